From an optimization exercise on the open Yosys and OpenROAD flow, aimed at small area; shortcuts taken in it are not production practice.
At most, simulation tests tie the RTL to the original design; equivalence was not proved.
Runs are listed by start time; runs that overlapped did not see each other's results, and the first one shown may already differ from the original design.
The series may have gaps, and a smaller design here may also do less where the tests do not look.
The RTL of runs 2 to 7, 12 and 13 was laid out without a check of its function.
The clock cells of runs 16 to 19 come from the design's own scripts or RTL, not from TritonCTS.
The clock port is modelled as an ideal driver, which makes a skipped or thinned clock tree look cheaper than it is; a real chip needs a root buffer or a tree.
No activity file was given, so power comes from the tool's default toggle rates.

**design/flow/config.mk**
```make
export PLATFORM = sky130hd
export DESIGN_NAME = sv_uart_engine
export DESIGN_NICKNAME = sv_uart_engine
export VERILOG_FILES = /design/flow/design.v
export SDC_FILE = /design/flow/constraint.sdc
export NUM_CORES = 4
export LEC_CHECK = 0
export CAP_MARGIN = 20
export CORE_MARGIN = 2
export CORE_UTILIZATION = 40
export PLACE_DENSITY = 0.6
export SLEW_MARGIN = 20
```
**design/flow/constraint.sdc**
```tcl
create_clock -name core_clock -period 5.0 [get_ports {iclk}]
set_input_delay 1.0000 -clock core_clock [delete_from_list [all_inputs] [get_ports {iclk}]]
set_output_delay 1.0000 -clock core_clock [all_outputs]
set_load 0.01 [all_outputs]
```
**design/flow/design.v**
```verilog
module sv_uart_rx
#(
  parameter int DATA_WIDTH = 8 ,
  parameter int IN_PIPE    = 5 
)
(
  input  logic                  iclk          ,
  input  logic                  irst          ,
  output logic [DATA_WIDTH-1:0] m_axis_tdata  ,
  output logic                  m_axis_tvalid ,
  input  logic                  m_axis_tready ,
  input  logic           [15:0] idivider      ,
  input  logic                  irx           
);
  logic               [2:0] metastab;
  logic       [IN_PIPE-1:0] frx;
  logic                     true_rx;
  logic                     dtrue_rx;
  logic                     ena;
  logic                     clk_ena;
  logic                     fall_rx;
  logic                     eop;
  logic              [15:0] cnt;
  logic               [3:0] cnt_pack;
  logic               [7:0] freg;
  always_ff@(posedge iclk) begin
    if (irst) begin
      metastab <= '0;
      frx      <= '0;
      true_rx  <= 1'b0;
      dtrue_rx <= 1'b0;
    end else begin
      metastab <= metastab << 1 | irx;
      frx <= frx << 1 | metastab[2];
      if (&frx)             true_rx <= 1'b1;
      else if (frx == 'd0)  true_rx <= 1'b0;
      dtrue_rx <= true_rx;
    end
  end
  always_ff@(posedge iclk) begin
    if (irst)  fall_rx <= 1'b0;
    else       fall_rx <= dtrue_rx & ~true_rx;
  end
  always_ff@(posedge iclk) begin
    if (irst)          ena <= 1'b0;
    else if (fall_rx)  ena <= 1'b1;
    else if (eop)      ena <= 1'b0;
    if (irst)          cnt <= '0;
    else if (clk_ena)  cnt <= '0;
      else if (~ena)   cnt <= '0;
        else if (ena)  cnt <= cnt + 1'b1;
    if (irst)
      clk_ena <= 1'b0;
    else if (cnt_pack == 0)
      clk_ena <= (cnt == (idivider >> 2)-2) && ena;
    else
      clk_ena <= (cnt == idivider-2) && ena;
    if (irst)                  cnt_pack <= '0;
    else if (~ena)             cnt_pack <= '0;
      else if (ena & clk_ena)  cnt_pack <= cnt_pack + 1'b1;
    if (irst)  eop <= 1'b0;
    else       eop <= (cnt_pack == 4'd8) & ena & clk_ena;  
  end
  always_ff@(posedge iclk) begin
    if (irst)          freg <= '0;
    else if (clk_ena)  freg <= {true_rx, freg[7:1]};
  end
  always_ff@(posedge iclk) begin
    if (irst)
      m_axis_tvalid <= 1'b0;
    else
      m_axis_tvalid <= eop && m_axis_tready;
    if (irst)
      m_axis_tdata <= '0;
    else if (m_axis_tready && eop)
      m_axis_tdata <= freg;
  end
endmodule
module sv_uart_tx
#(
  parameter int DATA_WIDTH = 8 ,
  parameter int STOP_BITS  = 1 
)
(
  input  logic                  iclk          ,
  input  logic                  irst          ,
  input  logic [DATA_WIDTH-1:0] s_axis_tdata  ,
  input  logic                  s_axis_tvalid ,
  output logic                  s_axis_tready ,
  input  logic           [15:0] idivider      ,
  output logic                  otx           
);
  localparam int INT_WIDTH = DATA_WIDTH + STOP_BITS + 1;
  localparam logic [STOP_BITS-1:0] stopbits = '1;
  logic                       clk_ena;
  logic                [15:0] baud_gen;
  logic                 [4:0] cnt;
  logic       [INT_WIDTH-1:0] freg;
  enum logic [1:0] {
    ST_WAIT = 2'd0,
    ST_SOP  = 2'd1,
    ST_DAT  = 2'd2,
    ST_EOP  = 2'd3
  } ST;
  always_ff@(posedge iclk) begin
    if (irst)                  baud_gen <= '0;
    else if (clk_ena)          baud_gen <= '0;
      else if (ST != ST_WAIT)  baud_gen <= baud_gen + 1'b1;
    if (irst)  clk_ena <= 1'b0;
    else       clk_ena <= (baud_gen == idivider-1);
  end
  always_ff@(posedge iclk) begin
    if (irst)  ST <= ST_WAIT;
    else case (ST)
      ST_WAIT : if (s_axis_tvalid)                  ST <= ST_SOP;
      ST_SOP  : if (clk_ena)                        ST <= ST_DAT;
      ST_DAT  : if (cnt == INT_WIDTH-2 && clk_ena)  ST <= ST_EOP;
      ST_EOP  : if (clk_ena)                        ST <= ST_WAIT;
      default : ST <= ST_WAIT;
    endcase
  end
  always_ff@(posedge iclk) begin
    if (irst)                            cnt <= '0;
    else if (ST == ST_SOP)               cnt <= '0;
    else if (clk_ena)                    cnt <= cnt + 1'b1;
    if (irst)                            freg <= '0;
    else if (s_axis_tvalid && s_axis_tready)  freg <= {stopbits, s_axis_tdata, 1'b0};  
    else if (clk_ena)                    freg <= freg >> 1;
  end
  assign s_axis_tready = (ST == ST_WAIT);
  always_ff@(posedge iclk) begin
    if (irst)
      otx <= 1'b1;
    else if ((cnt > INT_WIDTH-2) || (ST == ST_WAIT))
      otx <= 1'b1;
    else if (clk_ena)
      otx <= freg[$low(freg)];
  end
endmodule
module sv_uart_engine
#(
  parameter int DATA_WIDTH = 24 ,  
  parameter int RX_PIPE = 5  
)
(
  input  logic                  iclk          ,
  input  logic                  irst          ,
  output logic [DATA_WIDTH-1:0] m_axis_tdata  ,
  output logic                  m_axis_tvalid ,
  input  logic                  m_axis_tready ,
  input  logic [DATA_WIDTH-1:0] s_axis_tdata  ,
  input  logic                  s_axis_tvalid ,
  output logic                  s_axis_tready ,
  input  logic           [15:0] idivider      ,
  output logic                  otx           ,
  input  logic                  irx           
);
  localparam int WORD_WIDTH = 8;
  localparam int STOP_BITS  = 1;
  localparam int WORDS_NUM  = DATA_WIDTH/WORD_WIDTH;
  logic                  tx__iclk          ;
  logic                  tx__irst          ;
  logic [WORD_WIDTH-1:0] tx__s_axis_tdata  ;
  logic                  tx__s_axis_tvalid ;
  logic                  tx__s_axis_tready ;
  logic           [15:0] tx__idivider      ;
  logic                  tx__otx           ;
  logic                  rx__iclk          ;
  logic                  rx__irst          ;
  logic [WORD_WIDTH-1:0] rx__m_axis_tdata  ;
  logic                  rx__m_axis_tvalid ;
  logic                  rx__m_axis_tready ;
  logic           [15:0] rx__idivider      ;
  logic                  rx__irx           ;
  logic          [WORDS_NUM-1:0] tx_busy;
  logic                          busy;
  logic                          val_data;
  logic         [DATA_WIDTH-1:0] tx_dat;
  always_ff@(posedge iclk) begin
    if (irst)
      tx_busy <= 1'b0;
    else if (s_axis_tvalid && s_axis_tready)
      tx_busy <= '1;
    else if (tx__s_axis_tvalid && tx__s_axis_tready)
      tx_busy <= tx_busy << 1 | 1'b0;
    if (irst)
      busy <= 1'b0;
    else if (s_axis_tvalid && ~busy)
      busy <= 1'b1;
    else if ((tx_busy == 'd0) && tx__s_axis_tready)
      busy <= 1'b0;
    if (irst)
      tx_dat <= '0;
    if (s_axis_tvalid && s_axis_tready)
      tx_dat <= s_axis_tdata;
    else if (busy && (tx_busy != 'd0) && tx__s_axis_tready && tx__s_axis_tvalid)
      tx_dat <= tx_dat << 8 | 8'h00;
    if (irst)  val_data <= 1'b0;
    else       val_data <= busy && (tx_busy != 'd0);
  end
  assign m_axis_tdata = rx__m_axis_tdata;
  assign m_axis_tvalid = rx__m_axis_tvalid;
  assign s_axis_tready = ~busy;
  always_ff@(posedge iclk) begin
    if (irst)  otx <= 1'b1;
    else       otx <= tx__otx;
  end
  assign rx__iclk          = iclk;
  assign rx__irst          = irst;
  assign rx__m_axis_tready = m_axis_tready;
  assign rx__idivider      = idivider;
  assign rx__irx           = irx;
  assign tx__iclk          = iclk;
  assign tx__irst          = irst;
  assign tx__s_axis_tdata  = tx_dat[$high(tx_dat):$high(tx_dat)-7];
  assign tx__s_axis_tvalid = val_data;
  assign tx__idivider      = idivider;
  sv_uart_rx
  #(
    . DATA_WIDTH    (WORD_WIDTH              ) ,
    . IN_PIPE       (RX_PIPE                 ) 
  )
  rx__
  (
    .iclk           (rx__iclk               ) ,
    .irst           (rx__irst               ) ,
    .m_axis_tdata   (rx__m_axis_tdata       ) ,
    .m_axis_tvalid  (rx__m_axis_tvalid      ) ,
    .m_axis_tready  (rx__m_axis_tready      ) ,
    .idivider       (rx__idivider           ) ,
    .irx            (rx__irx                ) 
  );
  sv_uart_tx
  #(
    . DATA_WIDTH    (WORD_WIDTH             ) ,
    . STOP_BITS     (STOP_BITS              ) 
  )
  tx__
  (
    .iclk           (tx__iclk               ) ,
    .irst           (tx__irst               ) ,
    .s_axis_tdata   (tx__s_axis_tdata       ) ,
    .s_axis_tvalid  (tx__s_axis_tvalid      ) ,
    .s_axis_tready  (tx__s_axis_tready      ) ,
    .idivider       (tx__idivider           ) ,
    .otx            (tx__otx                ) 
  );
endmodule
```
**design/flow/run.sh**
```bash
#!/bin/bash
# synth_recipe.tcl (not shown) runs the flow's synth.tcl, then flattens the netlist and writes it again
# the make line also repeats each setting of config.mk as NAME=value (left out here)
make -C /OpenROAD-flow-scripts/flow DESIGN_CONFIG=/design/flow/config.mk WORK_HOME=/design/flow/orfs CLKGATE_MAP_FILE= SYNTH_SCRIPT=/design/flow/synth_recipe.tcl finish
```
==> impl_metrics.toml, run 1 <==
[layout]
fillers = 1492
fin_util = 0.492
stdcell_area_um2 = 7530
layout.cells.non_filler = 967
syn_to_final_growth_pct = 19.7
drive_above_1_share = 0.0662
final_nets = 802

[synthesis]
synth_edf_count = 24
yosysTopAreaCell = "dfxtp_1"
synth_area_leaders = "dfxtp_1 29%, edfxtp_1 11%, xnor2_1 5.7%"
ys.warnings.count = 3
synth_top_area_frac = 0.293
avgSynthCellArea_um2 = 8.84
syn_area_um2 = 6290
yosys_most_used_dff = "dfxtp_1"
syn-instance-count = 712
yosysMostFrequentCell = "dfxtp_1"
ys_ff_latch = 116
synth_seq_area_share = 0.407
synth_common_cells = "92 x dfxtp_1, 79 x nor2_1, 44 x nand2_1"
ys_async_sr_fraction = 0
ys_types = 57

[min_path]
whs_path_depth = 2
hp-class = "register to register"

[worst_setup_path]
required_ns = 5.28
critPathLaunchType = "input pin"
r2r_slack_ns = 1.91
startpoint = "idivider[3]"
cp.arrival_ns = 4.11
crit_fanout = 10
crit_path_end_kind = "register"
criticalPathCategory = "input pin to register"
r2r-end = "tx_dat[0]"
worstSetupEndpoint = "tx__.clk_ena"
worstRegToRegCells = 6
reg2reg_from = "tx__.ST[0]"

[place]
place.gp.congestion = 0.969
portBuffers = 55
place_ws_ns = 0.843
placed_area_um2 = 6890
dp_hpwl_um = 11100
placed_cells = 934

[route]
first_iter_violations = 432
wirelength_um = 15300
drt-pass1-iter-count = 5
num_vias = 5115
via_per_inst = 5.29
drtAntennaViolNets = 0
drcViolationCount = 0
post_drt_wl_per_cell_um = 15.9

[global_routing]
grt.total_usage = 0.194
grt_overflow = 0
grt_pass1_vias = 4799
antenna_found_initial = 1
grt_pass1_wl_um = 25300
grt_max_degree = 48

[outcome]
status = "no timing/DRC/antenna violations"

[floorplan]
io_pins = 72
coreArea_um2 = 15300
start_util = 0.411
die_w_um = 129
rows = 45
dieArea_um2 = 16800
die_h_um = 129

[sta]
drv_slew = 0
hold_violations = 0
fin_crit_sh = 0.766
hold-worst-slack_ns = 0.433
setup-tns-final_ns = 0
layout_setup_ws_ns = 1.17
rsz0062_at_grt = "false"
fin_skew_ns = 0.00941
setup_viol = 0
worst_slew_pin_slew_ns = 1.04
clock.fmax_mhz = 261
period_minus_slack_ns = 3.83
slew_headroom = 0.308

[clock_tree]
cts_tree = "done"
cts-root-buf = "clkbuf_16"
clk_path_buf_depth = 2
clk_latency_ns = 0.41
clk_pin_slew_ns = 0.05
cts.hold.buffers_added = 0
post_cts_resized = 0
clock_sinks = 116
cts_setup_buffers = 0
cts_made_buffers = 17
h-tree-depth = 4

[flow_run]
drv_cap = 0

[pwr]
p_per_area_nw_per_um2 = 350
ir_drop_uv = 277
power_mw = 2.64
power_leakage_nw = 2.68
-- critical path, stage by stage --
cell             delay [ns]
clkdlybuf4s50_1        0.60
inv_1                  0.23
ha_1                   0.31
nor3b_2                0.57
nand3_1                0.27
or3b_2                 0.52
a31oi_1                0.19
a21oi_1                0.08
a2111oi_0              0.32
-- final cells by class --
| cell class | count | area, um2 | share of cell area |
|---|---|---|---|
| repair buffers | 62 | 598 | 0.0794 |
| well taps | 211 | 264 | 0.0350 |
| diodes | 1 | 2.50 | 0.000332 |
| multi-input cells | 523 | 3390 | 0.450 |
| clock buffers | 18 | 429 | 0.0570 |
| flip-flops and latches | 116 | 2560 | 0.340 |
| inverters | 22 | 82.6 | 0.0110 |
| clock inverters | 14 | 209 | 0.0277 |
-- metal layers --
metal	global-route usage	routed length [um]	up-vias	share of wire
met3	0.0475	834	18	0.054
met5	0	0	-	0
met4	0.0670	254	0	0.017
met2	0.290	6880	137	0.45
met1	0.274	7380	2416	0.48
li1	-	-	2544	-
-- how the worst min path moves through the flow --
stage                                start                to
final                         rx__.fall_rx          rx__.ena
after detailed placement      rx__.true_rx      rx__.fall_rx
after CTS                     rx__.true_rx      rx__.fall_rx
after floorplan               rx__.true_rx      rx__.fall_rx
after global routing      rx__.metastab[0]  rx__.metastab[1]
after global placement        rx__.fall_rx          rx__.ena
-- layout by cell type, fill, tap and decap left out, types with 17 or more instances in the layout --
master / instances
mux2i_1: 27
o21ai_0: 17
nand2_1: 44
clkdlybuf4s50_1: 54
edfxtp_1: 24
nor2_1: 79
inv_1: 22
xor2_1: 35
a21oi_1: 24
nor3_1: 23
clkbuf_16: 17
nand3_1: 36
a211oi_1: 18
xnor2_1: 41
dfxtp_1: 92
-- state kept, by name, indices dropped and copies added (netlist names), 2 cells and up --
name and count:
tx_busy 3, rx__.cnt 16, tx__.ST 2, tx__.baud_gen 16
tx_dat 24, rx__.cnt_pack 4, tx__.freg 10, tx__.cnt 5
rx__.freg 8, rx__.frx 5, rx__.m_axis_tdata 8, rx__.metastab 3
-- power by group --
part | switching, mW | leakage (nW) | total, mW | internal, mW
Clock | 0.442 | 0.307 | 1.32 | 0.881
Sequential | 0.0256 | 1.00 | 1.03 | 1.00
Combinational | 0.161 | 1.37 | 0.283 | 0.123
-- kinds of logic after synthesis --
kind of cell | Yosys count | synth area share
and+or+nand+nor | 271 | 0.218
AOI/OAI and AO/OA | 118 | 0.131
muxes | 27 | 0.0429
other | 1 | 0.000596
DFF | 116 | 0.407
adders and majority gates | 15 | 0.0298
xor gates and xnor gates | 76 | 0.106
buffers and inverters | 88 | 0.0648
==> inputs of run 2 (changes only) <==
==> design/flow/design.v (replaced) <==
module sv_uart_rx
(
  input  logic        iclk          ,
  input  logic        irst          ,
  output logic  [7:0] m_axis_tdata  ,
  output logic        m_axis_tvalid ,
  input  logic        m_axis_tready ,
  input  logic [15:0] idivider      ,
  input  logic        irx
);
  logic  [2:0] metastab;
  logic  [4:0] frx;
  logic        true_rx;
  logic        dtrue_rx;
  logic        fall_rx;
  logic        ena;
  logic        eop;
  logic [15:0] cnt;
  logic  [3:0] cnt_pack;
  logic  [7:0] freg;
  logic        quarter;
  logic [15:0] cnt_inc;
  logic        clk_ena;
  always_ff @(posedge iclk) begin
    if (irst) begin
      metastab <= '0;
      frx      <= '0;
      true_rx  <= 1'b0;
      dtrue_rx <= 1'b0;
      fall_rx  <= 1'b0;
    end else begin
      metastab <= {metastab[1:0], irx};
      frx      <= {frx[3:0], metastab[2]};
      if (&frx)          true_rx <= 1'b1;
      else if (~|frx)    true_rx <= 1'b0;
      dtrue_rx <= true_rx;
      fall_rx  <= dtrue_rx & ~true_rx;
    end
  end
  assign quarter = (cnt_pack == 4'd0);
  assign cnt_inc = quarter ? {cnt[15:2] + 14'd1, cnt[1:0]} : cnt + 16'd1;
  assign clk_ena = ena && (cnt_inc[15:2] == idivider[15:2]) &&
                   (quarter || (cnt_inc[1:0] == idivider[1:0]));
  always_ff @(posedge iclk) begin
    if (irst)          ena <= 1'b0;
    else if (fall_rx)  ena <= 1'b1;
    else if (eop)      ena <= 1'b0;
    if (clk_ena || !ena)  cnt <= '0;
    else                  cnt <= cnt_inc;
    if (!ena)          cnt_pack <= '0;
    else if (clk_ena)  cnt_pack <= cnt_pack + 4'd1;
    eop <= (cnt_pack == 4'd8) && clk_ena;
    if (clk_ena)  freg <= {true_rx, freg[7:1]};
    if (irst)  m_axis_tvalid <= 1'b0;
    else       m_axis_tvalid <= eop && ena && m_axis_tready;
  end
  assign m_axis_tdata = freg;
endmodule
module sv_uart_tx
(
  input  logic        iclk          ,
  input  logic        irst          ,
  input  logic [23:0] s_axis_tdata  ,
  input  logic        s_axis_tvalid ,
  output logic        s_axis_tready ,
  input  logic [15:0] idivider      ,
  output logic        otx
);
  localparam logic [3:0] P_STOP  = 4'd0;    
  localparam logic [3:0] P_IDLE  = 4'd1;    
  localparam logic [3:0] P_EXTRA = 4'd4;    
  localparam logic [3:0] P_WAIT  = 4'd5;    
  localparam logic [3:0] P_SOP   = 4'd6;    
  localparam logic [3:0] P_START = 4'd7;    
  logic  [3:0] phase;
  logic  [1:0] byte_idx;
  logic [15:0] baud;
  logic [23:0] dat;      
  logic        timed;
  logic        bit_end;
  logic        dbit;
  assign s_axis_tready = (phase == P_IDLE);
  assign timed   = (phase == P_STOP) || (phase[3:1] == 3'b011) || phase[3];
  assign bit_end = timed && (baud == idivider);
  assign dbit    = dat[{byte_idx, phase[2:0]}];
  always_ff @(posedge iclk) begin
    if (timed && !bit_end)  baud <= baud + 16'd1;
    else                    baud <= '0;
    if (s_axis_tvalid && s_axis_tready)
      dat <= {s_axis_tdata[7:0], s_axis_tdata[15:8], s_axis_tdata[23:16]};
    if (s_axis_tvalid && s_axis_tready)  byte_idx <= 2'd0;
    else if (phase == P_STOP && bit_end) byte_idx <= byte_idx + 2'd1;
    if (irst)
      phase <= P_IDLE;
    else case (phase)
      P_IDLE  : if (s_axis_tvalid) phase <= P_EXTRA;
      P_EXTRA : phase <= P_WAIT;
      P_WAIT  : phase <= (byte_idx == 2'd3) ? P_IDLE : P_SOP;
      P_STOP  : if (bit_end) phase <= P_WAIT;
      default : if (bit_end) phase <= phase + 4'd1;    
    endcase
    if (irst)
      otx <= 1'b1;
    else
      otx <= !(phase == P_START || phase[3]) || (phase[3] && dbit);
  end
endmodule
module sv_uart_engine
#(
  parameter int DATA_WIDTH = 24
)
(
  input  logic                  iclk          ,
  input  logic                  irst          ,
  output logic [DATA_WIDTH-1:0] m_axis_tdata  ,
  output logic                  m_axis_tvalid ,
  input  logic                  m_axis_tready ,
  input  logic [DATA_WIDTH-1:0] s_axis_tdata  ,
  input  logic                  s_axis_tvalid ,
  output logic                  s_axis_tready ,
  input  logic           [15:0] idivider      ,
  output logic                  otx           ,
  input  logic                  irx
);
  logic [7:0] rx_data;
  sv_uart_rx rx__ (
    .iclk          (iclk          ),
    .irst          (irst          ),
    .m_axis_tdata  (rx_data       ),
    .m_axis_tvalid (m_axis_tvalid ),
    .m_axis_tready (m_axis_tready ),
    .idivider      (idivider      ),
    .irx           (irx           )
  );
  assign m_axis_tdata = {{(DATA_WIDTH-8){1'b0}}, rx_data};
  sv_uart_tx tx__ (
    .iclk          (iclk          ),
    .irst          (irst          ),
    .s_axis_tdata  (s_axis_tdata  ),
    .s_axis_tvalid (s_axis_tvalid ),
    .s_axis_tready (s_axis_tready ),
    .idivider      (idivider      ),
    .otx           (otx           )
  );
endmodule
==> run 2 against run 1 <==
Final cell count shrank 37%. Utilization down 0.48 points. Power fell by 33%. Non-clock buffer count fell by 5. Critical path type is now register to register. Highest routed layer unchanged.
==> impl_metrics.toml, run 2 <==
[sta]
period_minus_slack_ns = 3.67
fin_crit_sh = 0.734
rsz0062_at_grt = "false"
fin_skew_ns = 0.00678
hold_violations = 0
setup_viol = 0
drv_slew = 0
worst_slew_pin_slew_ns = 0.726
clock.fmax_mhz = 273
setup-tns-final_ns = 0
slew_headroom = 0.516
hold-worst-slack_ns = 0.444

[global_routing]
grt_max_degree = 27
grt_overflow = 0
grt_pass1_vias = 3051
antenna_found_initial = 0
grt.total_usage = 0.162
grt_pass1_wl_um = 14800

[synthesis]
avgSynthCellArea_um2 = 10.7
ys_async_sr_fraction = 0
yosys_most_used_dff = "dfxtp_1"
synth_edf_count = 32
synth_top_area_frac = 0.256
syn-instance-count = 416
ys_types = 55
yosysTopAreaCell = "dfxtp_1"
yosysMostFrequentCell = "dfxtp_1"
synth_seq_area_share = 0.472
ys.warnings.count = 2
synth_area_leaders = "dfxtp_1 26%, edfxtp_1 22%, xor2_1 6.7%"
syn_area_um2 = 4450
ys_ff_latch = 89
synth_common_cells = "57 x dfxtp_1, 49 x nor2_1, 34 x xor2_1"

[clock_tree]
cts.hold.buffers_added = 0
cts_setup_buffers = 0
clock_sinks = 89
clk_latency_ns = 0.36
cts_made_buffers = 9
clk_pin_slew_ns = 0.09
cts-root-buf = "clkbuf_8"
cts_tree = "done"
h-tree-depth = 3
post_cts_resized = 0
clk_path_buf_depth = 2

[pwr]
p_int_mw = 1.27
p_per_area_nw_per_um2 = 332
swShare = 0.274
p_clk_frac = 0.315
power_leakage_nw = 1.86
pwr-share-seq = 0.501
comb_power_share = 0.185
ir_drop_uv = 228
p_switching_mw = 0.481

[worst_setup_path]
cpPeakStageDelay_ns = 0.68
crit_path_top_delay_cell = "or3b_1"
crit_path_end_kind = "register"
crit_chain = "inv_1 -> ha_1 -> or3b_1 -> a211oi_1 -> xnor3_1 -> o21ai_0 -> nor4b_1 -> nand4_4 -> nand2_1 -> nor2_1"
cp.arrival_ns = 3.90
crit_fanout = 16
critPathLaunchType = "register"
required_ns = 5.23
criticalPathCategory = "register to register"

[layout]
antenna_cells = 0
top_regs = "tx__.dat: 24 flops, rx__.cnt: 16 flops, tx__.baud: 16 flops"
syn_to_final_growth_pct = 18.7
largest_reg_flops = 24
final_common_cell = "dfxtp_1"
final_cell_mix = "57 x dfxtp_1, 55 x clkdlybuf4s50_1, 49 x nor2_1, 34 x xor2_1, 32 x edfxtp_1"
final_nets = 524
regMostFlops = "tx__.dat"
drive_above_1_share = 0.0675

[floorplan]
die_w_um = 109
die_h_um = 109
start_util = 0.410
dieArea_um2 = 12000
io_pins = 72
rows = 38
coreArea_um2 = 10800

[route]
wirelength_um = 8740
post_drt_wl_per_cell_um = 14.2
first_iter_violations = 168
via_per_inst = 5.03
drcViolationCount = 0
num_vias = 3091
drtAntennaViolNets = 0
drt-pass1-iter-count = 4

[flow_run]
drv_cap = 0

[outcome]
status = "no timing/DRC/antenna violations"

[place]
dp_hpwl_um = 6660
place.gp.congestion = 0.816
portBuffers = 55

[min_path]
hp-class = "register to register"
run 2: changes by cell type after synthesis, moves of 13 or more:
cell,before,now
nor3_1,23,2
nand3_1,36,13
a21oi_1,24,10
nand2_1,44,19
xnor2_1,41,28
a22o_1,16,0
nor2_1,79,49
mux2i_1,27,11
dfxtp_1,92,57
clkbuf_1,39,9
run 2: final cells by class:
class	count	area, um2
repair buffers	57	566
clock inverters	7	100
clock buffers	9	124
inverters	18	67.6
fillers	1018	5560
multi-input cells	294	2150
flip-flops and latches	89	2100
well taps	140	175
run 2: worst max-delay path, delay by kind of cell (launching register included):
family	cells	cell delay, ns
AO/OA/AOI/OAI	2	0.63
buffers and inverters	1	0.10
flip-flops	1	0.34
adder cells (fa/ha/maj)	1	0.18
AND/OR/NAND/NOR	5	2.05
XOR/XNOR	1	0.23
run 2: power by group through the flow:
stage / Combinational [mW] / Sequential, mW / Clock (mW)
floorplan: 0.266 / 0.856 / 0
global placement: 0.319 / 0.895 / 0
detailed placement: 0.324 / 0.899 / 0
CTS: 0.326 / 0.882 / 0.572
global route: 0.361 / 0.891 / 0.602
finish: 0.324 / 0.878 / 0.552
run 2: through the flow:
step	instance area, um2	setup WS [ns]	util	total power, mW	instances
finish	5280	1.33	0.487	1.75	614
global route	5280	0.964	0.487	1.85	614
CTS	5280	1.32	0.487	1.78	614
detailed placement	5060	1.36	0.466	1.22	598
global placement	5060	1.44	0.466	1.21	598
floorplan	4510	1.80	-	1.12	431
run 2: cells by family (layout without fill, tap and decap cells):
kind of cell / Yosys count / after routing / share of synthesized area
AOI/OAI and AO/OA: 42 / 42 / 0.0734
xor gates and xnor gates: 64 / 64 / 0.132
muxes: 19 / 19 / 0.0627
and+or+nand+nor: 143 / 143 / 0.172
other: 1 / 16 / 0.000843
DFF: 89 / 89 / 0.472
buffers and inverters: 48 / 91 / 0.0579
adders and majority gates: 10 / 10 / 0.0281
run 2: worst paths after layout:
path | startpoint | to | slack, ns | depth (start not counted)
worst min-delay path | rx__.metastab[0] | rx__.metastab[1] | 0.44 | 1
worst max register to register | rx__.cnt_pack[0] | rx__.cnt[12] | 1.33 | 10
worst min register to register | rx__.metastab[0] | rx__.metastab[1] | 0.44 | 1
worst max-delay path | rx__.cnt_pack[0] | rx__.cnt[12] | 1.33 | 10
run 2: layer usage:
layer,up-vias,wire length (um),GRT usage
met4,0,182,0.0669
met1,1441,3950,0.209
met2,89,4160,0.265
met3,16,453,0.0320
met5,-,0,0
li1,1545,-,-
==> inputs of run 3 (changes only) <==
--- a/design/flow/design.v
+++ b/design/flow/design.v
@@ -39,5 +39,12 @@
   end
   assign quarter = (cnt_pack == 4'd0);
-  assign cnt_inc = quarter ? {cnt[15:2] + 14'd1, cnt[1:0]} : cnt + 16'd1;
+  logic [16:0] cy;
+  assign cy[0] = ~quarter;
+  assign cy[1] = cnt[0] & ~quarter;
+  assign cy[2] = quarter | (cnt[1] & cnt[0]);
+  for (genvar i = 2; i < 16; i++) begin : g_inc
+    assign cy[i+1] = cy[i] & cnt[i];
+  end
+  assign cnt_inc = cnt ^ cy[15:0];
   assign clk_ena = ena && (cnt_inc[15:2] == idivider[15:2]) &&
                    (quarter || (cnt_inc[1:0] == idivider[1:0]));
@@ -80,4 +87,11 @@
   logic        bit_end;
   logic        dbit;
+  logic [16:0] cy;
+  logic [15:0] baud_inc;
+  assign cy[0] = 1'b1;
+  for (genvar i = 0; i < 16; i++) begin : g_inc
+    assign cy[i+1] = cy[i] & baud[i];
+  end
+  assign baud_inc = baud ^ cy[15:0];
   assign s_axis_tready = (phase == P_IDLE);
   assign timed   = (phase == P_STOP) || (phase[3:1] == 3'b011) || phase[3];
@@ -85,5 +99,5 @@
   assign dbit    = dat[{byte_idx, phase[2:0]}];
   always_ff @(posedge iclk) begin
-    if (timed && !bit_end)  baud <= baud + 16'd1;
+    if (timed && !bit_end)  baud <= baud_inc;
     else                    baud <= '0;
     if (s_axis_tvalid && s_axis_tready)
--- a/design/flow/config.mk
+++ b/design/flow/config.mk
@@ -8,5 +8,8 @@
 export CAP_MARGIN = 20
 export CORE_MARGIN = 2
-export CORE_UTILIZATION = 40
-export PLACE_DENSITY = 0.6
+export CORE_UTILIZATION = 60
+export CTS_BUF_LIST = sky130_fd_sc_hd__clkbuf_4 sky130_fd_sc_hd__clkbuf_8
+export CTS_CLUSTER_DIAMETER = 60
+export CTS_CLUSTER_SIZE = 20
+export PLACE_DENSITY = 0.7
 export SLEW_MARGIN = 20
==> run 3 against run 2 <==
Sequential share of layout area rose by 3.0 points. Still clean. Non-clock buffer count up 1. Routed wire length decreased by 22%. First-iteration DRC count is 46% lower. Critical path depth up 12. Synthesized cell count shrank 19%. Highest routed layer unchanged. Clock-buffer cell count up 1. Sequential cell count unchanged. Die area is 37% lower. Final cell count shrank 21%. Clock skew increased by 0.0019 ns.
==> impl_metrics.toml, run 3 <==
[outcome]
status = "no timing/DRC/antenna violations"

[flow_run]
drv_cap = 0

[synthesis]
ys_ff_latch = 89
yosys_most_used_dff = "dfxtp_1"
yosys.area_share.simple = 0.166
synth.area.mux_share = 0.0489
synth-xor-area-share = 0.0785
yosysTopAreaCell = "dfxtp_1"
synth_common_cells = "57 x dfxtp_1, 34 x ha_1, 33 x xor2_1"
synth_area_leaders = "dfxtp_1 28%, edfxtp_1 23%, ha_1 10%"
synth_top_area_frac = 0.279
syn_area_um2 = 4100
ys_types = 45
synthAdderAreaFrac = 0.104
yosysMostFrequentCell = "dfxtp_1"
avgSynthCellArea_um2 = 12.1
ys_async_sr_fraction = 0
syn-instance-count = 339
synth_compound_area_frac = 0.0422
ys.warnings.count = 2
synth_edf_count = 32
synth_top_family_by_area = "simple AND/OR/NAND/NOR gates"
synth_seq_area_share = 0.513

[worst_setup_path]
cpPeakStageDelay_ns = 0.36
crit_path_end_kind = "register"
cp_top_family = "adder cells"
cp.buffers_inverters = 2
required_ns = 5.24
crit_top_cell = "ha_1"
crit_chain = "inv_1 -> ha_1 -> or3b_4 -> nand2_1 -> ha_1 -> ha_1 -> ha_1 -> ha_1 -> ha_1 -> ha_1 -> ha_1 -> ha_1 -> ha_1 -> ha_1 -> ha_1 -> ha_1 -> xor2_1 -> nor4_2 -> nand4_1 -> buf_4 -> o31ai_2 -> a21oi_1"
critPathLaunchType = "register"
cp.arrival_ns = 5.03
criticalPathCategory = "register to register"
crit_path_top_delay_cell = "dfxtp_2"
crit_fanout = 4

[place]
portBuffers = 55
placed_area_um2 = 4650
place_ws_ns = 0.0503
place.gp.congestion = 0.866
dp_hpwl_um = 5020

[route]
wirelength_um = 6820
first_iter_violations = 90
drcViolationCount = 0
drtAntennaViolNets = 0
drt-pass1-iter-count = 4
num_vias = 2519
via_per_inst = 5.19
post_drt_wl_per_cell_um = 14.1

[floorplan]
start_util = 0.613
die_h_um = 86.6
io_pins = 72
rows = 30
die_w_um = 86.6
dieArea_um2 = 7500
coreArea_um2 = 6680

[layout]
top_regs = "tx__.dat: 24 flops, rx__.cnt: 16 flops, tx__.baud: 16 flops"
regMostFlops = "tx__.dat"
final_cell_mix = "55 x clkdlybuf4s50_1, 55 x dfxtp_1, 33 x xor2_1, 33 x ha_1, 32 x edfxtp_1"
syn_to_final_growth_pct = 19.9
antenna_cells = 0
stdcell_area_um2 = 4910
multi_input_area_um2 = 1900
final_nets = 479
register_area_um2 = 2100
fillers = 472
drive_above_1_share = 0.114
largest_reg_flops = 24

[clock_tree]
clock_sinks = 89
h-tree-depth = 3
clk_latency_ns = 0.37
cts-root-buf = "clkbuf_8"
cts_tree = "done"
cts_made_buffers = 9
clk_path_buf_depth = 2
cts.hold.buffers_added = 0
clk_pin_slew_ns = 0.09

[sta]
hold-worst-slack_ns = 0.439
clock.fmax_mhz = 209
fin_skew_ns = 0.00867
worst_slew_pin_slew_ns = 0.707
period_minus_slack_ns = 4.79
hold_violations = 0
layout_setup_ws_ns = 0.210
slew_headroom = 0.527
setup_viol = 0
rsz0062_at_grt = "true"
drv_slew = 0
fin_crit_sh = 0.958

[min_path]
hp-class = "register to register"

[global_routing]
use_met2 = 0.307
antenna_found_initial = 0
busiest_layer = "met2"
grt.total_usage = 0.198
grt_overflow = 0
met3_usage = 0.0638
grt_pass1_wl_um = 11300
grt_pass1_vias = 2462
grt_max_degree = 27
met1_usage = 0.268

[pwr]
power_leakage_nw = 2.04
p_per_area_nw_per_um2 = 353
ir_drop_uv = 294
power_mw = 1.73
## run 3: cell types whose count changed in the layout (fill, tap and decap cells not counted), sizes merged, moves of 9 or more
cell / before / now
nor2: 49 / 16
and2: 2 / 32
xnor2: 28 / 1
ha: 10 / 34
nand2: 19 / 7
inv: 21 / 10
nand3: 13 / 4
## run 3: worst register-to-register path, cell delays in order (launching register included)
cell and delay (ns):
dfxtp_2 0.36, inv_1 0.07, ha_1 0.21, or3b_4 0.24
nand2_1 0.05, ha_1 0.19, ha_1 0.20, ha_1 0.21
ha_1 0.20, ha_1 0.19, ha_1 0.19, ha_1 0.19
ha_1 0.20, ha_1 0.19, ha_1 0.19, ha_1 0.19
ha_1 0.32, xor2_1 0.18, nor4_2 0.29, nand4_1 0.22
buf_4 0.21, o31ai_2 0.27, a21oi_1 0.10
## run 3: per-stage QoR
stage,cells,setup TNS (ns),utilization
after floorplan,354,0,-
after global placement,467,0,0.697
after detailed placement,467,0,0.697
after CTS,484,0,0.728
after global routing,485,-0.0693,0.735
final,485,0,0.735
## run 3: power by group
group          internal (mW)  switching [mW]  leakage [nW]
Sequential             0.830          0.0541         0.751
Clock                  0.245           0.259        0.0965
Combinational          0.171           0.172          1.19
Total                   1.25           0.485          2.04
## run 3: cell type report
class,instances,share of cell area
Multi-Input combinational cell,233,0.386
Clock buffer,10,0.0280
Sequential cell,89,0.428
Inverter,9,0.00688
Clock inverter,6,0.0135
Timing Repair Buffer,58,0.117
Tap cell,80,0.0204
## run 3: routing by layer
layer  routed length, um  share of wire
met1                3220           0.47
met2                3150           0.46
met3                 344          0.050
met4                  95          0.014
met5                   0              0
## run 3: logic make-up after synthesis
kind of cell,Yosys count
and+or+nand+nor,107
DFF,89
xor gates and xnor gates,35
adders and majority gates,34
buffers and inverters,32
AOI/OAI and AO/OA,29
muxes,12
other,1
## run 3: what timing repair did
| item | CTS | global route |
|---|---|---|
| buffers inserted | 1 | 1 |
| resized for setup | 0 | 7 |
| endpoints found under the setup margin | 8 | 29 |
| endpoints found under the hold margin | 0 | 0 |
| gates cloned | 0 | 0 |
| pin swaps | 1 | 5 |
## run 3: path summary, 6_finish.rpt
path / from / endpoint / slack [ns] / depth (start not counted)
setup / recovery: rx__.cnt_pack[0] / rx__.cnt_pack[1] / 0.21 / 22
hold / removal: rx__.true_rx / rx__.fall_rx / 0.44 / 1
setup reg to reg: rx__.cnt_pack[0] / rx__.cnt_pack[1] / 0.21 / 22
hold reg to reg: rx__.true_rx / rx__.fall_rx / 0.44 / 1
==> inputs of run 4 (changes only) <==
--- a/design/flow/config.mk
+++ b/design/flow/config.mk
@@ -9,7 +9,6 @@
 export CORE_MARGIN = 2
 export CORE_UTILIZATION = 60
-export CTS_BUF_LIST = sky130_fd_sc_hd__clkbuf_4 sky130_fd_sc_hd__clkbuf_8
-export CTS_CLUSTER_DIAMETER = 60
-export CTS_CLUSTER_SIZE = 20
+export CTS_BUF_LIST = sky130_fd_sc_hd__clkbuf_8
+export CTS_CLUSTER_SIZE = 30
 export PLACE_DENSITY = 0.7
 export SLEW_MARGIN = 20
==> run 4 against run 3 <==
Register-to-register slack about the same. Sequential share of layout area unchanged. Fmax unchanged. Utilization unchanged. Global-route usage is the same. Final cell count unchanged. Largest power group unchanged.
==> impl_metrics.toml, run 4 <==
[outcome]
status = "no timing/DRC/antenna violations"

[global_routing]
grt_overflow = 0
grt.total_usage = 0.198
antenna_found_initial = 0
grt_pass1_wl_um = 11300
grt_pass1_vias = 2462
grt_max_degree = 27

[layout]
largest_reg_flops = 24
multi_input_area_um2 = 1900
register_area_um2 = 2100
fillers = 472
syn_to_final_growth_pct = 19.9
final_nets = 479
layout.cells.non_filler = 485
regMostFlops = "tx__.dat"
final_cell_mix = "55 x clkdlybuf4s50_1, 55 x dfxtp_1, 33 x xor2_1, 33 x ha_1, 32 x edfxtp_1"
drive_above_1_share = 0.114
antenna_cells = 0
top_regs = "tx__.dat: 24 flops, rx__.cnt: 16 flops, tx__.baud: 16 flops"

[worst_setup_path]
crit_path_end_kind = "register"
criticalPathCategory = "register to register"
r2r_slack_ns = 0.21
cp.arrival_ns = 5.03
required_ns = 5.24
critPathLaunchType = "register"
r2r-end = "rx__.cnt_pack[1]"
worstRegToRegCells = 22
crit_fanout = 4
reg2reg_from = "rx__.cnt_pack[0]"

[sta]
fin_skew_ns = 0.00867
hold-worst-slack_ns = 0.439
clock.fmax_mhz = 209
setup_viol = 0
hold_violations = 0
fin_crit_sh = 0.958
worst_slew_pin_slew_ns = 0.707
period_minus_slack_ns = 4.79
slew_headroom = 0.527
drv_slew = 0
rsz0062_at_grt = "true"

[synthesis]
synth_top_area_frac = 0.279
yosys.area_share.simple = 0.166
synth-xor-area-share = 0.0785
synth_area_leaders = "dfxtp_1 28%, edfxtp_1 23%, ha_1 10%"
ys.warnings.count = 2
avgSynthCellArea_um2 = 12.1
synth_common_cells = "57 x dfxtp_1, 34 x ha_1, 33 x xor2_1"
synth_edf_count = 32
yosys_most_used_dff = "dfxtp_1"
ys_async_sr_fraction = 0
yosysMostFrequentCell = "dfxtp_1"
ys_types = 45
ys_ff_latch = 89
synth_top_family_by_area = "simple AND/OR/NAND/NOR gates"
synthAdderAreaFrac = 0.104
synth_compound_area_frac = 0.0422
synth_seq_area_share = 0.513
yosysTopAreaCell = "dfxtp_1"
syn_area_um2 = 4100
synth.area.mux_share = 0.0489
syn-instance-count = 339

[min_path]
whs_path_depth = 1
hold_start = "rx__.true_rx"
hp-class = "register to register"
hold_end = "rx__.fall_rx"

[route]
wirelength_um = 6820
post_drt_wl_per_cell_um = 14.1
num_vias = 2519
drtAntennaViolNets = 0
via_per_inst = 5.19
first_iter_violations = 90
drcViolationCount = 0
drt-pass1-iter-count = 4

[clock_tree]
cts_tree = "done"
clk_path_buf_depth = 2
cts_made_buffers = 9
clk_pin_slew_ns = 0.09
cts-root-buf = "clkbuf_8"
clk_latency_ns = 0.37
h-tree-depth = 3
clock_sinks = 89

[pwr]
ir_drop_uv = 294
power_leakage_nw = 2.04
p_per_area_nw_per_um2 = 353

[place]
dp_hpwl_um = 5020
place.gp.congestion = 0.866
placed_cells = 467
portBuffers = 55

[floorplan]
rows = 30
start_util = 0.613
die_h_um = 86.6
dieArea_um2 = 7500
coreArea_um2 = 6680
io_pins = 72
die_w_um = 86.6

[flow_run]
drv_cap = 0
## run 4: worst max path at each step
stage          slack [ns]              from               end
2_1_floorplan        0.17  rx__.cnt_pack[0]      rx__.freg[0]
3_3_place_gp         0.15  rx__.cnt_pack[0]      rx__.freg[7]
3_5_place_dp         0.05  rx__.cnt_pack[0]      rx__.freg[5]
4_1_cts              0.02  rx__.cnt_pack[0]      rx__.freg[4]
5_1_grt             -0.05  rx__.cnt_pack[0]  rx__.cnt_pack[1]
6_report             0.21  rx__.cnt_pack[0]  rx__.cnt_pack[1]
## run 4: cell families after synthesis
kind of cell | Yosys count
flip-flops | 89
adder cells (fa/ha/maj) | 34
XOR/XNOR | 35
other | 1
buffers and inverters | 32
multiplexers | 12
AO/OA/AOI/OAI | 29
AND/OR/NAND/NOR | 107
## run 4: final cells by class
cell class | instances | share of cell area
flip-flops and latches | 89 | 0.428
multi-input cells | 233 | 0.386
repair buffers | 58 | 0.117
clock buffers | 10 | 0.0280
well taps | 80 | 0.0204
clock inverters | 6 | 0.0135
inverters | 9 | 0.00688
## run 4: worst max-delay path: stages (launching register included)
cell     delay, ns
dfxtp_2       0.36
inv_1         0.07
ha_1          0.21
or3b_4        0.24
nand2_1       0.05
ha_1          0.19
ha_1          0.20
ha_1          0.21
ha_1          0.20
ha_1          0.19
ha_1          0.19
ha_1          0.19
ha_1          0.20
ha_1          0.19
ha_1          0.19
ha_1          0.19
ha_1          0.32
xor2_1        0.18
nor4_2        0.29
nand4_1       0.22
buf_4         0.21
o31ai_2       0.27
a21oi_1       0.10
## run 4: what timing repair did
action,in CTS,in global routing
setup endpoints to repair,8,29
gates resized for setup,0,7
setup buffers,1,1
pin swaps,1,5
hold buffers,0,0
## run 4: metrics by stage
stage / power, mW / worst slack (ns) / instance area [um2] / TNS (ns) / util
after floorplan: 1.15 / 0.174 / 4150 / 0 / -
after global placement: 1.24 / 0.148 / 4650 / 0 / 0.697
after detailed placement: 1.25 / 0.0503 / 4650 / 0 / 0.697
after CTS: 1.75 / 0.0177 / 4870 / 0 / 0.728
after global routing: 1.82 / -0.0507 / 4910 / -0.0693 / 0.735
final: 1.73 / 0.210 / 4910 / 0 / 0.735
## run 4: report_power, final
part / leakage (nW) / total (mW) / switching, mW / internal, mW
registers: 0.751 / 0.884 / 0.0541 / 0.830
logic: 1.19 / 0.343 / 0.172 / 0.171
clock network: 0.0965 / 0.504 / 0.259 / 0.245
total: 2.04 / 1.73 / 0.485 / 1.25
## run 4: per-layer routing
layer	vias up	share of wire	GRT usage	wire, um
met1	1167	0.47	0.268	3220
met3	11	0.050	0.0638	344
met4	0	0.014	0.0597	95
met5	-	0	0	0
li1	1283	-	-	-
met2	58	0.46	0.307	3150
==> inputs of run 5 (changes only) <==
--- a/design/flow/design.v
+++ b/design/flow/design.v
@@ -16,9 +16,9 @@
   logic        ena;
   logic        eop;
-  logic [15:0] cnt;
+  logic [15:0] ncnt;
   logic  [3:0] cnt_pack;
   logic  [7:0] freg;
   logic        quarter;
-  logic [15:0] cnt_inc;
+  logic [15:0] ncnt_inc;
   logic        clk_ena;
   always_ff @(posedge iclk) begin
@@ -41,18 +41,18 @@
   logic [16:0] cy;
   assign cy[0] = ~quarter;
-  assign cy[1] = cnt[0] & ~quarter;
-  assign cy[2] = quarter | (cnt[1] & cnt[0]);
+  assign cy[1] = ~quarter & ncnt[0];
+  assign cy[2] = quarter | (ncnt[1] & ncnt[0]);
   for (genvar i = 2; i < 16; i++) begin : g_inc
-    assign cy[i+1] = cy[i] & cnt[i];
+    assign cy[i+1] = cy[i] & ncnt[i];
   end
-  assign cnt_inc = cnt ^ cy[15:0];
-  assign clk_ena = ena && (cnt_inc[15:2] == idivider[15:2]) &&
-                   (quarter || (cnt_inc[1:0] == idivider[1:0]));
+  assign ncnt_inc = ncnt ^ cy[15:0];
+  assign clk_ena  = ena && (&ncnt[15:3]) &&
+                    (quarter ? !ncnt[2] : (ncnt[2:0] == 3'b110));
   always_ff @(posedge iclk) begin
     if (irst)          ena <= 1'b0;
     else if (fall_rx)  ena <= 1'b1;
     else if (eop)      ena <= 1'b0;
-    if (clk_ena || !ena)  cnt <= '0;
-    else                  cnt <= cnt_inc;
+    if (clk_ena || !ena)  ncnt <= ~idivider;
+    else                  ncnt <= ncnt_inc;
     if (!ena)          cnt_pack <= '0;
     else if (clk_ena)  cnt_pack <= cnt_pack + 4'd1;
@@ -82,23 +82,23 @@
   logic  [3:0] phase;
   logic  [1:0] byte_idx;
-  logic [15:0] baud;
+  logic [15:0] nbaud;
   logic [23:0] dat;      
   logic        timed;
   logic        bit_end;
   logic        dbit;
-  logic [16:0] cy;
-  logic [15:0] baud_inc;
+  logic [16:0] cy;         
+  logic [15:0] nbaud_inc;
   assign cy[0] = 1'b1;
   for (genvar i = 0; i < 16; i++) begin : g_inc
-    assign cy[i+1] = cy[i] & baud[i];
+    assign cy[i+1] = cy[i] & nbaud[i];
   end
-  assign baud_inc = baud ^ cy[15:0];
+  assign nbaud_inc = nbaud ^ cy[15:0];
   assign s_axis_tready = (phase == P_IDLE);
   assign timed   = (phase == P_STOP) || (phase[3:1] == 3'b011) || phase[3];
-  assign bit_end = timed && (baud == idivider);
+  assign bit_end = timed && cy[16];
   assign dbit    = dat[{byte_idx, phase[2:0]}];
   always_ff @(posedge iclk) begin
-    if (timed && !bit_end)  baud <= baud_inc;
-    else                    baud <= '0;
+    if (timed && !bit_end)  nbaud <= nbaud_inc;
+    else                    nbaud <= ~idivider;
     if (s_axis_tvalid && s_axis_tready)
       dat <= {s_axis_tdata[7:0], s_axis_tdata[15:8], s_axis_tdata[23:16]};
--- a/design/flow/config.mk
+++ b/design/flow/config.mk
@@ -8,7 +8,5 @@
 export CAP_MARGIN = 20
 export CORE_MARGIN = 2
-export CORE_UTILIZATION = 60
-export CTS_BUF_LIST = sky130_fd_sc_hd__clkbuf_8
-export CTS_CLUSTER_SIZE = 30
-export PLACE_DENSITY = 0.7
+export CORE_UTILIZATION = 50
+export PLACE_DENSITY = 0.65
 export SLEW_MARGIN = 20
==> run 5 against run 4 <==
Still clean. Fmax increased by 14%. Global-route usage shrank 2.8 points. Power increased by 14%. Synthesized area decreased by 5.3%. Design area decreased by 5.0%. Sequential cell count did not move. First-iteration DRC count rose by 6.7%. Die area up 13%. Critical path depth decreased by 3. Final cell count up 1.9%. Sequential power up 8.9%. Clock-buffer cell count up 4. Critical endpoint is now tx__.nbaud[7]. Largest cell class unchanged. Highest routed layer unchanged.
==> impl_metrics.toml, run 5 <==
[global_routing]
grt_overflow = 0
antenna_found_initial = 0
grt.total_usage = 0.170
grt_pass1_wl_um = 11300
grt_pass1_vias = 2426
grt_max_degree = 27

[layout]
final_cell_mix = "57 x dfxtp_1, 55 x clkdlybuf4s50_1, 35 x ha_1, 32 x o21ai_0, 32 x edfxtp_1"
register_area_um2 = 2100
largest_reg_flops = 24
syn_to_final_growth_pct = 20.3
top_regs = "tx__.dat: 24 flops, rx__.ncnt: 16 flops, tx__.nbaud: 16 flops"
fillers = 631
regMostFlops = "tx__.dat"
antenna_cells = 0
drive_above_1_share = 0.0663
final_nets = 467
final_common_cell = "dfxtp_1"
multi_input_area_um2 = 1610

[route]
num_vias = 2562
drt-pass1-iter-count = 5
drtAntennaViolNets = 0
wirelength_um = 6660
first_iter_violations = 96
drcViolationCount = 0
via_per_inst = 5.19
post_drt_wl_per_cell_um = 13.5

[worst_setup_path]
cp_top_family = "adder cells"
worstSetupEndpoint = "tx__.nbaud[7]"
crit_top_cell = "ha_1"
crit_path_end_kind = "register"
crit_chain = "ha_1 -> ha_1 -> ha_1 -> ha_1 -> ha_1 -> ha_1 -> ha_1 -> ha_1 -> ha_1 -> ha_1 -> ha_1 -> ha_1 -> ha_1 -> ha_1 -> ha_1 -> a21oi_2 -> buf_4 -> nand2_1 -> o21ai_0"
crit_cells = 19
crit_path_top_delay_cell = "a21oi_2"
reg2reg_from = "tx__.nbaud[0]"
criticalPathCategory = "register to register"
r2r_slack_ns = 0.79
worstRegToRegCells = 19
crit_fanout = 18
startpoint = "tx__.nbaud[0]"
r2r-end = "tx__.nbaud[7]"
critPathLaunchType = "register"
cp.arrival_ns = 4.48
cpPeakStageDelay_ns = 0.41
cp.buffers_inverters = 1
required_ns = 5.27

[floorplan]
start_util = 0.510
rows = 32
dieArea_um2 = 8480
die_w_um = 92.1
io_pins = 72
die_h_um = 92.1
coreArea_um2 = 7610

[clock_tree]
clock_sinks = 89
cts-root-buf = "clkbuf_8"
cts_made_buffers = 9
cts_setup_buffers = 0
cts.hold.buffers_added = 0
clk_latency_ns = 0.34
h-tree-depth = 3
clk_path_buf_depth = 2
cts_tree = "done"
post_cts_resized = 0
clk_pin_slew_ns = 0.08

[pwr]
power_mw = 1.97
power_leakage_nw = 1.81
ir_drop_uv = 294
p_per_area_nw_per_um2 = 423

[synthesis]
ys_types = 48
synth_seq_area_share = 0.542
yosys_most_used_dff = "dfxtp_1"
synth_common_cells = "57 x dfxtp_1, 35 x ha_1, 32 x edfxtp_1, 32 x o21ai_0, 19 x nand2_1"
ys_async_sr_fraction = 0
yosysTopAreaCell = "dfxtp_1"
synth_edf_count = 32
yosysMostFrequentCell = "dfxtp_1"
ys_ff_latch = 89
avgSynthCellArea_um2 = 11.6
ys.warnings.count = 2
syn_area_um2 = 3880
synth_area_leaders = "dfxtp_1 29%, edfxtp_1 25%, ha_1 11%"
synth_top_area_frac = 0.294
syn-instance-count = 335

[sta]
fin_skew_ns = 0.00964
fin_crit_sh = 0.842
drv_slew = 0
period_minus_slack_ns = 4.21
hold_violations = 0
setup_viol = 0
clock.fmax_mhz = 237
hold-worst-slack_ns = 0.437
worst_slew_pin_slew_ns = 0.822
slew_headroom = 0.452
rsz0062_at_grt = "false"
setup-tns-final_ns = 0

[place]
place.gp.congestion = 0.830
dp_hpwl_um = 4710
portBuffers = 55

[flow_run]
drv_cap = 0

[outcome]
status = "no timing/DRC/antenna violations"

[min_path]
hold_start = "rx__.true_rx"
hp-class = "register to register"
## run 5: metal layers
| layer | vias up | part of all wire | track usage | routed length [um] |
|---|---|---|---|---|
| met5 | - | 0 | 0 | 0 |
| met4 | 0 | 0.012 | 0.0448 | 80 |
| met3 | 9 | 0.054 | 0.0509 | 357 |
| met2 | 67 | 0.44 | 0.263 | 2940 |
| met1 | 1187 | 0.49 | 0.235 | 3280 |
| li1 | 1299 | - | - | - |
## run 5: cell families after synthesis
group,count (synthesis),share of synthesized area
DFF,89,0.542
AOI/OAI and AO/OA,77,0.123
and+or+nand+nor,70,0.102
buffers and inverters,43,0.0593
adders and majority gates,35,0.113
muxes,16,0.0513
xor gates and xnor gates,4,0.00903
other,1,0.000967
## run 5: report_power, final
part / internal (mW) / switching, mW / total, mW
Combinational: 0.233 / 0.272 / 0.505
Clock: 0.275 / 0.230 / 0.505
Sequential: 0.891 / 0.0725 / 0.963
Total: 1.40 / 0.574 / 1.97
## run 5: how the worst min path moves through the flow
stage	end	slack (ns)	cells past startpoint
floorplan	rx__.fall_rx	0.41	1
global placement	rx__.metastab[1]	0.42	1
detailed placement	rx__.fall_rx	0.43	1
CTS	rx__.fall_rx	0.44	1
global route	tx__.nbaud[0]	0.46	1
finish	rx__.fall_rx	0.44	1
## run 5: per-stage QoR
step / util / instances / setup WS (ns) / area, um2
3_3_place_gp: 0.585 / 478 / 0.862 / 4450
5_1_grt: 0.613 / 494 / 0.434 / 4670
3_5_place_dp: 0.586 / 478 / 0.772 / 4460
4_1_cts: 0.613 / 494 / 0.752 / 4660
6_report: 0.613 / 494 / 0.788 / 4670
2_1_floorplan: - / 350 / 1.14 / 3940
## run 5: layout make-up
class	count	share of cell area
Clock buffer	14	0.0373
Clock inverter	2	0.00751
Inverter	11	0.00885
Multi-Input combinational cell	218	0.346
Sequential cell	89	0.451
Tap cell	102	0.0274
Timing Repair Buffer	58	0.123
==> inputs of run 6 (changes only) <==
==> design/flow/flow/run.sh (new file) <==
#!/bin/bash
# Standard ORFS layout with the smallest buffer on each port and a clock
# tree of small buffers without dummy loads. make's output goes to
# make_flow.log here; ORFS writes each step's log under orfs/logs.
set -euo pipefail
export BUFFER_PORTS_ARGS="-buffer_cell sky130_fd_sc_hd__buf_1"
export CTS_ARGS="-sink_clustering_enable -repair_clock_nets -dont_use_dummy_load -buf_list \"sky130_fd_sc_hd__clkbuf_4 sky130_fd_sc_hd__clkbuf_8\""
bash standard.sh > make_flow.log 2>&1
==> design/flow/standard.sh (new file) <==
#!/bin/bash
# synth_recipe.tcl (not shown) runs the flow's synth.tcl, then flattens the netlist and writes it again
# the make line also repeats each setting of config.mk as NAME=value (left out here)
make -C /OpenROAD-flow-scripts/flow DESIGN_CONFIG=/design/flow/config.mk WORK_HOME=/design/flow/orfs CLKGATE_MAP_FILE= SYNTH_SCRIPT=/design/flow/synth_recipe.tcl "${@:-finish}"
removed: design/flow/run.sh
==> run 6 against run 5 <==
Still clean on timing, DRC and antenna. Clock skew up 0.0040 ns. Utilization fell by 5.8 points. Die area did not move. Final cell count down 1.6%. Synthesized area unchanged. Largest power group unchanged.
==> impl_metrics.toml, run 6 <==
[worst_setup_path]
cpPeakStageDelay_ns = 0.31
cp.arrival_ns = 4.22
crit_chain = "ha_1 -> ha_1 -> ha_1 -> ha_1 -> ha_1 -> ha_1 -> ha_1 -> ha_1 -> ha_1 -> ha_1 -> ha_1 -> ha_1 -> ha_1 -> ha_1 -> ha_1 -> a21oi_2 -> buf_4 -> mux2i_1"
criticalPathCategory = "register to register"
crit_top_cell = "ha_1"
worstRegToRegCells = 18
required_ns = 5.27
crit_fanout = 31
crit_path_top_delay_cell = "dfxtp_1"
critPathLaunchType = "register"
crit_path_end_kind = "register"
r2r_slack_ns = 1.05

[layout]
top_regs = "tx__.dat: 24 flops, rx__.ncnt: 16 flops, tx__.nbaud: 16 flops"
syn_to_final_growth_pct = 8.90
antenna_cells = 0
drive_above_1_share = 0.0521
final_cell_mix = "57 x dfxtp_1, 55 x buf_1, 35 x ha_1, 32 x o21ai_0, 32 x edfxtp_1"
fillers = 694
fin_util = 0.555
largest_reg_flops = 24
regMostFlops = "tx__.dat"
final_nets = 466
stdcell_area_um2 = 4230
final_common_cell = "dfxtp_1"

[clock_tree]
cts_setup_buffers = 0
h-tree-depth = 3
clk_path_buf_depth = 2
clk_pin_slew_ns = 0.08
cts_tree = "done"
cts-root-buf = "clkbuf_8"
cts_made_buffers = 9
cts.hold.buffers_added = 0
clock_sinks = 89
clk_latency_ns = 0.35
post_cts_resized = 0

[sta]
setup-tns-final_ns = 0
slew_headroom = 0.497
hold-worst-slack_ns = 0.445
fin_crit_sh = 0.790
fin_skew_ns = 0.0137
worst_slew_pin_slew_ns = 0.753
drv_slew = 0
hold_violations = 0
period_minus_slack_ns = 3.95
setup_viol = 0
clock.fmax_mhz = 253
rsz0062_at_grt = "false"

[route]
via_per_inst = 5.19
drcViolationCount = 0
drt-pass1-iter-count = 4
first_iter_violations = 123
post_drt_wl_per_cell_um = 13.3
num_vias = 2521
drtAntennaViolNets = 0
wirelength_um = 6460

[synthesis]
synth_area_leaders = "dfxtp_1 29%, edfxtp_1 25%, ha_1 11%"
ys.warnings.count = 2
yosysMostFrequentCell = "dfxtp_1"
ys_async_sr_fraction = 0
ys_ff_latch = 89
synth_top_area_frac = 0.294
yosys_most_used_dff = "dfxtp_1"
synth_seq_area_share = 0.542
syn_area_um2 = 3880
syn-instance-count = 335
synth_common_cells = "57 x dfxtp_1, 35 x ha_1, 32 x edfxtp_1, 32 x o21ai_0, 19 x nand2_1"
avgSynthCellArea_um2 = 11.6
ys_types = 48
yosysTopAreaCell = "dfxtp_1"
synth_edf_count = 32

[place]
dp_hpwl_um = 4670
portBuffers = 55
place.gp.congestion = 0.790
placed_area_um2 = 4100

[global_routing]
antenna_found_initial = 0
grt_pass1_vias = 2402
grt_pass1_wl_um = 10900
grt.total_usage = 0.165
grt_overflow = 0
grt_max_degree = 32

[floorplan]
dieArea_um2 = 8480
die_h_um = 92.1
coreArea_um2 = 7610
io_pins = 72
start_util = 0.510
die_w_um = 92.1
rows = 32

[min_path]
hp-class = "register to register"
whs_path_depth = 1

[outcome]
status = "no timing/DRC/antenna violations"

[pwr]
p_per_area_nw_per_um2 = 425
power_mw = 1.80
ir_drop_uv = 200
power_leakage_nw = 1.62

[flow_run]
drv_cap = 0
==> run 6: cell count changes in the layout (fill, tap and decap cells not counted) <==
cell	previous run	this run
clkbuf_1	3	0
buf_4	3	2
clkbuf_8	10	9
bufinv_16	1	0
clkdlybuf4s50_1	55	0
a21oi_1	11	12
a21oi_2	2	1
buf_1	0	55
clkinv_2	1	0
clkbuf_16	1	0
==> run 6: worst paths after layout <==
| kind | start | to |
|---|---|---|
| worst max-delay path | tx__.nbaud[0] | tx__.nbaud[0] |
| worst min-delay path | rx__.metastab[0] | rx__.metastab[1] |
| worst max register to register | tx__.nbaud[0] | tx__.nbaud[0] |
| worst min register to register | rx__.metastab[0] | rx__.metastab[1] |
==> run 6: final cells by class <==
class                           instances  area [um2]  share of cell area
Sequential cell                        89        2100               0.497
Multi-Input combinational cell        218        1610               0.381
Timing Repair Buffer                   57         221              0.0524
Tap cell                              102         128              0.0302
Clock buffer                            9         124              0.0293
Inverter                               11        41.3             0.00977
==> run 6: kinds of logic after synthesis <==
family                   count (synthesis)  share of synthesized area
AND/OR/NAND/NOR                         70                      0.102
multiplexers                            16                     0.0513
adder cells (fa/ha/maj)                 35                      0.113
AO/OA/AOI/OAI                           77                      0.123
buffers and inverters                   43                     0.0593
XOR/XNOR                                 4                    0.00903
other                                    1                   0.000967
flip-flops                              89                      0.542
==> run 6: critical path: cells and delay by family, from the launching register on <==
family / cells / cell delay [ns]
fa+ha+maj: 15 / 2.96
flops: 1 / 0.31
buf+inv: 1 / 0.27
mux: 1 / 0.21
compound gates: 1 / 0.11
==> run 6: metrics by stage <==
step           setup slack (ns)  std cells
6_report                   1.05        486
5_1_grt                   0.802        486
4_1_cts                    1.02        486
3_5_place_dp               1.04        477
3_3_place_gp               1.12        477
2_1_floorplan              1.14        350
==> run 6: where the power goes <==
group          internal (mW)  switching [mW]  leakage (nW)
Combinational          0.197           0.247         0.770
Clock                  0.161           0.210        0.0647
Sequential             0.891          0.0903         0.786
==> run 6: layer usage <==
| layer | track usage | part of all wire |
|---|---|---|
| met5 | 0 | 0 |
| met4 | 0.0883 | 0.017 |
| met3 | 0.0304 | 0.051 |
| met2 | 0.246 | 0.45 |
| met1 | 0.228 | 0.49 |
==> inputs of run 7 (changes only) <==
==> design/flow/flow/run.sh (replaced) <==
#!/bin/bash
# Standard ORFS layout with the smallest buffer on each port and a clock
# tree of small buffers without dummy loads. make's output goes to
# make_flow.log here; ORFS writes each step's log under orfs/logs.
set -euo pipefail
export BUFFER_PORTS_ARGS="-buffer_cell sky130_fd_sc_hd__buf_1"
export CTS_ARGS="-sink_clustering_enable -repair_clock_nets -dont_use_dummy_load -buf_list sky130_fd_sc_hd__clkbuf_4 -root_buf sky130_fd_sc_hd__clkbuf_8 -sink_clustering_size 10"
bash standard.sh > make_flow.log 2>&1
==> run 7 against run 6 <==
Fmax is the same. Die area unchanged. Still clean. Global-route usage is the same. Critical path depth did not move. Final cell count stayed put. Utilization did not move.
==> impl_metrics.toml, run 7 <==
[outcome]
status = "no timing/DRC/antenna violations"

[clock_tree]
cts_made_buffers = 9
clk_path_buf_depth = 2
cts-root-buf = "clkbuf_8"
cts.hold.buffers_added = 0
cts_setup_buffers = 0
clk_pin_slew_ns = 0.08
clock_sinks = 89
post_cts_resized = 0
clk_latency_ns = 0.35
cts_tree = "done"
h-tree-depth = 3

[min_path]
hold_end = "rx__.metastab[1]"
hp-class = "register to register"
hold_start = "rx__.metastab[0]"
whs_path_depth = 1

[layout]
largest_reg_flops = 24
multi_input_area_um2 = 1610
top_regs = "tx__.dat: 24 flops, rx__.ncnt: 16 flops, tx__.nbaud: 16 flops"
antenna_cells = 0
final_common_cell = "dfxtp_1"
drive_above_1_share = 0.0521
final_nets = 466
register_area_um2 = 2100
regMostFlops = "tx__.dat"
fin_util = 0.555
final_cell_mix = "57 x dfxtp_1, 55 x buf_1, 35 x ha_1, 32 x o21ai_0, 32 x edfxtp_1"
syn_to_final_growth_pct = 8.90
fillers = 694

[global_routing]
grt_overflow = 0
grt_max_degree = 32
antenna_found_initial = 0
grt.total_usage = 0.165
grt_pass1_vias = 2402
grt_pass1_wl_um = 10900

[floorplan]
rows = 32
die_w_um = 92.1
io_pins = 72
die_h_um = 92.1
dieArea_um2 = 8480
coreArea_um2 = 7610
start_util = 0.510

[sta]
fin_skew_ns = 0.0137
period_minus_slack_ns = 3.95
clock.fmax_mhz = 253
setup-tns-final_ns = 0
fin_crit_sh = 0.790
worst_slew_pin_slew_ns = 0.753
slew_headroom = 0.497
drv_slew = 0
rsz0062_at_grt = "false"
hold_violations = 0
setup_viol = 0

[pwr]
pwr-share-seq = 0.546
ir_drop_uv = 200
p_switching_mw = 0.548
p_clk_frac = 0.207
p_int_mw = 1.25
power_mw = 1.80
swShare = 0.305
p_per_area_nw_per_um2 = 425
power_leakage_nw = 1.62
comb_power_share = 0.247

[worst_setup_path]
crit_top_cell = "ha_1"
critPathLaunchType = "register"
reg2reg_from = "tx__.nbaud[0]"
crit_fanout = 31
r2r-end = "tx__.nbaud[0]"
crit_chain = "ha_1 -> ha_1 -> ha_1 -> ha_1 -> ha_1 -> ha_1 -> ha_1 -> ha_1 -> ha_1 -> ha_1 -> ha_1 -> ha_1 -> ha_1 -> ha_1 -> ha_1 -> a21oi_2 -> buf_4 -> mux2i_1"
required_ns = 5.27
crit_path_end_kind = "register"
cpPeakStageDelay_ns = 0.31
cp.arrival_ns = 4.22
worstRegToRegCells = 18
crit_path_top_delay_cell = "dfxtp_1"
r2r_slack_ns = 1.05
criticalPathCategory = "register to register"

[route]
wirelength_um = 6460
via_per_inst = 5.19
post_drt_wl_per_cell_um = 13.3
drtAntennaViolNets = 0
drt-pass1-iter-count = 4
first_iter_violations = 123
num_vias = 2521
drcViolationCount = 0

[synthesis]
yosysTopAreaCell = "dfxtp_1"
ys_ff_latch = 89
synth_common_cells = "57 x dfxtp_1, 35 x ha_1, 32 x edfxtp_1, 32 x o21ai_0, 19 x nand2_1"
synth_edf_count = 32
synth_area_leaders = "dfxtp_1 29%, edfxtp_1 25%, ha_1 11%"
avgSynthCellArea_um2 = 11.6
synth_top_area_frac = 0.294
syn-instance-count = 335
ys_types = 48
yosysMostFrequentCell = "dfxtp_1"
ys_async_sr_fraction = 0
yosys_most_used_dff = "dfxtp_1"
synth_seq_area_share = 0.542
ys.warnings.count = 2
syn_area_um2 = 3880

[place]
place.gp.congestion = 0.790
portBuffers = 55
dp_hpwl_um = 4670

[flow_run]
drv_cap = 0
run 7: cell counts after synthesis:
No cell type changed its count.
run 7: worst max path at each step:
stage / from / end / slack [ns]
final: tx__.nbaud[0] / tx__.nbaud[0] / 1.05
after global routing: tx__.nbaud[0] / tx__.nbaud[13] / 0.80
after CTS: tx__.nbaud[0] / tx__.nbaud[0] / 1.02
after detailed placement: tx__.nbaud[0] / tx__.nbaud[0] / 1.04
after global placement: tx__.nbaud[0] / tx__.phase[0] / 1.12
after floorplan: tx__.nbaud[0] / tx__.nbaud[15] / 1.14
run 7: power by group through the flow:
stage | registers, mW | logic, mW | clock network, mW
after floorplan | 0.940 | 0.403 | 0
after global placement | 0.997 | 0.436 | 0
after detailed placement | 0.999 | 0.447 | 0
after CTS | 0.983 | 0.447 | 0.387
after global routing | 0.999 | 0.515 | 0.412
final | 0.982 | 0.444 | 0.371
run 7: area by class of cell:
type	instances	area share
clock buffer	9	0.0293
inverter	11	0.00977
timing repair buffer	57	0.0524
tap	102	0.0302
sequential	89	0.497
multi-input combinational	218	0.381
run 7: metrics by stage:
stage / std cells / setup slack, ns / hold WS (ns) / area [um2]
6_report: 486 / 1.05 / 0.445 / 4230
2_1_floorplan: 350 / 1.14 / 0.408 / 3940
4_1_cts: 486 / 1.02 / 0.451 / 4220
3_5_place_dp: 477 / 1.04 / 0.426 / 4100
5_1_grt: 486 / 0.802 / 0.460 / 4230
3_3_place_gp: 477 / 1.12 / 0.420 / 4100
run 7: cells by family after synthesis:
group | share of synthesized area
compound gates | 0.123
xor+xnor | 0.00903
fa+ha+maj | 0.113
buf+inv | 0.0593
flops | 0.542
mux | 0.0513
other cells | 0.000967
simple gates | 0.102
run 7: per-layer routing:
metal | GRT usage | vias up | part of all wire
met1 | 0.228 | 1163 | 0.49
met2 | 0.246 | 58 | 0.45
li1 | - | 1292 | -
met5 | 0 | - | 0
met3 | 0.0304 | 8 | 0.051
met4 | 0.0883 | 0 | 0.017
run 7: worst max-delay path, delay by kind of cell (launching register included):
kind | cells | cell delay [ns]
flip-flops | 1 | 0.31
buffers and inverters | 1 | 0.27
adder cells (fa/ha/maj) | 15 | 2.96
multiplexers | 1 | 0.21
AO/OA/AOI/OAI | 1 | 0.11
==> inputs of run 8 (changes only) <==
--- a/design/flow/design.v
+++ b/design/flow/design.v
@@ -76,5 +76,6 @@
   localparam logic [3:0] P_STOP  = 4'd0;    
   localparam logic [3:0] P_IDLE  = 4'd1;    
-  localparam logic [3:0] P_EXTRA = 4'd4;    
+  localparam logic [3:0] P_PRE0  = 4'd3;    
+  localparam logic [3:0] P_PRE1  = 4'd4;    
   localparam logic [3:0] P_WAIT  = 4'd5;    
   localparam logic [3:0] P_SOP   = 4'd6;    
@@ -108,15 +109,13 @@
       phase <= P_IDLE;
     else case (phase)
-      P_IDLE  : if (s_axis_tvalid) phase <= P_EXTRA;
-      P_EXTRA : phase <= P_WAIT;
-      P_WAIT  : phase <= (byte_idx == 2'd3) ? P_IDLE : P_SOP;
-      P_STOP  : if (bit_end) phase <= P_WAIT;
+      P_IDLE  : if (s_axis_tvalid) phase <= P_PRE0;
+      P_PRE0  : phase <= P_PRE1;
+      P_PRE1  : phase <= P_WAIT;
+      P_WAIT  : phase <= P_SOP;
+      P_STOP  : if (bit_end) phase <= (byte_idx == 2'd2) ? P_IDLE : P_WAIT;
       default : if (bit_end) phase <= phase + 4'd1;    
     endcase
-    if (irst)
-      otx <= 1'b1;
-    else
-      otx <= !(phase == P_START || phase[3]) || (phase[3] && dbit);
   end
+  assign otx = !(phase == P_START || phase[3]) || (phase[3] && dbit);
 endmodule
 module sv_uart_engine
==> design/flow/flow/run.sh (replaced) <==
#!/bin/bash
# Standard ORFS layout, with three changes: every port gets the smallest
# buffer, logic cells start at their smallest drive strength (flow/downsize.tcl,
# before floorplanning; the repair steps size up what needs it), and the
# clock tree is built without dummy loads. make's output goes to
# make_flow.log here; ORFS writes each step's log under orfs/logs.
set -euo pipefail
here=$(pwd)
export BUFFER_PORTS_ARGS="-buffer_cell sky130_fd_sc_hd__buf_1"
export CTS_ARGS="-sink_clustering_enable -repair_clock_nets -dont_use_dummy_load -buf_list sky130_fd_sc_hd__clkbuf_8"
export PRE_FLOORPLAN_TCL="$here/flow/downsize.tcl"
bash standard.sh > make_flow.log 2>&1
==> design/flow/flow/downsize.tcl (new file) <==
# Sourced before floorplanning: give every logic cell the smallest drive
# strength of its function. Registers keep their cells. Later repair steps
# size up whatever slew, capacitance or timing needs.
set db [ord::get_db]
set dont_use {}
if { [info exists ::env(DONT_USE_CELLS)] } { set dont_use $::env(DONT_USE_CELLS) }
proc ds_usable { name dont_use } {
  foreach pat $dont_use { if { [string match $pat $name] } { return 0 } }
  return 1
}
set n 0
foreach inst [[ord::get_db_block] getInsts] {
  set m [$inst getMaster]
  set name [$m getName]
  if { ![regexp {^(sky130_fd_sc_hd__[a-z0-9]+)_([0-9]+)$} $name -> base drv] } { continue }
  if { [regexp {__(df|edf|sdf|sedf|dl|conb|tap|fill|decap)} $base] } { continue }
  set best $m
  set best_area [expr { [$m getWidth] * [$m getHeight] }]
  foreach s {0 1 2 3 4 6 8 12 16} {
    set c [$db findMaster ${base}_$s]
    if { $c eq "NULL" || $c eq "" } { continue }
    if { ![ds_usable ${base}_$s $dont_use] } { continue }
    set a [expr { [$c getWidth] * [$c getHeight] }]
    if { $a < $best_area } { set best $c; set best_area $a }
  }
  if { $best ne $m } { $inst swapMaster $best; incr n }
}
puts "downsize: $n cells swapped to a smaller drive strength"
==> run 8 against run 7 <==
First-iteration DRC count shrank 7.3%. Die area is 5.1% lower. Sequential cell count fell by 1. Fmax is 4.9% lower. Combinational power fell by 22%. Sequential power shrank 5.1%. Power shrank 8.5%. Design area fell by 2.9%. Clock-buffer cell count did not move. Sequential share of layout area increased by 1.0 points. Largest cell class unchanged.
==> impl_metrics.toml, run 8 <==
[outcome]
status = "no timing/DRC/antenna violations"

[pwr]
ir_drop_uv = 197
power_leakage_nw = 1.67
power_mw = 1.64
p_per_area_nw_per_um2 = 401

[layout]
final_nets = 459
register_area_um2 = 2080
top_regs = "tx__.dat: 24 flops, rx__.ncnt: 16 flops, tx__.nbaud: 16 flops"
fillers = 648
stdcell_area_um2 = 4100
drive_above_1_share = 0.0451
final_cell_mix = "56 x dfxtp_1, 55 x buf_1, 35 x ha_1, 33 x nand2_1, 32 x edfxtp_1"
multi_input_area_um2 = 1510
largest_reg_flops = 24
antenna_cells = 0
final_common_cell = "dfxtp_1"
regMostFlops = "tx__.dat"

[clock_tree]
clk_path_buf_depth = 2
cts.hold.buffers_added = 0
cts-root-buf = "clkbuf_8"
clock_sinks = 88
post_cts_resized = 0
h-tree-depth = 3
clk_pin_slew_ns = 0.08
clk_latency_ns = 0.35
cts_made_buffers = 9
cts_setup_buffers = 0
cts_tree = "done"

[floorplan]
dieArea_um2 = 8050
start_util = 0.512
io_pins = 72
rows = 31
die_w_um = 89.7
die_h_um = 89.7
coreArea_um2 = 7180

[synthesis]
syn-instance-count = 324
ys.warnings.count = 2

[global_routing]
grt_pass1_vias = 2231
grt_max_degree = 30
grt_overflow = 0
grt_pass1_wl_um = 9490
grt.total_usage = 0.147
antenna_found_initial = 0

[min_path]
hp-class = "register to register"

[worst_setup_path]
criticalPathCategory = "register to register"
crit_path_top_delay_cell = "or3_1"
crit_fanout = 5
required_ns = 5.23
cp_top_family = "adder cells"
critPathLaunchType = "register"
crit_top_cell = "ha_1"
cp.arrival_ns = 4.38
cp.buffers_inverters = 0
crit_path_end_kind = "register"
crit_chain = "ha_1 -> ha_1 -> ha_1 -> ha_1 -> ha_1 -> ha_1 -> ha_1 -> ha_1 -> ha_1 -> ha_1 -> ha_1 -> ha_1 -> ha_1 -> ha_1 -> ha_1 -> o31ai_1 -> a2bb2oi_1 -> o311a_1 -> or3_1"
cpPeakStageDelay_ns = 0.34

[sta]
hold_violations = 0
slew_headroom = 0.366
clock.fmax_mhz = 241
setup_viol = 0
fin_crit_sh = 0.831
layout_setup_ws_ns = 0.845
hold-worst-slack_ns = 0.436
worst_slew_pin_slew_ns = 0.942
period_minus_slack_ns = 4.16
drv_slew = 0
fin_skew_ns = 0.0206
rsz0062_at_grt = "false"
setup-tns-final_ns = 0

[flow_run]
drv_cap = 0

[route]
first_iter_violations = 114
wirelength_um = 5690
drtAntennaViolNets = 0
drt-pass1-iter-count = 4
drcViolationCount = 0
num_vias = 2355
post_drt_wl_per_cell_um = 12.0
via_per_inst = 4.95

[place]
place.gp.congestion = 0.807
portBuffers = 55
dp_hpwl_um = 4190
placed_area_um2 = 3970
place_ws_ns = 0.848
[run 8: worst paths after layout]
check	start	endpoint	slack [ns]	cells after the start
min reg2reg	rx__.metastab[1]	rx__.metastab[2]	0.44	1
max	tx__.nbaud[0]	tx__.phase[0]	0.84	19
min	rx__.metastab[1]	rx__.metastab[2]	0.44	1
max reg2reg	tx__.nbaud[0]	tx__.phase[0]	0.84	19
[run 8: layout make-up]
type	instances	share of cell area
flip-flops and latches	88	0.507
multi-input cells	210	0.367
repair buffers	56	0.0522
clock buffers	9	0.0302
well taps	99	0.0302
inverters	14	0.0128
[run 8: where the power goes]
group          internal [mW]  switching, mW  leakage (nW)
clock                  0.161          0.207        0.0647
combinational          0.155          0.191         0.824
sequential             0.865         0.0667         0.778
total                   1.18          0.464          1.67
[run 8: metal layers]
layer	wire, um	vias to the layer above	GRT usage
li1	-	1218	-
met4	157	0	0.0782
met3	285	13	0.0360
met1	2720	1061	0.190
met2	2520	63	0.228
met5	0	-	0
[run 8: through the flow]
step            util  std cells
2_1_floorplan      -        339
3_3_place_gp   0.553        467
3_5_place_dp   0.553        467
4_1_cts        0.571        476
5_1_grt        0.572        476
6_report       0.572        476
==> inputs of run 9 (changes only) <==
==> design/flow/flow/run.sh (replaced) <==
#!/bin/bash
# Standard ORFS layout, with these changes: every port gets the smallest
# buffer; logic cells start at their smallest drive strength (flow/downsize.tcl,
# before floorplanning; the repair steps size up what needs it); one tie cell
# drives all constant outputs; the clock tree is built from clkbuf_8, and leaves with at most 12 sinks get clkbuf_4 (flow/cts_leaves.tcl),
# without dummy loads. make's output goes to make_flow.log here; ORFS writes
# each step's log under orfs/logs.
set -euo pipefail
here=$(pwd)
export BUFFER_PORTS_ARGS="-buffer_cell sky130_fd_sc_hd__buf_1"
export CTS_ARGS="-sink_clustering_enable -repair_clock_nets -dont_use_dummy_load -buf_list sky130_fd_sc_hd__clkbuf_8"
export PRE_FLOORPLAN_TCL="$here/flow/downsize.tcl"
export SKIP_REPAIR_TIE_FANOUT=1
export POST_CTS_TCL="$here/flow/cts_leaves.tcl"
bash standard.sh > make_flow.log 2>&1
==> design/flow/flow/cts_leaves.tcl (new file) <==
set db [ord::get_db]
set small [$db findMaster sky130_fd_sc_hd__clkbuf_4]
set n 0
foreach inst [[ord::get_db_block] getInsts] {
  if { [[$inst getMaster] getName] ne "sky130_fd_sc_hd__clkbuf_8" } { continue }
  set out [$inst findITerm X]
  if { $out eq "NULL" } { continue }
  set net [$out getNet]
  if { $net eq "NULL" } { continue }
  set sinks 0
  set leaf 1
  foreach it [$net getITerms] {
    if { [$it isOutputSignal] } { continue }
    incr sinks
    if { [string match "*clkbuf*" [[[$it getInst] getMaster] getName]] } { set leaf 0 }
  }
  if { $leaf && $sinks <= 12 } { $inst swapMaster $small; incr n }
}
puts "cts_leaves: $n leaf clock buffers swapped to clkbuf_4"
detailed_placement
==> run 9 against run 8 <==
Global-route usage rose by 0.85 points. Clock-buffer cell count did not move. First-iteration DRC count rose by 17%. Routed wire length rose by 1.3%. Power fell by 3.7%. Sequential share of layout area rose by 1.3 points. Register-to-register slack got worse by 0.09 ns. Final cell count fell by 3.2%. Clock skew rose by 0.012 ns. Critical endpoint unchanged. Largest cell class unchanged. Highest routed layer unchanged.
==> impl_metrics.toml, run 9 <==
[min_path]
hold_end = "rx__.freg[6]"
hp-class = "register to register"
hold_start = "rx__.freg[7]"
whs_path_depth = 0

[sta]
fin_skew_ns = 0.0325
slew_headroom = 0.365
setup-tns-final_ns = 0
hold_violations = 0
worst_slew_pin_slew_ns = 0.944
hold-worst-slack_ns = 0.435
drv_slew = 0
clock.fmax_mhz = 235
period_minus_slack_ns = 4.25
setup_viol = 0
layout_setup_ws_ns = 0.753
rsz0062_at_grt = "false"
fin_crit_sh = 0.849

[floorplan]
rows = 31
die_h_um = 89.7
die_w_um = 89.7
coreArea_um2 = 7180
start_util = 0.512
io_pins = 72
dieArea_um2 = 8050

[layout]
fin_util = 0.558
register_area_um2 = 2080
regMostFlops = "tx__.dat"
layout.cells.non_filler = 461
top_regs = "tx__.dat: 24 flops, rx__.ncnt: 16 flops, tx__.nbaud: 16 flops"
drive_above_1_share = 0.0470
antenna_cells = 0
stdcell_area_um2 = 4000
largest_reg_flops = 24
final_nets = 444
final_cell_mix = "56 x dfxtp_1, 55 x buf_1, 35 x ha_1, 33 x nand2_1, 32 x edfxtp_1"
multi_input_area_um2 = 1450
fillers = 649
final_common_cell = "dfxtp_1"

[place]
placed_cells = 452
place_ws_ns = 0.788
placed_area_um2 = 3910
dp_hpwl_um = 4120
place.gp.congestion = 0.738
portBuffers = 55

[pwr]
power_leakage_nw = 1.60
swShare = 0.292
pwr-share-seq = 0.587
comb_power_share = 0.220
ir_drop_uv = 259
p_clk_frac = 0.193
power_mw = 1.58
p_per_area_nw_per_um2 = 396
p_int_mw = 1.12
p_switching_mw = 0.462

[worst_setup_path]
r2r_slack_ns = 0.75
crit_path_end_kind = "register"
critPathLaunchType = "register"
required_ns = 5.23
r2r-end = "tx__.phase[0]"
worstRegToRegCells = 19
criticalPathCategory = "register to register"
crit_fanout = 5
reg2reg_from = "tx__.nbaud[0]"
cp.arrival_ns = 4.48

[global_routing]
grt_pass1_vias = 2238
grt_max_degree = 30
grt_pass1_wl_um = 9950
antenna_found_initial = 0
grt_overflow = 0
grt.total_usage = 0.155

[synthesis]
ys.warnings.count = 2
syn-instance-count = 324

[route]
via_per_inst = 4.97
drtAntennaViolNets = 0
post_drt_wl_per_cell_um = 12.5
drcViolationCount = 0
wirelength_um = 5770
first_iter_violations = 133
drt-pass1-iter-count = 4
num_vias = 2291

[outcome]
status = "no timing/DRC/antenna violations"

[clock_tree]
cts_tree = "done"
clock_sinks = 88
clk_pin_slew_ns = 0.12
clk_latency_ns = 0.36

[flow_run]
drv_cap = 0
==> run 9: cell type report <==
type                       count  area share
clock buffer                   9      0.0200
inverter                      14      0.0131
sequential                    88       0.520
tap                           99      0.0309
timing repair buffer          56      0.0535
multi-input combinational    195       0.362
==> run 9: critical path, stage by stage, from the launching register on <==
cell       delay (ns)
dfxtp_1          0.34
ha_1             0.20
ha_1             0.20
ha_1             0.20
ha_1             0.20
ha_1             0.20
ha_1             0.20
ha_1             0.19
ha_1             0.20
ha_1             0.20
ha_1             0.21
ha_1             0.20
ha_1             0.20
ha_1             0.20
ha_1             0.20
ha_1             0.24
o31ai_1          0.08
a2bb2oi_1        0.17
o311a_1          0.14
or3_1            0.34
==> run 9: power by group through the flow <==
stage | logic (mW) | clock network (mW) | registers [mW]
finish | 0.348 | 0.305 | 0.930
global route | 0.404 | 0.352 | 0.945
detailed placement | 0.352 | 0 | 0.949
global placement | 0.343 | 0 | 0.948
floorplan | 0.300 | 0 | 0.909
==> run 9: routing by layer <==
metal / vias to the layer above / track usage / part of all wire
li1: 1198 / - / -
met1: 1040 / 0.203 / 0.49
met2: 45 / 0.235 / 0.44
met3: 8 / 0.0545 / 0.049
met4: 0 / 0.0654 / 0.018
met5: - / 0 / 0
==> run 9: how the worst max path moves through the flow <==
stage | depth (start not counted) | slack [ns] | end | start
floorplan | 19 | 0.89 | tx__.nbaud[15] | tx__.nbaud[0]
detailed placement | 19 | 0.79 | tx__.phase[0] | tx__.nbaud[0]
global placement | 19 | 0.89 | tx__.phase[0] | tx__.nbaud[0]
finish | 19 | 0.75 | tx__.phase[0] | tx__.nbaud[0]
global route | 19 | 0.59 | tx__.phase[0] | tx__.nbaud[0]
==> inputs of run 10 (changes only) <==
==> design/flow/flow/run.sh (replaced) <==
#!/bin/bash
# Standard ORFS layout, with these changes: every port gets the smallest
# buffer; logic cells start at their smallest drive strength (flow/downsize.tcl,
# before floorplanning; the repair steps size up what needs it); one tie cell
# drives all constant outputs; the clock tree is built from small buffers
# without dummy loads. make's output goes to make_flow.log here; ORFS writes
# each step's log under orfs/logs.
set -euo pipefail
here=$(pwd)
export BUFFER_PORTS_ARGS="-buffer_cell sky130_fd_sc_hd__buf_1"
export CTS_ARGS="-sink_clustering_enable -repair_clock_nets -dont_use_dummy_load -buf_list sky130_fd_sc_hd__clkbuf_8 -sink_clustering_size 25 -sink_clustering_max_diameter 100"
export PRE_FLOORPLAN_TCL="$here/flow/downsize.tcl"
export SKIP_REPAIR_TIE_FANOUT=1
bash standard.sh > make_flow.log 2>&1
removed: design/flow/flow/cts_leaves.tcl
==> run 10 against run 9 <==
Critical path type unchanged. Critical endpoint unchanged. Via count up 0.17%. Design area is 1.1% higher. Utilization grew 0.61 points. Synthesized cell count did not move. Non-clock buffer count stayed put. First-iteration DRC count decreased by 15%. Die area did not move. Global-route usage is the same. Sequential share of layout area shrank 0.56 points. Highest routed layer unchanged.
==> impl_metrics.toml, run 10 <==
[min_path]
hp-class = "register to register"

[clock_tree]
clk_path_buf_depth = 2
post_cts_resized = 0
clk_latency_ns = 0.36
cts_tree = "done"
clk_pin_slew_ns = 0.08
cts_made_buffers = 9
cts_setup_buffers = 0
h-tree-depth = 3
cts-root-buf = "clkbuf_8"
clock_sinks = 88
cts.hold.buffers_added = 0

[synthesis]
syn-instance-count = 324
ys.warnings.count = 2

[place]
portBuffers = 55
place_ws_ns = 0.788
dp_hpwl_um = 4120
place.gp.congestion = 0.738
placed_cells = 452

[floorplan]
dieArea_um2 = 8050
die_w_um = 89.7
die_h_um = 89.7
io_pins = 72
coreArea_um2 = 7180
start_util = 0.512
rows = 31

[pwr]
swShare = 0.286
p_switching_mw = 0.473
p_clk_frac = 0.227
p_per_area_nw_per_um2 = 409
power_mw = 1.65
power_leakage_nw = 1.62
comb_power_share = 0.210
ir_drop_uv = 263
pwr-share-seq = 0.563
p_int_mw = 1.18

[layout]
top_regs = "tx__.dat: 24 flops, rx__.ncnt: 16 flops, tx__.nbaud: 16 flops"
fillers = 644
final_nets = 444
regMostFlops = "tx__.dat"
multi_input_area_um2 = 1450
largest_reg_flops = 24
final_common_cell = "dfxtp_1"
final_cell_mix = "56 x dfxtp_1, 55 x buf_1, 35 x ha_1, 33 x nand2_1, 32 x edfxtp_1"
layout.cells.non_filler = 461
antenna_cells = 0
drive_above_1_share = 0.0470
register_area_um2 = 2080

[sta]
rsz0062_at_grt = "false"
hold_violations = 0
slew_headroom = 0.365
setup_viol = 0
setup-tns-final_ns = 0
hold-worst-slack_ns = 0.435
fin_skew_ns = 0.0243
fin_crit_sh = 0.845
period_minus_slack_ns = 4.23
drv_slew = 0
worst_slew_pin_slew_ns = 0.944
clock.fmax_mhz = 237
layout_setup_ws_ns = 0.774

[route]
drt-pass1-iter-count = 4
first_iter_violations = 113
via_per_inst = 4.98
drcViolationCount = 0
num_vias = 2295
drtAntennaViolNets = 0
post_drt_wl_per_cell_um = 12.6
wirelength_um = 5790

[global_routing]
grt_pass1_vias = 2241
grt_overflow = 0
antenna_found_initial = 0
grt_pass1_wl_um = 9940
grt_max_degree = 30
grt.total_usage = 0.155

[flow_run]
drv_cap = 0

[worst_setup_path]
criticalPathCategory = "register to register"
crit_fanout = 5
crit_path_end_kind = "register"
critPathLaunchType = "register"
cp.arrival_ns = 4.44
required_ns = 5.22

[outcome]
status = "no timing/DRC/antenna violations"
==> run 10: worst paths after layout <==
kind               startpoint          endpoint  slack [ns]  cells past startpoint
min reg2reg  rx__.metastab[1]  rx__.metastab[2]        0.43                      1
max reg2reg     tx__.nbaud[0]     tx__.phase[0]        0.77                     19
max             tx__.nbaud[0]     tx__.phase[0]        0.77                     19
min          rx__.metastab[1]  rx__.metastab[2]        0.43                      1
==> run 10: cell type report <==
class                   count  area share
well taps                  99      0.0306
flip-flops and latches     88       0.515
clock buffers               9      0.0306
repair buffers             56      0.0529
multi-input cells         195       0.358
inverters                  14      0.0130
==> run 10: routing by layer <==
layer / global-route usage / wire length (um) / vias up
li1: - / - / 1195
met1: 0.204 / 2860 / 1042
met2: 0.234 / 2520 / 49
met3: 0.0545 / 305 / 9
met4: 0.0654 / 105 / 0
met5: 0 / 0 / -
==> run 10: power groups by stage <==
stage          logic (mW)  registers [mW]  clock network (mW)
5_1_grt             0.404           0.945               0.420
3_5_place_dp        0.352           0.949                   0
6_report            0.348           0.932               0.375
3_3_place_gp        0.343           0.948                   0
2_1_floorplan       0.300           0.909                   0
4_1_cts             0.352           0.933               0.388
==> run 10: worst max-delay path, stage by stage, from the launching register on <==
cell       delay [ns]
dfxtp_1          0.33
ha_1             0.20
ha_1             0.20
ha_1             0.20
ha_1             0.20
ha_1             0.20
ha_1             0.20
ha_1             0.19
ha_1             0.20
ha_1             0.20
ha_1             0.21
ha_1             0.20
ha_1             0.20
ha_1             0.20
ha_1             0.20
ha_1             0.24
o31ai_1          0.08
a2bb2oi_1        0.17
o311a_1          0.14
or3_1            0.34
==> run 10: per-stage QoR <==
step           instance area (um2)  utilization
3_3_place_gp                  3910        0.545
5_1_grt                       4050        0.564
3_5_place_dp                  3910        0.545
4_1_cts                       4040        0.563
6_report                      4050        0.564
2_1_floorplan                 3670            -
==> inputs of run 11 (changes only) <==
==> design/flow/flow/run.sh (replaced) <==
#!/bin/bash
# Standard ORFS layout, with these changes: every port gets the smallest
# buffer; logic cells start at their smallest drive strength (flow/downsize.tcl,
# before floorplanning; the repair steps size up what needs it); one tie cell
# drives all constant outputs; the clock tree is built from clkbuf_8, and leaves with at most 10 sinks get clkbuf_4 (flow/cts_leaves.tcl),
# without dummy loads. make's output goes to make_flow.log here; ORFS writes
# each step's log under orfs/logs.
set -euo pipefail
here=$(pwd)
export BUFFER_PORTS_ARGS="-buffer_cell sky130_fd_sc_hd__buf_1"
export CTS_ARGS="-sink_clustering_enable -repair_clock_nets -dont_use_dummy_load -buf_list sky130_fd_sc_hd__clkbuf_8"
export PRE_FLOORPLAN_TCL="$here/flow/downsize.tcl"
export SKIP_REPAIR_TIE_FANOUT=1
export POST_CTS_TCL="$here/flow/cts_leaves.tcl"
bash standard.sh > make_flow.log 2>&1
==> design/flow/flow/cts_leaves.tcl (new file) <==
set db [ord::get_db]
set small [$db findMaster sky130_fd_sc_hd__clkbuf_4]
set n 0
foreach inst [[ord::get_db_block] getInsts] {
  if { [[$inst getMaster] getName] ne "sky130_fd_sc_hd__clkbuf_8" } { continue }
  set out [$inst findITerm X]
  if { $out eq "NULL" } { continue }
  set net [$out getNet]
  if { $net eq "NULL" } { continue }
  set sinks 0
  set leaf 1
  foreach it [$net getITerms] {
    if { [$it isOutputSignal] } { continue }
    incr sinks
    if { [string match "*clkbuf*" [[[$it getInst] getMaster] getName]] } { set leaf 0 }
  }
  if { $leaf && $sinks <= 10 } { $inst swapMaster $small; incr n }
}
puts "cts_leaves: $n leaf clock buffers swapped to clkbuf_4"
detailed_placement
--- a/design/flow/config.mk
+++ b/design/flow/config.mk
@@ -6,7 +6,7 @@
 export NUM_CORES = 4
 export LEC_CHECK = 0
-export CAP_MARGIN = 20
+export CAP_MARGIN = 0
 export CORE_MARGIN = 2
 export CORE_UTILIZATION = 50
 export PLACE_DENSITY = 0.65
-export SLEW_MARGIN = 20
+export SLEW_MARGIN = 0
==> run 11 against run 10 <==
Combinational power barely moved. Worst hold slack improved by 0.0014 ns. Clock power fell by 11%. Final cell count did not move. Worst setup slack improved by 0.036 ns. Utilization fell by 0.47 points. Register-to-register slack improved by 0.04 ns. Still clean on timing, DRC and antenna. Largest power group unchanged. Power fell by 2.6%. Die area did not move. Design area fell by 0.83%. Highest routed layer unchanged. Sequential share of layout area rose by 0.43 points.
==> impl_metrics.toml, run 11 <==
[layout]
antenna_cells = 0
largest_reg_flops = 24
regMostFlops = "tx__.dat"
final_cell_mix = "56 x dfxtp_1, 55 x buf_1, 35 x ha_1, 33 x nand2_1, 32 x edfxtp_1"
fillers = 648
final_nets = 444
final_common_cell = "dfxtp_1"
top_regs = "tx__.dat: 24 flops, rx__.ncnt: 16 flops, tx__.nbaud: 16 flops"
stdcell_area_um2 = 4010
drive_above_1_share = 0.0442

[synthesis]
ys.warnings.count = 2
syn-instance-count = 324

[worst_setup_path]
critPathLaunchType = "register"
r2r_slack_ns = 0.81
crit_path_end_kind = "register"
cp.arrival_ns = 4.43
crit_fanout = 5
worstRegToRegCells = 19
required_ns = 5.24
criticalPathCategory = "register to register"

[place]
dp_hpwl_um = 4120
portBuffers = 55
placed_area_um2 = 3910
place.gp.congestion = 0.738

[clock_tree]
clk_latency_ns = 0.36
clock_sinks = 88
cts_tree = "done"
clk_pin_slew_ns = 0.09

[pwr]
ir_drop_uv = 261
p_per_area_nw_per_um2 = 401
power_leakage_nw = 1.61

[min_path]
hp-class = "register to register"
whs_path_depth = 0

[route]
num_vias = 2275
first_iter_violations = 106
drt-pass1-iter-count = 4
wirelength_um = 5720
drcViolationCount = 0
drtAntennaViolNets = 0
via_per_inst = 4.93
post_drt_wl_per_cell_um = 12.4

[sta]
period_minus_slack_ns = 4.19
hold_violations = 0
setup_viol = 0
worst_slew_pin_slew_ns = 1.15
setup-tns-final_ns = 0
drv_slew = 0
clock.fmax_mhz = 239
slew_headroom = 0.232
fin_crit_sh = 0.838
hold-worst-slack_ns = 0.436
rsz0062_at_grt = "false"
fin_skew_ns = 0.0350

[floorplan]
rows = 31
die_w_um = 89.7
start_util = 0.512
coreArea_um2 = 7180
io_pins = 72
die_h_um = 89.7
dieArea_um2 = 8050

[outcome]
status = "no timing/DRC/antenna violations"

[global_routing]
grt_pass1_wl_um = 9940
antenna_found_initial = 0
grt.total_usage = 0.155
grt_pass1_vias = 2244
grt_overflow = 0
grt_max_degree = 30

[flow_run]
drv_cap = 0
## run 11: cell type report
cell class / instances / area (um2) / area share
inverters: 14 / 52.6 / 0.0131
well taps: 99 / 124 / 0.0309
clock buffers: 9 / 98.8 / 0.0246
flip-flops and latches: 88 / 2080 / 0.519
multi-input cells: 195 / 1440 / 0.359
repair buffers: 56 / 214 / 0.0533
## run 11: critical path, cell delays in order, from the launching register on
cell and delay, ns:
dfxtp_1 0.33, ha_1 0.20, ha_1 0.20, ha_1 0.20, ha_1 0.20, ha_1 0.20, ha_1 0.20, ha_1 0.19
ha_1 0.20, ha_1 0.20, ha_1 0.21, ha_1 0.20, ha_1 0.20, ha_1 0.20, ha_1 0.20, ha_1 0.24
o31ai_1 0.08, a2bb2oi_1 0.17, o311a_1 0.14, or3_1 0.34
## run 11: final timing paths
check	start	endpoint
setup / recovery	tx__.nbaud[0]	tx__.phase[0]
hold / removal	rx__.freg[6]	rx__.freg[5]
setup reg to reg	tx__.nbaud[0]	tx__.phase[0]
hold reg to reg	rx__.freg[6]	rx__.freg[5]
## run 11: per-layer routing
layer	track usage	routed length, um	vias to the layer above
met1	0.203	2800	1023
met2	0.235	2500	48
li1	-	-	1195
met3	0.0545	313	9
met5	0	0	-
met4	0.0654	108	0
## run 11: power breakdown
group | switching, mW | leakage [nW] | internal, mW
Sequential | 0.0655 | 0.778 | 0.865
Combinational | 0.191 | 0.775 | 0.154
Clock | 0.206 | 0.0544 | 0.128
## run 11: stage by stage
stage	utilization	power, mW	std cells	worst slack (ns)
global route	0.559	1.73	461	0.649
detailed placement	0.545	1.30	452	0.788
global placement	0.545	1.29	452	0.895
floorplan	-	1.21	324	0.893
finish	0.559	1.61	461	0.810
==> inputs of run 12 (changes only) <==
--- a/design/flow/design.v
+++ b/design/flow/design.v
@@ -22,19 +22,23 @@
   logic [15:0] ncnt_inc;
   logic        clk_ena;
+  logic m0_n, m1, m2_n, f0, f1_n, f2, f3_n, f4;
+  logic true_rx_n;
+  assign metastab = {~m2_n, m1, ~m0_n};
+  assign frx      = {f4, ~f3_n, f2, ~f1_n, f0};
+  assign true_rx  = ~true_rx_n;
   always_ff @(posedge iclk) begin
-    if (irst) begin
-      metastab <= '0;
-      frx      <= '0;
-      true_rx  <= 1'b0;
-      dtrue_rx <= 1'b0;
-      fall_rx  <= 1'b0;
-    end else begin
-      metastab <= {metastab[1:0], irx};
-      frx      <= {frx[3:0], metastab[2]};
-      if (&frx)          true_rx <= 1'b1;
-      else if (~|frx)    true_rx <= 1'b0;
-      dtrue_rx <= true_rx;
-      fall_rx  <= dtrue_rx & ~true_rx;
-    end
+    m0_n <= ~(irx & ~irst);
+    m1   <= ~(m0_n | irst);
+    m2_n <= ~(m1 & ~irst);
+    f0   <= ~(m2_n | irst);
+    f1_n <= ~(f0 & ~irst);
+    f2   <= ~(f1_n | irst);
+    f3_n <= ~(f2 & ~irst);
+    f4   <= ~(f3_n | irst);
+    if (irst)             true_rx_n <= 1'b1;
+    else if (&frx)        true_rx_n <= 1'b0;
+    else if (~|frx)       true_rx_n <= 1'b1;
+    dtrue_rx <= ~(true_rx_n | irst);
+    fall_rx  <= dtrue_rx & true_rx_n & ~irst;
   end
   assign quarter = (cnt_pack == 4'd0);
--- a/design/flow/config.mk
+++ b/design/flow/config.mk
@@ -6,7 +6,7 @@
 export NUM_CORES = 4
 export LEC_CHECK = 0
-export CAP_MARGIN = 0
+export CAP_MARGIN = 20
 export CORE_MARGIN = 2
 export CORE_UTILIZATION = 50
 export PLACE_DENSITY = 0.65
-export SLEW_MARGIN = 0
+export SLEW_MARGIN = 20
==> run 12 against run 11 <==
Highest routed layer unchanged. Design area grew 2.8%. Clock-buffer cell count is the same. Power grew 5.3%.
==> impl_metrics.toml, run 12 <==
[outcome]
status = "no timing/DRC/antenna violations"

[sta]
drv_slew = 0
layout_setup_ws_ns = 0.756
setup_viol = 0
setup-tns-final_ns = 0
period_minus_slack_ns = 4.24
worst_slew_pin_slew_ns = 1.09
fin_crit_sh = 0.849
rsz0062_at_grt = "false"
fin_skew_ns = 0.0325
slew_headroom = 0.273
hold_violations = 0
clock.fmax_mhz = 236

[place]
place_ws_ns = 0.756
placed_area_um2 = 4030
dp_hpwl_um = 4750
place.gp.congestion = 0.880
portBuffers = 55

[global_routing]
grt_pass1_wl_um = 11200
grt.total_usage = 0.169
grt_max_degree = 32
antenna_found_initial = 0
grt_overflow = 0
grt_pass1_vias = 2373

[worst_setup_path]
cp_top_family = "adder cells"
crit_path_top_delay_cell = "o21bai_2"
required_ns = 5.20
crit_chain = "ha_1 -> ha_1 -> ha_1 -> ha_1 -> ha_1 -> ha_1 -> ha_1 -> ha_1 -> ha_1 -> ha_1 -> ha_1 -> ha_1 -> ha_1 -> ha_1 -> ha_1 -> o21bai_2 -> nor2_1 -> a21oi_1"
reg2reg_from = "tx__.nbaud[0]"
startpoint = "tx__.nbaud[0]"
cp.arrival_ns = 4.44
cpPeakStageDelay_ns = 0.48
cp.buffers_inverters = 0
criticalPathCategory = "register to register"
crit_top_cell = "ha_1"
crit_path_end_kind = "register"
critPathLaunchType = "register"
crit_fanout = 31

[layout]
stdcell_area_um2 = 4130
drive_above_1_share = 0.0456
fin_util = 0.566
fillers = 649
register_area_um2 = 2080
antenna_cells = 0
top_regs = "tx__.dat: 24 flops, rx__.ncnt: 16 flops, tx__.nbaud: 16 flops"
final_common_cell = "dfxtp_1"
largest_reg_flops = 24
final_cell_mix = "56 x dfxtp_1, 55 x buf_1, 35 x ha_1, 32 x edfxtp_1, 28 x nor2_1"
final_nets = 455
regMostFlops = "tx__.dat"
multi_input_area_um2 = 1560

[flow_run]
drv_cap = 0

[floorplan]
coreArea_um2 = 7290
die_h_um = 91.2
io_pins = 72
start_util = 0.522
dieArea_um2 = 8320
die_w_um = 91.2
rows = 31

[synthesis]
syn-instance-count = 340
ys.warnings.count = 2

[clock_tree]
clk_pin_slew_ns = 0.10
cts_tree = "done"
clock_sinks = 88
clk_latency_ns = 0.34

[route]
first_iter_violations = 111
wirelength_um = 6440
via_per_inst = 5.28
post_drt_wl_per_cell_um = 13.6
num_vias = 2494
drt-pass1-iter-count = 4
drcViolationCount = 0
drtAntennaViolNets = 0

[pwr]
power_mw = 1.70
p_per_area_nw_per_um2 = 411
power_leakage_nw = 1.56
ir_drop_uv = 202

[min_path]
hp-class = "register to register"
hold_start = "rx__.m0_n"
==> run 12: layout make-up <==
class,count,share of cell area
repair buffers,56,0.0519
flip-flops and latches,88,0.505
clock buffers,9,0.0240
well taps,99,0.0300
multi-input cells,208,0.379
inverters,12,0.0109
==> run 12: layer usage <==
layer  track usage  vias to the layer above  part of all wire
met2         0.227                       72              0.41
met4        0.0745                        0             0.015
met5             0                        -                 0
met1         0.264                     1128              0.54
met3        0.0266                        8             0.038
li1              -                     1286                 -
==> run 12: path summary, 6_finish.rpt <==
path | to | slack (ns) | cells after the start
setup reg to reg | tx__.nbaud[9] | 0.76 | 18
setup / recovery | tx__.nbaud[9] | 0.76 | 18
hold / removal | rx__.m1 | 0.38 | 1
hold reg to reg | rx__.m1 | 0.38 | 1
==> run 12: through the flow <==
step	std cells	hold WS, ns
finish	472	0.378
global route	472	0.392
detailed placement	463	0.366
global placement	463	0.369
floorplan	340	0.356
==> run 12: report_power, final <==
part           internal [mW]  switching [mW]  leakage (nW)
logic                  0.184           0.242         0.747
registers              0.872          0.0749         0.756
clock network          0.128           0.195        0.0544
==> inputs of run 13 (changes only) <==
--- a/design/flow/design.v
+++ b/design/flow/design.v
@@ -22,23 +22,19 @@
   logic [15:0] ncnt_inc;
   logic        clk_ena;
-  logic m0_n, m1, m2_n, f0, f1_n, f2, f3_n, f4;
-  logic true_rx_n;
-  assign metastab = {~m2_n, m1, ~m0_n};
-  assign frx      = {f4, ~f3_n, f2, ~f1_n, f0};
-  assign true_rx  = ~true_rx_n;
   always_ff @(posedge iclk) begin
-    m0_n <= ~(irx & ~irst);
-    m1   <= ~(m0_n | irst);
-    m2_n <= ~(m1 & ~irst);
-    f0   <= ~(m2_n | irst);
-    f1_n <= ~(f0 & ~irst);
-    f2   <= ~(f1_n | irst);
-    f3_n <= ~(f2 & ~irst);
-    f4   <= ~(f3_n | irst);
-    if (irst)             true_rx_n <= 1'b1;
-    else if (&frx)        true_rx_n <= 1'b0;
-    else if (~|frx)       true_rx_n <= 1'b1;
-    dtrue_rx <= ~(true_rx_n | irst);
-    fall_rx  <= dtrue_rx & true_rx_n & ~irst;
+    if (irst) begin
+      metastab <= '0;
+      frx      <= '0;
+      true_rx  <= 1'b0;
+      dtrue_rx <= 1'b0;
+      fall_rx  <= 1'b0;
+    end else begin
+      metastab <= {metastab[1:0], irx};
+      frx      <= {frx[3:0], metastab[2]};
+      if (&frx)          true_rx <= 1'b1;
+      else if (~|frx)    true_rx <= 1'b0;
+      dtrue_rx <= true_rx;
+      fall_rx  <= dtrue_rx & ~true_rx;
+    end
   end
   assign quarter = (cnt_pack == 4'd0);
@@ -78,11 +74,11 @@
   output logic        otx
 );
-  localparam logic [3:0] P_STOP  = 4'd0;    
-  localparam logic [3:0] P_IDLE  = 4'd1;    
-  localparam logic [3:0] P_PRE0  = 4'd3;    
-  localparam logic [3:0] P_PRE1  = 4'd4;    
-  localparam logic [3:0] P_WAIT  = 4'd5;    
-  localparam logic [3:0] P_SOP   = 4'd6;    
-  localparam logic [3:0] P_START = 4'd7;    
+  localparam logic [3:0] P_STOP  = 4'd8;     
+  localparam logic [3:0] P_IDLE  = 4'd10;    
+  localparam logic [3:0] P_PRE0  = 4'd11;    
+  localparam logic [3:0] P_PRE1  = 4'd12;    
+  localparam logic [3:0] P_WAIT  = 4'd13;    
+  localparam logic [3:0] P_SOP   = 4'd14;    
+  localparam logic [3:0] P_START = 4'd15;    
   logic  [3:0] phase;
   logic  [1:0] byte_idx;
@@ -100,5 +96,5 @@
   assign nbaud_inc = nbaud ^ cy[15:0];
   assign s_axis_tready = (phase == P_IDLE);
-  assign timed   = (phase == P_STOP) || (phase[3:1] == 3'b011) || phase[3];
+  assign timed   = !phase[3] || (phase == P_STOP) || (phase[3:1] == 3'b111);
   assign bit_end = timed && cy[16];
   assign dbit    = dat[{byte_idx, phase[2:0]}];
@@ -114,12 +110,10 @@
     else case (phase)
       P_IDLE  : if (s_axis_tvalid) phase <= P_PRE0;
-      P_PRE0  : phase <= P_PRE1;
-      P_PRE1  : phase <= P_WAIT;
-      P_WAIT  : phase <= P_SOP;
+      P_PRE0, P_PRE1, P_WAIT : phase <= phase + 4'd1;
       P_STOP  : if (bit_end) phase <= (byte_idx == 2'd2) ? P_IDLE : P_WAIT;
       default : if (bit_end) phase <= phase + 4'd1;    
     endcase
   end
-  assign otx = !(phase == P_START || phase[3]) || (phase[3] && dbit);
+  assign otx = phase[3] ? (phase != P_START) : dbit;
 endmodule
 module sv_uart_engine
--- a/design/flow/config.mk
+++ b/design/flow/config.mk
@@ -6,7 +6,7 @@
 export NUM_CORES = 4
 export LEC_CHECK = 0
-export CAP_MARGIN = 20
+export CAP_MARGIN = 0
 export CORE_MARGIN = 2
 export CORE_UTILIZATION = 50
 export PLACE_DENSITY = 0.65
-export SLEW_MARGIN = 20
+export SLEW_MARGIN = 0
==> run 13 against run 12 <==
Still clean. Global-route usage barely moved. Via count fell by 1.2%. Clock power rose by 5%. Worst hold slack improved by 0.056 ns. Final cell count rose by 0.42%. Clock-buffer cell count did not move. Routed wire length rose by 1.1%. First-iteration DRC count rose by 1.8%. Sequential power rose by 4.2%. Utilization rose by 0.059 points. Power rose by 6.9%. Critical endpoint is now tx__.phase[2]. Highest routed layer unchanged.
==> impl_metrics.toml, run 13 <==
[outcome]
status = "no timing/DRC/antenna violations"

[worst_setup_path]
worstRegToRegCells = 19
crit_fanout = 4
critPathLaunchType = "register"
crit_path_end_kind = "register"
required_ns = 5.25
criticalPathCategory = "register to register"
cp.arrival_ns = 4.33

[flow_run]
drv_cap = 0

[floorplan]
dieArea_um2 = 8330
die_h_um = 91.3
rows = 31
coreArea_um2 = 7330
start_util = 0.519
die_w_um = 91.3
io_pins = 72

[route]
drt-pass1-iter-count = 4
wirelength_um = 6510
via_per_inst = 5.20
drcViolationCount = 0
drtAntennaViolNets = 0
post_drt_wl_per_cell_um = 13.7
first_iter_violations = 113
num_vias = 2463

[clock_tree]
clock_sinks = 88
clk_latency_ns = 0.35
clk_pin_slew_ns = 0.10
cts_tree = "done"

[global_routing]
grt.total_usage = 0.169
grt_pass1_wl_um = 11100
antenna_found_initial = 0
grt_max_degree = 31
grt_pass1_vias = 2373
grt_overflow = 0

[synthesis]
syn-instance-count = 339
ys.warnings.count = 2

[pwr]
power_mw = 1.81
ir_drop_uv = 193
power_leakage_nw = 1.59
p_per_area_nw_per_um2 = 436

[sta]
setup_viol = 0
fin_skew_ns = 0.0287
setup-tns-final_ns = 0
period_minus_slack_ns = 4.08
rsz0062_at_grt = "false"
fin_crit_sh = 0.816
drv_slew = 0
hold_violations = 0
clock.fmax_mhz = 245
worst_slew_pin_slew_ns = 1.13
slew_headroom = 0.249

[layout]
drive_above_1_share = 0.0427
final_nets = 458
largest_reg_flops = 24
final_cell_mix = "56 x dfxtp_1, 55 x buf_1, 36 x ha_1, 32 x edfxtp_1, 26 x o21ai_0"
fillers = 648
top_regs = "tx__.dat: 24 flops, rx__.ncnt: 16 flops, tx__.nbaud: 16 flops"
multi_input_area_um2 = 1560
antenna_cells = 0
regMostFlops = "tx__.dat"
final_common_cell = "dfxtp_1"
register_area_um2 = 2080

[place]
place.gp.congestion = 0.856
portBuffers = 55
dp_hpwl_um = 4710

[min_path]
hp-class = "register to register"
whs_path_depth = 0
run 13: cell type report:
type                            instances  area share
Inverter                               16      0.0145
Tap cell                               99      0.0298
Sequential cell                        88       0.502
Clock buffer                            9      0.0253
Multi-Input combinational cell        205       0.376
Timing Repair Buffer                   57      0.0533
run 13: path summary, 6_finish.rpt:
kind	start	to	slack, ns
min	rx__.freg[7]	rx__.freg[6]	0.43
max	tx__.nbaud[0]	tx__.phase[2]	0.92
min reg2reg	rx__.freg[7]	rx__.freg[6]	0.43
max reg2reg	tx__.nbaud[0]	tx__.phase[2]	0.92
run 13: routing by layer:
layer | share of wire | global-route usage | up-vias | wire [um]
met5 | 0 | 0 | - | 0
met4 | 0.025 | 0.0783 | 0 | 161
met3 | 0.042 | 0.0365 | 13 | 271
met2 | 0.41 | 0.238 | 51 | 2650
met1 | 0.53 | 0.247 | 1107 | 3420
li1 | - | - | 1292 | -
run 13: worst max-delay path: stages (launching register included):
cell and delay [ns]:
dfxtp_1 0.33, ha_1 0.20, ha_1 0.20, ha_1 0.19, ha_1 0.20, ha_1 0.20
ha_1 0.20, ha_1 0.19, ha_1 0.20, ha_1 0.20, ha_1 0.19, ha_1 0.19
ha_1 0.19, ha_1 0.20, ha_1 0.20, ha_1 0.24, inv_1 0.09, a31oi_1 0.07
o21a_1 0.24, a221oi_1 0.28
run 13: per-stage QoR:
| stage | std cells | area (um2) | worst slack [ns] | hold WS [ns] | util |
|---|---|---|---|---|---|
| after global routing | 474 | 4150 | 0.695 | 0.451 | 0.566 |
| after floorplan | 339 | 3810 | 1.06 | 0.408 | - |
| after global placement | 465 | 4050 | 1.00 | 0.421 | 0.552 |
| final | 474 | 4150 | 0.921 | 0.434 | 0.566 |
| after detailed placement | 465 | 4050 | 0.927 | 0.434 | 0.552 |
run 13: report_power, final:
part | leakage, nW | internal [mW] | switching, mW
registers | 0.779 | 0.900 | 0.0862
logic | 0.754 | 0.211 | 0.274
clock network | 0.0569 | 0.136 | 0.204
total | 1.59 | 1.25 | 0.565
==> inputs of run 14 (changes only) <==
--- a/design/flow/design.v
+++ b/design/flow/design.v
@@ -74,11 +74,11 @@
   output logic        otx
 );
-  localparam logic [3:0] P_STOP  = 4'd8;     
-  localparam logic [3:0] P_IDLE  = 4'd10;    
-  localparam logic [3:0] P_PRE0  = 4'd11;    
-  localparam logic [3:0] P_PRE1  = 4'd12;    
-  localparam logic [3:0] P_WAIT  = 4'd13;    
-  localparam logic [3:0] P_SOP   = 4'd14;    
-  localparam logic [3:0] P_START = 4'd15;    
+  localparam logic [3:0] P_STOP  = 4'd0;    
+  localparam logic [3:0] P_IDLE  = 4'd1;    
+  localparam logic [3:0] P_PRE0  = 4'd3;    
+  localparam logic [3:0] P_PRE1  = 4'd4;    
+  localparam logic [3:0] P_WAIT  = 4'd5;    
+  localparam logic [3:0] P_SOP   = 4'd6;    
+  localparam logic [3:0] P_START = 4'd7;    
   logic  [3:0] phase;
   logic  [1:0] byte_idx;
@@ -96,5 +96,5 @@
   assign nbaud_inc = nbaud ^ cy[15:0];
   assign s_axis_tready = (phase == P_IDLE);
-  assign timed   = !phase[3] || (phase == P_STOP) || (phase[3:1] == 3'b111);
+  assign timed   = (phase == P_STOP) || (phase[3:1] == 3'b011) || phase[3];
   assign bit_end = timed && cy[16];
   assign dbit    = dat[{byte_idx, phase[2:0]}];
@@ -110,10 +110,12 @@
     else case (phase)
       P_IDLE  : if (s_axis_tvalid) phase <= P_PRE0;
-      P_PRE0, P_PRE1, P_WAIT : phase <= phase + 4'd1;
+      P_PRE0  : phase <= P_PRE1;
+      P_PRE1  : phase <= P_WAIT;
+      P_WAIT  : phase <= P_SOP;
       P_STOP  : if (bit_end) phase <= (byte_idx == 2'd2) ? P_IDLE : P_WAIT;
       default : if (bit_end) phase <= phase + 4'd1;    
     endcase
   end
-  assign otx = phase[3] ? (phase != P_START) : dbit;
+  assign otx = !(phase == P_START || phase[3]) || (phase[3] && dbit);
 endmodule
 module sv_uart_engine
--- a/design/flow/config.mk
+++ b/design/flow/config.mk
@@ -6,4 +6,5 @@
 export NUM_CORES = 4
 export LEC_CHECK = 0
+export ABC_AREA = 1
 export CAP_MARGIN = 0
 export CORE_MARGIN = 2
==> run 14 against run 13 <==
Register-to-register slack lost 0.31 ns. Fmax fell by 7.1%. Sequential cell count unchanged. Combinational power decreased by 11%. Routed wire length grew 4.6%. Global-route usage grew 0.94 points. Clock-buffer cell count stayed put. Largest power group unchanged. Highest routed layer unchanged.
==> impl_metrics.toml, run 14 <==
[layout]
regMostFlops = "tx__.dat"
antenna_cells = 0
largest_reg_flops = 24
layout.cells.non_filler = 579
fin_util = 0.552
fillers = 710
final_cell_mix = "97 x nand2_1, 56 x dfxtp_1, 55 x buf_1, 52 x inv_1, 45 x nand3_1"
drive_above_1_share = 0.0335
final_common_cell = "nand2_1"
top_regs = "tx__.dat: 24 flops, rx__.ncnt: 16 flops, tx__.nbaud: 16 flops"
stdcell_area_um2 = 4200
final_nets = 559

[route]
wirelength_um = 6810
post_drt_wl_per_cell_um = 11.8
first_iter_violations = 106
num_vias = 2823
via_per_inst = 4.88
drt-pass1-iter-count = 4
drcViolationCount = 0
drtAntennaViolNets = 0

[outcome]
status = "no timing/DRC/antenna violations"

[worst_setup_path]
worstRegToRegCells = 19
r2r-end = "tx__.nbaud[2]"
crit_chain = "ha_1 -> ha_1 -> ha_1 -> ha_1 -> ha_1 -> ha_1 -> ha_1 -> ha_1 -> ha_1 -> ha_1 -> ha_1 -> ha_1 -> ha_1 -> ha_1 -> ha_1 -> inv_1 -> nand2_1 -> nor2_1 -> a21oi_1"
cp.arrival_ns = 4.59
crit_top_cell = "ha_1"
crit_fanout = 32
reg2reg_from = "tx__.nbaud[0]"
cpPeakStageDelay_ns = 0.50
cp_top_family = "adder cells"
required_ns = 5.20
r2r_slack_ns = 0.61
critPathLaunchType = "register"
criticalPathCategory = "register to register"
cp.buffers_inverters = 1
crit_path_end_kind = "register"
crit_path_top_delay_cell = "nand2_1"

[pwr]
p_per_area_nw_per_um2 = 407
power_mw = 1.71
ir_drop_uv = 173
power_leakage_nw = 1.90

[floorplan]
start_util = 0.509
io_pins = 72
coreArea_um2 = 7610
dieArea_um2 = 8460
die_w_um = 92.0
die_h_um = 92.0
rows = 32

[clock_tree]
clk_latency_ns = 0.35
clock_sinks = 88
clk_pin_slew_ns = 0.09
cts_tree = "done"

[global_routing]
grt_overflow = 0
grt.total_usage = 0.178
grt_pass1_vias = 2774
grt_max_degree = 33
antenna_found_initial = 0
grt_pass1_wl_um = 12300

[sta]
fin_crit_sh = 0.878
setup_viol = 0
period_minus_slack_ns = 4.39
rsz0062_at_grt = "false"
clock.fmax_mhz = 228
layout_setup_ws_ns = 0.610
hold-worst-slack_ns = 0.406
fin_skew_ns = 0.0317
hold_violations = 0
setup-tns-final_ns = 0
drv_slew = 0
slew_headroom = 0.396
worst_slew_pin_slew_ns = 0.903

[min_path]
hold_end = "rx__.metastab[2]"
hp-class = "register to register"
whs_path_depth = 2
hold_start = "rx__.metastab[1]"

[flow_run]
drv_cap = 0

[synthesis]
ys.warnings.count = 2
syn-instance-count = 442

[place]
dp_hpwl_um = 4820
place_ws_ns = 0.608
portBuffers = 55
placed_cells = 570
place.gp.congestion = 0.792
placed_area_um2 = 4100
[run 14: worst min-delay path: cells and delay by family, from the launching register on]
family                 cells  cell delay (ns)
and+or+nand+nor            1             0.03
buffers and inverters      1             0.04
DFF                        1             0.30
[run 14: worst max path at each step]
stage             startpoint             end  slack [ns]  cells past startpoint
2_1_floorplan  tx__.nbaud[0]  tx__.nbaud[11]        1.25                     20
3_3_place_gp   tx__.nbaud[0]   tx__.nbaud[3]        0.77                     19
3_5_place_dp   tx__.nbaud[0]   tx__.nbaud[2]        0.61                     19
5_1_grt        tx__.nbaud[0]   tx__.nbaud[2]        0.35                     19
6_report       tx__.nbaud[0]   tx__.nbaud[2]        0.61                     19
[run 14: cell type report]
cell class / count / area (um2) / area share
Clock buffer: 9 / 98.8 / 0.0235
Inverter: 58 / 218 / 0.0518
Timing Repair Buffer: 56 / 214 / 0.0509
Sequential cell: 88 / 2080 / 0.495
Tap cell: 102 / 128 / 0.0304
Multi-Input combinational cell: 266 / 1460 / 0.348
[run 14: metal layers]
| metal | GRT usage | up-vias | share of wire |
|---|---|---|---|
| li1 | - | 1469 | - |
| met1 | 0.243 | 1280 | 0.51 |
| met2 | 0.284 | 66 | 0.44 |
| met3 | 0.0312 | 8 | 0.038 |
| met4 | 0.0672 | 0 | 0.015 |
| met5 | 0 | - | 0 |
[run 14: power by group]
part           leakage (nW)  total [mW]  internal, mW  switching [mW]
logic                  1.08       0.432         0.155           0.277
registers             0.765       0.948         0.880          0.0682
clock network        0.0544       0.332         0.128           0.204
total                  1.90        1.71          1.16           0.549
==> inputs of run 15 (changes only) <==
==> design/flow/flow/run.sh (replaced) <==
#!/bin/bash
# The standard ORFS layout with these changes:
# - synthesis is synth_recipe.tcl unchanged except that ABC maps with
#   flow/abc_area.script (an area-oriented mapping) instead of ORFS's speed
#   script; registers are mapped before ABC, so they are the same as the
#   standard synthesis's;
# - logic cells start at their smallest drive strength (flow/downsize.tcl,
#   before floorplanning); the repair steps size up whatever needs it;
# - every port gets the smallest buffer, buf_1;
# - one tie cell drives all constant outputs;
# - the clock tree is built from clkbuf_8 without dummy loads, and leaves
#   with at most 10 sinks then get clkbuf_4 (flow/cts_leaves.tcl).
# make's output goes to make_synth.log and make_flow.log here; ORFS writes
# each step's log under orfs/logs.
set -euo pipefail
here=$(pwd)
{
  printf 'proc abc {args} {\n'
  printf '  set i [lsearch $args -script]\n'
  printf '  if {$i >= 0} { lset args [expr {$i + 1}] {%s} }\n' "$here/flow/abc_area.script"
  printf '  yosys abc {*}$args\n'
  printf '}\n'
  cat synth_recipe.tcl
} > area_synth.tcl
sed "s|SYNTH_SCRIPT=[^ ]*|SYNTH_SCRIPT=$here/area_synth.tcl|" standard.sh > area_standard.sh
grep -q "SYNTH_SCRIPT=$here/area_synth.tcl" area_standard.sh

export BUFFER_PORTS_ARGS="-buffer_cell sky130_fd_sc_hd__buf_1"
export CTS_ARGS="-sink_clustering_enable -repair_clock_nets -dont_use_dummy_load -buf_list sky130_fd_sc_hd__clkbuf_8"
export PRE_FLOORPLAN_TCL="$here/flow/downsize.tcl"
export POST_CTS_TCL="$here/flow/cts_leaves.tcl"
export SKIP_REPAIR_TIE_FANOUT=1

bash area_standard.sh synth > make_synth.log 2>&1
bash standard.sh > make_flow.log 2>&1
==> design/flow/flow/abc_area.script (new file) <==
strash
dch
amap
topo
--- a/design/flow/config.mk
+++ b/design/flow/config.mk
@@ -6,5 +6,4 @@
 export NUM_CORES = 4
 export LEC_CHECK = 0
-export ABC_AREA = 1
 export CAP_MARGIN = 0
 export CORE_MARGIN = 2
==> run 15 against run 14 <==
Still clean on timing, DRC and antenna. Worst hold slack improved by 0.029 ns. Clock power down 2%. Sequential cell count unchanged. Power down 2.9%. Critical path depth grew 1. Via count shrank 16%. Sequential share of layout area up 3.6 points. Global-route usage shrank 1.7 points. Worst setup slack got worse by 0.092 ns. Highest routed layer unchanged.
==> impl_metrics.toml, run 15 <==
[outcome]
status = "no timing/DRC/antenna violations"

[worst_setup_path]
crit_fanout = 8
startpoint = "tx__.nbaud[0]"
crit_chain = "ha_1 -> ha_1 -> ha_1 -> ha_1 -> ha_1 -> ha_1 -> ha_1 -> ha_1 -> ha_1 -> ha_1 -> ha_1 -> ha_1 -> ha_1 -> ha_1 -> ha_1 -> nand2b_1 -> o21ai_0 -> o21ai_0 -> nor4_1 -> a2111oi_0"
criticalPathCategory = "register to register"
crit_top_cell = "ha_1"
crit_path_end_kind = "register"
cpPeakStageDelay_ns = 0.40
reg2reg_from = "tx__.nbaud[0]"
crit_path_top_delay_cell = "a2111oi_0"
critPathLaunchType = "register"
cp.arrival_ns = 4.69
required_ns = 5.21

[min_path]
hp-class = "register to register"
hold_start = "rx__.frx[1]"

[layout]
final_cell_mix = "56 x dfxtp_1, 55 x buf_1, 38 x o21ai_0, 35 x ha_1, 33 x nand2_1"
fillers = 610
fin_util = 0.574
final_nets = 458
stdcell_area_um2 = 3920
regMostFlops = "tx__.dat"
top_regs = "tx__.dat: 24 flops, rx__.ncnt: 16 flops, tx__.nbaud: 16 flops"
antenna_cells = 0
drive_above_1_share = 0.0346
final_common_cell = "dfxtp_1"
largest_reg_flops = 24

[global_routing]
grt.total_usage = 0.162
grt_max_degree = 32
grt_overflow = 0
grt_pass1_wl_um = 9580
grt_pass1_vias = 2185
antenna_found_initial = 0

[synthesis]
syn-instance-count = 325
ys.warnings.count = 2

[route]
wirelength_um = 5660
m1WireLength_um = 2770
drtAntennaViolNets = 0
post_drt_wl_per_cell_um = 12.0
drcViolationCount = 0
num_vias = 2382
drt-pass1-iter-count = 4
met3WireLength_um = 236
via_per_inst = 5.05
route.met2.wl_um = 2540
top_layer = "met4"
first_iter_violations = 79

[sta]
rsz0062_at_grt = "false"
drv_slew = 0
slew_headroom = 0.496
fin_crit_sh = 0.896
worst_slew_pin_slew_ns = 0.748
clock.fmax_mhz = 223
setup_viol = 0
fin_skew_ns = 0.0240
period_minus_slack_ns = 4.48
setup-tns-final_ns = 0
hold_violations = 0

[place]
portBuffers = 55
placed_area_um2 = 3820
place.gp.congestion = 0.950
dp_hpwl_um = 4150

[clock_tree]
clk_pin_slew_ns = 0.10
clk_latency_ns = 0.34
cts_tree = "done"
clock_sinks = 88

[floorplan]
start_util = 0.517
io_pins = 72
dieArea_um2 = 7750
rows = 30
die_h_um = 88.0
die_w_um = 88.0
coreArea_um2 = 6830

[flow_run]
drv_cap = 0

[pwr]
power_leakage_nw = 1.46
p_per_area_nw_per_um2 = 424
ir_drop_uv = 206
[run 15: power breakdown]
group / switching (mW) / internal, mW
registers: 0.0628 / 0.876
clock network: 0.198 / 0.128
logic: 0.248 / 0.149
[run 15: critical path: cells and delay by family (launching register included)]
| family | cells | cell delay, ns |
|---|---|---|
| AND/OR/NAND/NOR | 2 | 0.25 |
| flip-flops | 1 | 0.33 |
| AO/OA/AOI/OAI | 3 | 0.79 |
| adder cells (fa/ha/maj) | 15 | 2.97 |
[run 15: cell type report]
type,count,area (um2),area share
flip-flops and latches,88,2080,0.531
multi-input cells,197,1300,0.332
repair buffers,58,229,0.0584
well taps,96,120,0.0306
clock buffers,9,98.8,0.0252
inverters,24,90.1,0.0230
[run 15: worst paths after layout]
check	endpoint	slack, ns	depth (start not counted)
worst max-delay path	tx__.phase[3]	0.52	20
worst min-delay path	rx__.frx[2]	0.44	2
worst max register to register	tx__.phase[3]	0.52	20
worst min register to register	rx__.frx[2]	0.44	2
[run 15: per-layer routing]
layer,vias up,track usage
met5,-,0
met4,0,0.0785
met3,13,0.0368
met2,62,0.256
met1,1050,0.210
li1,1257,-
[run 15: stage by stage]
step                power, mW  setup slack [ns]  instances  hold WS [ns]
finish                   1.66             0.518        472         0.435
global placement         1.35             0.698        463         0.425
detailed placement       1.36             0.576        463         0.423
floorplan                1.24             0.677        325         0.401
global route             1.78             0.240        472         0.456
==> inputs of run 16 (changes only) <==
--- a/design/flow/flow/run.sh
+++ b/design/flow/flow/run.sh
@@ -9,6 +9,7 @@
 # - every port gets the smallest buffer, buf_1;
 # - one tie cell drives all constant outputs;
-# - the clock tree is built from clkbuf_8 without dummy loads, and leaves
-#   with at most 10 sinks then get clkbuf_4 (flow/cts_leaves.tcl).
+# - instead of a clock tree, four clkbuf_8, each driving a quarter of the
+#   registers grouped by position, hang directly off the clock port
+#   (flow/clock_buffer.tcl, before CTS).
 # make's output goes to make_synth.log and make_flow.log here; ORFS writes
 # each step's log under orfs/logs.
@@ -27,7 +28,7 @@
 
 export BUFFER_PORTS_ARGS="-buffer_cell sky130_fd_sc_hd__buf_1"
-export CTS_ARGS="-sink_clustering_enable -repair_clock_nets -dont_use_dummy_load -buf_list sky130_fd_sc_hd__clkbuf_8"
+
 export PRE_FLOORPLAN_TCL="$here/flow/downsize.tcl"
-export POST_CTS_TCL="$here/flow/cts_leaves.tcl"
+export PRE_CTS_TCL="$here/flow/clock_buffer.tcl"
 export SKIP_REPAIR_TIE_FANOUT=1
 
==> design/flow/flow/clock_buffer.tcl (new file) <==
# Sourced before CTS, in place of the tree: the register clock pins are split
# into four groups by position (halves by x, then each half by y), and one
# clock buffer at each group's centre drives its group. The clock port drives
# only these four buffers. clock_tree_synthesis then has nothing to build.
set block [ord::get_db_block]
set db [ord::get_db]
set clknet [$block findNet iclk]
set master [$db findMaster sky130_fd_sc_hd__clkbuf_8]
set sinks {}
foreach it [$clknet getITerms] {
  if { ![$it isInputSignal] } { continue }
  set bb [[$it getInst] getBBox]
  lappend sinks [list $it [expr { ([$bb xMin] + [$bb xMax]) / 2 }] [expr { ([$bb yMin] + [$bb yMax]) / 2 }]]
}
proc halves { items key } {
  set s [lsort -integer -index $key $items]
  set h [expr { [llength $s] / 2 }]
  return [list [lrange $s 0 [expr { $h - 1 }]] [lrange $s $h end]]
}
set groups {}
foreach half [halves $sinks 1] {
  foreach q [halves $half 2] { lappend groups $q }
}
set g 0
foreach grp $groups {
  set buf [odb::dbInst_create $block $master clkbuf_leaf_${g}_iclk]
  set net [odb::dbNet_create $block clknet_leaf_${g}_iclk]
  $net setSigType CLOCK
  set sx 0; set sy 0
  foreach s $grp {
    lassign $s it x y
    set sx [expr { $sx + $x }]; set sy [expr { $sy + $y }]
    $it disconnect
    $it connect $net
  }
  [$buf findITerm A] connect $clknet
  [$buf findITerm X] connect $net
  set n [llength $grp]
  $buf setLocation [expr { $sx / $n }] [expr { $sy / $n }]
  $buf setPlacementStatus PLACED
  puts "clock_buffer: clkbuf_leaf_${g}_iclk drives $n clock pins"
  incr g
}
proc clock_tree_synthesis { args } { puts "clock_tree_synthesis skipped: the clock is buffered already" }
removed: design/flow/flow/cts_leaves.tcl
==> run 16 against run 15 <==
Still clean. Design area decreased by 1.1%. Power decreased by 5.3%. First-iteration DRC count fell by 8.9%. Critical path depth is the same. Synthesized cell count unchanged. Sequential cell count stayed put. Combinational power about the same. Clock skew shrank 0.017 ns. Largest power group unchanged. Via count decreased by 0.88%. Global-route usage down 1.4 points.
==> impl_metrics.toml, run 16 <==
[outcome]
status = "no timing/DRC/antenna violations"

[place]
placed_cells = 463
place.gp.congestion = 0.950
portBuffers = 55
place_ws_ns = 0.576
dp_hpwl_um = 4150

[global_routing]
grt.total_usage = 0.148
antenna_found_initial = 0
grt_overflow = 0
grt_pass1_wl_um = 9520
use_met2 = 0.258
met3_usage = 0.0141
met1_usage = 0.209
grt_max_degree = 32
busiest_layer = "met2"
grt_pass1_vias = 2157

[floorplan]
start_util = 0.517
dieArea_um2 = 7750
die_w_um = 88.0
io_pins = 72
coreArea_um2 = 6830
die_h_um = 88.0
rows = 30

[worst_setup_path]
crit_path_end_kind = "register"
criticalPathCategory = "register to register"
crit_path_top_delay_cell = "a2111oi_0"
cpPeakStageDelay_ns = 0.40
crit_top_cell = "ha_1"
crit_fanout = 8
required_ns = 5.07
crit_chain = "ha_1 -> ha_1 -> ha_1 -> ha_1 -> ha_1 -> ha_1 -> ha_1 -> ha_1 -> ha_1 -> ha_1 -> ha_1 -> ha_1 -> ha_1 -> ha_1 -> ha_1 -> nand2b_1 -> o21ai_0 -> o21ai_0 -> nor4_1 -> a2111oi_0"
critPathLaunchType = "register"
cp.arrival_ns = 4.53

[sta]
hold-worst-slack_ns = 0.439
fin_crit_sh = 0.891
layout_setup_ws_ns = 0.543
worst_slew_pin_slew_ns = 0.732
drv_slew = 0
rsz0062_at_grt = "false"
setup_viol = 0
period_minus_slack_ns = 4.46
fin_skew_ns = 0.00667
hold_violations = 0
slew_headroom = 0.507
setup-tns-final_ns = 0
clock.fmax_mhz = 224

[min_path]
hp-class = "register to register"

[layout]
layout.cells.non_filler = 467
regMostFlops = "tx__.dat"
top_regs = "tx__.dat: 24 flops, rx__.ncnt: 16 flops, tx__.nbaud: 16 flops"
antenna_cells = 0
drive_above_1_share = 0.0216
final_cell_mix = "56 x dfxtp_1, 55 x buf_1, 38 x o21ai_0, 35 x ha_1, 33 x nand2_1"
final_nets = 453
final_common_cell = "dfxtp_1"
largest_reg_flops = 24

[clock_tree]
cts.hold.buffers_added = 0
cts_setup_buffers = 0
clk_latency_ns = 0.17
post_cts_resized = 0
clk_pin_slew_ns = 0.12

[pwr]
p_per_area_nw_per_um2 = 406
p_clk_frac = 0.151
p_int_mw = 1.10
ir_drop_uv = 212
power_leakage_nw = 1.43
pwr-share-seq = 0.596
p_switching_mw = 0.475
comb_power_share = 0.253
swShare = 0.301

[route]
first_iter_violations = 72
via_per_inst = 5.06
post_drt_wl_per_cell_um = 12.0
drt-pass1-iter-count = 4
wirelength_um = 5600
drtAntennaViolNets = 0
num_vias = 2361
drcViolationCount = 0

[flow_run]
drv_cap = 0

[synthesis]
ys.warnings.count = 2
syn-instance-count = 325
-- run 16: metrics by stage --
| step | utilization | power, mW | cell area, um2 |
|---|---|---|---|
| floorplan | - | 1.24 | 3530 |
| global placement | 0.560 | 1.35 | 3820 |
| detailed placement | 0.560 | 1.36 | 3820 |
| CTS | 0.568 | 1.54 | 3880 |
| global route | 0.568 | 1.69 | 3880 |
| finish | 0.568 | 1.57 | 3880 |
-- run 16: path summary, 6_finish.rpt --
path | start | end | cells after the start | slack (ns)
worst min register to register | rx__.frx[1] | rx__.frx[2] | 2 | 0.44
worst max register to register | tx__.nbaud[0] | tx__.phase[3] | 20 | 0.54
worst min-delay path | rx__.frx[1] | rx__.frx[2] | 2 | 0.44
worst max-delay path | tx__.nbaud[0] | tx__.phase[3] | 20 | 0.54
-- run 16: layout make-up --
cell class,instances,area [um2]
Inverter,24,90.1
Fill cell,606,2950
Buffer,4,55.1
Tap cell,96,120
Timing Repair Buffer,58,229
Multi-Input combinational cell,197,1300
Sequential cell,88,2080
-- run 16: worst max-delay path, delay by kind of cell, from the launching register on --
| kind | cells | cell delay (ns) |
|---|---|---|
| simple gates | 2 | 0.25 |
| compound gates | 3 | 0.78 |
| flops | 1 | 0.34 |
| fa+ha+maj | 15 | 2.96 |
-- run 16: per-layer routing --
metal | wire length (um) | share of wire | vias to the layer above
met5 | 0 | 0 | -
met4 | 70 | 0.013 | 0
met3 | 294 | 0.053 | 6
met2 | 2580 | 0.46 | 65
met1 | 2650 | 0.47 | 1042
li1 | - | - | 1248
-- run 16: power groups by stage --
stage                     clock (mW)  sequential [mW]  combinational [mW]
final                          0.238            0.939               0.398
after global routing           0.275            0.953               0.460
after CTS                      0.180            0.957               0.400
after detailed placement           0            0.957               0.400
after global placement             0            0.955               0.392
after floorplan                    0            0.938               0.300
==> inputs of run 17 (changes only) <==
==> design/flow/flow/abc_area.script (replaced) <==
strash
dch
amap
strash
dch
amap
topo
--- a/design/flow/config.mk
+++ b/design/flow/config.mk
@@ -8,5 +8,5 @@
 export CAP_MARGIN = 0
 export CORE_MARGIN = 2
-export CORE_UTILIZATION = 50
-export PLACE_DENSITY = 0.65
+export CORE_UTILIZATION = 65
+export PLACE_DENSITY = 0.75
 export SLEW_MARGIN = 0
==> run 17 against run 16 <==
Register-to-register slack worse by 0.03 ns. Via count is 1.5% higher. Power is 0.59% higher. Clock power is 2% lower. Sequential cell count stayed put. Worst hold slack worse by 0.0047 ns. Fmax is 0.72% lower. Routed wire length is 4.0% higher.
==> impl_metrics.toml, run 17 <==
[outcome]
status = "no timing/DRC/antenna violations"

[layout]
largest_reg_flops = 24
top_regs = "tx__.dat: 24 flops, rx__.ncnt: 16 flops, tx__.nbaud: 16 flops"
final_cell_mix = "56 x dfxtp_1, 55 x buf_1, 41 x nor2_1, 35 x ha_1, 32 x edfxtp_1"
drive_above_1_share = 0.0246
final_common_cell = "dfxtp_1"
final_nets = 448
regMostFlops = "tx__.dat"
fin_util = 0.740
antenna_cells = 0

[sta]
clock.fmax_mhz = 223
fin_skew_ns = 0.0114
setup-tns-final_ns = 0
rsz0062_at_grt = "false"
hold_violations = 0
fin_crit_sh = 0.898
setup_viol = 0
drv_slew = 0
period_minus_slack_ns = 4.49
worst_slew_pin_slew_ns = 1.18
slew_headroom = 0.209

[worst_setup_path]
cp_top_family = "adder cells"
cp.arrival_ns = 4.54
crit_chain = "ha_1 -> ha_1 -> ha_1 -> ha_1 -> ha_1 -> ha_1 -> ha_1 -> ha_1 -> ha_1 -> ha_1 -> ha_1 -> ha_1 -> ha_1 -> ha_1 -> ha_1 -> nand2b_1 -> o21ai_0 -> o21ai_0 -> nor4_1 -> a2111oi_0"
critPathLaunchType = "register"
crit_path_top_delay_cell = "a2111oi_0"
crit_fanout = 8
crit_path_end_kind = "register"
r2r-end = "tx__.phase[3]"
required_ns = 5.06
startpoint = "tx__.nbaud[0]"
crit_top_cell = "ha_1"
criticalPathCategory = "register to register"
reg2reg_from = "tx__.nbaud[0]"
worstRegToRegCells = 20
cpPeakStageDelay_ns = 0.45
cp.buffers_inverters = 0
r2r_slack_ns = 0.51

[floorplan]
rows = 26
die_w_um = 77.5
coreArea_um2 = 5170
start_util = 0.679
dieArea_um2 = 6000
die_h_um = 77.5
io_pins = 72

[route]
first_iter_violations = 128
drtAntennaViolNets = 0
wirelength_um = 5820
drcViolationCount = 0
post_drt_wl_per_cell_um = 13.3
num_vias = 2396
drt-pass1-iter-count = 4
via_per_inst = 5.50

[synthesis]
syn-instance-count = 320
ys.warnings.count = 2

[pwr]
power_leakage_nw = 1.44
p_per_area_nw_per_um2 = 413
ir_drop_uv = 262

[place]
place.gp.congestion = 0.882
dp_hpwl_um = 4360
portBuffers = 55

[min_path]
hold_end = "rx__.frx[2]"
hp-class = "register to register"
hold_start = "rx__.frx[1]"
whs_path_depth = 2

[clock_tree]
cts_setup_buffers = 0
clk_pin_slew_ns = 0.12
cts.hold.buffers_added = 0
clk_latency_ns = 0.17
post_cts_resized = 0

[global_routing]
grt_overflow = 0
antenna_found_initial = 0
grt_max_degree = 33
grt_pass1_vias = 2142
grt.total_usage = 0.197
grt_pass1_wl_um = 9790

[flow_run]
drv_cap = 0
run 17: stage by stage:
step	setup slack (ns)	hold slack (ns)	power (mW)	cells	instance area, um2
after CTS	0.482	0.419	1.55	436	3830
after detailed placement	0.497	0.419	1.37	432	3770
after global placement	0.722	0.405	1.35	432	3770
after floorplan	0.677	0.397	1.25	320	3510
after global routing	0.180	0.453	1.70	436	3830
final	0.511	0.434	1.58	436	3830
run 17: worst max-delay path by stage:
stage | endpoint | slack (ns) | cells after the start
floorplan | tx__.nbaud[0] | 0.68 | 17
global placement | tx__.phase[3] | 0.72 | 20
detailed placement | tx__.phase[3] | 0.50 | 20
CTS | tx__.phase[3] | 0.48 | 20
global route | tx__.phase[3] | 0.18 | 20
finish | tx__.phase[3] | 0.51 | 20
run 17: area by class of cell:
| cell class | instances | area [um2] |
|---|---|---|
| Multi-Input combinational cell | 201 | 1320 |
| Timing Repair Buffer | 58 | 229 |
| Buffer | 4 | 55.1 |
| Tap cell | 70 | 87.6 |
| Inverter | 15 | 56.3 |
| Sequential cell | 88 | 2080 |
| Fill cell | 360 | 1340 |
run 17: per-layer routing:
metal / up-vias / GRT usage / wire length, um
met5: - / 0 / 0
met4: 0 / 0.0161 / 60
met3: 4 / 0.0186 / 333
met2: 58 / 0.320 / 2640
met1: 1089 / 0.301 / 2790
li1: 1245 / - / -
run 17: worst reg2reg max path, delay by kind of cell, from the launching register on:
kind                     cells  cell delay, ns
AO/OA/AOI/OAI                3            0.83
adder cells (fa/ha/maj)     15            3.01
flip-flops                   1            0.34
AND/OR/NAND/NOR              2            0.22
run 17: power by group:
| part | switching, mW | internal, mW |
|---|---|---|
| clock | 0.159 | 0.0751 |
| combinational | 0.263 | 0.160 |
| sequential | 0.0500 | 0.877 |
| total | 0.472 | 1.11 |
==> inputs of run 18 (changes only) <==
--- a/design/flow/config.mk
+++ b/design/flow/config.mk
@@ -8,5 +8,5 @@
 export CAP_MARGIN = 0
 export CORE_MARGIN = 2
-export CORE_UTILIZATION = 65
-export PLACE_DENSITY = 0.75
+export CORE_UTILIZATION = 75
+export PLACE_DENSITY = 0.85
 export SLEW_MARGIN = 0
==> run 18 against run 17 <==
Design area is 0.78% lower. Routed wire length grew 19%. Largest cell class unchanged. Final cell count down 4.4%. Combinational power up 1%. Still clean. Die area fell by 13%. Utilization increased by 11 points.
==> impl_metrics.toml, run 18 <==
[place]
place_ws_ns = 0.465
portBuffers = 55
place.gp.congestion = 0.794
dp_hpwl_um = 5120

[outcome]
status = "no timing/DRC/antenna violations"

[layout]
final_cell_mix = "56 x dfxtp_1, 55 x buf_1, 41 x nor2_1, 35 x ha_1, 32 x edfxtp_1"
drive_above_1_share = 0.0219
top_regs = "tx__.dat: 24 flops, rx__.ncnt: 16 flops, tx__.nbaud: 16 flops"
antenna_cells = 0
fillers = 252
regMostFlops = "tx__.dat"
largest_reg_flops = 24
final_nets = 447
final_common_cell = "dfxtp_1"
fin_util = 0.855

[worst_setup_path]
criticalPathCategory = "register to register"
worstSetupEndpoint = "tx__.phase[3]"
crit_path_end_kind = "register"
r2r_slack_ns = 0.44
cp.arrival_ns = 4.63
reg2reg_from = "tx__.nbaud[0]"
startpoint = "tx__.nbaud[0]"
crit_fanout = 8
worstRegToRegCells = 20
critPathLaunchType = "register"
required_ns = 5.07
r2r-end = "tx__.phase[3]"

[floorplan]
dieArea_um2 = 5240
coreArea_um2 = 4440
io_pins = 72
start_util = 0.790
die_w_um = 72.4
die_h_um = 72.4
rows = 24

[pwr]
ir_drop_uv = 287
power_leakage_nw = 1.44
p_per_area_nw_per_um2 = 425

[route]
num_vias = 2519
drtAntennaViolNets = 0
drcViolationCount = 0
first_iter_violations = 152
drt-pass1-iter-count = 4
via_per_inst = 6.04
wirelength_um = 6940
post_drt_wl_per_cell_um = 16.6

[sta]
fin_skew_ns = 0.00901
slew_headroom = 0.178
worst_slew_pin_slew_ns = 1.23
clock.fmax_mhz = 219
rsz0062_at_grt = "false"
setup-tns-final_ns = 0
period_minus_slack_ns = 4.56
hold_violations = 0
setup_viol = 0
layout_setup_ws_ns = 0.439
fin_crit_sh = 0.912
drv_slew = 0

[synthesis]
syn-instance-count = 320
ys.warnings.count = 2

[global_routing]
grt_pass1_vias = 2501
grt.total_usage = 0.267
grt_max_degree = 33
grt_overflow = 0
grt_pass1_wl_um = 11000
antenna_found_initial = 0

[flow_run]
drv_cap = 0

[clock_tree]
cts.hold.buffers_added = 0
cts_setup_buffers = 0
clk_latency_ns = 0.18
post_cts_resized = 0
clk_pin_slew_ns = 0.12

[min_path]
hold_start = "rx__.frx[1]"
hp-class = "register to register"
## run 18: how the worst min path moves through the flow
stage,slack (ns),to,cells past startpoint
after CTS,0.43,rx__.frx[0],1
after global routing,0.46,rx__.frx[2],2
after floorplan,0.40,rx__.frx[2],2
after detailed placement,0.44,rx__.freg[3],0
after global placement,0.40,rx__.frx[2],2
final,0.46,rx__.frx[2],2
## run 18: area by class of cell
| class | count | area [um2] | share of cell area |
|---|---|---|---|
| Sequential cell | 88 | 2080 | 0.548 |
| Tap cell | 52 | 65.1 | 0.0171 |
| Buffer | 4 | 55.1 | 0.0145 |
| Inverter | 15 | 56.3 | 0.0148 |
| Timing Repair Buffer | 57 | 221 | 0.0583 |
| Multi-Input combinational cell | 201 | 1320 | 0.347 |
## run 18: per-stage QoR
| stage | instance area (um2) | std cells | total power [mW] | hold slack (ns) |
|---|---|---|---|---|
| after floorplan | 3510 | 320 | 1.25 | 0.397 |
| after global placement | 3740 | 413 | 1.34 | 0.404 |
| after detailed placement | 3740 | 413 | 1.38 | 0.437 |
| after CTS | 3800 | 417 | 1.57 | 0.432 |
| after global routing | 3800 | 417 | 1.71 | 0.464 |
| final | 3800 | 417 | 1.62 | 0.459 |
## run 18: report_power, final
| group | internal, mW | leakage, nW | switching [mW] | total (mW) |
|---|---|---|---|---|
| logic | 0.159 | 0.650 | 0.269 | 0.428 |
| clock network | 0.0753 | 0.0288 | 0.165 | 0.240 |
| registers | 0.878 | 0.760 | 0.0702 | 0.948 |
| total | 1.11 | 1.44 | 0.504 | 1.62 |
## run 18: metal layers
| metal | global-route usage | up-vias | share of wire |
|---|---|---|---|
| met5 | 0 | - | 0 |
| met4 | 0.0741 | 0 | 0.025 |
| met3 | 0.0250 | 14 | 0.057 |
| met2 | 0.514 | 98 | 0.52 |
| met1 | 0.317 | 1171 | 0.40 |
| li1 | - | 1236 | - |
## run 18: worst max-delay path, stage by stage (launching register included)
cell	delay [ns]
dfxtp_1	0.34
ha_1	0.20
ha_1	0.20
ha_1	0.19
ha_1	0.20
ha_1	0.22
ha_1	0.21
ha_1	0.21
ha_1	0.21
ha_1	0.22
ha_1	0.21
ha_1	0.21
ha_1	0.20
ha_1	0.20
ha_1	0.19
ha_1	0.22
nand2b_1	0.11
o21ai_0	0.08
o21ai_0	0.30
nor4_1	0.12
a2111oi_0	0.42
==> inputs of run 19 (changes only) <==
--- a/design/flow/flow/run.sh
+++ b/design/flow/flow/run.sh
@@ -2,5 +2,5 @@
 # The standard ORFS layout with these changes:
 # - synthesis is synth_recipe.tcl unchanged except that ABC maps with
-#   flow/abc_area.script (an area-oriented mapping) instead of ORFS's speed
+#   flow/abc_area.script (an area-oriented mapping, amap, run twice) instead of ORFS's speed
 #   script; registers are mapped before ABC, so they are the same as the
 #   standard synthesis's;
@@ -9,6 +9,6 @@
 # - every port gets the smallest buffer, buf_1;
 # - one tie cell drives all constant outputs;
-# - instead of a clock tree, four clkbuf_8, each driving a quarter of the
-#   registers grouped by position, hang directly off the clock port
+# - instead of a clock tree, four clock buffers, each driving a group of
+#   registers close together, hang directly off the clock port
 #   (flow/clock_buffer.tcl, before CTS).
 # make's output goes to make_synth.log and make_flow.log here; ORFS writes
==> design/flow/flow/clock_buffer.tcl (replaced) <==
# Sourced before CTS, in place of the tree: the register clock pins are split
# into four groups by position: sorted by x, the first 40 pins are split by y
# into two groups of 20, the rest by y into 20 and the remainder. One clock
# buffer at each group's centre drives its group: clkbuf_8 for up to 20 pins,
# clkbuf_16 for more. The clock port drives only these four buffers.
# clock_tree_synthesis then has nothing to build.
set block [ord::get_db_block]
set db [ord::get_db]
set clknet [$block findNet iclk]
set sinks {}
foreach it [$clknet getITerms] {
  if { ![$it isInputSignal] } { continue }
  set bb [[$it getInst] getBBox]
  lappend sinks [list $it [expr { ([$bb xMin] + [$bb xMax]) / 2 }] [expr { ([$bb yMin] + [$bb yMax]) / 2 }]]
}
proc split_at { items key n } {
  set s [lsort -integer -index $key $items]
  return [list [lrange $s 0 [expr { $n - 1 }]] [lrange $s $n end]]
}
set groups {}
lassign [split_at $sinks 1 40] left right
foreach q [split_at $left 2 20] { lappend groups $q }
foreach q [split_at $right 2 20] { lappend groups $q }
set g 0
foreach grp $groups {
  if { [llength $grp] > 20 } {
    set master [$db findMaster sky130_fd_sc_hd__clkbuf_16]
  } else {
    set master [$db findMaster sky130_fd_sc_hd__clkbuf_8]
  }
  set buf [odb::dbInst_create $block $master clkbuf_leaf_${g}_iclk]
  set net [odb::dbNet_create $block clknet_leaf_${g}_iclk]
  $net setSigType CLOCK
  set sx 0; set sy 0
  foreach s $grp {
    lassign $s it x y
    set sx [expr { $sx + $x }]; set sy [expr { $sy + $y }]
    $it disconnect
    $it connect $net
  }
  [$buf findITerm A] connect $clknet
  [$buf findITerm X] connect $net
  set n [llength $grp]
  $buf setLocation [expr { $sx / $n }] [expr { $sy / $n }]
  $buf setPlacementStatus PLACED
  puts "clock_buffer: clkbuf_leaf_${g}_iclk ([$master getName]) drives $n clock pins"
  incr g
}
proc clock_tree_synthesis { args } { puts "clock_tree_synthesis skipped: the clock is buffered already" }
--- a/design/flow/config.mk
+++ b/design/flow/config.mk
@@ -8,5 +8,5 @@
 export CAP_MARGIN = 0
 export CORE_MARGIN = 2
-export CORE_UTILIZATION = 75
-export PLACE_DENSITY = 0.85
+export CORE_UTILIZATION = 65
+export PLACE_DENSITY = 0.75
 export SLEW_MARGIN = 0
==> run 19 against run 18 <==
Worst setup slack gained 0.054 ns. Design area grew 1.1%. Combinational power is essentially flat. Sequential power shrank 2%. Register-to-register slack gained 0.05 ns. Utilization shrank 11 points. Clock power grew 6%. First-iteration DRC count shrank 9.2%. Power shrank 0.47%. Clock skew grew 0.0012 ns. Sequential share of layout area shrank 0.59 points. Critical path type unchanged. Critical endpoint unchanged. Largest cell class unchanged.
==> impl_metrics.toml, run 19 <==
[outcome]
status = "no timing/DRC/antenna violations"

[floorplan]
coreArea_um2 = 5170
die_w_um = 77.5
start_util = 0.679
die_h_um = 77.5
rows = 26
io_pins = 72
dieArea_um2 = 6000

[place]
portBuffers = 55
placed_cells = 432
dp_hpwl_um = 4360
place.gp.congestion = 0.882

[worst_setup_path]
cp.buffers_inverters = 0
crit_chain = "ha_1 -> ha_1 -> ha_1 -> ha_1 -> ha_1 -> ha_1 -> ha_1 -> ha_1 -> ha_1 -> ha_1 -> ha_1 -> ha_1 -> ha_1 -> ha_1 -> ha_1 -> nand2b_1 -> o21ai_0 -> o21ai_0 -> nor4_1 -> a2111oi_0"
r2r_slack_ns = 0.49
crit_path_end_kind = "register"
required_ns = 5.04
crit_path_top_delay_cell = "a2111oi_0"
startpoint = "tx__.nbaud[0]"
reg2reg_from = "tx__.nbaud[0]"
criticalPathCategory = "register to register"
crit_fanout = 8
crit_cells = 20
critPathLaunchType = "register"
cp.arrival_ns = 4.55
crit_top_cell = "ha_1"
cpPeakStageDelay_ns = 0.46
worstRegToRegCells = 20
cp_top_family = "adder cells"
worstSetupEndpoint = "tx__.phase[3]"
r2r-end = "tx__.phase[3]"

[pwr]
pwr-share-seq = 0.577
p_int_mw = 1.13
comb_power_share = 0.265
swShare = 0.297
ir_drop_uv = 268
p_clk_frac = 0.158
power_leakage_nw = 1.45
power_mw = 1.61
p_switching_mw = 0.478
p_per_area_nw_per_um2 = 419

[clock_tree]
cts_setup_buffers = 0
clk_pin_slew_ns = 0.11
clk_latency_ns = 0.17
cts.hold.buffers_added = 0
post_cts_resized = 0

[layout]
fillers = 354
regMostFlops = "tx__.dat"
register_area_um2 = 2080
largest_reg_flops = 24
top_regs = "tx__.dat: 24 flops, rx__.ncnt: 16 flops, tx__.nbaud: 16 flops"
multi_input_area_um2 = 1320
final_cell_mix = "56 x dfxtp_1, 55 x buf_1, 41 x nor2_1, 35 x ha_1, 32 x edfxtp_1"
antenna_cells = 0
final_nets = 448
final_common_cell = "dfxtp_1"
drive_above_1_share = 0.0246
layout.cells.non_filler = 436

[sta]
hold-worst-slack_ns = 0.432
fin_skew_ns = 0.0102
setup_viol = 0
period_minus_slack_ns = 4.51
drv_slew = 0
fin_crit_sh = 0.901
hold_violations = 0
clock.fmax_mhz = 222
slew_headroom = 0.194
rsz0062_at_grt = "false"
worst_slew_pin_slew_ns = 1.20
setup-tns-final_ns = 0

[route]
num_vias = 2376
first_iter_violations = 138
drcViolationCount = 0
drt-pass1-iter-count = 4
drtAntennaViolNets = 0
post_drt_wl_per_cell_um = 13.5
via_per_inst = 5.45
wirelength_um = 5900

[min_path]
hp-class = "register to register"

[synthesis]
syn-instance-count = 320
ys.warnings.count = 2

[global_routing]
grt_overflow = 0
grt_pass1_wl_um = 9910
antenna_found_initial = 0
grt_pass1_vias = 2168
grt_max_degree = 33
grt.total_usage = 0.199

[flow_run]
drv_cap = 0
-- run 19: area by class of cell --
type,count,area share
tap,70,0.0228
buffer,4,0.0173
multi-input combinational,201,0.344
inverter,15,0.0147
timing repair buffer,58,0.0596
sequential,88,0.542
-- run 19: metrics by stage --
| step | util | setup WS (ns) | instance area [um2] |
|---|---|---|---|
| detailed placement | 0.730 | 0.497 | 3770 |
| global placement | 0.730 | 0.722 | 3770 |
| CTS | 0.743 | 0.482 | 3840 |
| floorplan | - | 0.677 | 3510 |
| finish | 0.743 | 0.493 | 3840 |
| global route | 0.743 | 0.180 | 3840 |
-- run 19: power groups by stage --
stage | Clock (mW) | Combinational, mW | Sequential [mW]
6_report | 0.255 | 0.426 | 0.928
5_1_grt | 0.289 | 0.497 | 0.941
4_1_cts | 0.197 | 0.424 | 0.946
3_5_place_dp | 0 | 0.420 | 0.945
3_3_place_gp | 0 | 0.412 | 0.942
2_1_floorplan | 0 | 0.309 | 0.938
-- run 19: tightest hold or removal path: stages (launching register included) --
cell and delay [ns]:
dfxtp_1 0.32, clkinv_1 0.05, nor2_1 0.04
-- run 19: worst min-delay path by stage --
stage | startpoint | endpoint | slack, ns | depth (start not counted)
floorplan | rx__.frx[1] | rx__.frx[2] | 0.40 | 2
global placement | rx__.frx[1] | rx__.frx[2] | 0.40 | 2
detailed placement | rx__.frx[1] | rx__.frx[2] | 0.42 | 2
CTS | rx__.frx[1] | rx__.frx[2] | 0.42 | 2
finish | rx__.frx[1] | rx__.frx[2] | 0.43 | 2
global route | rx__.frx[1] | rx__.frx[2] | 0.45 | 2
-- run 19: per-layer routing --
metal  vias to the layer above  part of all wire  track usage
met1                      1072              0.48        0.302
met3                         8             0.045       0.0140
met2                        48              0.46        0.323
met4                         0             0.017       0.0339
met5                         -                 0            0
li1                       1248                 -            -

afterwards: timing with drivers on the ports:
How much do the figures lean on ideal ports? The routed layouts below were timed once more, with nothing changed but the port constraints.
Step 1: set_driving_cell puts a clkbuf_16 on iclk and a buf_2 on each other input, an assumption about the parent block.
Step 2 also shifts input and output timing later by t, the mid clock arrival at the registers, as if the neighbouring blocks saw the same clock.
Three values: ideal, step 1, step 2; two values: the first two.
run | shift t [ns] | setup slack, ns | slew at the worst register clock pin (ns) | worst slew at a driven data input, ns
run 1 | 0.448 | 1.169 / 1.172 / 0.724 | 0.06 / 0.06 | 0.07
run 2 | 0.388 | 1.330 / 1.330 / 1.330 | 0.09 / 0.09 | 0.04
run 3 | 0.396 | 0.210 / 0.210 / 0.210 | 0.09 / 0.09 | 0.04
run 4 | 0.396 | 0.210 / 0.210 / 0.210 | 0.09 / 0.09 | 0.04
run 5 | 0.368 | 0.788 / 0.788 / 0.788 | 0.08 / 0.08 | 0.04
run 6 | 0.374 | 1.050 / 1.050 / 1.050 | 0.08 / 0.08 | 0.04
run 7 | 0.374 | 1.050 / 1.050 / 1.050 | 0.08 / 0.08 | 0.04
run 8 | 0.365 | 0.845 / 0.845 / 0.845 | 0.08 / 0.08 | 0.04
run 9 | 0.378 | 0.753 / 0.753 / 0.753 | 0.12 / 0.12 | 0.04
run 10 | 0.374 | 0.774 / 0.774 / 0.774 | 0.09 / 0.09 | 0.04
run 11 | 0.371 | 0.810 / 0.810 / 0.810 | 0.11 / 0.11 | 0.04
run 12 | 0.358 | 0.756 / 0.756 / 0.756 | 0.11 / 0.11 | 0.04
run 13 | 0.376 | 0.921 / 0.921 / 0.921 | 0.11 / 0.11 | 0.06
run 14 | 0.364 | 0.610 / 0.610 / 0.610 | 0.11 / 0.11 | 0.03
run 15 | 0.361 | 0.518 / 0.518 / 0.518 | 0.10 / 0.10 | 0.05
run 16 | 0.233 | 0.543 / 0.543 / 0.543 | 0.12 / 0.12 | 0.05
run 17 | 0.227 | 0.511 / 0.511 / 0.511 | 0.12 / 0.12 | 0.04
run 18 | 0.229 | 0.439 / 0.440 / 0.440 | 0.12 / 0.12 | 0.04
run 19 | 0.224 | 0.493 / 0.493 / 0.493 | 0.11 / 0.11 | 0.04
After both steps every run listed still meets setup and hold. For run 1, which loses most, drivers alone change the setup slack by +0.003 ns; drivers and shift together by -0.445 ns.
